Source: an optimization exercise on an open RTL-to-GDS flow (aim: small area and a short achievable clock period). Production flows keep margins and buffers that such runs may drop.
RTL that was checked went through simulation tests only; none was proved equivalent to the original.
Order is by start time. A run may have started before the one above it ended, and the first run may already hold edits.
Not every run is shown, and edits may drop behaviour that the tests do not exercise.
Function not checked in runs 1, 2, 5, 6 and 15 to 18: the RTL went through the layout flow alone.
The clock port is modelled as an ideal driver, which makes a skipped or thinned clock tree look cheaper than it is; a real chip needs a root buffer or a tree.
Power and IR drop assume default switching activity.

==> flow/flow/run.sh <==
#!/bin/bash
# Standard layout with: port buffers of buf_2 (the default picks a delay cell),
# and the clock tree built without dummy loads, from larger sink clusters.
set -uo pipefail
bash standard.sh "BUFFER_PORTS_ARGS=-buffer_cell sky130_fd_sc_hd__buf_2" \
  "CTS_ARGS=-sink_clustering_enable -repair_clock_nets -dont_use_dummy_load -sink_clustering_size 30 -sink_clustering_max_diameter 100 -buf_list sky130_fd_sc_hd__clkbuf_16" \
  finish > make_finish.log 2>&1
==> flow/standard.sh <==
#!/bin/bash
# synth_recipe.tcl (not shown) runs the flow's synth.tcl, then flattens the netlist and writes it again
# the make line also repeats each setting of config.mk as NAME=value (left out here)
make -C /OpenROAD-flow-scripts/flow DESIGN_CONFIG=/design/flow/config.mk WORK_HOME=/design/flow/orfs CLKGATE_MAP_FILE= SYNTH_SCRIPT=/design/flow/synth_recipe.tcl "${@:-finish}"
==> flow/config.mk <==
export PLATFORM = sky130hd
export DESIGN_NAME = fifo_32
export DESIGN_NICKNAME = fifo_32
export VERILOG_FILES = /design/flow/design.v
export SDC_FILE = /design/flow/constraint.sdc
export NUM_CORES = 4
export LEC_CHECK = 0
export CAP_MARGIN = 20
export CORE_MARGIN = 2
export CORE_UTILIZATION = 40
export SETUP_SLACK_MARGIN = 1.9
export SLEW_MARGIN = 20
export SYNTH_HIERARCHICAL = 1
==> flow/constraint.sdc <==
create_clock -name core_clock -period 3.5 [get_ports {clock}]
set_input_delay 0.7000 -clock core_clock [delete_from_list [all_inputs] [get_ports {clock}]]
set_output_delay 0.7000 -clock core_clock [all_outputs]
set_load 0.01 [all_outputs]
==> flow/design.v <==
module fifo_32_incdec(
	input [4:0] a,
	output [4:0] inc,
	output [4:0] dec
	);
	assign inc = a + 5'd1;
	assign dec = a - 5'd1;
endmodule
module fifo_32_rmux(
	input [255:0] data,
	input [31:0] sel,
	output [7:0] q
	);
	reg [7:0] r;
	integer i;
	always @(*) begin
		r = 8'd0;
		for (i = 0; i < 32; i = i + 1)
			r = r | (data[8*i +: 8] & {8{sel[i]}});
	end
	assign q = r;
endmodule
module fifo_32_wdec(
	input [4:0] a,
	input en,
	output [31:0] sel
	);
	assign sel = {31'd0, en} << a;
endmodule
module fifo_32(
	clock,
	reset,
	write,
	datain,
	read,
	dataout,
	full,
	empty
	);
	input clock;
	input reset;
	input write, read;
	input [7:0] datain;
	output [7:0] dataout;
	output full, empty;
	reg [255:0] buffer;
	reg [4:0] wPtr;
	reg [31:0] rSel;
	reg [4:0] cnt;
	reg fullR, emptyR, nFull, nEmpty, aeR, afR;
	reg [7:0] dataoutReg;
	assign dataout = dataoutReg;
	assign full = fullR;
	assign empty = emptyR;
	wire writeEn = write & nFull;
	wire readEn = read & nEmpty;
	wire [31:0] wSel;
	fifo_32_wdec u_wdec(.a(wPtr), .en(nFull), .sel(wSel));
	integer k;
	always @(posedge clock) begin
		for (k = 0; k < 32; k = k + 1)
			if (write & wSel[k])
				buffer[8*k +: 8] <= datain;
	end
	wire [7:0] rData;
	fifo_32_rmux u_rmux(.data(buffer), .sel(rSel), .q(rData));
	wire rAdv = readEn & ~reset;
	wire rHold = ~readEn & ~reset;
	wire [31:0] rSelNext = ({32{rAdv}} & {rSel[30:0], rSel[31]})
	                     | ({32{rHold}} & rSel)
	                     | {31'd0, reset};
	always @(posedge clock) begin
		rSel <= rSelNext;
	end
	wire [4:0] cntInc, cntDec, wInc, wDecUnused;
	fifo_32_incdec u_cnt(.a(cnt), .inc(cntInc), .dec(cntDec));
	fifo_32_incdec u_wp(.a(wPtr), .inc(wInc), .dec(wDecUnused));
	wire onlyW = writeEn & ~readEn;
	wire onlyR = readEn & ~writeEn;
	wire eq2 = (cnt == 5'd2);
	wire eq30 = (cnt == 5'd30);
	wire emptyNext = ~writeEn & (~nEmpty | (read & aeR));
	wire fullNext = ~readEn & (~nFull | (write & afR));
	always @(posedge clock) begin
		if (reset) begin
			wPtr <= 5'd0;
			cnt <= 5'd0;
			fullR <= 1'b0;
			nFull <= 1'b1;
			emptyR <= 1'b1;
			nEmpty <= 1'b0;
			aeR <= 1'b0;
			afR <= 1'b0;
			dataoutReg <= 8'd0;
		end
		else begin
			if (writeEn) wPtr <= wInc;
			if (onlyW) cnt <= cntInc;
			else if (onlyR) cnt <= cntDec;
			emptyR <= emptyNext;
			nEmpty <= ~emptyNext;
			fullR <= fullNext;
			nFull <= ~fullNext;
			if (onlyW) begin
				aeR <= ~nEmpty;
				afR <= eq30;
			end
			else if (onlyR) begin
				aeR <= eq2;
				afR <= ~nFull;
			end
			dataoutReg <= readEn ? rData : 8'd0;
		end
	end
endmodule
==> summary.txt, run 1 <==
Detailed routing
  – Met3 wire len: 1530 um
  – Routed Antenna Nets: 0
  – Average via count per standard cell: 5.64
  – DR DRC count: 0
  – Highest routing layer actually used: met4
  – Final WL: 27100 um
  – Starting DRT DRC Count: 756
  – Metal2 WL: 12400 um
  – DRT met1 WL: 12600 um
  – Number of search-and-repair iterations in the first detailed-routing pass: 5
  – Via count of the routed design: 6675
  – Routed len/inst: around 23 um

Setup path
  – Capturing element type of the critical path: flop
  – Register-to-register path setup slack: 1.71 ns
  – Required time of the critical path: 3.90 ns
  – Worst Path Class, Setup: flop to flop
  – Max incr delay on CP: 0.58 ns
  – Delay-heaviest family, CP: simple AND/OR/NAND/NOR gates
  – Number of cells on the worst reg-to-reg path: 4
  – Cell with the largest stage delay on the worst path: sky130_fd_sc_hd__or4_4
  – Startpoint type of the worst setup path: flop
  – Cell chain of the critical path: a22oi_2 -> nand4_1 -> or4_4 -> and2_1
  – Reg-to-Reg Start: buffer[20]
  – Arrival time of the worst setup path: 2.20 ns
  – Destination of the worst register-to-register timing path: dataoutReg[4]
  – Critical path buffer and inverter count: 0
  – Crit-path max FO: 1

Timing
  – Highest clock rate: 0.558 GHz
  – Worst rel slew slack: 55.2%
  – Setup violators final: 0
  – Worst Max-Slew Pin Slew: 0.672 ns
  – Worst clock skew: 0.0320 ns
  – Final cycle utilization of the critical path: 51.2%
  – Setup TNS Final: 0 ns
  – Unrepaired setup endpoints after global routing: true
  – Post-layout min period: around 1.8 ns
  – Final count of pins violating max slew: 0
  – Final hold viol count: 0

GRT
  – Antenna violations before repair: 2
  – Maximum number of pins on one net before global-route repair: 39
  – Final global-route overflow total: 0
  – Overall fraction of global-route tracks in use: 17.8%
  – Vias in the first global route: 6388
  – Global-route wire length before repair: 41200 um

Floorplanning
  – Initial cell density of the core: 40.8%
  – Core Region: 0.0288 mm^2
  – Cell Rows: 62
  – Horizontal die dimension: 175 um
  – Total die area: 0.0308 mm^2
  – I/O pin total: 22
  – Chip height: approximately 180 um

Worst hold path
  – Hold worst-path end: nEmpty
  – Hold path startpoint: write
  – Worst hold path depth: 3
  – Worst min-delay path category: primary input to flop

Clocking
  – Clock-pin slew on the worst setup and hold paths: 0.12 ns
  – Maximum level of the CTS H-tree: 1
  – Number of buffers created by CTS: 14
  – CTS Root Buffer Type: sky130_fd_sc_hd__clkbuf_16
  – TritonCTS clock tree: yes
  – Total number of clock tree sinks: 312
  – Maximum buffer depth of the clock tree: 3
  – Clk Latency, worst-skew pair: 0.50 ns

Placement
  – Post-Place Cell Area: 0.0121 mm^2
  – Last weighted congestion value of the routability-driven placer: around 0.76
  – IO Port Bufs: 21
  – Half-perimeter wire length of the detailed placement result: approximately 17000 um

Final layout
  – Commonest cells after routing, fill and taps aside: 256 x sky130_fd_sc_hd__edfxtp_1, 102 x sky130_fd_sc_hd__a22oi_1, 77 x sky130_fd_sc_hd__nand2_1
  – Design Area, Final: about 0.013 mm^2
  – Fillcell total: about 2600
  – Commonest non-fill, non-tap cell in the layout: sky130_fd_sc_hd__edfxtp_1
  – Post-synthesis to final-layout area growth: 10.0%
  – Share of cells above drive strength 1: ~22%
  – Total Nets Final: 816

Yosys
  – Yosys warnings: 8
  – Number of cells produced by synthesis: 799
  – Post-Synthesis Mean Instance Area: 14.7 um^2
  – Post-Syn Nets: 816
  – Summed instance area of the synthesized netlist: 0.0117 mm^2

Job
  – Max-cap violations: 0

Power and ir drop
  – Final total power: 6140 uW
  – Power density relative to cell area: 475 mW/mm^2
  – IR drop worst, VDD: between 0.3 and 0.4 mV
  – Cell leakage power: 0.00397 uW

Status
  – Status: complete, no violations
[metrics by stage]
stage	instances	worst slack (ns)	utilization, %	hold slack, ns
finish	1183	1.71	44.9	0.526
global route	1183	1.71	44.9	0.527
CTS	1176	1.78	44.5	0.517
detailed placement	1148	0.949	42.0	0.496
global placement	1148	0.965	42.0	0.490
floorplan	799	1.46	-	0.442
[state kept, by name (all words and copies together) (netlist names)]
name        flops
aeR             1
afR             1
buffer        256
cnt             5
dataoutReg      8
emptyR          1
fullR           1
nEmpty          1
nFull           1
rSel           32
wPtr            5
[power breakdown]
| part | internal (uW) | switching (uW) | leakage [uW] | total, uW |
|---|---|---|---|---|
| logic | 98.0 | 179 | 0.00101 | 277 |
| clock network | 727 | 1070 | 0.000173 | 1790 |
| registers | 4030 | 35.3 | 0.00278 | 4070 |
[routing by layer]
layer  track usage [%]  vias up
li1                  -     3039
met3              2.27       31
met2              27.3      187
met1              27.0     3418
met5                 0        -
met4              4.20        0
[worst reg2reg max path, stage by stage, from the launching register on]
cell and delay (ns):
sky130_fd_sc_hd__edfxtp_1 0.40, sky130_fd_sc_hd__a22oi_2 0.25, sky130_fd_sc_hd__nand4_1 0.31, sky130_fd_sc_hd__or4_4 0.58, sky130_fd_sc_hd__and2_1 0.15
[worst max path at each step]
stage / cells past startpoint / from / slack, ns / to
3_3_place_gp: 6 / read / 0.97 / afR
4_1_cts: 4 / buffer[17] / 1.78 / dataoutReg[1]
5_1_grt: 4 / rSel[2] / 1.71 / dataoutReg[1]
6_report: 4 / buffer[20] / 1.71 / dataoutReg[4]
2_1_floorplan: 7 / read / 1.46 / aeR
3_5_place_dp: 6 / read / 0.95 / afR
[what timing repair did]
action | 4_1_cts | 5_1_grt
resized for setup | 82 | 33
pin swaps | 17 | 13
hold buffers | 0 | 0
gates cloned | 2 | 0
setup buffers | 12 | 5
endpoints found under the setup margin | 281 | 228
[area by class of cell]
class,count,area (um^2),area share [%]
sequential,312,8890,68.8
antenna,2,5.00,0.0387
timing repair inverter,1,8.76,0.0678
clock buffer,14,350,2.71
timing repair buffer,40,275,2.13
inverter,8,42.5,0.329
tap,384,480,3.72
multi-input combinational,422,2870,22.2
==> run 2, diff against run 1 <==
--- a/flow/config.mk
+++ b/flow/config.mk
@@ -11,3 +11,2 @@
 export SETUP_SLACK_MARGIN = 1.9
 export SLEW_MARGIN = 20
-export SYNTH_HIERARCHICAL = 1
==> summary.txt, run 2 <==
Final layout
  – Total Nets Final: 804 (was 816)
  – Antenna cell count: 0 (was 2)
  – Commonest cells after routing, fill and taps aside: 256 x sky130_fd_sc_hd__edfxtp_1, 105 x sky130_fd_sc_hd__a22oi_1, 70 x sky130_fd_sc_hd__nand2_1 (was 256 x sky130_fd_sc_hd__edfxtp_1, 102 x sky130_fd_sc_hd__a22oi_1, 77 x sky130_fd_sc_hd__nand2_1)
  – Commonest non-fill, non-tap cell in the layout: sky130_fd_sc_hd__edfxtp_1 (unchanged)
  – Core occupancy in the finished layout: 47.8% (was 44.9%)
  – Register with the most flip-flops: buffer (unchanged)
  – Post-synthesis to final-layout area growth: 17.6% (was 10.0%)
  – Share of cells above drive strength 1: 27.7% (was 22.3%)
  – Non-filler instance count after layout: 1162 (was 1183)
  – Largest registers: buffer: 256 flops, rSel: 32 flops, dataoutReg: 8 flops (unchanged)
  – Fillcell total: 2343 (was 2554)
  – Max FFs per register: 256 (unchanged)

Power and ir drop
  – Power density relative to cell area: 467 mW/mm^2 (was 475 mW/mm^2)
  – IR drop worst, VDD: 0.242 mV (was 0.331 mV)
  – Cell leakage power: 0.00402 uW (was 0.00397 uW)

GRT
  – Vias in the first global route: 6413 (was 6388)
  – Global-route wire length before repair: 46000 um (was 41200 um)
  – Antenna violations before repair: 1 (was 2)
  – Overall fraction of global-route tracks in use: 22.2% (was 17.8%)
  – Final global-route overflow total: 0 (unchanged)
  – Maximum number of pins on one net before global-route repair: 35 (was 39)

Timing
  – Highest clock rate: 0.524 GHz (was 0.558 GHz)
  – Worst rel slew slack: 50.8% (was 55.2%)
  – Setup TNS Final: 0 ns (unchanged)
  – Final cycle utilization of the critical path: 54.5% (was 51.2%)
  – Final hold viol count: 0 (unchanged)
  – Worst clock skew: 0.0615 ns (was 0.0320 ns)
  – Final count of pins violating max slew: 0 (unchanged)
  – Setup violators final: 0 (unchanged)
  – Worst Max-Slew Pin Slew: 0.739 ns (was 0.672 ns)
  – Unrepaired setup endpoints after global routing: true (unchanged)
  – Final Worst Setup Slack: 1.59 ns (was 1.71 ns)
  – Post-layout min period: 1.91 ns (was 1.79 ns)

Setup path
  – Cell with the largest stage delay on the worst path: sky130_fd_sc_hd__fa_2 (was sky130_fd_sc_hd__or4_4)
  – Worst Path Class, Setup: flop to flop (unchanged)
  – Arrival time of the worst setup path: 2.32 ns (was 2.20 ns)
  – Cell chain of the critical path: and2_4 -> inv_12 -> ha_4 -> inv_6 -> fa_2 -> nand3_2 -> a211oi_1 -> a31oi_1 -> mux2_1 (was a22oi_2 -> nand4_1 -> or4_4 -> and2_1)
  – Capturing element type of the critical path: flop (unchanged)
  – Required time of the critical path: 3.91 ns (was 3.90 ns)
  – Critical path buffer and inverter count: 2 (was 0)
  – Delay-heaviest family, CP: adder cells (was simple AND/OR/NAND/NOR gates)
  – Max incr delay on CP: 0.38 ns (was 0.58 ns)
  – Startpoint type of the worst setup path: flop (unchanged)
  – Crit-path max FO: 6 (was 1)

Placement
  – Last weighted congestion value of the routability-driven placer: 0.849 (was 0.760)
  – Worst setup slack after placement: 0.804 ns (was 0.949 ns)
  – IO Port Bufs: 21 (unchanged)
  – Half-perimeter wire length of the detailed placement result: 20700 um (was 16700 um)
  – Count of placed standard cells including taps: 1098 (was 1148)

Yosys
  – Ys flop type: sky130_fd_sc_hd__edfxtp_1
  – Number of cells produced by synthesis: 747 (was 799)
  – Number of synthesized flops with an enable pin: 256
  – Portion of the post-synthesis area used by sequential elements: 77.8%
  – Count of different cell masters after synthesis: 39
  – Cell type with the largest total area after synthesis: sky130_fd_sc_hd__edfxtp_1
  – Yosys warnings: 2 (was 8)
  – Register bit count reported by yosys: 312
  – Post-Synthesis Mean Instance Area: 15.2 um^2 (was 14.7 um^2)
  – Area share of the largest cell type after synthesis: 67.9%
  – Most frequent cell after synthesis: sky130_fd_sc_hd__edfxtp_1
  – Post-Syn Nets: 765 (was 816)
  – Share of synthesized flip-flops with an asynchronous set or reset: 0%
  – Synth cell count leaders: 256 x sky130_fd_sc_hd__edfxtp_1, 128 x sky130_fd_sc_hd__a22oi_1, 75 x sky130_fd_sc_hd__nand2_1
  – Summed instance area of the synthesized netlist: 0.0113 mm^2 (was 0.0117 mm^2)
  – Synth area leaders: sky130_fd_sc_hd__edfxtp_1 68%, sky130_fd_sc_hd__dfxtp_1 9.9%, sky130_fd_sc_hd__a22oi_1 8.5%

Clocking
  – Maximum level of the CTS H-tree: 1 (unchanged)
  – Clk Latency, worst-skew pair: 0.51 ns (was 0.50 ns)
  – Clock-pin slew on the worst setup and hold paths: 0.11 ns (was 0.12 ns)
  – TritonCTS clock tree: yes (unchanged)
  – Maximum buffer depth of the clock tree: 3 (unchanged)
  – Total number of clock tree sinks: 312 (unchanged)
  – Number of buffers created by CTS: 14 (unchanged)
  – CTS Root Buffer Type: sky130_fd_sc_hd__clkbuf_16 (unchanged)

Status
  – Status: complete, no violations (unchanged)

Floorplanning
  – Cell Rows: 61 (was 62)
  – Horizontal die dimension: 172 um (was 175 um)
  – Total die area: 0.0297 mm^2 (was 0.0308 mm^2)
  – I/O pin total: 22 (unchanged)
  – Initial cell density of the core: 40.6% (was 40.8%)
  – Chip height: 172 um (was 175 um)
  – Core Region: 0.0279 mm^2 (was 0.0288 mm^2)

Worst hold path
  – Worst min-delay path category: primary input to flop (unchanged)

Detailed routing
  – Routed Antenna Nets: 0 (unchanged)
  – Routed len/inst: 28.2 um (was 22.9 um)
  – Number of search-and-repair iterations in the first detailed-routing pass: 5 (unchanged)
  – Starting DRT DRC Count: 1047 (was 756)
  – Via count of the routed design: 6904 (was 6675)
  – Final WL: 32700 um (was 27100 um)
  – Average via count per standard cell: 5.94 (was 5.64)
  – DR DRC count: 0 (unchanged)

Job
  – Max-cap violations: 0 (unchanged)
-- run 2: stage by stage --
stage | power [uW] | instance area (um^2) | hold slack [ns]
after global placement | 4460 | 12100 | 0.484
after detailed placement | 4460 | 12100 | 0.491
after floorplan | 4340 | 11700 | 0.464
final | 6220 | 13300 | 0.511
after global routing | 6370 | 13300 | 0.544
after CTS | 6210 | 13000 | 0.504
-- run 2: final cells by class --
class / instances / area, um^2 / share of cell area (%)
multi-input combinational: 380 / 2820 / 21.2
inverter: 5 / 36.3 / 0.272
sequential: 312 / 8870 / 66.6
timing repair inverter: 1 / 8.76 / 0.0658
timing repair buffer: 72 / 762 / 5.72
clock buffer: 14 / 350 / 2.63
tap: 378 / 473 / 3.55
-- run 2: kinds of logic after synthesis --
| group | after synthesis | synth area share (%) |
|---|---|---|
| compound gates | 172 | 10.6 |
| simple gates | 193 | 7.91 |
| buf+inv | 55 | 2.21 |
| fa+ha+maj | 6 | 0.729 |
| mux | 4 | 0.365 |
| xor+xnor | 5 | 0.387 |
| flops | 312 | 77.8 |
-- run 2: layer usage --
metal | part of all wire, % | global-route usage (%)
met1 | 40 | 31.7
met2 | 48 | 36.2
met3 | 9.6 | 3.34
met4 | 2.1 | 4.97
met5 | 0.18 | 0
-- run 2: report_power, final --
group	internal [uW]	switching [uW]
logic	131	208
clock network	727	1070
registers	4040	43.0
-- run 2: path summary, 6_finish.rpt --
check / startpoint / endpoint / slack [ns] / cells past startpoint
worst min register to register: afR / afR / 0.51 / 2
worst max register to register: nEmpty / cnt[4] / 1.59 / 9
worst min-delay path: read / nEmpty / 0.51 / 4
worst max-delay path: nEmpty / cnt[4] / 1.59 / 9
-- run 2: tightest hold or removal path, cell delays in order --
cell,delay (ns)
sky130_fd_sc_hd__buf_2,0.10
sky130_fd_sc_hd__nand2_1,0.05
sky130_fd_sc_hd__nand2_1,0.06
sky130_fd_sc_hd__a21oi_1,0.07
-- run 2: timing repair --
item	CTS	global route
setup buffers	33	16
hold buffers	0	0
pin swaps	32	30
gates cloned	1	0
endpoints found under the setup margin	279	132
gates resized for setup	65	27
==> run 3, diff against run 2 <==
==> flow/design.v (replaced) <==
module fifo_32_pre(
	input [4:0] cnt,
	input [4:0] wPtr,
	input nFull,
	output [4:0] cntInc,
	output [4:0] cntDec,
	output [4:0] wInc,
	output eq2,
	output eq30,
	output [3:0] wLo,
	output [7:0] wHi
	);
	assign cntInc = cnt + 5'd1;
	assign cntDec = cnt - 5'd1;
	assign wInc = wPtr + 5'd1;
	assign eq2 = (cnt == 5'd2);
	assign eq30 = (cnt == 5'd30);
	assign wLo = 4'd1 << wPtr[1:0];
	assign wHi = {7'd0, nFull} << wPtr[4:2];
endmodule
module fifo_32_nand4(
	input a,
	input b,
	input c,
	input d,
	output y
	);
	assign y = ~(a & b & c & d);
endmodule
module fifo_32_nor2(
	input a,
	input b,
	output y
	);
	assign y = ~(a | b);
endmodule
module fifo_32_ao22(
	input a,
	input b,
	input c,
	input d,
	output y
	);
	assign y = (a & b) | (c & d);
endmodule
module fifo_32_oa21(
	input a,
	input b,
	input c,
	output y
	);
	assign y = (a | b) & c;
endmodule
module fifo_32_and3(
	input a,
	input b,
	input c,
	output y
	);
	assign y = a & b & c;
endmodule
module fifo_32(
	clock,
	reset,
	write,
	datain,
	read,
	dataout,
	full,
	empty
	);
	input clock;
	input reset;
	input write, read;
	input [7:0] datain;
	output [7:0] dataout;
	output full, empty;
	reg [255:0] buffer;
	reg [4:0] wPtr;
	reg [31:0] rSel;
	reg [4:0] cnt;
	reg fullR, emptyR, nFull, nEmpty, aeR, afR;
	reg [7:0] dataoutReg;
	assign dataout = dataoutReg;
	assign full = fullR;
	assign empty = emptyR;
	wire writeEn = write & nFull;
	wire readEn = read & nEmpty;
	wire [4:0] cntInc, cntDec, wInc;
	wire eq2, eq30;
	wire [3:0] wLo;
	wire [7:0] wHi;
	fifo_32_pre u_pre(
		.cnt(cnt), .wPtr(wPtr), .nFull(nFull),
		.cntInc(cntInc), .cntDec(cntDec), .wInc(wInc),
		.eq2(eq2), .eq30(eq30), .wLo(wLo), .wHi(wHi));
	wire [31:0] rowWe;
	genvar g;
	generate
		for (g = 0; g < 32; g = g + 1) begin : gwe
			fifo_32_and3 u_we(.a(write), .b(wLo[g % 4]), .c(wHi[g / 4]), .y(rowWe[g]));
		end
	endgenerate
	integer k;
	always @(posedge clock) begin
		for (k = 0; k < 32; k = k + 1)
			if (rowWe[k])
				buffer[8*k +: 8] <= datain;
	end
	wire [8*16-1:0] pair;
	wire [8*8-1:0] quadN;
	wire [8*2-1:0] half;
	wire readOk = read & nEmpty & ~reset;
	wire [7:0] dataoutNext;
	genvar b;
	generate
		for (b = 0; b < 8; b = b + 1) begin : gbit
			for (g = 0; g < 16; g = g + 1) begin : gpair
				fifo_32_ao22 u_p(
					.a(buffer[16*g + b]), .b(rSel[2*g]),
					.c(buffer[16*g + 8 + b]), .d(rSel[2*g+1]),
					.y(pair[8*g + b]));
			end
			for (g = 0; g < 8; g = g + 1) begin : gquad
				fifo_32_nor2 u_q(
					.a(pair[16*g + b]), .b(pair[16*g + 8 + b]),
					.y(quadN[8*g + b]));
			end
			for (g = 0; g < 2; g = g + 1) begin : ghalf
				fifo_32_nand4 u_h(
					.a(quadN[32*g + b]), .b(quadN[32*g + 8 + b]),
					.c(quadN[32*g + 16 + b]), .d(quadN[32*g + 24 + b]),
					.y(half[8*g + b]));
			end
			fifo_32_oa21 u_d(.a(half[b]), .b(half[8 + b]), .c(readOk), .y(dataoutNext[b]));
		end
	endgenerate
	wire rAdv = readEn & ~reset;
	wire rHold = ~readEn & ~reset;
	wire [31:0] rSelNext;
	generate
		for (g = 0; g < 32; g = g + 1) begin : gsel
			wire ring;
			fifo_32_ao22 u_s(
				.a(rAdv), .b(rSel[(g + 31) % 32]),
				.c(rHold), .d(rSel[g]), .y(ring));
			if (g == 0) begin : g0
				assign rSelNext[g] = ring | reset;
			end else begin : gn
				assign rSelNext[g] = ring;
			end
		end
	endgenerate
	always @(posedge clock) begin
		rSel <= rSelNext;
		dataoutReg <= dataoutNext;
	end
	wire onlyW = writeEn & ~readEn;
	wire onlyR = readEn & ~writeEn;
	wire emptyNext = ~writeEn & (~nEmpty | (read & aeR));
	wire fullNext = ~readEn & (~nFull | (write & afR));
	always @(posedge clock) begin
		if (reset) begin
			wPtr <= 5'd0;
			cnt <= 5'd0;
			fullR <= 1'b0;
			nFull <= 1'b1;
			emptyR <= 1'b1;
			nEmpty <= 1'b0;
			aeR <= 1'b0;
			afR <= 1'b0;
		end
		else begin
			if (writeEn) wPtr <= wInc;
			if (onlyW) cnt <= cntInc;
			else if (onlyR) cnt <= cntDec;
			emptyR <= emptyNext;
			nEmpty <= ~emptyNext;
			fullR <= fullNext;
			nFull <= ~fullNext;
			if (onlyW) begin
				aeR <= ~nEmpty;
				afR <= eq30;
			end
			else if (onlyR) begin
				aeR <= eq2;
				afR <= ~nFull;
			end
		end
	end
endmodule
==> flow/flow/run.sh (replaced) <==
#!/bin/bash
# Standard layout (standard.sh) with three changes:
#  - port buffers are buf_2 (the default choice is a slow delay cell);
#  - the clock tree is built without dummy loads, from larger sink clusters;
#  - flow/cts_pre.tcl then removes the middle level of the clock tree, so the
#    root buffer drives the leaf buffers directly (every register still sees
#    two buffers from the clock port, balanced).
set -uo pipefail
HERE=$(pwd)
bash standard.sh "BUFFER_PORTS_ARGS=-buffer_cell sky130_fd_sc_hd__buf_2" \
  "PRE_CTS_TCL=$HERE/flow/cts_pre.tcl" \
  "CTS_ARGS=-sink_clustering_enable -repair_clock_nets -dont_use_dummy_load -sink_clustering_size 30 -sink_clustering_max_diameter 100 -buf_list sky130_fd_sc_hd__clkbuf_16" \
  finish > make_finish.log 2>&1
==> flow/flow/cts_pre.tcl (new file) <==
# Wrap clock_tree_synthesis: after the tree is built, remove the buffers between
# the root buffer and the leaf buffers, so the root drives every leaf buffer
# directly (two buffers from the clock port to each register, all balanced).
proc my_flatten_clock_tree {} {
  set block [ord::get_db_block]
  set port_net [[$block findBTerm clock] getNet]
  set roots {}
  foreach it [$port_net getITerms] { lappend roots [$it getInst] }
  foreach root $roots {
    set rnet [[$root findITerm X] getNet]
    set changed 1
    while {$changed} {
      set changed 0
      foreach it [$rnet getITerms] {
        if {[$it isOutputSignal]} { continue }
        set b [$it getInst]
        set m [[$b getMaster] getName]
        if {![string match "*clkbuf*" $m]} { continue }
        set bout [$b findITerm X]
        set bnet [$bout getNet]
        # only a buffer whose loads are all clock buffers is removed
        set allbuf 1
        foreach l [$bnet getITerms] {
          if {[$l isOutputSignal]} { continue }
          if {![string match "*clkbuf*" [[[$l getInst] getMaster] getName]]} { set allbuf 0 }
        }
        if {!$allbuf} { continue }
        set loads {}
        foreach l [$bnet getITerms] { if {![$l isOutputSignal]} { lappend loads $l } }
        foreach l $loads { $l disconnect; $l connect $rnet }
        $bout disconnect
        $it disconnect
        puts "flatten_clock_tree: removed [$b getName] ([llength $loads] loads moved to [$rnet getName])"
        odb::dbInst_destroy $b
        odb::dbNet_destroy $bnet
        set changed 1
        break
      }
    }
  }
}
rename clock_tree_synthesis my_orig_clock_tree_synthesis
proc clock_tree_synthesis {args} {
  my_orig_clock_tree_synthesis {*}$args
  my_flatten_clock_tree
}
--- a/flow/config.mk
+++ b/flow/config.mk
@@ -9,4 +9,5 @@
 export CORE_MARGIN = 2
 export CORE_UTILIZATION = 40
-export SETUP_SLACK_MARGIN = 1.9
+export SETUP_SLACK_MARGIN = 2.0
 export SLEW_MARGIN = 20
+export SYNTH_HIERARCHICAL = 1
==> summary.txt, run 3 <==
Status
  – Status: complete, no violations (unchanged)

GRT
  – Global-route wire length before repair: 37900 um (was 46000 um)
  – Overall fraction of global-route tracks in use: 17.1% (was 22.2%)
  – Final global-route overflow total: 0 (unchanged)
  – Antenna violations before repair: 0 (was 1)
  – Maximum number of pins on one net before global-route repair: 45 (was 35)
  – Vias in the first global route: 6241 (was 6413)

Floorplanning
  – Initial cell density of the core: 40.4% (was 40.6%)
  – Horizontal die dimension: 174 um (was 172 um)
  – Cell Rows: 62 (was 61)
  – I/O pin total: 22 (unchanged)
  – Total die area: 0.0302 mm^2 (was 0.0297 mm^2)
  – Chip height: 174 um (was 172 um)
  – Core Region: 0.0285 mm^2 (was 0.0279 mm^2)

Clocking
  – Quantity of hold-fixing buffers added after cts: 0 (unchanged)
  – Total number of clock tree sinks: 312 (unchanged)
  – Clk Latency, worst-skew pair: 0.45 ns (was 0.51 ns)
  – Clock-pin slew on the worst setup and hold paths: 0.11 ns (about the same)

Timing
  – Worst clock skew: 0.0471 ns (was 0.0615 ns)
  – Final cycle utilization of the critical path: 46.1% (was 54.5%)
  – Final count of pins violating max slew: 0 (unchanged)
  – Final hold viol count: 0 (unchanged)
  – Unrepaired setup endpoints after global routing: true (unchanged)
  – Post-layout min period: 1.61 ns (was 1.91 ns)
  – Worst rel slew slack: 51.1% (was 50.8%)
  – Highest clock rate: 0.620 GHz (was 0.524 GHz)
  – Setup TNS Final: 0 ns (unchanged)
  – Setup violators final: 0 (unchanged)
  – Worst Max-Slew Pin Slew: 0.734 ns (was 0.739 ns)

Placement
  – Last weighted congestion value of the routability-driven placer: 0.824 (was 0.849)
  – IO Port Bufs: 21 (unchanged)
  – Count of placed standard cells including taps: 1090 (was 1098)
  – Half-perimeter wire length of the detailed placement result: 15800 um (was 20700 um)

Yosys
  – Synth area leaders: sky130_fd_sc_hd__edfxtp_1 67%, sky130_fd_sc_hd__a22o_1 12%, sky130_fd_sc_hd__dfxtp_1 9.7% (was sky130_fd_sc_hd__edfxtp_1 68%, sky130_fd_sc_hd__dfxtp_1 9.9%, sky130_fd_sc_hd__a22oi_1 8.5%)
  – Share of synthesized flip-flops with an asynchronous set or reset: 0% (unchanged)
  – Count of different cell masters after synthesis: 36 (was 39)
  – Post-Synthesis Mean Instance Area: 16.6 um^2 (was 15.2 um^2)
  – Summed instance area of the synthesized netlist: 0.0115 mm^2 (was 0.0113 mm^2)
  – Number of cells produced by synthesis: 693 (was 747)
  – Cell type with the largest total area after synthesis: sky130_fd_sc_hd__edfxtp_1 (unchanged)
  – Most frequent cell after synthesis: sky130_fd_sc_hd__edfxtp_1 (unchanged)
  – Number of synthesized flops with an enable pin: 256 (unchanged)
  – Post-Syn Nets: 713 (was 765)
  – Yosys warnings: 7 (was 2)
  – Ys flop type: sky130_fd_sc_hd__edfxtp_1 (unchanged)
  – Synth cell count leaders: 256 x sky130_fd_sc_hd__edfxtp_1, 160 x sky130_fd_sc_hd__a22o_1, 71 x sky130_fd_sc_hd__nor2_1 (was 256 x sky130_fd_sc_hd__edfxtp_1, 128 x sky130_fd_sc_hd__a22oi_1, 75 x sky130_fd_sc_hd__nand2_1)
  – Register bit count reported by yosys: 312 (unchanged)
  – Portion of the post-synthesis area used by sequential elements: 76.4% (was 77.8%)
  – Area share of the largest cell type after synthesis: 66.6% (was 67.9%)

Worst hold path
  – Worst min-delay path category: flop to flop (was primary input to flop)

Power and ir drop
  – IR drop worst, VDD: 0.316 mV (was 0.242 mV)
  – Cell leakage power: 0.00416 uW (was 0.00402 uW)
  – Power density relative to cell area: 467 mW/mm^2 (about the same)

Detailed routing
  – Starting DRT DRC Count: 762 (was 1047)
  – Via count of the routed design: 6256 (was 6904)
  – Routed len/inst: 22.8 um (was 28.2 um)
  – Final WL: 25400 um (was 32700 um)
  – Number of search-and-repair iterations in the first detailed-routing pass: 5 (unchanged)
  – DR DRC count: 0 (unchanged)
  – Routed Antenna Nets: 0 (unchanged)
  – Average via count per standard cell: 5.62 (was 5.94)

Setup path
  – Capturing element type of the critical path: primary output (was flop)
  – Required time of the critical path: 2.80 ns (was 3.91 ns)
  – Critical path buffer and inverter count: 1 (was 2)
  – Startpoint type of the worst setup path: flop (unchanged)
  – Worst Path Class, Setup: flop to primary output (was flop to flop)
  – Delay-heaviest family, CP: flip-flops (was adder cells)
  – Max incr delay on CP: 0.37 ns (was 0.38 ns)
  – Crit-path max FO: 1 (was 6)
  – Cell chain of the critical path: buf_6 (was and2_4 -> inv_12 -> ha_4 -> inv_6 -> fa_2 -> nand3_2 -> a211oi_1 -> a31oi_1 -> mux2_1)
  – Arrival time of the worst setup path: 0.91 ns (was 2.32 ns)
  – Cell with the largest stage delay on the worst path: sky130_fd_sc_hd__dfxtp_2 (was sky130_fd_sc_hd__fa_2)

Final layout
  – Register with the most flip-flops: buffer (unchanged)
  – Max FFs per register: 256 (unchanged)
  – Commonest cells after routing, fill and taps aside: 256 x sky130_fd_sc_hd__edfxtp_1, 160 x sky130_fd_sc_hd__a22o_1, 62 x sky130_fd_sc_hd__nor2_1 (was 256 x sky130_fd_sc_hd__edfxtp_1, 105 x sky130_fd_sc_hd__a22oi_1, 70 x sky130_fd_sc_hd__nand2_1)
  – Antenna cell count: 0 (unchanged)
  – Largest registers: buffer: 256 flops, rSel: 32 flops, dataoutReg: 8 flops (unchanged)
  – Total Nets Final: 751 (was 804)
  – Fillcell total: 2513 (was 2343)
  – Commonest non-fill, non-tap cell in the layout: sky130_fd_sc_hd__edfxtp_1 (unchanged)
  – Share of cells above drive strength 1: 18.9% (was 27.7%)
  – Post-synthesis to final-layout area growth: 12.0% (was 17.6%)
  – Non-filler instance count after layout: 1113 (was 1162)

Job
  – Max-cap violations: 0 (unchanged)
run 3: changes by cell type in the layout (fill, tap and decap cells not counted), moves of 18 or more:
cell,previous run,this run
sky130_fd_sc_hd__and3_4,1,28
sky130_fd_sc_hd__a21oi_1,35,5
sky130_fd_sc_hd__nor2_4,33,5
sky130_fd_sc_hd__nor2_1,19,62
sky130_fd_sc_hd__a22oi_2,23,0
sky130_fd_sc_hd__buf_12,19,1
sky130_fd_sc_hd__a22o_1,0,160
sky130_fd_sc_hd__dfxtp_1,17,36
sky130_fd_sc_hd__nand2_1,70,3
sky130_fd_sc_hd__a22oi_1,105,0
sky130_fd_sc_hd__buf_4,29,7
run 3: what timing repair did:
action	CTS	global route
endpoints found under the hold margin	0	0
pin swaps	1	6
resized for setup	78	59
gates cloned	2	0
endpoints found under the setup margin	317	292
setup buffers	0	9
run 3: per-stage QoR:
stage / util [%] / total power (uW) / setup WS (ns) / area [um^2] / hold slack [ns]
finish: 45.3 / 6040 / 1.89 / 12900 / 0.495
global route: 45.3 / 6230 / 1.84 / 12900 / 0.524
CTS: 44.2 / 6040 / 1.85 / 12600 / 0.506
detailed placement: 42.4 / 4430 / 1.24 / 12100 / 0.482
global placement: 42.4 / 4420 / 1.27 / 12100 / 0.488
floorplan: - / 4310 / 1.71 / 11600 / 0.458
run 3: final cells by class:
cell class	count	area (um^2)	area share, %
Clock buffer	12	300	2.32
Inverter	6	26.3	0.203
Multi-Input combinational cell	369	3030	23.4
Sequential cell	312	8840	68.4
Tap cell	384	480	3.72
Timing Repair Buffer	30	249	1.93
run 3: path summary, 6_finish.rpt:
kind                  from         end  slack (ns)  cells past startpoint
max reg2reg          nFull  buffer[87]        1.99                      4
min reg2reg            afR       fullR        0.50                      2
max          dataoutReg[5]  dataout[5]        1.89                      1
min                    afR       fullR        0.50                      2
run 3: kinds of logic after synthesis:
family                   after synthesis  share of synthesized area, %
AND/OR/NAND/NOR                      154                          6.72
flip-flops                           312                          76.4
AO/OA/AOI/OAI                        191                          14.3
buffers and inverters                 14                         0.672
adder cells (fa/ha/maj)                8                         0.868
multiplexers                           5                         0.434
XOR/XNOR                               9                         0.683
run 3: per-module statistics from Yosys, one instance, submodules excluded:
module         times used  flops+latches  cells
fifo_32                 1            312    368
fifo_32_ao22          160              0      1
fifo_32_nor2           64              0      1
fifo_32_nand4          16              0      1
fifo_32_and3           32              0      1
fifo_32_pre             1              0     45
fifo_32_oa21            8              0      1
run 3: routing by layer:
metal  track usage, %  part of all wire, %  up-vias
li1                 -                    -     2870
met1             23.6                   46     3190
met2             26.5                   47      163
met3             3.90                  5.5       33
met4             6.34                  2.3        0
met5                0                    0        -
run 3: power by group:
group          switching (uW)  total (uW)  internal, uW
Sequential               43.3        4090          4050
Combinational             207         325           118
Clock                    1010        1630           619
Total                    1260        6040          4780
==> run 4, diff against run 3 <==
--- a/flow/config.mk
+++ b/flow/config.mk
@@ -8,5 +8,5 @@
 export CAP_MARGIN = 20
 export CORE_MARGIN = 2
-export CORE_UTILIZATION = 40
+export CORE_UTILIZATION = 60
 export SETUP_SLACK_MARGIN = 2.0
 export SLEW_MARGIN = 20
==> summary.txt, run 4 <==
Yosys
  – Share of synthesized flip-flops with an asynchronous set or reset: 0% (unchanged)
  – Summed instance area of the synthesized netlist: 0.0115 mm^2 (unchanged)
  – Area share of the largest cell type after synthesis: 66.6% (unchanged)
  – Synth cell count leaders: 256 x sky130_fd_sc_hd__edfxtp_1, 160 x sky130_fd_sc_hd__a22o_1, 71 x sky130_fd_sc_hd__nor2_1 (unchanged)
  – Post-Synthesis Mean Instance Area: 16.6 um^2 (unchanged)
  – Number of cells produced by synthesis: 693 (unchanged)
  – Cell type with the largest total area after synthesis: sky130_fd_sc_hd__edfxtp_1 (unchanged)
  – Portion of the post-synthesis area used by sequential elements: 76.4% (unchanged)
  – Synth area leaders: sky130_fd_sc_hd__edfxtp_1 67%, sky130_fd_sc_hd__a22o_1 12%, sky130_fd_sc_hd__dfxtp_1 9.7% (unchanged)
  – Post-Syn Nets: 713 (unchanged)
  – Count of different cell masters after synthesis: 36 (unchanged)
  – Yosys warnings: 7 (unchanged)
  – Most frequent cell after synthesis: sky130_fd_sc_hd__edfxtp_1 (unchanged)
  – Register bit count reported by yosys: 312 (unchanged)
  – Number of synthesized flops with an enable pin: 256 (unchanged)
  – Ys flop type: sky130_fd_sc_hd__edfxtp_1 (unchanged)

Final layout
  – Post-synthesis to final-layout area growth: 9.71% (was 12.0%)
  – Register Area: 0.00883 mm^2 (was 0.00884 mm^2)
  – Max FFs per register: 256 (unchanged)
  – Total Nets Final: 747 (was 751)
  – Antenna cell count: 0 (unchanged)
  – Commonest cells after routing, fill and taps aside: 256 x sky130_fd_sc_hd__edfxtp_1, 160 x sky130_fd_sc_hd__a22o_1, 57 x sky130_fd_sc_hd__nor2_1 (was 256 x sky130_fd_sc_hd__edfxtp_1, 160 x sky130_fd_sc_hd__a22o_1, 62 x sky130_fd_sc_hd__nor2_1)
  – Share of cells above drive strength 1: 17.8% (was 18.9%)
  – Register with the most flip-flops: buffer (unchanged)
  – Commonest non-fill, non-tap cell in the layout: sky130_fd_sc_hd__edfxtp_1 (unchanged)
  – Footprint of the multi-input gates: 0.00302 mm^2 (was 0.00303 mm^2)
  – Largest registers: buffer: 256 flops, rSel: 32 flops, dataoutReg: 8 flops (unchanged)
  – Fillcell total: 1303 (was 2513)

Placement
  – IO Port Bufs: 21 (unchanged)
  – Last weighted congestion value of the routability-driven placer: 0.771 (was 0.824)
  – Worst setup slack after placement: 1.19 ns (was 1.24 ns)
  – Half-perimeter wire length of the detailed placement result: 15500 um (was 15800 um)

Setup path
  – Destination of the worst register-to-register timing path: dataoutReg[2] (was buffer[87])
  – Register-to-register path setup slack: 1.99 ns (about the same)
  – Delay-heaviest family, CP: flip-flops (unchanged)
  – Required time of the critical path: 2.80 ns (about the same)
  – Worst Path Class, Setup: flop to primary output (unchanged)
  – Startpoint type of the worst setup path: flop (unchanged)
  – Reg-to-Reg Start: rSel[21] (was nFull)
  – Max incr delay on CP: 0.33 ns (was 0.37 ns)
  – Number of cells on the worst reg-to-reg path: 4 (unchanged)
  – Cell chain of the critical path: buf_2 (was buf_6)
  – Arrival time of the worst setup path: 0.89 ns (was 0.91 ns)
  – Cell with the largest stage delay on the worst path: sky130_fd_sc_hd__dfxtp_1 (was sky130_fd_sc_hd__dfxtp_2)
  – Critical path buffer and inverter count: 1 (unchanged)
  – Capturing element type of the critical path: primary output (unchanged)
  – Crit-path max FO: 1 (unchanged)

Clocking
  – Total number of clock tree sinks: 312 (unchanged)
  – Clock-pin slew on the worst setup and hold paths: 0.11 ns (about the same)
  – Clk Latency, worst-skew pair: 0.43 ns (was 0.45 ns)
  – Quantity of hold-fixing buffers added after cts: 0 (unchanged)

Status
  – Status: complete, no violations (unchanged)

Timing
  – Unrepaired setup endpoints after global routing: true (unchanged)
  – Post-layout min period: 1.59 ns (was 1.61 ns)
  – Final cycle utilization of the critical path: 45.5% (was 46.1%)
  – Worst clock skew: 0.0463 ns (was 0.0471 ns)
  – Final Worst Setup Slack: 1.91 ns (was 1.89 ns)
  – Final hold viol count: 0 (unchanged)
  – Worst rel slew slack: 47.4% (was 51.1%)
  – Setup violators final: 0 (unchanged)
  – Setup TNS Final: 0 ns (unchanged)
  – Final count of pins violating max slew: 0 (unchanged)
  – Worst Max-Slew Pin Slew: 0.789 ns (was 0.734 ns)
  – Highest clock rate: 0.628 GHz (was 0.620 GHz)
  – Worst hold margin: 0.495 ns (about the same)

Detailed routing
  – DR DRC count: 0 (unchanged)
  – Via count of the routed design: 6347 (was 6256)
  – Routed Antenna Nets: 0 (unchanged)
  – Final WL: 25100 um (was 25400 um)
  – Starting DRT DRC Count: 643 (was 762)
  – Highest routing layer actually used: met4 (unchanged)
  – Number of search-and-repair iterations in the first detailed-routing pass: 7 (was 5)
  – Average via count per standard cell: 6.62 (was 5.62)
  – Metal2 WL: 12200 um (was 11900 um)
  – Met3 wire len: 1550 um (was 1390 um)
  – Routed len/inst: 26.2 um (was 22.8 um)
  – DRT met1 WL: 10800 um (was 11600 um)

Floorplanning
  – Cell Rows: 50 (was 62)
  – I/O pin total: 22 (unchanged)
  – Total die area: 0.0204 mm^2 (was 0.0302 mm^2)
  – Core Region: 0.0188 mm^2 (was 0.0285 mm^2)
  – Initial cell density of the core: 61.5% (was 40.4%)
  – Horizontal die dimension: 143 um (was 174 um)
  – Chip height: 143 um (was 174 um)

GRT
  – Vias in the first global route: 6100 (was 6241)
  – Antenna violations before repair: 0 (unchanged)
  – Maximum number of pins on one net before global-route repair: 45 (unchanged)
  – Overall fraction of global-route tracks in use: 25.7% (was 17.1%)
  – Global-route wire length before repair: 37000 um (was 37900 um)
  – Final global-route overflow total: 0 (unchanged)

Power and ir drop
  – Power density relative to cell area: 473 mW/mm^2 (was 467 mW/mm^2)
  – IR drop worst, VDD: 0.617 mV (was 0.316 mV)
  – Cell leakage power: 0.00414 uW (was 0.00416 uW)

Worst hold path
  – Hold path startpoint: afR (unchanged)
  – Hold worst-path end: fullR (unchanged)
  – Worst min-delay path category: flop to flop (unchanged)
  – Worst hold path depth: 2 (unchanged)

Job
  – Max-cap violations: 0 (unchanged)
[run 4: modules after synthesis (local to each module, per instance)]
module / cells inside / copies in the design / flip-flops and latches / area (um^2)
fifo_32: 368 / 1 / 312 / 9210
fifo_32_oa21: 1 / 8 / 0 / 7.51
fifo_32_nand4: 1 / 16 / 0 / 6.26
fifo_32_ao22: 1 / 160 / 0 / 8.76
fifo_32_pre: 45 / 1 / 0 / 329
fifo_32_and3: 1 / 32 / 0 / 6.26
fifo_32_nor2: 1 / 64 / 0 / 3.75
[run 4: per-stage QoR]
step,util (%),instance area [um^2],std cells,total power [uW]
finish,67.4,12700,959,5980
global route,67.4,12700,959,6170
CTS,66.5,12500,956,6000
detailed placement,63.5,11900,941,4430
global placement,63.5,11900,941,4420
floorplan,-,11600,693,4310
[run 4: layer usage]
| layer | global-route usage [%] | vias up |
|---|---|---|
| met5 | 0 | - |
| met3 | 4.06 | 33 |
| li1 | - | 2861 |
| met4 | 8.29 | 0 |
| met2 | 40.2 | 206 |
| met1 | 37.6 | 3247 |
[run 4: cell families (layout without fill, tap and decap cells)]
| family | count (synthesis) | count (layout) | synth area share, % |
|---|---|---|---|
| DFF | 312 | 312 | 76.4 |
| and+or+nand+nor | 154 | 154 | 6.72 |
| adders and majority gates | 8 | 8 | 0.868 |
| buffers and inverters | 14 | 45 | 0.672 |
| AOI/OAI and AO/OA | 191 | 192 | 14.3 |
| muxes | 5 | 5 | 0.434 |
| xor gates and xnor gates | 9 | 9 | 0.683 |
[run 4: worst max path at each step]
stage | startpoint | end | slack, ns | cells past startpoint
3_3_place_gp | write | aeR | 1.27 | 5
6_report | dataoutReg[0] | dataout[0] | 1.91 | 1
5_1_grt | dataoutReg[7] | dataout[7] | 1.89 | 1
4_1_cts | dataoutReg[0] | dataout[0] | 1.90 | 1
2_1_floorplan | reset | rSel[0] | 1.71 | 5
3_5_place_dp | write | aeR | 1.19 | 5
[run 4: layout make-up]
class                           count  area share [%]
Timing Repair Buffer               27            1.52
Tap cell                          234            2.31
Multi-Input combinational cell    368            23.8
Inverter                            6           0.178
Clock buffer                       12            2.37
Sequential cell                   312            69.8
[run 4: repair_timing]
item                       in CTS  in global routing
buffers inserted                2                  3
gates resized for setup        83                 45
setup endpoints to repair     313                240
cloned                          1                  0
pin swaps                       2                  5
[run 4: where the power goes]
group          switching, uW  internal (uW)  leakage, uW
logic                    195            105      0.00122
clock network            977            619     0.000148
registers               42.5           4050      0.00277
[run 4: tightest hold or removal path, cell delays in order, from the launching register on]
cell	delay, ns
sky130_fd_sc_hd__dfxtp_1	0.31
sky130_fd_sc_hd__nand2_1	0.08
sky130_fd_sc_hd__a21boi_1	0.07
==> run 5, diff against run 4 <==
--- a/flow/design.v
+++ b/flow/design.v
@@ -1,21 +1,13 @@
 module fifo_32_pre(
 	input [4:0] cnt,
-	input [4:0] wPtr,
-	input nFull,
 	output [4:0] cntInc,
 	output [4:0] cntDec,
-	output [4:0] wInc,
 	output eq2,
-	output eq30,
-	output [3:0] wLo,
-	output [7:0] wHi
+	output eq30
 	);
 	assign cntInc = cnt + 5'd1;
 	assign cntDec = cnt - 5'd1;
-	assign wInc = wPtr + 5'd1;
 	assign eq2 = (cnt == 5'd2);
 	assign eq30 = (cnt == 5'd30);
-	assign wLo = 4'd1 << wPtr[1:0];
-	assign wHi = {7'd0, nFull} << wPtr[4:2];
 endmodule
 module fifo_32_nand4(
@@ -77,5 +69,6 @@
 	output full, empty;
 	reg [255:0] buffer;
-	reg [4:0] wPtr;
+	reg [3:0] wLo;
+	reg [7:0] wHi;
 	reg [31:0] rSel;
 	reg [4:0] cnt;
@@ -87,17 +80,50 @@
 	wire writeEn = write & nFull;
 	wire readEn = read & nEmpty;
-	wire [4:0] cntInc, cntDec, wInc;
+	wire [4:0] cntInc, cntDec;
 	wire eq2, eq30;
-	wire [3:0] wLo;
-	wire [7:0] wHi;
 	fifo_32_pre u_pre(
-		.cnt(cnt), .wPtr(wPtr), .nFull(nFull),
-		.cntInc(cntInc), .cntDec(cntDec), .wInc(wInc),
-		.eq2(eq2), .eq30(eq30), .wLo(wLo), .wHi(wHi));
+		.cnt(cnt), .cntInc(cntInc), .cntDec(cntDec),
+		.eq2(eq2), .eq30(eq30));
+	wire wAdv = writeEn & ~reset;
+	wire wHold = ~writeEn & ~reset;
+	wire wWrap = writeEn & wLo[3];
+	wire wHiAdv = wWrap & ~reset;
+	wire wHiHold = ~wWrap & ~reset;
+	wire [3:0] wLoNext;
+	wire [7:0] wHiNext;
+	wire [7:0] wHiF = wHi & {8{nFull}};
+	genvar g;
+	generate
+		for (g = 0; g < 4; g = g + 1) begin : gwlo
+			wire ring;
+			fifo_32_ao22 u_s(
+				.a(wAdv), .b(wLo[(g + 3) % 4]),
+				.c(wHold), .d(wLo[g]), .y(ring));
+			if (g == 0) begin : g0
+				assign wLoNext[g] = ring | reset;
+			end else begin : gn
+				assign wLoNext[g] = ring;
+			end
+		end
+		for (g = 0; g < 8; g = g + 1) begin : gwhi
+			wire ring;
+			fifo_32_ao22 u_s(
+				.a(wHiAdv), .b(wHi[(g + 7) % 8]),
+				.c(wHiHold), .d(wHi[g]), .y(ring));
+			if (g == 0) begin : g0
+				assign wHiNext[g] = ring | reset;
+			end else begin : gn
+				assign wHiNext[g] = ring;
+			end
+		end
+	endgenerate
+	always @(posedge clock) begin
+		wLo <= wLoNext;
+		wHi <= wHiNext;
+	end
 	wire [31:0] rowWe;
-	genvar g;
 	generate
 		for (g = 0; g < 32; g = g + 1) begin : gwe
-			fifo_32_and3 u_we(.a(write), .b(wLo[g % 4]), .c(wHi[g / 4]), .y(rowWe[g]));
+			fifo_32_and3 u_we(.a(write), .b(wLo[g % 4]), .c(wHiF[g / 4]), .y(rowWe[g]));
 		end
 	endgenerate
@@ -162,5 +188,4 @@
 	always @(posedge clock) begin
 		if (reset) begin
-			wPtr <= 5'd0;
 			cnt <= 5'd0;
 			fullR <= 1'b0;
@@ -172,5 +197,4 @@
 		end
 		else begin
-			if (writeEn) wPtr <= wInc;
 			if (onlyW) cnt <= cntInc;
 			else if (onlyR) cnt <= cntDec;
--- a/flow/flow/run.sh
+++ b/flow/flow/run.sh
@@ -5,5 +5,6 @@
 #  - flow/cts_pre.tcl then removes the middle level of the clock tree, so the
 #    root buffer drives the leaf buffers directly (every register still sees
-#    two buffers from the clock port, balanced).
+#    two buffers from the clock port, balanced), and splits the root into one
+#    root buffer per quadrant, each driven by the clock port.
 set -uo pipefail
 HERE=$(pwd)
--- a/flow/flow/cts_pre.tcl
+++ b/flow/flow/cts_pre.tcl
@@ -40,7 +40,57 @@
   }
 }
+proc my_split_clock_root {} {
+  set block [ord::get_db_block]
+  set port_net [[$block findBTerm clock] getNet]
+  set its [$port_net getITerms]
+  if {[llength $its] != 1} { return }
+  set root [[lindex $its 0] getInst]
+  set rnet [[$root findITerm X] getNet]
+  set loads {}
+  foreach l [$rnet getITerms] { if {![$l isOutputSignal]} { lappend loads $l } }
+  if {[llength $loads] < 6} { return }
+  set sx 0; set sy 0
+  foreach l $loads {
+    set loc [[$l getInst] getLocation]
+    set sx [expr {$sx + [lindex $loc 0]}]; set sy [expr {$sy + [lindex $loc 1]}]
+  }
+  set cx [expr {$sx / [llength $loads]}]; set cy [expr {$sy / [llength $loads]}]
+  array set grp {}
+  foreach l $loads {
+    set loc [[$l getInst] getLocation]
+    set q [expr {([lindex $loc 0] >= $cx ? 1 : 0) + ([lindex $loc 1] >= $cy ? 2 : 0)}]
+    lappend grp($q) $l
+  }
+  set master [$root getMaster]
+  set n 0
+  foreach q [lsort [array names grp]] {
+    set members $grp($q)
+    set gx 0; set gy 0
+    foreach l $members {
+      set loc [[$l getInst] getLocation]
+      set gx [expr {$gx + [lindex $loc 0]}]; set gy [expr {$gy + [lindex $loc 1]}]
+    }
+    set gx [expr {$gx / [llength $members]}]; set gy [expr {$gy / [llength $members]}]
+    if {$n == 0} {
+      $root setLocation $gx $gy
+      set keep $members
+    } else {
+      set b [odb::dbInst_create $block $master "clkbuf_root_${n}_clock"]
+      set net [odb::dbNet_create $block "clknet_root_${n}_clock"]
+      $net setSigType CLOCK
+      $b setLocation $gx $gy
+      $b setPlacementStatus PLACED
+      [$b findITerm A] connect $port_net
+      [$b findITerm X] connect $net
+      foreach l $members { $l disconnect; $l connect $net }
+      puts "split_clock_root: [$b getName] drives [llength $members] leaf buffers"
+    }
+    incr n
+  }
+}
 rename clock_tree_synthesis my_orig_clock_tree_synthesis
 proc clock_tree_synthesis {args} {
   my_orig_clock_tree_synthesis {*}$args
   my_flatten_clock_tree
+  my_split_clock_root
 }
--- a/flow/config.mk
+++ b/flow/config.mk
@@ -9,5 +9,5 @@
 export CORE_MARGIN = 2
 export CORE_UTILIZATION = 60
-export SETUP_SLACK_MARGIN = 2.0
+export SETUP_SLACK_MARGIN = 2.15
 export SLEW_MARGIN = 20
 export SYNTH_HIERARCHICAL = 1
==> summary.txt, run 5 <==
Floorplanning
  – Cell Rows: 50 (unchanged)
  – Core Region: 0.0188 mm^2 (about the same)
  – Total die area: 0.0204 mm^2 (about the same)
  – I/O pin total: 22 (unchanged)
  – Horizontal die dimension: 143 um (about the same)
  – Initial cell density of the core: 61.5% (about the same)
  – Chip height: 143 um (about the same)

Power and ir drop
  – IR drop worst, VDD: 0.434 mV (was 0.617 mV)
  – Final total power: 6190 uW (was 5980 uW)
  – Power density relative to cell area: 469 mW/mm^2 (was 473 mW/mm^2)
  – Cell leakage power: 0.00438 uW (was 0.00414 uW)

Detailed routing
  – Starting DRT DRC Count: 595 (was 643)
  – Average via count per standard cell: 6.46 (was 6.62)
  – Number of search-and-repair iterations in the first detailed-routing pass: 5 (was 7)
  – Via count of the routed design: 6494 (was 6347)
  – DR DRC count: 0 (unchanged)
  – Routed len/inst: 25.4 um (was 26.2 um)
  – Routed Antenna Nets: 0 (unchanged)
  – Final WL: 25500 um (was 25100 um)

Yosys
  – Most frequent cell after synthesis: sky130_fd_sc_hd__edfxtp_1 (unchanged)
  – Number of cells produced by synthesis: 689 (was 693)
  – Post-Syn Nets: 704 (was 713)
  – Post-Synthesis Mean Instance Area: 16.8 um^2 (was 16.6 um^2)
  – Ys flop type: sky130_fd_sc_hd__edfxtp_1 (unchanged)
  – Area share of the largest cell type after synthesis: 66.4% (was 66.6%)
  – Register bit count reported by yosys: 319 (was 312)
  – Synth cell count leaders: 256 x sky130_fd_sc_hd__edfxtp_1, 172 x sky130_fd_sc_hd__a22o_1, 69 x sky130_fd_sc_hd__nor2_1 (was 256 x sky130_fd_sc_hd__edfxtp_1, 160 x sky130_fd_sc_hd__a22o_1, 71 x sky130_fd_sc_hd__nor2_1)
  – Cell type with the largest total area after synthesis: sky130_fd_sc_hd__edfxtp_1 (unchanged)
  – Summed instance area of the synthesized netlist: 0.0116 mm^2 (was 0.0115 mm^2)
  – Yosys warnings: 7 (unchanged)
  – Number of synthesized flops with an enable pin: 256 (unchanged)
  – Portion of the post-synthesis area used by sequential elements: 77.3% (was 76.4%)
  – Share of synthesized flip-flops with an asynchronous set or reset: 0% (unchanged)
  – Synth area leaders: sky130_fd_sc_hd__edfxtp_1 66%, sky130_fd_sc_hd__a22o_1 13%, sky130_fd_sc_hd__dfxtp_1 11% (was sky130_fd_sc_hd__edfxtp_1 67%, sky130_fd_sc_hd__a22o_1 12%, sky130_fd_sc_hd__dfxtp_1 9.7%)
  – Count of different cell masters after synthesis: 34 (was 36)

GRT
  – Maximum number of pins on one net before global-route repair: 33 (was 45)
  – Vias in the first global route: 6039 (was 6100)
  – Overall fraction of global-route tracks in use: 25.3% (was 25.7%)
  – Antenna violations before repair: 0 (unchanged)
  – Global-route wire length before repair: 37200 um (was 37000 um)
  – Final global-route overflow total: 0 (unchanged)

Final layout
  – Share of cells above drive strength 1: 25.8% (was 17.8%)
  – Post-synthesis to final-layout area growth: 13.9% (was 9.71%)
  – Antenna cell count: 0 (unchanged)
  – Largest registers: buffer: 256 flops, rSel: 32 flops (was buffer: 256 flops, rSel: 32 flops, dataoutReg: 8 flops)
  – Commonest non-fill, non-tap cell in the layout: sky130_fd_sc_hd__edfxtp_1 (unchanged)
  – Register with the most flip-flops: buffer (unchanged)
  – Total Nets Final: 762 (was 747)
  – Non-filler instance count after layout: 1005 (was 959)
  – Max FFs per register: 256 (unchanged)
  – Commonest cells after routing, fill and taps aside: 256 x sky130_fd_sc_hd__edfxtp_1, 172 x sky130_fd_sc_hd__a22o_1, 45 x sky130_fd_sc_hd__nor2_1 (was 256 x sky130_fd_sc_hd__edfxtp_1, 160 x sky130_fd_sc_hd__a22o_1, 57 x sky130_fd_sc_hd__nor2_1)
  – Design Area, Final: 0.0132 mm^2 (was 0.0127 mm^2)
  – Fillcell total: 1220 (was 1303)

Placement
  – Post-Place Cell Area: 0.0121 mm^2 (was 0.0119 mm^2)
  – Count of placed standard cells including taps: 966 (was 941)
  – Half-perimeter wire length of the detailed placement result: 15200 um (was 15500 um)
  – IO Port Bufs: 21 (unchanged)
  – Last weighted congestion value of the routability-driven placer: 0.794 (was 0.771)

Clocking
  – Quantity of hold-fixing buffers added after cts: 0 (unchanged)
  – Clk Latency, worst-skew pair: 0.32 ns (was 0.43 ns)
  – Total number of clock tree sinks: 319 (was 312)
  – Clock-pin slew on the worst setup and hold paths: 0.11 ns (about the same)

Worst hold path
  – Worst min-delay path category: flop to flop (unchanged)

Timing
  – Unrepaired setup endpoints after global routing: true (unchanged)
  – Setup violators final: 0 (unchanged)
  – Worst clock skew: 0.0283 ns (was 0.0463 ns)
  – Post-layout min period: 1.51 ns (was 1.59 ns)
  – Worst Max-Slew Pin Slew: 0.749 ns (was 0.789 ns)
  – Worst hold margin: 0.485 ns (was 0.495 ns)
  – Highest clock rate: 0.662 GHz (was 0.628 GHz)
  – Worst rel slew slack: 50.0% (was 47.4%)
  – Final count of pins violating max slew: 0 (unchanged)
  – Final hold viol count: 0 (unchanged)
  – Final cycle utilization of the critical path: 43.2% (was 45.5%)
  – Setup TNS Final: 0 ns (unchanged)

Setup path
  – Max incr delay on CP: 0.38 ns (was 0.33 ns)
  – Startpoint type of the worst setup path: flop (unchanged)
  – Capturing element type of the critical path: primary output (unchanged)
  – Cell chain of the critical path: buf_6 (was buf_2)
  – Arrival time of the worst setup path: 0.81 ns (was 0.89 ns)
  – Required time of the critical path: 2.80 ns (about the same)
  – Critical path buffer and inverter count: 1 (unchanged)
  – Worst Path Class, Setup: flop to primary output (unchanged)
  – Cell with the largest stage delay on the worst path: sky130_fd_sc_hd__dfxtp_2 (was sky130_fd_sc_hd__dfxtp_1)
  – Delay-heaviest family, CP: flip-flops (unchanged)
  – Crit-path max FO: 1 (unchanged)

Status
  – Status: complete, no violations (unchanged)

Job
  – Max-cap violations: 0 (unchanged)
[run 5: cell types whose count changed in the layout (fill, tap and decap cells not counted), sizes merged, moves of 6 or more]
cell / before / now
a22o: 160 / 172
and2: 1 / 10
buf: 26 / 40
dfxtp: 56 / 63
nand2: 5 / 11
nand3: 9 / 2
nor2b: 7 / 0
[run 5: layout make-up, clock buffers not listed]
class	count	area (um^2)	share of cell area, %
repair buffers	41	427	3.24
inverters	5	23.8	0.180
well taps	260	325	2.47
plain buffers	3	75.1	0.569
flip-flops and latches	319	9020	68.4
multi-input cells	365	3010	22.9
[run 5: cells by family after synthesis]
kind of cell    count (synthesis)  share of synthesized area, %
fa+ha+maj                       3                         0.324
compound gates                200                          14.7
flops                         319                          77.3
simple gates                  150                          6.65
xor+xnor                        8                         0.670
buf+inv                         9                         0.389
[run 5: final timing paths]
| kind | to | slack, ns | cells after the start | start |
|---|---|---|---|---|
| worst min register to register | wHi[6] | 0.49 | 1 | wHi[5] |
| worst min-delay path | wHi[6] | 0.49 | 1 | wHi[5] |
| worst max register to register | wHi[0] | 2.12 | 6 | nFull |
| worst max-delay path | dataout[0] | 1.99 | 1 | dataoutReg[0] |
[run 5: Yosys stat by module (local to each module, per instance)]
module         flops+latches  times used  cell area (um^2)  cells
fifo_32                  319           1              9290    377
fifo_32_and3               0          32              6.26      1
fifo_32_nand4              0          16              6.26      1
fifo_32_pre                0           1               178     20
fifo_32_ao22               0         172              8.76      1
fifo_32_oa21               0           8              7.51      1
fifo_32_nor2               0          64              3.75      1
[run 5: through the flow]
| step | setup slack (ns) | utilization, % |
|---|---|---|
| floorplan | 1.83 | - |
| global placement | 1.32 | 64.0 |
| detailed placement | 1.28 | 64.0 |
| CTS | 2.01 | 68.2 |
| global route | 1.97 | 70.0 |
| finish | 1.99 | 70.0 |
[run 5: power breakdown]
| part | switching, uW | leakage, uW | internal, uW |
|---|---|---|---|
| clock network | 1000 | 0.000185 | 779 |
| registers | 35.0 | 0.00284 | 4110 |
| logic | 165 | 0.00136 | 99.0 |
[run 5: timing repair]
item | in CTS | in global routing
setup endpoints to repair | 327 | 256
pin swaps | 4 | 29
buffers inserted | 7 | 12
gates cloned | 5 | 0
resized for setup | 85 | 77
[run 5: metal layers]
layer / up-vias / track usage [%] / routed length, um
li1: 2911 / - / -
met1: 3334 / 38.5 / 11500
met2: 219 / 38.7 / 11900
met3: 30 / 4.19 / 1630
met4: 0 / 6.25 / 461
met5: - / 0 / 0
==> run 6, diff against run 5 <==
--- a/flow/flow/run.sh
+++ b/flow/flow/run.sh
@@ -5,6 +5,5 @@
 #  - flow/cts_pre.tcl then removes the middle level of the clock tree, so the
 #    root buffer drives the leaf buffers directly (every register still sees
-#    two buffers from the clock port, balanced), and splits the root into one
-#    root buffer per quadrant, each driven by the clock port.
+#    two buffers from the clock port, balanced).
 set -uo pipefail
 HERE=$(pwd)
==> flow/flow/cts_pre.tcl (replaced) <==
# Wrap clock_tree_synthesis: after the tree is built, remove the buffers between
# the root buffer and the leaf buffers, so the root drives every leaf buffer
# directly (two buffers from the clock port to each register, all balanced).
proc my_flatten_clock_tree {} {
  set block [ord::get_db_block]
  set port_net [[$block findBTerm clock] getNet]
  set roots {}
  foreach it [$port_net getITerms] { lappend roots [$it getInst] }
  foreach root $roots {
    set rnet [[$root findITerm X] getNet]
    set changed 1
    while {$changed} {
      set changed 0
      foreach it [$rnet getITerms] {
        if {[$it isOutputSignal]} { continue }
        set b [$it getInst]
        set m [[$b getMaster] getName]
        if {![string match "*clkbuf*" $m]} { continue }
        set bout [$b findITerm X]
        set bnet [$bout getNet]
        # only a buffer whose loads are all clock buffers is removed
        set allbuf 1
        foreach l [$bnet getITerms] {
          if {[$l isOutputSignal]} { continue }
          if {![string match "*clkbuf*" [[[$l getInst] getMaster] getName]]} { set allbuf 0 }
        }
        if {!$allbuf} { continue }
        set loads {}
        foreach l [$bnet getITerms] { if {![$l isOutputSignal]} { lappend loads $l } }
        foreach l $loads { $l disconnect; $l connect $rnet }
        $bout disconnect
        $it disconnect
        puts "flatten_clock_tree: removed [$b getName] ([llength $loads] loads moved to [$rnet getName])"
        odb::dbInst_destroy $b
        odb::dbNet_destroy $bnet
        set changed 1
        break
      }
    }
  }
}
rename clock_tree_synthesis my_orig_clock_tree_synthesis
proc clock_tree_synthesis {args} {
  my_orig_clock_tree_synthesis {*}$args
  my_flatten_clock_tree
}
--- a/flow/config.mk
+++ b/flow/config.mk
@@ -9,5 +9,5 @@
 export CORE_MARGIN = 2
 export CORE_UTILIZATION = 60
-export SETUP_SLACK_MARGIN = 2.15
+export SETUP_SLACK_MARGIN = 2.0
 export SLEW_MARGIN = 20
 export SYNTH_HIERARCHICAL = 1
==> summary.txt, run 6 <==
Timing
  – Worst hold margin: 0.514 ns (was 0.485 ns)
  – Unrepaired setup endpoints after global routing: true (unchanged)
  – Final cycle utilization of the critical path: 45.7% (was 43.2%)
  – Worst clock skew: 0.0336 ns (was 0.0283 ns)
  – Highest clock rate: 0.626 GHz (was 0.662 GHz)
  – Worst Max-Slew Pin Slew: 0.699 ns (was 0.749 ns)
  – Worst rel slew slack: 53.4% (was 50.0%)
  – Final count of pins violating max slew: 0 (unchanged)
  – Post-layout min period: 1.60 ns (was 1.51 ns)
  – Setup violators final: 0 (unchanged)
  – Setup TNS Final: 0 ns (unchanged)
  – Final hold viol count: 0 (unchanged)

Final layout
  – Register with the most flip-flops: buffer (unchanged)
  – Commonest non-fill, non-tap cell in the layout: sky130_fd_sc_hd__edfxtp_1 (unchanged)
  – Antenna cell count: 0 (unchanged)
  – Largest registers: buffer: 256 flops, rSel: 32 flops (unchanged)
  – Post-synthesis to final-layout area growth: 8.08% (was 13.9%)
  – Max FFs per register: 256 (unchanged)
  – Commonest cells after routing, fill and taps aside: 256 x sky130_fd_sc_hd__edfxtp_1, 172 x sky130_fd_sc_hd__a22o_1, 59 x sky130_fd_sc_hd__nor2_1 (was 256 x sky130_fd_sc_hd__edfxtp_1, 172 x sky130_fd_sc_hd__a22o_1, 45 x sky130_fd_sc_hd__nor2_1)
  – Core occupancy in the finished layout: 66.5% (was 70.0%)
  – Total Nets Final: 739 (was 762)
  – Share of cells above drive strength 1: 15.0% (was 25.8%)

Status
  – Status: complete, no violations (unchanged)

Yosys
  – Count of different cell masters after synthesis: 34 (unchanged)
  – Register bit count reported by yosys: 319 (unchanged)
  – Portion of the post-synthesis area used by sequential elements: 77.3% (unchanged)
  – Area share of the largest cell type after synthesis: 66.4% (unchanged)
  – Number of cells produced by synthesis: 689 (unchanged)
  – Synth cell count leaders: 256 x sky130_fd_sc_hd__edfxtp_1, 172 x sky130_fd_sc_hd__a22o_1, 69 x sky130_fd_sc_hd__nor2_1 (unchanged)
  – Synth area leaders: sky130_fd_sc_hd__edfxtp_1 66%, sky130_fd_sc_hd__a22o_1 13%, sky130_fd_sc_hd__dfxtp_1 11% (unchanged)
  – Post-Syn Nets: 704 (unchanged)
  – Cell type with the largest total area after synthesis: sky130_fd_sc_hd__edfxtp_1 (unchanged)
  – Ys flop type: sky130_fd_sc_hd__edfxtp_1 (unchanged)
  – Post-Synthesis Mean Instance Area: 16.8 um^2 (unchanged)
  – Yosys warnings: 7 (unchanged)
  – Summed instance area of the synthesized netlist: 0.0116 mm^2 (unchanged)
  – Share of synthesized flip-flops with an asynchronous set or reset: 0% (unchanged)
  – Most frequent cell after synthesis: sky130_fd_sc_hd__edfxtp_1 (unchanged)
  – Number of synthesized flops with an enable pin: 256 (unchanged)

Clocking
  – Quantity of hold-fixing buffers added after cts: 0 (unchanged)
  – Clk Latency, worst-skew pair: 0.44 ns (was 0.32 ns)
  – Clock-pin slew on the worst setup and hold paths: 0.11 ns (about the same)
  – Total number of clock tree sinks: 319 (unchanged)
  – Setup bufs post-CTS: 0 (was 7)

Setup path
  – Reg-to-Reg Start: rSel[6] (was nFull)
  – Arrival time of the worst setup path: 0.90 ns (was 0.81 ns)
  – Max incr delay on CP: 0.36 ns (was 0.38 ns)
  – Worst Path Class, Setup: flop to primary output (unchanged)
  – Capturing element type of the critical path: primary output (unchanged)
  – Required time of the critical path: 2.80 ns (about the same)
  – Delay-heaviest family, CP: flip-flops (unchanged)
  – Cell with the largest stage delay on the worst path: sky130_fd_sc_hd__dfxtp_2 (unchanged)
  – Crit-path max FO: 1 (unchanged)
  – Launching element of the worst setup path: dataoutReg[1] (was dataoutReg[0])
  – Startpoint type of the worst setup path: flop (unchanged)
  – Critical path buffer and inverter count: 1 (unchanged)
  – Cell chain of the critical path: buf_6 (unchanged)

Worst hold path
  – Hold path startpoint: wHi[2] (was wHi[5])
  – Worst min-delay path category: flop to flop (unchanged)

GRT
  – Overall fraction of global-route tracks in use: 25.3% (about the same)
  – Global-route wire length before repair: 36800 um (was 37200 um)
  – Met3 Resource Use GR: 5.90% (was 4.19%)
  – Most Crowded Layer GR: met1 (was met2)
  – Final global-route overflow total: 0 (unchanged)
  – Met1 track utilization from global routing: 38.0% (was 38.5%)
  – Antenna violations before repair: 0 (unchanged)
  – Maximum number of pins on one net before global-route repair: 38 (was 33)
  – Vias in the first global route: 6051 (was 6039)
  – GR Layer Usage met2: 38.0% (was 38.7%)

Placement
  – Last weighted congestion value of the routability-driven placer: 0.796 (was 0.794)
  – Half-perimeter wire length of the detailed placement result: 15000 um (was 15200 um)
  – IO Port Bufs: 21 (unchanged)

Detailed routing
  – Routed Antenna Nets: 0 (unchanged)
  – Starting DRT DRC Count: 749 (was 595)
  – DR DRC count: 0 (unchanged)
  – Average via count per standard cell: 6.43 (was 6.46)
  – Final WL: 24800 um (was 25500 um)
  – Routed len/inst: 25.2 um (was 25.4 um)
  – Number of search-and-repair iterations in the first detailed-routing pass: 5 (unchanged)
  – Via count of the routed design: 6315 (was 6494)

Power and ir drop
  – Power density relative to cell area: 476 mW/mm^2 (was 469 mW/mm^2)
  – Cell leakage power: 0.00420 uW (was 0.00438 uW)
  – IR drop worst, VDD: 0.459 mV (was 0.434 mV)

Floorplanning
  – Chip height: 143 um (unchanged)
  – Core Region: 0.0188 mm^2 (unchanged)
  – Horizontal die dimension: 143 um (unchanged)
  – Total die area: 0.0204 mm^2 (unchanged)
  – Initial cell density of the core: 61.5% (unchanged)
  – I/O pin total: 22 (unchanged)
  – Cell Rows: 50 (unchanged)

Job
  – Max-cap violations: 0 (unchanged)
[run 6: cell counts after synthesis]
Identical to the previous run, type by type.
[run 6: timing repair]
action | CTS | global route
pin swaps | 3 | 0
setup endpoints to repair | 318 | 126
cloned | 4 | 0
resized for setup | 48 | 23
[run 6: layout make-up]
| class | count | area [um^2] |
|---|---|---|
| inverter | 5 | 18.8 |
| multi-input combinational | 365 | 2720 |
| sequential | 319 | 8980 |
| tap | 260 | 325 |
| fill | 1311 | 6320 |
| timing repair buffer | 21 | 178 |
| clock buffer | 12 | 300 |
[run 6: kinds of logic after synthesis]
kind of cell / after synthesis / synth area share [%]
and+or+nand+nor: 150 / 6.65
xor gates and xnor gates: 8 / 0.670
buffers and inverters: 9 / 0.389
AOI/OAI and AO/OA: 200 / 14.7
DFF: 319 / 77.3
adders and majority gates: 3 / 0.324
[run 6: final timing paths]
| path | end | slack [ns] | cells after the start |
|---|---|---|---|
| worst max-delay path | dataout[1] | 1.90 | 1 |
| worst min-delay path | wHi[2] | 0.51 | 1 |
| worst max register to register | dataoutReg[7] | 2.00 | 4 |
| worst min register to register | wHi[2] | 0.51 | 1 |
[run 6: report_power, final]
part,internal [uW],leakage [uW],switching [uW]
sequential,4110,0.00282,32.6
combinational,56.4,0.00123,144
clock,619,0.000148,1000
total,4780,0.00420,1180
[run 6: Yosys stat by module (local to each module, per instance), excerpt]
module | cells inside | flops+latches
fifo_32_and3 | 1 | 0
fifo_32 | 377 | 319
fifo_32_pre | 20 | 0
fifo_32_nor2 | 1 | 0
fifo_32_nand4 | 1 | 0
fifo_32_ao22 | 1 | 0
[run 6: metrics by stage]
| step | std cells | setup slack, ns | power (uW) | instance area (um^2) |
|---|---|---|---|---|
| floorplan | 689 | 1.83 | 4300 | 11600 |
| CTS | 982 | 1.89 | 5990 | 12500 |
| detailed placement | 966 | 1.31 | 4410 | 12000 |
| global route | 982 | 1.87 | 6140 | 12500 |
| finish | 982 | 1.90 | 5960 | 12500 |
| global placement | 966 | 1.33 | 4400 | 12000 |
[run 6: routing by layer]
layer,wire length [um],share of wire [%],vias to the layer above
met5,0,0,-
met4,353,1.4,0
met3,1810,7.3,20
met2,11400,46,217
met1,11200,45,3210
li1,-,-,2868
==> run 7, diff against run 6 <==
--- a/flow/design.v
+++ b/flow/design.v
@@ -36,11 +36,20 @@
 	assign y = (a & b) | (c & d);
 endmodule
-module fifo_32_oa21(
-	input a,
-	input b,
-	input c,
-	output y
-	);
-	assign y = (a | b) & c;
+module fifo_32_aoi21(
+	input a,
+	input b,
+	input c,
+	output y
+	);
+	assign y = ~((a & b) | c);
+endmodule
+module fifo_32_aoi22(
+	input a,
+	input b,
+	input c,
+	input d,
+	output y
+	);
+	assign y = ~((a & b) | (c & d));
 endmodule
 module fifo_32_and3(
@@ -134,8 +143,8 @@
 				buffer[8*k +: 8] <= datain;
 	end
-	wire [8*16-1:0] pair;
-	wire [8*8-1:0] quadN;
-	wire [8*2-1:0] half;
-	wire readOk = read & nEmpty & ~reset;
+	wire [8*16-1:0] pairN;
+	wire [8*4-1:0] oct;
+	wire [8*2-1:0] halfN;
+	wire readOkN = ~(read & nEmpty & ~reset);
 	wire [7:0] dataoutNext;
 	genvar b;
@@ -143,21 +152,21 @@
 		for (b = 0; b < 8; b = b + 1) begin : gbit
 			for (g = 0; g < 16; g = g + 1) begin : gpair
-				fifo_32_ao22 u_p(
+				fifo_32_aoi22 u_p(
 					.a(buffer[16*g + b]), .b(rSel[2*g]),
 					.c(buffer[16*g + 8 + b]), .d(rSel[2*g+1]),
-					.y(pair[8*g + b]));
-			end
-			for (g = 0; g < 8; g = g + 1) begin : gquad
-				fifo_32_nor2 u_q(
-					.a(pair[16*g + b]), .b(pair[16*g + 8 + b]),
-					.y(quadN[8*g + b]));
+					.y(pairN[8*g + b]));
+			end
+			for (g = 0; g < 4; g = g + 1) begin : goct
+				fifo_32_nand4 u_o(
+					.a(pairN[32*g + b]), .b(pairN[32*g + 8 + b]),
+					.c(pairN[32*g + 16 + b]), .d(pairN[32*g + 24 + b]),
+					.y(oct[8*g + b]));
 			end
 			for (g = 0; g < 2; g = g + 1) begin : ghalf
-				fifo_32_nand4 u_h(
-					.a(quadN[32*g + b]), .b(quadN[32*g + 8 + b]),
-					.c(quadN[32*g + 16 + b]), .d(quadN[32*g + 24 + b]),
-					.y(half[8*g + b]));
-			end
-			fifo_32_oa21 u_d(.a(half[b]), .b(half[8 + b]), .c(readOk), .y(dataoutNext[b]));
+				fifo_32_nor2 u_h(
+					.a(oct[16*g + b]), .b(oct[16*g + 8 + b]),
+					.y(halfN[8*g + b]));
+			end
+			fifo_32_aoi21 u_d(.a(halfN[b]), .b(halfN[8 + b]), .c(readOkN), .y(dataoutNext[b]));
 		end
 	endgenerate
--- a/flow/flow/run.sh
+++ b/flow/flow/run.sh
@@ -1,4 +1,6 @@
 #!/bin/bash
-# Standard layout (standard.sh) with three changes:
+# Standard layout (standard.sh) with these changes:
+#  - flow/fp_pre.tcl sets the synthesised combinational cells to drive
+#    strength 1 before floorplanning (the resizer upsizes what timing needs);
 #  - port buffers are buf_2 (the default choice is a slow delay cell);
 #  - the clock tree is built without dummy loads, from larger sink clusters;
@@ -9,4 +11,5 @@
 HERE=$(pwd)
 bash standard.sh "BUFFER_PORTS_ARGS=-buffer_cell sky130_fd_sc_hd__buf_2" \
+  "PRE_FLOORPLAN_TCL=$HERE/flow/fp_pre.tcl" \
   "PRE_CTS_TCL=$HERE/flow/cts_pre.tcl" \
   "CTS_ARGS=-sink_clustering_enable -repair_clock_nets -dont_use_dummy_load -sink_clustering_size 30 -sink_clustering_max_diameter 100 -buf_list sky130_fd_sc_hd__clkbuf_16" \
==> flow/flow/fp_pre.tcl (new file) <==
# Before floorplanning, set every combinational cell of the synthesised
# netlist to its smallest drive strength (_1). Synthesis sizes cells for an
# assumed load; the resizer later upsizes the cells that timing needs.
# Registers and clock cells are left as synthesis made them.
set my_db [ord::get_db]
set my_n 0
foreach inst [[ord::get_db_block] getInsts] {
  set name [[$inst getMaster] getName]
  if {![regexp {^(sky130_fd_sc_hd__[a-z0-9]+)_([0-9]+)$} $name -> base size]} { continue }
  if {$size <= 1} { continue }
  if {[regexp {df|dl|clk|conb|tap|fill|decap} $base]} { continue }
  set small [$my_db findMaster ${base}_1]
  if {$small == "NULL" || $small == ""} { continue }
  $inst swapMaster $small
  incr my_n
}
puts "fp_pre: set $my_n cells to drive strength 1"
==> summary.txt, run 7 <==
Clocking
  – Clk Latency, worst-skew pair: 0.44 ns (about the same)
  – Quantity of hold-fixing buffers added after cts: 0 (unchanged)
  – Total number of clock tree sinks: 319 (unchanged)
  – Clock-pin slew on the worst setup and hold paths: 0.11 ns (about the same)

Timing
  – Setup TNS Final: 0 ns (unchanged)
  – Post-layout min period: 1.59 ns (was 1.60 ns)
  – Highest clock rate: 0.628 GHz (was 0.626 GHz)
  – Worst Max-Slew Pin Slew: 0.757 ns (was 0.699 ns)
  – Final cycle utilization of the critical path: 45.5% (was 45.7%)
  – Final count of pins violating max slew: 0 (unchanged)
  – Setup violators final: 0 (unchanged)
  – Final Worst Setup Slack: 1.91 ns (was 1.90 ns)
  – Worst rel slew slack: 49.6% (was 53.4%)
  – Final hold viol count: 0 (unchanged)
  – Worst clock skew: 0.0379 ns (was 0.0336 ns)
  – Unrepaired setup endpoints after global routing: true (unchanged)

GRT
  – Antenna violations before repair: 0 (unchanged)
  – Vias in the first global route: 5952 (was 6051)
  – Final global-route overflow total: 0 (unchanged)
  – Maximum number of pins on one net before global-route repair: 37 (was 38)
  – Overall fraction of global-route tracks in use: 25.6% (was 25.3%)
  – Global-route wire length before repair: 36600 um (was 36800 um)

Final layout
  – Non-filler instance count after layout: 925 (was 982)
  – Core occupancy in the finished layout: 65.5% (was 66.5%)
  – Antenna cell count: 0 (unchanged)
  – Register Area: 0.00897 mm^2 (was 0.00898 mm^2)
  – Register with the most flip-flops: buffer (unchanged)
  – Share of cells above drive strength 1: 13.0% (was 15.0%)
  – Fillcell total: 1339 (was 1311)
  – Largest registers: buffer: 256 flops, rSel: 32 flops (unchanged)
  – Commonest cells after routing, fill and taps aside: 256 x sky130_fd_sc_hd__edfxtp_1, 131 x sky130_fd_sc_hd__a22oi_1, 51 x sky130_fd_sc_hd__dfxtp_1 (was 256 x sky130_fd_sc_hd__edfxtp_1, 172 x sky130_fd_sc_hd__a22o_1, 59 x sky130_fd_sc_hd__nor2_1)
  – Max FFs per register: 256 (unchanged)
  – Total Nets Final: 708 (was 739)
  – Commonest non-fill, non-tap cell in the layout: sky130_fd_sc_hd__edfxtp_1 (unchanged)
  – Footprint of the multi-input gates: 0.00239 mm^2 (was 0.00272 mm^2)

Detailed routing
  – Average via count per standard cell: 6.73 (was 6.43)
  – Routed len/inst: 26.7 um (was 25.2 um)
  – Starting DRT DRC Count: 621 (was 749)
  – Routed Antenna Nets: 0 (unchanged)
  – Number of search-and-repair iterations in the first detailed-routing pass: 5 (unchanged)
  – DR DRC count: 0 (unchanged)
  – Final WL: 24700 um (was 24800 um)
  – Via count of the routed design: 6225 (was 6315)

Power and ir drop
  – Power density relative to cell area: 488 mW/mm^2 (was 476 mW/mm^2)
  – Switching Share: 19.5% (was 19.8%)
  – IR drop worst, VDD: 0.457 mV (was 0.459 mV)
  – Combinational share of power: 3.0% (was 3.4%)
  – Switch Pwr: 1160 uW (was 1180 uW)
  – Internal cell power: 4780 uW (about the same)
  – Sequential power share: 69.7% (was 69.4%)
  – Clock share of power: 27.3% (was 27.2%)
  – Final total power: 5930 uW (was 5960 uW)
  – Cell leakage power: 0.00389 uW (was 0.00420 uW)

Setup path
  – Capturing element type of the critical path: primary output (unchanged)
  – Cell with the largest stage delay on the worst path: sky130_fd_sc_hd__dfxtp_1 (was sky130_fd_sc_hd__dfxtp_2)
  – Worst Path Class, Setup: flop to primary output (unchanged)
  – Required time of the critical path: 2.80 ns (about the same)
  – Max incr delay on CP: 0.33 ns (was 0.36 ns)
  – Arrival time of the worst setup path: 0.89 ns (was 0.90 ns)
  – Crit-path max FO: 1 (unchanged)
  – Cell chain of the critical path: buf_2 (was buf_6)
  – Startpoint type of the worst setup path: flop (unchanged)
  – Critical path buffer and inverter count: 1 (unchanged)
  – Delay-heaviest family, CP: flip-flops (unchanged)

Job
  – Max-cap violations: 0 (unchanged)

Status
  – Status: complete, no violations (unchanged)

Floorplanning
  – Horizontal die dimension: 141 um (was 143 um)
  – Chip height: 141 um (was 143 um)
  – Initial cell density of the core: 60.5% (was 61.5%)
  – Core Region: 0.0186 mm^2 (was 0.0188 mm^2)
  – Cell Rows: 50 (unchanged)
  – I/O pin total: 22 (unchanged)
  – Total die area: 0.0199 mm^2 (was 0.0204 mm^2)

Placement
  – Half-perimeter wire length of the detailed placement result: 15200 um (was 15000 um)
  – Count of placed standard cells including taps: 906 (was 966)
  – Last weighted congestion value of the routability-driven placer: 0.774 (was 0.796)
  – Worst setup slack after placement: 1.02 ns (was 1.31 ns)
  – IO Port Bufs: 21 (unchanged)

Yosys
  – Yosys warnings: 7 (unchanged)
  – Post-Syn Nets: 670 (was 704)
  – Number of cells produced by synthesis: 655 (was 689)

Worst hold path
  – Worst min-delay path category: flop to flop (unchanged)
[run 7: metrics by stage]
step	area, um^2	hold slack (ns)
global route	12200	0.537
CTS	12100	0.512
detailed placement	11700	0.486
floorplan	11300	0.435
finish	12200	0.511
global placement	11700	0.483
[run 7: final timing paths]
kind | slack [ns] | to | startpoint | cells past startpoint
worst max-delay path | 1.91 | dataout[3] | dataoutReg[3] | 1
worst min register to register | 0.51 | wHi[2] | wHi[2] | 1
worst min-delay path | 0.51 | wHi[2] | wHi[2] | 1
worst max register to register | 1.97 | dataoutReg[6] | rSel[16] | 4
[run 7: final cells by class]
cell class,instances,area share [%]
flip-flops and latches,319,73.7
multi-input cells,327,19.7
clock buffers,12,2.47
well taps,234,2.41
repair buffers,26,1.45
inverters,6,0.216
repair inverters,1,0.0617
[run 7: routing by layer]
| metal | share of wire (%) | global-route usage (%) |
|---|---|---|
| met5 | 0 | 0 |
| met4 | 1.7 | 6.89 |
| met3 | 7.7 | 6.05 |
| met2 | 46 | 38.5 |
| met1 | 44 | 38.5 |
[run 7: repair_timing]
item                       4_1_cts  5_1_grt
pin swaps                        1        1
setup buffers                    5        0
setup endpoints to repair      309      122
gates cloned                     2        0
resized for setup               29       23
[run 7: power groups by stage]
stage               Sequential [uW]  Clock [uW]  Combinational, uW
floorplan                      4210           0               76.4
global placement               4220           0                161
detailed placement             4220           0                168
CTS                            4140        1660                176
global route                   4140        1770                196
finish                         4140        1620                180
==> run 8, diff against run 7 <==
--- a/flow/flow/run.sh
+++ b/flow/flow/run.sh
@@ -7,5 +7,6 @@
 #  - flow/cts_pre.tcl then removes the middle level of the clock tree, so the
 #    root buffer drives the leaf buffers directly (every register still sees
-#    two buffers from the clock port, balanced).
+#    two buffers from the clock port, balanced), and splits the root into one
+#    root buffer per quadrant, each driven by the clock port.
 set -uo pipefail
 HERE=$(pwd)
--- a/flow/flow/cts_pre.tcl
+++ b/flow/flow/cts_pre.tcl
@@ -40,7 +40,57 @@
   }
 }
+proc my_split_clock_root {} {
+  set block [ord::get_db_block]
+  set port_net [[$block findBTerm clock] getNet]
+  set its [$port_net getITerms]
+  if {[llength $its] != 1} { return }
+  set root [[lindex $its 0] getInst]
+  set rnet [[$root findITerm X] getNet]
+  set loads {}
+  foreach l [$rnet getITerms] { if {![$l isOutputSignal]} { lappend loads $l } }
+  if {[llength $loads] < 6} { return }
+  set sx 0; set sy 0
+  foreach l $loads {
+    set loc [[$l getInst] getLocation]
+    set sx [expr {$sx + [lindex $loc 0]}]; set sy [expr {$sy + [lindex $loc 1]}]
+  }
+  set cx [expr {$sx / [llength $loads]}]; set cy [expr {$sy / [llength $loads]}]
+  array set grp {}
+  foreach l $loads {
+    set loc [[$l getInst] getLocation]
+    set q [expr {([lindex $loc 0] >= $cx ? 1 : 0) + ([lindex $loc 1] >= $cy ? 2 : 0)}]
+    lappend grp($q) $l
+  }
+  set master [$root getMaster]
+  set n 0
+  foreach q [lsort [array names grp]] {
+    set members $grp($q)
+    set gx 0; set gy 0
+    foreach l $members {
+      set loc [[$l getInst] getLocation]
+      set gx [expr {$gx + [lindex $loc 0]}]; set gy [expr {$gy + [lindex $loc 1]}]
+    }
+    set gx [expr {$gx / [llength $members]}]; set gy [expr {$gy / [llength $members]}]
+    if {$n == 0} {
+      $root setLocation $gx $gy
+      set keep $members
+    } else {
+      set b [odb::dbInst_create $block $master "clkbuf_root_${n}_clock"]
+      set net [odb::dbNet_create $block "clknet_root_${n}_clock"]
+      $net setSigType CLOCK
+      $b setLocation $gx $gy
+      $b setPlacementStatus PLACED
+      [$b findITerm A] connect $port_net
+      [$b findITerm X] connect $net
+      foreach l $members { $l disconnect; $l connect $net }
+      puts "split_clock_root: [$b getName] drives [llength $members] leaf buffers"
+    }
+    incr n
+  }
+}
 rename clock_tree_synthesis my_orig_clock_tree_synthesis
 proc clock_tree_synthesis {args} {
   my_orig_clock_tree_synthesis {*}$args
   my_flatten_clock_tree
+  my_split_clock_root
 }
--- a/flow/config.mk
+++ b/flow/config.mk
@@ -9,5 +9,5 @@
 export CORE_MARGIN = 2
 export CORE_UTILIZATION = 60
-export SETUP_SLACK_MARGIN = 2.0
+export SETUP_SLACK_MARGIN = 2.1
 export SLEW_MARGIN = 20
 export SYNTH_HIERARCHICAL = 1
==> summary.txt, run 8 <==
Setup path
  – Critical path buffer and inverter count: 1 (unchanged)
  – Required time of the critical path: 2.80 ns (about the same)
  – Capturing element type of the critical path: primary output (unchanged)
  – Crit-path max FO: 1 (unchanged)
  – Worst Path Class, Setup: flop to primary output (unchanged)
  – Cell chain of the critical path: buf_2 (unchanged)
  – Arrival time of the worst setup path: 0.77 ns (was 0.89 ns)
  – Cell with the largest stage delay on the worst path: sky130_fd_sc_hd__dfxtp_1 (unchanged)
  – Max incr delay on CP: 0.33 ns (about the same)
  – Startpoint type of the worst setup path: flop (unchanged)
  – Delay-heaviest family, CP: flip-flops (unchanged)

Final layout
  – Fillcell total: 1262 (was 1339)
  – Antenna cell count: 0 (unchanged)
  – Register with the most flip-flops: buffer (unchanged)
  – Share of cells above drive strength 1: 21.5% (was 13.0%)
  – Commonest non-fill, non-tap cell in the layout: sky130_fd_sc_hd__edfxtp_1 (unchanged)
  – Design Area, Final: 0.0126 mm^2 (was 0.0122 mm^2)
  – Non-filler instance count after layout: 940 (was 925)
  – Total Nets Final: 723 (was 708)
  – Commonest cells after routing, fill and taps aside: 256 x sky130_fd_sc_hd__edfxtp_1, 131 x sky130_fd_sc_hd__a22oi_1, 44 x sky130_fd_sc_hd__a22o_1 (was 256 x sky130_fd_sc_hd__edfxtp_1, 131 x sky130_fd_sc_hd__a22oi_1, 51 x sky130_fd_sc_hd__dfxtp_1)
  – Max FFs per register: 256 (unchanged)
  – Largest registers: buffer: 256 flops, rSel: 32 flops (unchanged)
  – Core occupancy in the finished layout: 67.9% (was 65.5%)

Timing
  – Setup TNS Final: 0 ns (unchanged)
  – Final count of pins violating max slew: 0 (unchanged)
  – Final hold viol count: 0 (unchanged)
  – Worst clock skew: 0.0317 ns (was 0.0379 ns)
  – Post-layout min period: 1.47 ns (was 1.59 ns)
  – Final cycle utilization of the critical path: 42.0% (was 45.5%)
  – Worst Max-Slew Pin Slew: 0.705 ns (was 0.757 ns)
  – Highest clock rate: 0.681 GHz (was 0.628 GHz)
  – Worst rel slew slack: 53.0% (was 49.6%)
  – Setup violators final: 0 (unchanged)
  – Unrepaired setup endpoints after global routing: true (unchanged)

Job
  – Max-cap violations: 0 (unchanged)

Detailed routing
  – Routed Antenna Nets: 0 (unchanged)
  – Final WL: 24500 um (was 24700 um)
  – Starting DRT DRC Count: 631 (was 621)
  – Routed len/inst: 26.1 um (was 26.7 um)
  – DR DRC count: 0 (unchanged)
  – Via count of the routed design: 6226 (was 6225)
  – Number of search-and-repair iterations in the first detailed-routing pass: 5 (unchanged)
  – Average via count per standard cell: 6.62 (was 6.73)

Placement
  – Post-Place Cell Area: 0.0117 mm^2 (unchanged)
  – Last weighted congestion value of the routability-driven placer: 0.831 (was 0.774)
  – Count of placed standard cells including taps: 906 (unchanged)
  – IO Port Bufs: 21 (unchanged)
  – Half-perimeter wire length of the detailed placement result: 15400 um (was 15200 um)

GRT
  – Maximum number of pins on one net before global-route repair: 37 (unchanged)
  – Overall fraction of global-route tracks in use: 24.8% (was 25.6%)
  – Global-route wire length before repair: 36200 um (was 36600 um)
  – Vias in the first global route: 5878 (was 5952)
  – Final global-route overflow total: 0 (unchanged)
  – Antenna violations before repair: 0 (unchanged)

Yosys
  – Yosys warnings: 7 (unchanged)
  – Post-Syn Nets: 670 (unchanged)
  – Number of cells produced by synthesis: 655 (unchanged)

Status
  – Status: complete, no violations (unchanged)

Power and ir drop
  – Internal cell power: 4960 uW (was 4780 uW)
  – Sequential power share: 67.7% (was 69.7%)
  – Power density relative to cell area: 485 mW/mm^2 (was 488 mW/mm^2)
  – Combinational share of power: 3.5% (was 3.0%)
  – Clock share of power: 28.8% (was 27.3%)
  – Cell leakage power: 0.00403 uW (was 0.00389 uW)
  – Switching Share: 18.9% (was 19.5%)
  – Switch Pwr: 1150 uW (was 1160 uW)
  – IR drop worst, VDD: 0.357 mV (was 0.457 mV)

Floorplanning
  – Core Region: 0.0186 mm^2 (unchanged)
  – I/O pin total: 22 (unchanged)
  – Horizontal die dimension: 141 um (unchanged)
  – Chip height: 141 um (unchanged)
  – Cell Rows: 50 (unchanged)
  – Total die area: 0.0199 mm^2 (unchanged)
  – Initial cell density of the core: 60.5% (unchanged)

Clocking
  – Quantity of hold-fixing buffers added after cts: 0 (unchanged)
  – Clock-pin slew on the worst setup and hold paths: 0.11 ns (about the same)
  – Total number of clock tree sinks: 319 (unchanged)
  – Clk Latency, worst-skew pair: 0.32 ns (was 0.44 ns)

Worst hold path
  – Worst min-delay path category: flop to flop (unchanged)
==> run 8: final cells by class, clock buffers not listed <==
| type | count | area [um^2] | area share, % |
|---|---|---|---|
| Tap cell | 234 | 293 | 2.32 |
| Sequential cell | 319 | 9000 | 71.4 |
| Buffer | 3 | 75.1 | 0.595 |
| Timing Repair Buffer | 38 | 392 | 3.11 |
| Inverter | 6 | 26.3 | 0.208 |
| Multi-Input combinational cell | 327 | 2520 | 20.0 |
| Timing Repair inverter | 1 | 7.51 | 0.0595 |
==> run 8: per-layer routing <==
layer  global-route usage [%]  part of all wire, %  up-vias
met5                        0                    0        -
met4                     7.16                  1.6        0
met3                     3.36                  6.1       25
met2                     36.5                   45      228
met1                     39.5                   47     3150
li1                         -                    -     2823
==> run 8: power by group through the flow <==
stage                     clock network (uW)  registers (uW)  logic [uW]
after global routing                    1920            4140         233
final                                   1760            4140         214
after global placement                     0            4220         159
after detailed placement                   0            4220         166
after floorplan                            0            4210        77.3
after CTS                               1800            4140         190
==> run 8: what timing repair did <==
| item | CTS | global route |
|---|---|---|
| gates cloned | 3 | 2 |
| setup endpoints to repair | 327 | 167 |
| resized for setup | 77 | 49 |
| pin swaps | 1 | 32 |
| setup buffers | 9 | 5 |
==> run 8: per-stage QoR <==
stage / worst slack (ns) / hold WS (ns) / total power (uW)
2_1_floorplan: 1.66 / 0.433 / 4290
3_3_place_gp: 1.15 / 0.473 / 4380
3_5_place_dp: 1.12 / 0.481 / 4390
4_1_cts: 2.02 / 0.475 / 6120
5_1_grt: 2.00 / 0.498 / 6300
6_report: 2.03 / 0.469 / 6110
==> run 8: final timing paths <==
path	from	to	slack, ns	cells after the start
hold / removal	wHi[4]	wHi[5]	0.47	1
hold reg to reg	wHi[4]	wHi[5]	0.47	1
setup / recovery	fullR	full	2.03	1
setup reg to reg	nEmpty	dataoutReg[2]	2.07	5
==> run 9, diff against run 8 <==
--- a/flow/design.v
+++ b/flow/design.v
@@ -52,4 +52,12 @@
 	);
 	assign y = ~((a & b) | (c & d));
+endmodule
+module fifo_32_nand3(
+	input a,
+	input b,
+	input c,
+	output y
+	);
+	assign y = ~(a & b & c);
 endmodule
 module fifo_32_and3(
@@ -102,5 +110,5 @@
 	wire [7:0] wHiNext;
 	wire [7:0] wHiF = wHi & {8{nFull}};
-	genvar g;
+	genvar g, b;
 	generate
 		for (g = 0; g < 4; g = g + 1) begin : gwlo
@@ -131,15 +139,20 @@
 		wHi <= wHiNext;
 	end
-	wire [31:0] rowWe;
+	wire [31:0] rowWe, rowWeN;
+	wire [255:0] bufferNext;
 	generate
 		for (g = 0; g < 32; g = g + 1) begin : gwe
 			fifo_32_and3 u_we(.a(write), .b(wLo[g % 4]), .c(wHiF[g / 4]), .y(rowWe[g]));
-		end
-	endgenerate
-	integer k;
-	always @(posedge clock) begin
-		for (k = 0; k < 32; k = k + 1)
-			if (rowWe[k])
-				buffer[8*k +: 8] <= datain;
+			fifo_32_nand3 u_wen(.a(write), .b(wLo[g % 4]), .c(wHiF[g / 4]), .y(rowWeN[g]));
+			for (b = 0; b < 8; b = b + 1) begin : gbit
+				fifo_32_ao22 u_d(
+					.a(rowWe[g]), .b(datain[b]),
+					.c(rowWeN[g]), .d(buffer[8*g + b]),
+					.y(bufferNext[8*g + b]));
+			end
+		end
+	endgenerate
+	always @(posedge clock) begin
+		buffer <= bufferNext;
 	end
 	wire [8*16-1:0] pairN;
@@ -148,7 +161,6 @@
 	wire readOkN = ~(read & nEmpty & ~reset);
 	wire [7:0] dataoutNext;
-	genvar b;
-	generate
-		for (b = 0; b < 8; b = b + 1) begin : gbit
+	generate
+		for (b = 0; b < 8; b = b + 1) begin : gbitr
 			for (g = 0; g < 16; g = g + 1) begin : gpair
 				fifo_32_aoi22 u_p(
--- a/flow/config.mk
+++ b/flow/config.mk
@@ -8,5 +8,5 @@
 export CAP_MARGIN = 20
 export CORE_MARGIN = 2
-export CORE_UTILIZATION = 60
+export CORE_UTILIZATION = 70
 export SETUP_SLACK_MARGIN = 2.1
 export SLEW_MARGIN = 20
==> summary.txt, run 9 <==
Timing
  – Worst rel slew slack: 61.5% (was 53.0%)
  – Setup violators final: 0 (unchanged)
  – Final cycle utilization of the critical path: 41.7% (was 42.0%)
  – Highest clock rate: 0.685 GHz (was 0.681 GHz)
  – Worst Max-Slew Pin Slew: 0.578 ns (was 0.705 ns)
  – Final count of pins violating max slew: 0 (unchanged)
  – Final hold viol count: 0 (unchanged)
  – Worst clock skew: 0.0351 ns (was 0.0317 ns)
  – Post-layout min period: 1.46 ns (was 1.47 ns)
  – Unrepaired setup endpoints after global routing: true (unchanged)
  – Setup TNS Final: 0 ns (unchanged)

Clocking
  – Total number of clock tree sinks: 319 (unchanged)
  – Clock-pin slew on the worst setup and hold paths: 0.11 ns (about the same)
  – Clk Latency, worst-skew pair: 0.32 ns (about the same)

Yosys
  – Number of cells produced by synthesis: 943 (was 655)
  – Post-Syn Nets: 958 (was 670)
  – Yosys warnings: 7 (unchanged)

GRT
  – Final global-route overflow total: 0 (unchanged)
  – Overall fraction of global-route tracks in use: 37.2% (was 24.8%)
  – Maximum number of pins on one net before global-route repair: 33 (was 37)
  – Global-route wire length before repair: 48600 um (was 36200 um)
  – Antenna violations before repair: 0 (unchanged)
  – Vias in the first global route: 8564 (was 5878)

Placement
  – Last weighted congestion value of the routability-driven placer: 0.880 (was 0.831)
  – Count of placed standard cells including taps: 1177 (was 906)
  – Half-perimeter wire length of the detailed placement result: 19500 um (was 15400 um)
  – IO Port Bufs: 21 (unchanged)
  – Post-Place Cell Area: 0.0115 mm^2 (was 0.0117 mm^2)

Final layout
  – Total Nets Final: 1015 (was 723)
  – Design Area, Final: 0.0126 mm^2 (about the same)
  – Largest registers: buffer: 256 flops, rSel: 32 flops (unchanged)
  – Register with the most flip-flops: buffer (unchanged)
  – Share of cells above drive strength 1: 15.9% (was 21.5%)
  – Antenna cell count: 0 (unchanged)
  – Non-filler instance count after layout: 1214 (was 940)
  – Fillcell total: 940 (was 1262)
  – Commonest non-fill, non-tap cell in the layout: sky130_fd_sc_hd__a22o_1 (was sky130_fd_sc_hd__edfxtp_1)
  – Register Area: 0.00643 mm^2 (was 0.00900 mm^2)
  – Footprint of the multi-input gates: 0.00503 mm^2 (was 0.00252 mm^2)
  – Max FFs per register: 256 (unchanged)
  – Commonest cells after routing, fill and taps aside: 300 x sky130_fd_sc_hd__a22o_1, 297 x sky130_fd_sc_hd__dfxtp_1, 124 x sky130_fd_sc_hd__a22oi_1 (was 256 x sky130_fd_sc_hd__edfxtp_1, 131 x sky130_fd_sc_hd__a22oi_1, 44 x sky130_fd_sc_hd__a22o_1)

Setup path
  – Crit-path max FO: 1 (unchanged)
  – Register-to-register path setup slack: 2.09 ns (was 2.07 ns)
  – Number of cells on the worst reg-to-reg path: 3 (was 5)
  – Destination of the worst register-to-register timing path: buffer[6] (was dataoutReg[2])
  – Max incr delay on CP: 0.31 ns (was 0.33 ns)
  – Capturing element type of the critical path: primary output (unchanged)
  – Cell with the largest stage delay on the worst path: sky130_fd_sc_hd__dfxtp_1 (unchanged)
  – Cell chain of the critical path: buf_2 (unchanged)
  – Startpoint type of the worst setup path: flop (unchanged)
  – Required time of the critical path: 2.80 ns (about the same)
  – Critical path buffer and inverter count: 1 (unchanged)
  – Delay-heaviest family, CP: flip-flops (unchanged)
  – Reg-to-Reg Start: nFull (was nEmpty)
  – Worst Path Class, Setup: flop to primary output (unchanged)
  – Arrival time of the worst setup path: 0.76 ns (was 0.77 ns)

Floorplanning
  – Horizontal die dimension: 130 um (was 141 um)
  – Chip height: 130 um (was 141 um)
  – Initial cell density of the core: 70.8% (was 60.5%)
  – Total die area: 0.0169 mm^2 (was 0.0199 mm^2)
  – I/O pin total: 22 (unchanged)
  – Cell Rows: 46 (was 50)
  – Core Region: 0.0157 mm^2 (was 0.0186 mm^2)

Power and ir drop
  – IR drop worst, VDD: 0.447 mV (was 0.357 mV)
  – Cell leakage power: 0.00473 uW (was 0.00403 uW)
  – Power density relative to cell area: 479 mW/mm^2 (was 485 mW/mm^2)

Detailed routing
  – Final WL: 32200 um (was 24500 um)
  – Routed Antenna Nets: 0 (unchanged)
  – Number of search-and-repair iterations in the first detailed-routing pass: 5 (unchanged)
  – DR DRC count: 0 (unchanged)
  – Routed len/inst: 26.5 um (was 26.1 um)
  – Via count of the routed design: 9198 (was 6226)
  – Starting DRT DRC Count: 1245 (was 631)
  – Average via count per standard cell: 7.58 (was 6.62)

Worst hold path
  – Worst min-delay path category: flop to flop (unchanged)
  – Worst hold path depth: 1 (unchanged)
  – Hold path startpoint: buffer[155] (was wHi[4])
  – Hold worst-path end: buffer[155] (was wHi[5])

Status
  – Status: complete, no violations (unchanged)

Job
  – Max-cap violations: 0 (unchanged)
-- run 9: changes by cell type in the layout (fill, tap and decap cells not counted), sizes merged, moves of 4 or more --
cell and delta:
dfxtp +256, a22o +256, nand3 +32, clkbuf +4, edfxtp -256
-- run 9: timing repair --
| action | 4_1_cts | 5_1_grt |
|---|---|---|
| buffers inserted | 7 | 11 |
| hold buffers | 0 | 0 |
| resized for setup | 66 | 68 |
| setup endpoints to repair | 325 | 200 |
| endpoints found under the hold margin | 0 | 0 |
| cloned | 4 | 0 |
| pin swaps | 1 | 12 |
-- run 9: how the worst max path moves through the flow --
stage	start	to	slack, ns	cells after the start
after floorplan	read	rSel[0]	1.66	5
after global placement	reset	rSel[0]	1.18	5
after detailed placement	reset	rSel[0]	1.12	5
after CTS	dataoutReg[1]	dataout[1]	2.04	1
after global routing	dataoutReg[1]	dataout[1]	2.01	1
final	dataoutReg[5]	dataout[5]	2.04	1
-- run 9: stage by stage --
step	setup WS [ns]	utilization [%]	hold slack [ns]	total power [uW]
floorplan	1.66	-	0.433	4040
global placement	1.18	73.7	0.453	4190
detailed placement	1.12	73.7	0.455	4210
CTS	2.04	78.3	0.482	5960
global route	2.01	80.4	0.490	6170
finish	2.04	80.4	0.483	6030
-- run 9: final cells by class, clock buffers not listed --
| type | instances | area share (%) |
|---|---|---|
| buffer | 3 | 0.596 |
| tap | 216 | 2.15 |
| multi-input combinational | 615 | 40.0 |
| timing repair inverter | 1 | 0.0596 |
| timing repair buffer | 42 | 3.57 |
| inverter | 6 | 0.209 |
| sequential | 319 | 51.1 |
-- run 9: layer usage --
| layer | up-vias | GRT usage (%) | share of wire, % | wire length, um |
|---|---|---|---|---|
| met4 | 0 | 14.3 | 3.0 | 970 |
| met5 | - | 0 | 0 | 0 |
| met2 | 607 | 55.8 | 44 | 14200 |
| met1 | 4496 | 52.7 | 42 | 13400 |
| met3 | 88 | 8.28 | 11 | 3580 |
| li1 | 4007 | - | - | - |
-- run 9: report_power, final --
group	total [uW]	internal (uW)	switching (uW)
logic	395	164	230
clock network	1800	779	1020
registers	3840	3740	102
total	6030	4680	1360
==> run 10, diff against run 9 <==
--- a/flow/config.mk
+++ b/flow/config.mk
@@ -8,6 +8,6 @@
 export CAP_MARGIN = 20
 export CORE_MARGIN = 2
-export CORE_UTILIZATION = 70
-export SETUP_SLACK_MARGIN = 2.1
+export CORE_UTILIZATION = 60
+export SETUP_SLACK_MARGIN = 2.2
 export SLEW_MARGIN = 20
 export SYNTH_HIERARCHICAL = 1
==> summary.txt, run 10 <==
Clocking
  – Clock-pin slew on the worst setup and hold paths: 0.11 ns (about the same)
  – Total number of clock tree sinks: 319 (unchanged)
  – Clk Latency, worst-skew pair: 0.32 ns (about the same)

Final layout
  – Antenna cell count: 0 (unchanged)
  – Register with the most flip-flops: buffer (unchanged)
  – Commonest cells after routing, fill and taps aside: 300 x sky130_fd_sc_hd__a22o_1, 283 x sky130_fd_sc_hd__dfxtp_1, 99 x sky130_fd_sc_hd__a22oi_1 (was 300 x sky130_fd_sc_hd__a22o_1, 297 x sky130_fd_sc_hd__dfxtp_1, 124 x sky130_fd_sc_hd__a22oi_1)
  – Design Area, Final: 0.0136 mm^2 (was 0.0126 mm^2)
  – Largest registers: buffer: 256 flops, rSel: 32 flops (unchanged)
  – Commonest non-fill, non-tap cell in the layout: sky130_fd_sc_hd__a22o_1 (unchanged)
  – Total Nets Final: 1045 (was 1015)
  – Max FFs per register: 256 (unchanged)
  – Share of cells above drive strength 1: 26.1% (was 15.9%)

Floorplanning
  – Chip height: 140 um (was 130 um)
  – Cell Rows: 49 (was 46)
  – I/O pin total: 22 (unchanged)
  – Initial cell density of the core: 61.5% (was 70.8%)
  – Core Region: 0.0180 mm^2 (was 0.0157 mm^2)
  – Horizontal die dimension: 140 um (was 130 um)
  – Total die area: 0.0196 mm^2 (was 0.0169 mm^2)

Setup path
  – Startpoint type of the worst setup path: primary input (was flop)
  – Number of cells on the worst reg-to-reg path: 5 (was 3)
  – Arrival time of the worst setup path: 1.69 ns (was 0.76 ns)
  – Max incr delay on CP: 0.26 ns (was 0.31 ns)
  – Worst Setup EP: rSel[0] (was dataout[5])
  – Cell with the largest stage delay on the worst path: sky130_fd_sc_hd__a22o_1 (was sky130_fd_sc_hd__dfxtp_1)
  – Cell chain of the critical path: buf_12 -> nand2_8 -> or2_4 -> clkinvlp_4 -> a22o_1 -> or2_1 (was buf_2)
  – Reg-to-Reg Start: rSel[22] (was nFull)
  – Register-to-register path setup slack: 2.08 ns (was 2.09 ns)
  – Capturing element type of the critical path: flop (was primary output)
  – Worst Path Class, Setup: primary input to flop (was flop to primary output)
  – Required time of the critical path: 3.72 ns (was 2.80 ns)
  – Crit-path max FO: 4 (was 1)
  – Launching element of the worst setup path: read (was dataoutReg[5])
  – Destination of the worst register-to-register timing path: dataoutReg[2] (was buffer[6])

Timing
  – Final count of pins violating max slew: 0 (unchanged)
  – Highest clock rate: 0.679 GHz (was 0.685 GHz)
  – Setup TNS Final: 0 ns (unchanged)
  – Final cycle utilization of the critical path: 42.1% (was 41.7%)
  – Unrepaired setup endpoints after global routing: true (unchanged)
  – Worst clock skew: 0.0316 ns (was 0.0351 ns)
  – Post-layout min period: 1.47 ns (was 1.46 ns)
  – Worst hold margin: 0.481 ns (was 0.483 ns)
  – Worst rel slew slack: 61.7% (was 61.5%)
  – Setup violators final: 0 (unchanged)
  – Final hold viol count: 0 (unchanged)
  – Worst Max-Slew Pin Slew: 0.575 ns (was 0.578 ns)

GRT
  – Overall fraction of global-route tracks in use: 33.4% (was 37.2%)
  – Final global-route overflow total: 0 (unchanged)
  – Maximum number of pins on one net before global-route repair: 33 (unchanged)
  – Global-route wire length before repair: 51400 um (was 48600 um)
  – Vias in the first global route: 8698 (was 8564)
  – Antenna violations before repair: 0 (unchanged)

Placement
  – IO Port Bufs: 21 (unchanged)
  – Post-Place Cell Area: 0.0116 mm^2 (was 0.0115 mm^2)
  – Last weighted congestion value of the routability-driven placer: 0.921 (was 0.880)
  – Half-perimeter wire length of the detailed placement result: 20300 um (was 19500 um)

Detailed routing
  – Average via count per standard cell: 7.52 (was 7.58)
  – Starting DRT DRC Count: 1270 (was 1245)
  – Routed len/inst: 27.9 um (was 26.5 um)
  – Via count of the routed design: 9455 (was 9198)
  – Number of search-and-repair iterations in the first detailed-routing pass: 6 (was 5)
  – DR DRC count: 0 (unchanged)
  – Final WL: 35100 um (was 32200 um)
  – Routed Antenna Nets: 0 (unchanged)

Power and ir drop
  – Power density relative to cell area: 451 mW/mm^2 (was 479 mW/mm^2)
  – Cell leakage power: 0.00493 uW (was 0.00473 uW)
  – Final total power: 6130 uW (was 6030 uW)
  – IR drop worst, VDD: 0.622 mV (was 0.447 mV)

Worst hold path
  – Worst min-delay path category: flop to flop (unchanged)

Yosys
  – Post-Syn Nets: 958 (unchanged)
  – Yosys warnings: 7 (unchanged)
  – Number of cells produced by synthesis: 943 (unchanged)

Job
  – Max-cap violations: 0 (unchanged)

Status
  – Status: complete, no violations (unchanged)
-- run 10: routing by layer --
layer	global-route usage (%)	share of wire, %
met1	50.1	42
met2	50.3	44
met3	5.68	11
met4	8.58	3.6
met5	0	0
-- run 10: area by class of cell, clock buffers not listed --
| cell class | instances | area [um^2] |
|---|---|---|
| plain buffers | 3 | 75.1 |
| fillers | 1141 | 4420 |
| inverters | 6 | 28.8 |
| multi-input cells | 615 | 5590 |
| flip-flops and latches | 319 | 6460 |
| well taps | 229 | 287 |
| repair buffers | 72 | 863 |
| repair inverters | 1 | 7.51 |
-- run 10: how the worst min path moves through the flow --
stage / startpoint / end / slack, ns / depth (start not counted)
floorplan: cnt[2] / cnt[2] / 0.43 / 2
global placement: buffer[46] / buffer[46] / 0.45 / 1
detailed placement: buffer[223] / buffer[223] / 0.45 / 1
CTS: buffer[180] / buffer[180] / 0.48 / 1
global route: buffer[54] / buffer[54] / 0.49 / 1
finish: buffer[217] / buffer[217] / 0.48 / 1
-- run 10: critical path: cells and delay by family --
family	cells	cell delay [ns]
AOI/OAI and AO/OA	1	0.26
buffers and inverters	2	0.28
and+or+nand+nor	3	0.45
-- run 10: timing repair --
item | in CTS | in global routing
endpoints found under the setup margin | 329 | 221
resized for setup | 160 | 112
gates cloned | 7 | 1
buffers inserted | 20 | 23
hold buffers | 0 | 0
pin swaps | 15 | 65
-- run 10: report_power, final --
part / internal (uW) / switching (uW) / leakage [uW]
logic: 205 / 257 / 0.00214
registers: 3730 / 109 / 0.00260
clock network: 780 / 1050 / 0.000185
-- run 10: metrics by stage --
| stage | std cells | utilization (%) | worst slack, ns |
|---|---|---|---|
| global placement | 1191 | 64.5 | 1.09 |
| floorplan | 943 | - | 1.66 |
| detailed placement | 1191 | 64.5 | 1.01 |
| finish | 1257 | 75.5 | 2.03 |
| global route | 1257 | 75.5 | 2.01 |
| CTS | 1233 | 71.4 | 2.04 |
==> run 11, diff against run 10 <==
--- a/flow/config.mk
+++ b/flow/config.mk
@@ -9,5 +9,5 @@
 export CORE_MARGIN = 2
 export CORE_UTILIZATION = 60
-export SETUP_SLACK_MARGIN = 2.2
+export SETUP_SLACK_MARGIN = 2.04
 export SLEW_MARGIN = 20
 export SYNTH_HIERARCHICAL = 1
==> summary.txt, run 11 <==
Detailed routing
  – Average via count per standard cell: 7.38 (was 7.52)
  – Starting DRT DRC Count: 1266 (was 1270)
  – Routed len/inst: 26.2 um (was 27.9 um)
  – Number of search-and-repair iterations in the first detailed-routing pass: 6 (unchanged)
  – Final WL: 32000 um (was 35100 um)
  – Via count of the routed design: 9014 (was 9455)
  – Routed Antenna Nets: 0 (unchanged)
  – DR DRC count: 0 (unchanged)

Power and ir drop
  – Clock share of power: 30.1% (was 29.8%)
  – IR drop worst, VDD: 0.613 mV (was 0.622 mV)
  – Cell leakage power: 0.00468 uW (was 0.00493 uW)
  – Combinational share of power: 6.0% (was 7.5%)
  – Internal cell power: 4660 uW (was 4720 uW)
  – Switching Share: 22.4% (was 23.1%)
  – Switch Pwr: 1340 uW (was 1410 uW)
  – Sequential power share: 63.9% (was 62.6%)
  – Power density relative to cell area: 483 mW/mm^2 (was 451 mW/mm^2)

Timing
  – Unrepaired setup endpoints after global routing: true (unchanged)
  – Final cycle utilization of the critical path: 42.7% (was 42.1%)
  – Final count of pins violating max slew: 0 (unchanged)
  – Worst hold margin: 0.481 ns (about the same)
  – Setup TNS Final: 0 ns (unchanged)
  – Final hold viol count: 0 (unchanged)
  – Worst clock skew: 0.0434 ns (was 0.0316 ns)
  – Highest clock rate: 0.669 GHz (was 0.679 GHz)
  – Setup violators final: 0 (unchanged)
  – Post-layout min period: 1.50 ns (was 1.47 ns)
  – Worst Max-Slew Pin Slew: 0.958 ns (was 0.575 ns)
  – Worst rel slew slack: 36.1% (was 61.7%)

Placement
  – Half-perimeter wire length of the detailed placement result: 20000 um (was 20300 um)
  – Last weighted congestion value of the routability-driven placer: 0.895 (was 0.921)
  – IO Port Bufs: 21 (unchanged)
  – Count of placed standard cells including taps: 1191 (unchanged)

Setup path
  – Required time of the critical path: 3.69 ns (was 3.72 ns)
  – Arrival time of the worst setup path: 1.69 ns (about the same)
  – Worst Path Class, Setup: flop to flop (was primary input to flop)
  – Launching element of the worst setup path: rSel[0] (was read)
  – Capturing element type of the critical path: flop (unchanged)
  – Startpoint type of the worst setup path: flop (was primary input)
  – Crit-path max FO: 10 (was 4)
  – Reg-to-Reg Start: rSel[0] (was rSel[22])

GRT
  – Global-route wire length before repair: 49700 um (was 51400 um)
  – Maximum number of pins on one net before global-route repair: 33 (unchanged)
  – Overall fraction of global-route tracks in use: 32.2% (was 33.4%)
  – Antenna violations before repair: 0 (unchanged)
  – Final global-route overflow total: 0 (unchanged)
  – Vias in the first global route: 8649 (was 8698)

Floorplanning
  – Chip height: 140 um (unchanged)
  – Horizontal die dimension: 140 um (unchanged)
  – I/O pin total: 22 (unchanged)
  – Total die area: 0.0196 mm^2 (unchanged)
  – Core Region: 0.0180 mm^2 (unchanged)
  – Initial cell density of the core: 61.5% (unchanged)
  – Cell Rows: 49 (unchanged)

Clocking
  – Total number of clock tree sinks: 319 (unchanged)
  – Quantity of hold-fixing buffers added after cts: 0 (unchanged)
  – Clock-pin slew on the worst setup and hold paths: 0.12 ns (was 0.11 ns)
  – Clk Latency, worst-skew pair: 0.33 ns (was 0.32 ns)

Final layout
  – Commonest cells after routing, fill and taps aside: 305 x sky130_fd_sc_hd__dfxtp_1, 300 x sky130_fd_sc_hd__a22o_1, 126 x sky130_fd_sc_hd__a22oi_1 (was 300 x sky130_fd_sc_hd__a22o_1, 283 x sky130_fd_sc_hd__dfxtp_1, 99 x sky130_fd_sc_hd__a22oi_1)
  – Non-filler instance count after layout: 1222 (was 1257)
  – Largest registers: buffer: 256 flops, rSel: 32 flops (unchanged)
  – Total Nets Final: 1010 (was 1045)
  – Max FFs per register: 256 (unchanged)
  – Share of cells above drive strength 1: 13.0% (was 26.1%)
  – Commonest non-fill, non-tap cell in the layout: sky130_fd_sc_hd__dfxtp_1 (was sky130_fd_sc_hd__a22o_1)
  – Register with the most flip-flops: buffer (unchanged)
  – Antenna cell count: 0 (unchanged)

Worst hold path
  – Worst min-delay path category: flop to flop (unchanged)
  – Hold path startpoint: buffer[178] (was buffer[217])

Yosys
  – Yosys warnings: 7 (unchanged)
  – Number of cells produced by synthesis: 943 (unchanged)
  – Post-Syn Nets: 958 (unchanged)

Job
  – Max-cap violations: 0 (unchanged)

Status
  – Status: complete, no violations (unchanged)
==> run 11: metrics by stage <==
stage	worst slack, ns	util (%)	total power, uW	instance area [um^2]
floorplan	1.66	-	4040	11200
global placement	1.12	64.1	4200	11500
detailed placement	1.03	64.1	4210	11500
CTS	2.00	67.8	5980	12200
global route	1.91	68.9	6160	12400
finish	2.00	68.9	6000	12400
==> run 11: layout make-up, clock buffers not listed <==
type                    instances  area, um^2
flip-flops and latches        319        6420
fillers                      1315        5610
well taps                     229         287
repair buffers                 37         357
inverters                       6        26.3
repair inverters                1        7.51
multi-input cells             615        4950
plain buffers                   3        75.1
==> run 11: routing by layer <==
layer  GRT usage [%]  vias up  share of wire [%]
met5               0        -                  0
met4            10.6        0                3.3
met3            7.04       93                 10
met2            47.8      512                 43
met1            47.1     4404                 43
li1                -     4005                  -
==> run 11: timing repair <==
item / 4_1_cts / 5_1_grt
pin swaps: 1 / 5
buffers inserted: 7 / 6
resized for setup: 52 / 40
setup endpoints to repair: 315 / 192
cloned: 3 / 0
==> run 11: worst max-delay path: stages (launching register included) <==
cell	delay, ns
sky130_fd_sc_hd__dfxtp_1	0.45
sky130_fd_sc_hd__a22oi_1	0.29
sky130_fd_sc_hd__nand4_1	0.21
sky130_fd_sc_hd__nor2_1	0.25
sky130_fd_sc_hd__a21oi_1	0.15
==> run 11: power groups by stage <==
stage / Clock (uW) / Sequential (uW) / Combinational (uW)
floorplan: 0 / 3870 / 164
global placement: 0 / 3900 / 294
detailed placement: 0 / 3900 / 307
CTS: 1820 / 3830 / 336
global route: 1940 / 3850 / 376
finish: 1810 / 3830 / 357
==> run 11: path summary, 6_finish.rpt <==
| path | to | slack [ns] | depth (start not counted) |
|---|---|---|---|
| max | dataoutReg[3] | 2.00 | 4 |
| min | buffer[178] | 0.48 | 1 |
| min reg2reg | buffer[178] | 0.48 | 1 |
| max reg2reg | dataoutReg[3] | 2.00 | 4 |
==> run 12, diff against run 11 <==
--- a/flow/flow/run.sh
+++ b/flow/flow/run.sh
@@ -14,4 +14,4 @@
   "PRE_FLOORPLAN_TCL=$HERE/flow/fp_pre.tcl" \
   "PRE_CTS_TCL=$HERE/flow/cts_pre.tcl" \
-  "CTS_ARGS=-sink_clustering_enable -repair_clock_nets -dont_use_dummy_load -sink_clustering_size 30 -sink_clustering_max_diameter 100 -buf_list sky130_fd_sc_hd__clkbuf_16" \
+  "CTS_ARGS=-sink_clustering_enable -repair_clock_nets -dont_use_dummy_load -sink_clustering_size 20 -sink_clustering_max_diameter 80 -buf_list sky130_fd_sc_hd__clkbuf_16" \
   finish > make_finish.log 2>&1
--- a/flow/config.mk
+++ b/flow/config.mk
@@ -9,5 +9,5 @@
 export CORE_MARGIN = 2
 export CORE_UTILIZATION = 60
-export SETUP_SLACK_MARGIN = 2.04
+export SETUP_SLACK_MARGIN = 2.1
 export SLEW_MARGIN = 20
 export SYNTH_HIERARCHICAL = 1
==> summary.txt, run 12 <==
Setup path
  – Critical path buffer and inverter count: 2 (was 0)
  – Cell with the largest stage delay on the worst path: sky130_fd_sc_hd__a22o_1 (was sky130_fd_sc_hd__dfxtp_1)
  – Crit-path max FO: 5 (was 10)
  – Required time of the critical path: 3.69 ns (about the same)
  – Cell chain of the critical path: buf_12 -> nand2_8 -> or2_4 -> clkinvlp_4 -> a22o_1 -> or2_1 (was a22oi_1 -> nand4_1 -> nor2_1 -> a21oi_1)
  – Worst Path Class, Setup: primary input to flop (was flop to flop)
  – Reg-to-Reg Start: rSel[25] (was rSel[0])
  – Launching element of the worst setup path: read (was rSel[0])
  – Delay-heaviest family, CP: simple AND/OR/NAND/NOR gates (unchanged)
  – Arrival time of the worst setup path: 1.68 ns (was 1.69 ns)
  – Startpoint type of the worst setup path: primary input (was flop)
  – Capturing element type of the critical path: flop (unchanged)
  – Max incr delay on CP: 0.26 ns (was 0.45 ns)

Final layout
  – Register with the most flip-flops: buffer (unchanged)
  – Fillcell total: 1370 (was 1315)
  – Non-filler instance count after layout: 1226 (was 1222)
  – Footprint of the multi-input gates: 0.00504 mm^2 (was 0.00495 mm^2)
  – Antenna cell count: 0 (unchanged)
  – Commonest cells after routing, fill and taps aside: 300 x sky130_fd_sc_hd__a22o_1, 297 x sky130_fd_sc_hd__dfxtp_1, 121 x sky130_fd_sc_hd__a22oi_1 (was 305 x sky130_fd_sc_hd__dfxtp_1, 300 x sky130_fd_sc_hd__a22o_1, 126 x sky130_fd_sc_hd__a22oi_1)
  – Register Area: 0.00643 mm^2 (was 0.00642 mm^2)
  – Largest registers: buffer: 256 flops, rSel: 32 flops (unchanged)
  – Total Nets Final: 1014 (was 1010)
  – Commonest non-fill, non-tap cell in the layout: sky130_fd_sc_hd__a22o_1 (was sky130_fd_sc_hd__dfxtp_1)
  – Share of cells above drive strength 1: 17.9% (was 13.0%)
  – Design Area, Final: 0.0127 mm^2 (was 0.0124 mm^2)
  – Max FFs per register: 256 (unchanged)

Worst hold path
  – Worst min-delay path category: flop to flop (unchanged)
  – Hold path startpoint: buffer[49] (was buffer[178])

Power and ir drop
  – Cell leakage power: 0.00474 uW (was 0.00468 uW)
  – Sequential power share: 60.4% (was 63.9%)
  – Final total power: 6340 uW (was 6000 uW)
  – Combinational share of power: 5.7% (was 6.0%)
  – Power density relative to cell area: 501 mW/mm^2 (was 483 mW/mm^2)
  – Internal cell power: 4910 uW (was 4660 uW)
  – Switch Pwr: 1430 uW (was 1340 uW)
  – Switching Share: 22.6% (was 22.4%)
  – Clock share of power: 33.9% (was 30.1%)
  – IR drop worst, VDD: 0.557 mV (was 0.613 mV)

Detailed routing
  – Number of search-and-repair iterations in the first detailed-routing pass: 6 (unchanged)
  – Routed len/inst: 27.0 um (was 26.2 um)
  – Final WL: 33200 um (was 32000 um)
  – Routed Antenna Nets: 0 (unchanged)
  – Average via count per standard cell: 7.45 (was 7.38)
  – Starting DRT DRC Count: 1144 (was 1266)
  – Via count of the routed design: 9137 (was 9014)
  – DR DRC count: 0 (unchanged)

Floorplanning
  – Horizontal die dimension: 140 um (unchanged)
  – Chip height: 140 um (unchanged)
  – I/O pin total: 22 (unchanged)
  – Cell Rows: 49 (unchanged)
  – Total die area: 0.0196 mm^2 (unchanged)
  – Core Region: 0.0180 mm^2 (unchanged)
  – Initial cell density of the core: 61.5% (unchanged)

Timing
  – Final hold viol count: 0 (unchanged)
  – Highest clock rate: 0.671 GHz (was 0.669 GHz)
  – Worst rel slew slack: 59.4% (was 36.1%)
  – Final count of pins violating max slew: 0 (unchanged)
  – Final Worst Setup Slack: 2.01 ns (was 2.00 ns)
  – Post-layout min period: 1.49 ns (was 1.50 ns)
  – Unrepaired setup endpoints after global routing: true (unchanged)
  – Setup violators final: 0 (unchanged)
  – Setup TNS Final: 0 ns (unchanged)
  – Worst Max-Slew Pin Slew: 0.608 ns (was 0.958 ns)
  – Final cycle utilization of the critical path: 42.6% (was 42.7%)
  – Worst clock skew: 0.0333 ns (was 0.0434 ns)

Clocking
  – Clock-pin slew on the worst setup and hold paths: 0.08 ns (was 0.12 ns)
  – Quantity of hold-fixing buffers added after cts: 0 (unchanged)
  – Total number of clock tree sinks: 319 (unchanged)
  – Clk Latency, worst-skew pair: 0.32 ns (was 0.33 ns)

Placement
  – IO Port Bufs: 21 (unchanged)
  – Worst setup slack after placement: 1.12 ns (was 1.03 ns)
  – Count of placed standard cells including taps: 1194 (was 1191)
  – Half-perimeter wire length of the detailed placement result: 20500 um (was 20000 um)
  – Last weighted congestion value of the routability-driven placer: 0.949 (was 0.895)
  – Post-Place Cell Area: 0.0116 mm^2 (was 0.0115 mm^2)

Job
  – Max-cap violations: 0 (unchanged)

Yosys
  – Number of cells produced by synthesis: 943 (unchanged)
  – Yosys warnings: 7 (unchanged)
  – Post-Syn Nets: 958 (unchanged)

GRT
  – Final global-route overflow total: 0 (unchanged)
  – Vias in the first global route: 8814 (was 8649)
  – Antenna violations before repair: 0 (unchanged)
  – Overall fraction of global-route tracks in use: 33.6% (was 32.2%)
  – Maximum number of pins on one net before global-route repair: 33 (unchanged)
  – Global-route wire length before repair: 51600 um (was 49700 um)

Status
  – Status: complete, no violations (unchanged)
## run 12: layout make-up, clock buffers not listed
cell class	instances	area share (%)
buffer	3	0.593
sequential	319	50.8
timing repair inverter	2	0.119
inverter	6	0.208
multi-input combinational	614	39.8
tap	229	2.26
timing repair buffer	36	2.86
## run 12: metal layers
layer / share of wire (%) / vias to the layer above / GRT usage [%] / routed length, um
met4: 3.5 / 0 / 13.7 / 1160
met2: 45 / 552 / 51.6 / 14800
met5: 0 / - / 0 / 0
li1: - / 4014 / - / -
met3: 9.5 / 109 / 6.94 / 3160
met1: 42 / 4462 / 46.7 / 14000
## run 12: worst paths after layout
check             cells after the start  slack (ns)       endpoint
setup / recovery                      6        2.01        rSel[0]
hold reg to reg                       1        0.48     buffer[49]
setup reg to reg                      4        2.10  dataoutReg[5]
hold / removal                        1        0.48     buffer[49]
## run 12: power groups by stage
stage	Sequential, uW	Combinational, uW	Clock, uW
after floorplan	3870	165	0
after global placement	3900	297	0
after detailed placement	3910	307	0
after CTS	3820	338	2150
after global routing	3840	377	2280
final	3830	359	2150
## run 12: metrics by stage
stage	hold slack, ns	util, %
after floorplan	0.433	-
after global routing	0.491	70.2
after CTS	0.478	69.1
after detailed placement	0.454	64.2
after global placement	0.453	64.2
final	0.479	70.2
## run 12: worst register-to-register path, stage by stage (launching register included)
cell	delay, ns
sky130_fd_sc_hd__dfxtp_1	0.47
sky130_fd_sc_hd__a22oi_1	0.29
sky130_fd_sc_hd__nand4_1	0.15
sky130_fd_sc_hd__nor2_1	0.21
sky130_fd_sc_hd__a21oi_1	0.14
## run 12: repair_timing
action,CTS,global route
setup endpoints to repair,318,228
pin swaps,2,11
gates resized for setup,82,69
buffers inserted,8,1
endpoints found under the hold margin,0,0
gates cloned,3,0
==> run 13, diff against run 12 <==
--- a/flow/flow/run.sh
+++ b/flow/flow/run.sh
@@ -14,4 +14,4 @@
   "PRE_FLOORPLAN_TCL=$HERE/flow/fp_pre.tcl" \
   "PRE_CTS_TCL=$HERE/flow/cts_pre.tcl" \
-  "CTS_ARGS=-sink_clustering_enable -repair_clock_nets -dont_use_dummy_load -sink_clustering_size 20 -sink_clustering_max_diameter 80 -buf_list sky130_fd_sc_hd__clkbuf_16" \
+  "CTS_ARGS=-sink_clustering_enable -repair_clock_nets -dont_use_dummy_load -sink_clustering_size 30 -sink_clustering_max_diameter 100 -buf_list sky130_fd_sc_hd__clkbuf_16" \
   finish > make_finish.log 2>&1
--- a/flow/config.mk
+++ b/flow/config.mk
@@ -9,4 +9,5 @@
 export CORE_MARGIN = 2
 export CORE_UTILIZATION = 60
+export GPL_TIMING_DRIVEN = 1
 export SETUP_SLACK_MARGIN = 2.1
 export SLEW_MARGIN = 20
==> summary.txt, run 13 <==
Yosys
  – Yosys warnings: 7 (unchanged)
  – Post-Syn Nets: 958 (unchanged)
  – Number of cells produced by synthesis: 943 (unchanged)

Clocking
  – Clock-pin slew on the worst setup and hold paths: 0.11 ns (was 0.08 ns)
  – Clk Latency, worst-skew pair: 0.32 ns (about the same)
  – Total number of clock tree sinks: 319 (unchanged)
  – Quantity of hold-fixing buffers added after cts: 0 (unchanged)

Setup path
  – Worst Path Class, Setup: flop to primary output (was primary input to flop)
  – Cell with the largest stage delay on the worst path: sky130_fd_sc_hd__dfxtp_1 (was sky130_fd_sc_hd__a22o_1)
  – Arrival time of the worst setup path: 0.76 ns (was 1.68 ns)
  – Launching element of the worst setup path: dataoutReg[0] (was read)
  – Required time of the critical path: 2.80 ns (was 3.69 ns)
  – Cell chain of the critical path: buf_2 (was buf_12 -> nand2_8 -> or2_4 -> clkinvlp_4 -> a22o_1 -> or2_1)
  – Critical path buffer and inverter count: 1 (was 2)
  – Startpoint type of the worst setup path: flop (was primary input)
  – Capturing element type of the critical path: primary output (was flop)
  – Crit-path max FO: 1 (was 5)
  – Reg-to-Reg Start: rSel[20] (was rSel[25])
  – Max incr delay on CP: 0.33 ns (was 0.26 ns)
  – Delay-heaviest family, CP: flip-flops (was simple AND/OR/NAND/NOR gates)

Job
  – Max-cap violations: 0 (unchanged)

Power and ir drop
  – Cell leakage power: 0.00469 uW (was 0.00474 uW)
  – Power density relative to cell area: 479 mW/mm^2 (was 501 mW/mm^2)
  – IR drop worst, VDD: 0.532 mV (was 0.557 mV)

Final layout
  – Total Nets Final: 1010 (was 1014)
  – Design Area, Final: 0.0125 mm^2 (was 0.0127 mm^2)
  – Non-filler instance count after layout: 1223 (was 1226)
  – Commonest cells after routing, fill and taps aside: 300 x sky130_fd_sc_hd__a22o_1, 296 x sky130_fd_sc_hd__dfxtp_1, 124 x sky130_fd_sc_hd__a22oi_1 (was 300 x sky130_fd_sc_hd__a22o_1, 297 x sky130_fd_sc_hd__dfxtp_1, 121 x sky130_fd_sc_hd__a22oi_1)
  – Fillcell total: 1393 (was 1370)
  – Commonest non-fill, non-tap cell in the layout: sky130_fd_sc_hd__a22o_1 (unchanged)
  – Register with the most flip-flops: buffer (unchanged)
  – Share of cells above drive strength 1: 17.3% (was 17.9%)
  – Largest registers: buffer: 256 flops, rSel: 32 flops (unchanged)
  – Max FFs per register: 256 (unchanged)

Detailed routing
  – Number of search-and-repair iterations in the first detailed-routing pass: 6 (unchanged)
  – Routed len/inst: 26.9 um (was 27.0 um)
  – Via count of the routed design: 9114 (was 9137)
  – Starting DRT DRC Count: 1171 (was 1144)
  – Routed Antenna Nets: 0 (unchanged)
  – DR DRC count: 0 (unchanged)
  – Average via count per standard cell: 7.45 (about the same)
  – Final WL: 32900 um (was 33200 um)

Floorplanning
  – Core Region: 0.0180 mm^2 (unchanged)
  – Initial cell density of the core: 61.5% (unchanged)
  – Cell Rows: 49 (unchanged)
  – Chip height: 140 um (unchanged)
  – I/O pin total: 22 (unchanged)
  – Horizontal die dimension: 140 um (unchanged)
  – Total die area: 0.0196 mm^2 (unchanged)

GRT
  – Global-route wire length before repair: 50900 um (was 51600 um)
  – Maximum number of pins on one net before global-route repair: 33 (unchanged)
  – Final global-route overflow total: 0 (unchanged)
  – Antenna violations before repair: 0 (unchanged)
  – Vias in the first global route: 8755 (was 8814)
  – Overall fraction of global-route tracks in use: 33.1% (was 33.6%)

Worst hold path
  – Hold path startpoint: buffer[182] (was buffer[49])
  – Worst min-delay path category: flop to flop (unchanged)

Timing
  – Highest clock rate: 0.683 GHz (was 0.671 GHz)
  – Worst clock skew: 0.0339 ns (was 0.0333 ns)
  – Setup violators final: 0 (unchanged)
  – Unrepaired setup endpoints after global routing: true (unchanged)
  – Final hold viol count: 0 (unchanged)
  – Final count of pins violating max slew: 0 (unchanged)
  – Worst Max-Slew Pin Slew: 0.609 ns (was 0.608 ns)
  – Worst rel slew slack: 59.4% (about the same)
  – Final Worst Setup Slack: 2.04 ns (was 2.01 ns)
  – Setup TNS Final: 0 ns (unchanged)
  – Worst hold margin: 0.480 ns (was 0.479 ns)
  – Final cycle utilization of the critical path: 41.8% (was 42.6%)
  – Post-layout min period: 1.46 ns (was 1.49 ns)

Placement
  – Half-perimeter wire length of the detailed placement result: 20500 um (unchanged)
  – Worst setup slack after placement: 1.12 ns (unchanged)
  – IO Port Bufs: 21 (unchanged)
  – Post-Place Cell Area: 0.0116 mm^2 (unchanged)
  – Last weighted congestion value of the routability-driven placer: 0.949 (unchanged)
  – Count of placed standard cells including taps: 1194 (unchanged)

Status
  – Status: complete, no violations (unchanged)
[run 13: cell type report, clock buffers not listed]
type	instances	area, um^2	area share, %
inverter	6	26.3	0.209
multi-input combinational	614	5030	40.1
buffer	3	75.1	0.598
timing repair inverter	1	7.51	0.0598
timing repair buffer	38	384	3.06
sequential	319	6430	51.3
tap	229	287	2.28
antenna	1	2.50	0.0199
[run 13: path summary, 6_finish.rpt]
kind	endpoint	slack (ns)	depth (start not counted)
max	dataout[0]	2.04	1
max reg2reg	dataoutReg[2]	2.10	4
min reg2reg	buffer[182]	0.48	1
min	buffer[182]	0.48	1
[run 13: report_power, final]
group	total, uW	leakage (uW)	switching, uW	internal (uW)
Combinational	361	0.00191	212	150
Sequential	3830	0.00259	96.2	3730
Clock	1820	0.000185	1040	780
[run 13: what timing repair did]
item / 4_1_cts / 5_1_grt
buffers inserted: 5 / 6
gates cloned: 2 / 0
pin swaps: 3 / 6
resized for setup: 85 / 70
endpoints found under the setup margin: 318 / 213
[run 13: routing by layer]
| metal | up-vias | wire (um) | track usage (%) |
|---|---|---|---|
| met4 | 0 | 922 | 13.0 |
| met1 | 4495 | 14100 | 46.9 |
| met5 | - | 0 | 0 |
| met3 | 79 | 3040 | 5.47 |
| met2 | 538 | 14800 | 51.0 |
| li1 | 4002 | - | - |
[run 13: stage by stage]
stage / power, uW / util, %
4_1_cts: 5980 / 68.2
6_report: 6010 / 69.6
3_3_place_gp: 4200 / 64.2
3_5_place_dp: 4210 / 64.2
2_1_floorplan: 4040 / -
5_1_grt: 6170 / 69.6
==> run 14, diff against run 13 <==
--- a/flow/config.mk
+++ b/flow/config.mk
@@ -9,5 +9,4 @@
 export CORE_MARGIN = 2
 export CORE_UTILIZATION = 60
-export GPL_TIMING_DRIVEN = 1
 export SETUP_SLACK_MARGIN = 2.1
 export SLEW_MARGIN = 20
==> summary.txt, run 14 <==
Detailed routing
  – Final WL: 32900 um (unchanged)
  – Average via count per standard cell: 7.45 (unchanged)
  – Via count of the routed design: 9114 (unchanged)
  – Number of search-and-repair iterations in the first detailed-routing pass: 6 (unchanged)
  – DRT met1 WL: 14100 um (unchanged)
  – Met3 wire len: 3040 um (unchanged)
  – Metal2 WL: 14800 um (unchanged)
  – Routed Antenna Nets: 0 (unchanged)
  – DR DRC count: 0 (unchanged)
  – Starting DRT DRC Count: 1171 (unchanged)
  – Routed len/inst: 26.9 um (unchanged)
  – Highest routing layer actually used: met4 (unchanged)

Job
  – Max-cap violations: 0 (unchanged)

Power and ir drop
  – Power density relative to cell area: 479 mW/mm^2 (unchanged)
  – IR drop worst, VDD: 0.532 mV (unchanged)
  – Cell leakage power: 0.00469 uW (unchanged)
  – Final total power: 6010 uW (unchanged)

Yosys
  – Yosys warnings: 7 (unchanged)
  – Post-Syn Nets: 958 (unchanged)
  – Number of cells produced by synthesis: 943 (unchanged)

Placement
  – Half-perimeter wire length of the detailed placement result: 20500 um (unchanged)
  – Post-Place Cell Area: 0.0116 mm^2 (unchanged)
  – Last weighted congestion value of the routability-driven placer: 0.949 (unchanged)
  – IO Port Bufs: 21 (unchanged)

Clocking
  – Clock-pin slew on the worst setup and hold paths: 0.11 ns (about the same)
  – Quantity of hold-fixing buffers added after cts: 0 (unchanged)
  – Clk Latency, worst-skew pair: 0.32 ns (about the same)
  – Total number of clock tree sinks: 319 (unchanged)

Final layout
  – Max FFs per register: 256 (unchanged)
  – Fillcell total: 1393 (unchanged)
  – Register Area: 0.00643 mm^2 (unchanged)
  – Total Nets Final: 1010 (unchanged)
  – Largest registers: buffer: 256 flops, rSel: 32 flops (unchanged)
  – Commonest cells after routing, fill and taps aside: 300 x sky130_fd_sc_hd__a22o_1, 296 x sky130_fd_sc_hd__dfxtp_1, 124 x sky130_fd_sc_hd__a22oi_1 (unchanged)
  – Commonest non-fill, non-tap cell in the layout: sky130_fd_sc_hd__a22o_1 (unchanged)
  – Register with the most flip-flops: buffer (unchanged)
  – Share of cells above drive strength 1: 17.3% (unchanged)
  – Footprint of the multi-input gates: 0.00503 mm^2 (unchanged)
  – Design Area, Final: 0.0125 mm^2 (unchanged)

Status
  – Status: complete, no violations (unchanged)

Setup path
  – Cell chain of the critical path: buf_2 (unchanged)
  – Worst Path Class, Setup: flop to primary output (unchanged)
  – Reg-to-Reg Start: rSel[20] (unchanged)
  – Max incr delay on CP: 0.33 ns (about the same)
  – Startpoint type of the worst setup path: flop (unchanged)
  – Delay-heaviest family, CP: flip-flops (unchanged)
  – Launching element of the worst setup path: dataoutReg[0] (unchanged)
  – Critical path buffer and inverter count: 1 (unchanged)
  – Crit-path max FO: 1 (unchanged)
  – Capturing element type of the critical path: primary output (unchanged)
  – Number of cells on the worst reg-to-reg path: 4 (unchanged)
  – Cell with the largest stage delay on the worst path: sky130_fd_sc_hd__dfxtp_1 (unchanged)
  – Arrival time of the worst setup path: 0.76 ns (about the same)
  – Register-to-register path setup slack: 2.10 ns (about the same)
  – Worst Setup EP: dataout[0] (unchanged)
  – Required time of the critical path: 2.80 ns (about the same)
  – Destination of the worst register-to-register timing path: dataoutReg[2] (unchanged)
  – Number of stages on the worst setup path: 1 (unchanged)

Floorplanning
  – Core Region: 0.0180 mm^2 (unchanged)
  – Total die area: 0.0196 mm^2 (unchanged)
  – Initial cell density of the core: 61.5% (unchanged)
  – Cell Rows: 49 (unchanged)
  – Chip height: 140 um (unchanged)
  – I/O pin total: 22 (unchanged)
  – Horizontal die dimension: 140 um (unchanged)

Timing
  – Worst clock skew: 0.0339 ns (unchanged)
  – Highest clock rate: 0.683 GHz (unchanged)
  – Unrepaired setup endpoints after global routing: true (unchanged)
  – Final cycle utilization of the critical path: 41.8% (unchanged)
  – Final hold viol count: 0 (unchanged)
  – Setup TNS Final: 0 ns (unchanged)
  – Worst Max-Slew Pin Slew: 0.609 ns (unchanged)
  – Setup violators final: 0 (unchanged)
  – Final count of pins violating max slew: 0 (unchanged)
  – Post-layout min period: 1.46 ns (unchanged)
  – Worst rel slew slack: 59.4% (unchanged)

GRT
  – Maximum number of pins on one net before global-route repair: 33 (unchanged)
  – Global-route wire length before repair: 50900 um (unchanged)
  – Final global-route overflow total: 0 (unchanged)
  – Vias in the first global route: 8755 (unchanged)
  – Antenna violations before repair: 0 (unchanged)
  – Overall fraction of global-route tracks in use: 33.1% (unchanged)

Worst hold path
  – Worst min-delay path category: flop to flop (unchanged)
[run 14: cell counts in the layout (fill, tap and decap cells not counted)]
Identical to the previous run, type by type.
[run 14: metal layers]
layer | global-route usage [%] | vias up
li1 | - | 4002
met1 | 46.9 | 4495
met2 | 51.0 | 538
met3 | 5.47 | 79
met4 | 13.0 | 0
met5 | 0 | -
[run 14: worst min path at each step]
| stage | cells after the start | from | endpoint |
|---|---|---|---|
| 6_report | 1 | buffer[182] | buffer[182] |
| 3_5_place_dp | 1 | buffer[49] | buffer[49] |
| 4_1_cts | 1 | buffer[179] | buffer[179] |
| 3_3_place_gp | 1 | buffer[201] | buffer[201] |
| 2_1_floorplan | 2 | cnt[2] | cnt[2] |
| 5_1_grt | 1 | buffer[179] | buffer[179] |
[run 14: cell type report, clock buffers not listed]
cell class | count | share of cell area [%]
diodes | 1 | 0.0199
repair buffers | 38 | 3.06
inverters | 6 | 0.209
repair inverters | 1 | 0.0598
well taps | 229 | 2.28
flip-flops and latches | 319 | 51.3
plain buffers | 3 | 0.598
multi-input cells | 614 | 40.1
[run 14: what timing repair did]
action	CTS	global route
resized for setup	85	70
gates cloned	2	0
pin swaps	3	6
setup buffers	5	6
setup endpoints to repair	318	213
[run 14: per-stage QoR]
step / hold slack [ns] / util [%] / setup WS, ns / std cells
after global routing: 0.497 / 69.6 / 2.00 / 1222
after CTS: 0.479 / 68.2 / 2.03 / 1216
after floorplan: 0.433 / - / 1.66 / 943
after global placement: 0.453 / 64.2 / 1.18 / 1194
final: 0.480 / 69.6 / 2.04 / 1223
after detailed placement: 0.454 / 64.2 / 1.12 / 1194
[run 14: power breakdown]
group | switching, uW | internal, uW
combinational | 212 | 150
clock | 1040 | 780
sequential | 96.2 | 3730
==> run 15, diff against run 14 <==
==> flow/design.v (replaced) <==
module fifo_32_pre(
	input [4:0] cnt,
	output [4:0] cntInc,
	output [4:0] cntDec,
	output eq2,
	output eq30
	);
	assign cntInc = cnt + 5'd1;
	assign cntDec = cnt - 5'd1;
	assign eq2 = (cnt == 5'd2);
	assign eq30 = (cnt == 5'd30);
endmodule
module fifo_32_ao22(
	input a,
	input b,
	input c,
	input d,
	output y
	);
	assign y = (a & b) | (c & d);
endmodule
module fifo_32_ao221(
	input a,
	input b,
	input c,
	input d,
	input e,
	output y
	);
	assign y = (a & b) | (c & d) | e;
endmodule
module fifo_32_ao222(
	input a,
	input b,
	input c,
	input d,
	input e,
	input f,
	output y
	);
	assign y = (a & b) | (c & d) | (e & f);
endmodule
module fifo_32_aoi21(
	input a,
	input b,
	input c,
	output y
	);
	assign y = ~((a & b) | c);
endmodule
module fifo_32_aoi22(
	input a,
	input b,
	input c,
	input d,
	output y
	);
	assign y = ~((a & b) | (c & d));
endmodule
module fifo_32_and3b(
	input a,
	input b,
	input c,
	output y
	);
	assign y = a & b & ~c;
endmodule
module fifo_32_nand4(
	input a,
	input b,
	input c,
	input d,
	output y
	);
	assign y = ~(a & b & c & d);
endmodule
module fifo_32_nand3(
	input a,
	input b,
	input c,
	output y
	);
	assign y = ~(a & b & c);
endmodule
module fifo_32_and3(
	input a,
	input b,
	input c,
	output y
	);
	assign y = a & b & c;
endmodule
module fifo_32_nor2(
	input a,
	input b,
	output y
	);
	assign y = ~(a | b);
endmodule
module fifo_32(
	clock,
	reset,
	write,
	datain,
	read,
	dataout,
	full,
	empty
	);
	input clock;
	input reset;
	input write, read;
	input [7:0] datain;
	output [7:0] dataout;
	output full, empty;
	reg [255:0] buffer;
	reg [3:0] wLo;
	reg [7:0] wHi;
	reg [31:0] rSel;
	reg [4:0] cnt;
	reg fullR, emptyR, nFull, nEmpty, aeR, afR;
	reg [7:0] dataoutReg;
	assign dataout = dataoutReg;
	assign full = fullR;
	assign empty = emptyR;
	wire writeEn = write & nFull;
	wire readEn = read & nEmpty;
	wire [4:0] cntInc, cntDec;
	wire eq2, eq30;
	fifo_32_pre u_pre(
		.cnt(cnt), .cntInc(cntInc), .cntDec(cntDec),
		.eq2(eq2), .eq30(eq30));
	genvar g, b;
	wire wLo3F = wLo[3] & nFull;
	wire wAdv, wHold, wHiAdv, wHiHold;
	fifo_32_and3b u_wadv(.a(write), .b(nFull), .c(reset), .y(wAdv));
	fifo_32_aoi21 u_whold(.a(write), .b(nFull), .c(reset), .y(wHold));
	fifo_32_and3b u_whadv(.a(write), .b(wLo3F), .c(reset), .y(wHiAdv));
	fifo_32_aoi21 u_whhold(.a(write), .b(wLo3F), .c(reset), .y(wHiHold));
	wire [3:0] wLoNext;
	wire [7:0] wHiNext;
	generate
		for (g = 0; g < 4; g = g + 1) begin : gwlo
			if (g == 0) begin : g0
				fifo_32_ao221 u_s(
					.a(wAdv), .b(wLo[3]), .c(wHold), .d(wLo[0]), .e(reset),
					.y(wLoNext[0]));
			end else begin : gn
				fifo_32_ao22 u_s(
					.a(wAdv), .b(wLo[g - 1]), .c(wHold), .d(wLo[g]),
					.y(wLoNext[g]));
			end
		end
		for (g = 0; g < 8; g = g + 1) begin : gwhi
			if (g == 0) begin : g0
				fifo_32_ao221 u_s(
					.a(wHiAdv), .b(wHi[7]), .c(wHiHold), .d(wHi[0]), .e(reset),
					.y(wHiNext[0]));
			end else begin : gn
				fifo_32_ao22 u_s(
					.a(wHiAdv), .b(wHi[g - 1]), .c(wHiHold), .d(wHi[g]),
					.y(wHiNext[g]));
			end
		end
	endgenerate
	always @(posedge clock) begin
		wLo <= wLoNext;
		wHi <= wHiNext;
	end
	wire [7:0] wHiF = wHi & {8{nFull}};
	wire [31:0] rowWe, rowWeN;
	wire [255:0] bufferNext;
	generate
		for (g = 0; g < 32; g = g + 1) begin : gwe
			fifo_32_and3 u_we(.a(write), .b(wLo[g % 4]), .c(wHiF[g / 4]), .y(rowWe[g]));
			fifo_32_nand3 u_wen(.a(write), .b(wLo[g % 4]), .c(wHiF[g / 4]), .y(rowWeN[g]));
			for (b = 0; b < 8; b = b + 1) begin : gbit
				fifo_32_ao22 u_d(
					.a(rowWe[g]), .b(datain[b]),
					.c(rowWeN[g]), .d(buffer[8*g + b]),
					.y(bufferNext[8*g + b]));
			end
		end
	endgenerate
	always @(posedge clock) begin
		buffer <= bufferNext;
	end
	wire [8*16-1:0] pairN;
	wire [8*4-1:0] oct;
	wire [8*2-1:0] halfN;
	wire readOkN = ~(read & nEmpty & ~reset);
	wire [7:0] dataoutNext;
	generate
		for (b = 0; b < 8; b = b + 1) begin : gbitr
			for (g = 0; g < 16; g = g + 1) begin : gpair
				fifo_32_aoi22 u_p(
					.a(buffer[16*g + b]), .b(rSel[2*g]),
					.c(buffer[16*g + 8 + b]), .d(rSel[2*g+1]),
					.y(pairN[8*g + b]));
			end
			for (g = 0; g < 4; g = g + 1) begin : goct
				fifo_32_nand4 u_o(
					.a(pairN[32*g + b]), .b(pairN[32*g + 8 + b]),
					.c(pairN[32*g + 16 + b]), .d(pairN[32*g + 24 + b]),
					.y(oct[8*g + b]));
			end
			for (g = 0; g < 2; g = g + 1) begin : ghalf
				fifo_32_nor2 u_h(
					.a(oct[16*g + b]), .b(oct[16*g + 8 + b]),
					.y(halfN[8*g + b]));
			end
			fifo_32_aoi21 u_d(.a(halfN[b]), .b(halfN[8 + b]), .c(readOkN), .y(dataoutNext[b]));
		end
	endgenerate
	wire rAdv, rHold;
	fifo_32_and3b u_radv(.a(read), .b(nEmpty), .c(reset), .y(rAdv));
	fifo_32_aoi21 u_rhold(.a(read), .b(nEmpty), .c(reset), .y(rHold));
	wire [31:0] rSelNext;
	generate
		for (g = 0; g < 32; g = g + 1) begin : gsel
			if (g == 0) begin : g0
				fifo_32_ao221 u_s(
					.a(rAdv), .b(rSel[31]), .c(rHold), .d(rSel[0]), .e(reset),
					.y(rSelNext[0]));
			end else begin : gn
				fifo_32_ao22 u_s(
					.a(rAdv), .b(rSel[g - 1]), .c(rHold), .d(rSel[g]),
					.y(rSelNext[g]));
			end
		end
	endgenerate
	always @(posedge clock) begin
		rSel <= rSelNext;
		dataoutReg <= dataoutNext;
	end
	wire onlyW = writeEn & ~readEn;
	wire onlyR = readEn & ~writeEn;
	wire sW = onlyW & ~reset;
	wire sR = onlyR & ~reset;
	wire sK = ~onlyW & ~onlyR & ~reset;
	wire [4:0] cntNext;
	wire aeNext, afNext;
	generate
		for (g = 0; g < 5; g = g + 1) begin : gcnt
			fifo_32_ao222 u_c(
				.a(sW), .b(cntInc[g]), .c(sR), .d(cntDec[g]), .e(sK), .f(cnt[g]),
				.y(cntNext[g]));
		end
	endgenerate
	fifo_32_ao222 u_ae(.a(sW), .b(~nEmpty), .c(sR), .d(eq2), .e(sK), .f(aeR), .y(aeNext));
	fifo_32_ao222 u_af(.a(sW), .b(eq30), .c(sR), .d(~nFull), .e(sK), .f(afR), .y(afNext));
	wire emptyNext = reset | (~writeEn & (~nEmpty | (read & aeR)));
	wire fullNext = ~reset & ~readEn & (~nFull | (write & afR));
	always @(posedge clock) begin
		cnt <= cntNext;
		aeR <= aeNext;
		afR <= afNext;
		emptyR <= emptyNext;
		nEmpty <= ~emptyNext;
		fullR <= fullNext;
		nFull <= ~fullNext;
	end
endmodule
==> summary.txt, run 15 <==
GRT
  – Final global-route overflow total: 0 (unchanged)
  – Vias in the first global route: 8664 (was 8755)
  – Global-route wire length before repair: 50500 um (was 50900 um)
  – Overall fraction of global-route tracks in use: 33.1% (about the same)
  – Antenna violations before repair: 0 (unchanged)
  – Maximum number of pins on one net before global-route repair: 39 (was 33)

Setup path
  – Required time of the critical path: 3.70 ns (was 2.80 ns)
  – Capturing element type of the critical path: flop (was primary output)
  – Worst Path Class, Setup: primary input to flop (was flop to primary output)
  – Cell with the largest stage delay on the worst path: sky130_fd_sc_hd__and3_2 (was sky130_fd_sc_hd__dfxtp_1)
  – Crit-path max FO: 19 (was 1)
  – Startpoint type of the worst setup path: primary input (was flop)
  – Arrival time of the worst setup path: 1.69 ns (was 0.76 ns)
  – Max incr delay on CP: 0.27 ns (was 0.33 ns)
  – Cell chain of the critical path: buf_12 -> buf_4 -> buf_16 -> and3_2 -> a22o_1 (was buf_2)

Clocking
  – Clk Latency, worst-skew pair: 0.32 ns (about the same)
  – Clock-pin slew on the worst setup and hold paths: 0.10 ns (was 0.11 ns)
  – Quantity of hold-fixing buffers added after cts: 0 (unchanged)
  – Total number of clock tree sinks: 319 (unchanged)

Final layout
  – Share of cells above drive strength 1: 19.0% (was 17.3%)
  – Core occupancy in the finished layout: 70.9% (was 69.6%)
  – Largest registers: buffer: 256 flops, rSel: 32 flops (unchanged)
  – Antenna cell count: 0 (was 1)
  – Register with the most flip-flops: buffer (unchanged)
  – Fillcell total: 1274 (was 1393)
  – Commonest non-fill, non-tap cell in the layout: sky130_fd_sc_hd__a22o_1 (unchanged)
  – Commonest cells after routing, fill and taps aside: 297 x sky130_fd_sc_hd__a22o_1, 294 x sky130_fd_sc_hd__dfxtp_1, 105 x sky130_fd_sc_hd__a22oi_1 (was 300 x sky130_fd_sc_hd__a22o_1, 296 x sky130_fd_sc_hd__dfxtp_1, 124 x sky130_fd_sc_hd__a22oi_1)
  – Design Area, Final: 0.0128 mm^2 (was 0.0125 mm^2)
  – Max FFs per register: 256 (unchanged)
  – Total Nets Final: 1007 (was 1010)

Yosys
  – Yosys warnings: 7 (unchanged)
  – Post-Syn Nets: 952 (was 958)
  – Number of cells produced by synthesis: 935 (was 943)

Floorplanning
  – Total die area: 0.0196 mm^2 (about the same)
  – Horizontal die dimension: 140 um (about the same)
  – Chip height: 140 um (about the same)
  – Cell Rows: 49 (unchanged)
  – Initial cell density of the core: 61.4% (was 61.5%)
  – I/O pin total: 22 (unchanged)
  – Core Region: 0.0181 mm^2 (was 0.0180 mm^2)

Detailed routing
  – Final WL: 33700 um (was 32900 um)
  – Routed len/inst: 27.7 um (was 26.9 um)
  – Starting DRT DRC Count: 1126 (was 1171)
  – Via count of the routed design: 9187 (was 9114)
  – DR DRC count: 0 (unchanged)
  – Average via count per standard cell: 7.55 (was 7.45)
  – Routed Antenna Nets: 0 (unchanged)
  – Number of search-and-repair iterations in the first detailed-routing pass: 20 (was 6)

Timing
  – Setup TNS Final: 0 ns (unchanged)
  – Final cycle utilization of the critical path: 42.7% (was 41.8%)
  – Worst Max-Slew Pin Slew: 0.735 ns (was 0.609 ns)
  – Unrepaired setup endpoints after global routing: true (unchanged)
  – Worst clock skew: 0.0339 ns (about the same)
  – Post-layout min period: 1.50 ns (was 1.46 ns)
  – Highest clock rate: 0.668 GHz (was 0.683 GHz)
  – Final hold viol count: 0 (unchanged)
  – Setup violators final: 0 (unchanged)
  – Worst rel slew slack: 51.0% (was 59.4%)
  – Final count of pins violating max slew: 0 (unchanged)

Status
  – Status: complete, no violations (unchanged)

Power and ir drop
  – IR drop worst, VDD: 0.387 mV (was 0.532 mV)
  – Power density relative to cell area: 471 mW/mm^2 (was 479 mW/mm^2)
  – Cell leakage power: 0.00476 uW (was 0.00469 uW)

Placement
  – Half-perimeter wire length of the detailed placement result: 20000 um (was 20500 um)
  – IO Port Bufs: 21 (unchanged)
  – Post-Place Cell Area: 0.0116 mm^2 (about the same)
  – Last weighted congestion value of the routability-driven placer: 0.939 (was 0.949)

Job
  – Max-cap violations: 0 (unchanged)

Worst hold path
  – Worst min-delay path category: flop to flop (unchanged)
-- run 15: timing repair --
action | CTS | global route
endpoints found under the setup margin | 318 | 265
resized for setup | 73 | 127
cloned | 3 | 4
pin swaps | 6 | 12
buffers inserted | 4 | 6
-- run 15: cell type report, clock buffers not listed --
class,instances,area (um^2),share of cell area [%]
Buffer,3,75.1,0.585
Timing Repair Buffer,38,429,3.35
Sequential cell,319,6430,50.1
Tap cell,229,287,2.23
Inverter,14,52.6,0.410
Multi-Input combinational cell,602,5250,40.9
-- run 15: per-layer routing --
metal,global-route usage (%),part of all wire [%]
met2,48.6,43
met1,47.6,42
met5,0,0
met3,8.07,11
met4,12.7,3.9
-- run 15: critical path: cells and delay by family --
| family | cells | cell delay [ns] |
|---|---|---|
| AOI/OAI and AO/OA | 1 | 0.25 |
| buffers and inverters | 3 | 0.47 |
| and+or+nand+nor | 1 | 0.27 |
-- run 15: per-stage QoR --
stage / hold WS, ns / cells / total power [uW] / worst slack [ns]
2_1_floorplan: 0.440 / 935 / 4040 / 1.89
5_1_grt: 0.494 / 1217 / 6220 / 1.91
3_3_place_gp: 0.453 / 1185 / 4210 / 1.37
4_1_cts: 0.478 / 1207 / 5990 / 2.01
6_report: 0.484 / 1217 / 6040 / 2.00
3_5_place_dp: 0.453 / 1185 / 4220 / 1.27
-- run 15: worst paths after layout --
check,startpoint,endpoint,slack [ns],cells after the start
max,write,buffer[219],2.00,5
min,buffer[95],buffer[95],0.48,1
max reg2reg,cnt[0],cnt[4],2.04,6
min reg2reg,buffer[95],buffer[95],0.48,1
-- run 15: power by group --
group | switching, uW | internal [uW]
sequential | 102 | 3740
combinational | 230 | 153
clock | 1040 | 780
total | 1370 | 4670
==> run 16, diff against run 15 <==
--- a/flow/config.mk
+++ b/flow/config.mk
@@ -9,5 +9,5 @@
 export CORE_MARGIN = 2
 export CORE_UTILIZATION = 60
-export SETUP_SLACK_MARGIN = 2.1
+export SETUP_SLACK_MARGIN = 2.15
 export SLEW_MARGIN = 20
 export SYNTH_HIERARCHICAL = 1
==> summary.txt, run 16 <==
Floorplanning
  – Total die area: 0.0196 mm^2 (unchanged)
  – Horizontal die dimension: 140 um (unchanged)
  – Core Region: 0.0181 mm^2 (unchanged)
  – Cell Rows: 49 (unchanged)
  – Chip height: 140 um (unchanged)
  – Initial cell density of the core: 61.4% (unchanged)
  – I/O pin total: 22 (unchanged)

Final layout
  – Antenna cell count: 0 (unchanged)
  – Total Nets Final: 1009 (was 1007)
  – Footprint of the multi-input gates: 0.00524 mm^2 (was 0.00525 mm^2)
  – Design Area, Final: 0.0128 mm^2 (about the same)
  – Largest registers: buffer: 256 flops, rSel: 32 flops (unchanged)
  – Commonest cells after routing, fill and taps aside: 297 x sky130_fd_sc_hd__a22o_1, 290 x sky130_fd_sc_hd__dfxtp_1, 117 x sky130_fd_sc_hd__a22oi_1 (was 297 x sky130_fd_sc_hd__a22o_1, 294 x sky130_fd_sc_hd__dfxtp_1, 105 x sky130_fd_sc_hd__a22oi_1)
  – Register Area: 0.00644 mm^2 (was 0.00643 mm^2)
  – Commonest non-fill, non-tap cell in the layout: sky130_fd_sc_hd__a22o_1 (unchanged)
  – Fillcell total: 1247 (was 1274)
  – Register with the most flip-flops: buffer (unchanged)
  – Max FFs per register: 256 (unchanged)
  – Share of cells above drive strength 1: 18.4% (was 19.0%)

Setup path
  – Max incr delay on CP: 0.33 ns (was 0.27 ns)
  – Crit-path max FO: 13 (was 19)
  – Cell chain of the critical path: buf_16 -> buf_4 -> buf_12 -> and3b_2 -> a221o_1 (was buf_12 -> buf_4 -> buf_16 -> and3_2 -> a22o_1)
  – Worst Path Class, Setup: primary input to flop (unchanged)
  – Required time of the critical path: 3.71 ns (was 3.70 ns)
  – Arrival time of the worst setup path: 1.73 ns (was 1.69 ns)
  – Cell with the largest stage delay on the worst path: sky130_fd_sc_hd__a221o_1 (was sky130_fd_sc_hd__and3_2)
  – Capturing element type of the critical path: flop (unchanged)
  – Startpoint type of the worst setup path: primary input (unchanged)

Timing
  – Setup TNS Final: 0 ns (unchanged)
  – Worst rel slew slack: 54.0% (was 51.0%)
  – Worst Max-Slew Pin Slew: 0.689 ns (was 0.735 ns)
  – Highest clock rate: 0.658 GHz (was 0.668 GHz)
  – Setup violators final: 0 (unchanged)
  – Worst clock skew: 0.0381 ns (was 0.0339 ns)
  – Final count of pins violating max slew: 0 (unchanged)
  – Unrepaired setup endpoints after global routing: true (unchanged)
  – Final hold viol count: 0 (unchanged)
  – Post-layout min period: 1.52 ns (was 1.50 ns)
  – Final cycle utilization of the critical path: 43.4% (was 42.7%)
  – Worst hold margin: 0.484 ns (about the same)

Placement
  – Last weighted congestion value of the routability-driven placer: 0.949 (was 0.939)
  – Half-perimeter wire length of the detailed placement result: 19900 um (was 20000 um)
  – IO Port Bufs: 21 (unchanged)
  – Post-Place Cell Area: 0.0116 mm^2 (about the same)

Detailed routing
  – Starting DRT DRC Count: 1285 (was 1126)
  – Number of search-and-repair iterations in the first detailed-routing pass: 22 (was 20)
  – DR DRC count: 0 (unchanged)
  – Final WL: 33600 um (was 33700 um)
  – Average via count per standard cell: 7.50 (was 7.55)
  – Via count of the routed design: 9140 (was 9187)
  – Routed Antenna Nets: 0 (unchanged)
  – Routed len/inst: 27.6 um (was 27.7 um)

Power and ir drop
  – Clock share of power: 30.1% (about the same)
  – Cell leakage power: 0.00477 uW (was 0.00476 uW)
  – Combinational share of power: 6.5% (was 6.3%)
  – Switch Pwr: 1370 uW (about the same)
  – Switching Share: 22.7% (about the same)
  – Sequential power share: 63.5% (was 63.6%)
  – IR drop worst, VDD: 0.340 mV (was 0.387 mV)
  – Power density relative to cell area: 471 mW/mm^2 (about the same)
  – Internal cell power: 4680 uW (was 4670 uW)

Yosys
  – Yosys warnings: 7 (unchanged)
  – Number of cells produced by synthesis: 935 (unchanged)
  – Post-Syn Nets: 952 (unchanged)

GRT
  – Final global-route overflow total: 0 (unchanged)
  – Antenna violations before repair: 0 (unchanged)
  – Vias in the first global route: 8653 (was 8664)
  – Global-route wire length before repair: 50300 um (was 50500 um)
  – Overall fraction of global-route tracks in use: 32.9% (was 33.1%)
  – Maximum number of pins on one net before global-route repair: 33 (was 39)

Clocking
  – Clock-pin slew on the worst setup and hold paths: 0.11 ns (was 0.10 ns)
  – Total number of clock tree sinks: 319 (unchanged)
  – Quantity of hold-fixing buffers added after cts: 0 (unchanged)
  – Clk Latency, worst-skew pair: 0.33 ns (was 0.32 ns)

Worst hold path
  – Worst min-delay path category: flop to flop (unchanged)

Status
  – Status: complete, no violations (unchanged)

Job
  – Max-cap violations: 0 (unchanged)
==> run 16: changes by cell type in the layout (fill, tap and decap cells not counted), moves of 3 or more <==
cell | before | now
sky130_fd_sc_hd__dfxtp_2 | 20 | 23
sky130_fd_sc_hd__nand3_2 | 21 | 15
sky130_fd_sc_hd__a22oi_1 | 105 | 117
sky130_fd_sc_hd__nand3_4 | 11 | 15
sky130_fd_sc_hd__a22oi_2 | 23 | 11
sky130_fd_sc_hd__and3_4 | 22 | 26
sky130_fd_sc_hd__dfxtp_1 | 294 | 290
sky130_fd_sc_hd__and2_2 | 8 | 1
sky130_fd_sc_hd__and2_4 | 1 | 8
==> run 16: critical path: cells and delay by family <==
family | cells | cell delay [ns]
simple gates | 1 | 0.27
compound gates | 1 | 0.33
buf+inv | 3 | 0.42
==> run 16: repair_timing <==
item | 4_1_cts | 5_1_grt
pin swaps | 8 | 11
buffers inserted | 4 | 9
resized for setup | 106 | 94
endpoints found under the setup margin | 318 | 271
gates cloned | 4 | 3
==> run 16: power by group through the flow <==
stage / combinational (uW) / sequential [uW] / clock (uW)
final: 390 / 3840 / 1820
after global routing: 406 / 3850 / 1950
after CTS: 344 / 3830 / 1820
after global placement: 296 / 3900 / 0
after floorplan: 166 / 3880 / 0
after detailed placement: 310 / 3910 / 0
==> run 16: cell type report, clock buffers not listed <==
cell class / instances / share of cell area (%)
Sequential cell: 319 / 50.2
Multi-Input combinational cell: 602 / 40.8
Timing Repair Buffer: 40 / 3.48
Tap cell: 229 / 2.23
Buffer: 3 / 0.585
Inverter: 14 / 0.409
==> run 16: path summary, 6_finish.rpt <==
kind                   start    endpoint  slack [ns]  cells after the start
setup / recovery       write      wHi[0]        1.98                      5
hold / removal    buffer[25]  buffer[25]        0.48                      1
setup reg to reg      wLo[2]  buffer[50]        1.99                      2
hold reg to reg   buffer[25]  buffer[25]        0.48                      1
==> run 16: per-layer routing <==
layer / wire [um] / GRT usage [%]
met4: 807 / 11.2
met5: 0 / 0
met2: 15100 / 49.7
met1: 14600 / 48.7
met3: 3180 / 4.82
==> run 16: through the flow <==
stage | utilization (%) | power (uW) | instances | setup WS, ns
finish | 71.0 | 6050 | 1219 | 1.98
global route | 71.0 | 6210 | 1219 | 1.93
CTS | 68.4 | 6000 | 1207 | 1.99
detailed placement | 63.9 | 4220 | 1184 | 1.30
global placement | 63.9 | 4200 | 1184 | 1.40
floorplan | - | 4040 | 935 | 1.89
==> run 17, diff against run 16 <==
--- a/flow/design.v
+++ b/flow/design.v
@@ -75,11 +75,17 @@
 	assign y = ~(a & b & c & d);
 endmodule
-module fifo_32_nand3(
-	input a,
-	input b,
-	input c,
-	output y
-	);
-	assign y = ~(a & b & c);
+module fifo_32_nand2(
+	input a,
+	input b,
+	output y
+	);
+	assign y = ~(a & b);
+endmodule
+module fifo_32_and2(
+	input a,
+	input b,
+	output y
+	);
+	assign y = a & b;
 endmodule
 module fifo_32_and3(
@@ -168,11 +174,14 @@
 		wHi <= wHiNext;
 	end
-	wire [7:0] wHiF = wHi & {8{nFull}};
+	wire [3:0] wSelLo;
 	wire [31:0] rowWe, rowWeN;
 	wire [255:0] bufferNext;
 	generate
+		for (g = 0; g < 4; g = g + 1) begin : gwsel
+			fifo_32_and3 u_ws(.a(write), .b(nFull), .c(wLo[g]), .y(wSelLo[g]));
+		end
 		for (g = 0; g < 32; g = g + 1) begin : gwe
-			fifo_32_and3 u_we(.a(write), .b(wLo[g % 4]), .c(wHiF[g / 4]), .y(rowWe[g]));
-			fifo_32_nand3 u_wen(.a(write), .b(wLo[g % 4]), .c(wHiF[g / 4]), .y(rowWeN[g]));
+			fifo_32_and2 u_we(.a(wSelLo[g % 4]), .b(wHi[g / 4]), .y(rowWe[g]));
+			fifo_32_nand2 u_wen(.a(wSelLo[g % 4]), .b(wHi[g / 4]), .y(rowWeN[g]));
 			for (b = 0; b < 8; b = b + 1) begin : gbit
 				fifo_32_ao22 u_d(
--- a/flow/config.mk
+++ b/flow/config.mk
@@ -9,5 +9,5 @@
 export CORE_MARGIN = 2
 export CORE_UTILIZATION = 60
-export SETUP_SLACK_MARGIN = 2.15
+export SETUP_SLACK_MARGIN = 2.1
 export SLEW_MARGIN = 20
 export SYNTH_HIERARCHICAL = 1
==> summary.txt, run 17 <==
Status
  – Status: complete, no violations (unchanged)

Detailed routing
  – Highest routing layer actually used: met4 (unchanged)
  – Routed Antenna Nets: 0 (unchanged)
  – Number of search-and-repair iterations in the first detailed-routing pass: 6 (was 22)
  – Routed len/inst: 25.4 um (was 27.6 um)
  – Average via count per standard cell: 7.17 (was 7.50)
  – DR DRC count: 0 (unchanged)
  – Via count of the routed design: 8666 (was 9140)
  – Starting DRT DRC Count: 957 (was 1285)
  – Met3 wire len: 2260 um (was 3180 um)
  – Metal2 WL: 13700 um (was 15100 um)
  – Final WL: 30600 um (was 33600 um)
  – DRT met1 WL: 13700 um (was 14600 um)

Yosys
  – Yosys warnings: 7 (unchanged)
  – Number of cells produced by synthesis: 930 (was 935)
  – Post-Syn Nets: 947 (was 952)

Setup path
  – Worst Path Class, Setup: primary input to flop (unchanged)
  – Required time of the critical path: 3.70 ns (was 3.71 ns)
  – Crit-path max FO: 12 (was 13)
  – Startpoint type of the worst setup path: primary input (unchanged)
  – Register-to-register path setup slack: 2.03 ns (was 1.99 ns)
  – Arrival time of the worst setup path: 1.70 ns (was 1.73 ns)
  – Capturing element type of the critical path: flop (unchanged)

Final layout
  – Share of cells above drive strength 1: 18.7% (was 18.4%)
  – Max FFs per register: 256 (unchanged)
  – Largest registers: buffer: 256 flops, rSel: 32 flops (unchanged)
  – Antenna cell count: 0 (unchanged)
  – Fillcell total: 1301 (was 1247)
  – Commonest cells after routing, fill and taps aside: 297 x sky130_fd_sc_hd__a22o_1, 294 x sky130_fd_sc_hd__dfxtp_1, 107 x sky130_fd_sc_hd__a22oi_1 (was 297 x sky130_fd_sc_hd__a22o_1, 290 x sky130_fd_sc_hd__dfxtp_1, 117 x sky130_fd_sc_hd__a22oi_1)
  – Total Nets Final: 998 (was 1009)
  – Register with the most flip-flops: buffer (unchanged)
  – Commonest non-fill, non-tap cell in the layout: sky130_fd_sc_hd__a22o_1 (unchanged)
  – Design Area, Final: 0.0125 mm^2 (was 0.0128 mm^2)

Placement
  – Last weighted congestion value of the routability-driven placer: 0.856 (was 0.949)
  – Half-perimeter wire length of the detailed placement result: 19600 um (was 19900 um)
  – IO Port Bufs: 21 (unchanged)
  – Post-Place Cell Area: 0.0117 mm^2 (was 0.0116 mm^2)

Floorplanning
  – Core Region: 0.0180 mm^2 (was 0.0181 mm^2)
  – I/O pin total: 22 (unchanged)
  – Total die area: 0.0195 mm^2 (was 0.0196 mm^2)
  – Initial cell density of the core: 61.2% (was 61.4%)
  – Chip height: 140 um (about the same)
  – Horizontal die dimension: 140 um (about the same)
  – Cell Rows: 49 (unchanged)

Power and ir drop
  – IR drop worst, VDD: 0.625 mV (was 0.340 mV)
  – Final total power: 5980 uW (was 6050 uW)
  – Power density relative to cell area: 477 mW/mm^2 (was 471 mW/mm^2)
  – Cell leakage power: 0.00483 uW (was 0.00477 uW)

GRT
  – Vias in the first global route: 8166 (was 8653)
  – Antenna violations before repair: 0 (unchanged)
  – Maximum number of pins on one net before global-route repair: 33 (unchanged)
  – Final global-route overflow total: 0 (unchanged)
  – Overall fraction of global-route tracks in use: 30.7% (was 32.9%)
  – Global-route wire length before repair: 47500 um (was 50300 um)

Clocking
  – Clock-pin slew on the worst setup and hold paths: 0.10 ns (was 0.11 ns)
  – Clk Latency, worst-skew pair: 0.32 ns (was 0.33 ns)
  – Total number of clock tree sinks: 319 (unchanged)
  – Quantity of hold-fixing buffers added after cts: 0 (unchanged)

Timing
  – Worst rel slew slack: 38.6% (was 54.0%)
  – Post-layout min period: 1.50 ns (was 1.52 ns)
  – Unrepaired setup endpoints after global routing: true (unchanged)
  – Highest clock rate: 0.666 GHz (was 0.658 GHz)
  – Final cycle utilization of the critical path: 42.9% (was 43.4%)
  – Final count of pins violating max slew: 0 (unchanged)
  – Final hold viol count: 0 (unchanged)
  – Setup violators final: 0 (unchanged)
  – Setup TNS Final: 0 ns (unchanged)
  – Worst clock skew: 0.0333 ns (was 0.0381 ns)
  – Worst Max-Slew Pin Slew: 0.922 ns (was 0.689 ns)

Worst hold path
  – Worst min-delay path category: flop to flop (unchanged)

Job
  – Max-cap violations: 0 (unchanged)
## run 17: cell type report, clock buffers not listed
class                      count  area, um^2  share of cell area [%]
multi-input combinational    597        5030                    40.1
sequential                   319        6420                    51.2
buffer                         3        75.1                   0.599
timing repair buffer          34         373                    2.97
tap                          229         287                    2.29
inverter                      14        52.6                   0.419
## run 17: power by group
part           internal, uW  switching (uW)  total (uW)
Sequential             3740            85.4        3820
Clock                   780            1030        1810
Combinational           143             210         353
## run 17: layer usage
| layer | vias up | GRT usage, % |
|---|---|---|
| met1 | 4334 | 45.5 |
| met4 | 0 | 10.6 |
| met2 | 370 | 46.5 |
| met5 | - | 0 |
| met3 | 61 | 4.09 |
| li1 | 3901 | - |
## run 17: path summary, 6_finish.rpt
| kind | start | end | cells past startpoint |
|---|---|---|---|
| setup reg to reg | cnt[1] | cnt[4] | 6 |
| setup / recovery | write | buffer[198] | 6 |
| hold / removal | buffer[187] | buffer[187] | 1 |
| hold reg to reg | buffer[187] | buffer[187] | 1 |
## run 17: repair_timing
item                                    CTS  global route
cloned                                    2             0
pin swaps                                10             5
endpoints found under the setup margin  321            88
gates resized for setup                  37            47
setup buffers                            12             1
## run 17: worst max-delay path, cell delays in order
cell	delay, ns
sky130_fd_sc_hd__buf_12	0.11
sky130_fd_sc_hd__buf_12	0.12
sky130_fd_sc_hd__and3_4	0.19
sky130_fd_sc_hd__buf_12	0.16
sky130_fd_sc_hd__and2_4	0.20
sky130_fd_sc_hd__a22o_1	0.21
## run 17: through the flow
step                      cells  hold WS, ns  utilization [%]  setup WS [ns]
after floorplan             930        0.440                -           1.89
after global placement     1178        0.452             64.9           1.61
after detailed placement   1178        0.454             64.9           1.57
after CTS                  1207        0.478             68.6           2.02
after global routing       1208        0.497             69.6           1.95
final                      1208        0.481             69.6           2.00
==> run 18, diff against run 17 <==
--- a/flow/config.mk
+++ b/flow/config.mk
@@ -9,5 +9,5 @@
 export CORE_MARGIN = 2
 export CORE_UTILIZATION = 60
-export SETUP_SLACK_MARGIN = 2.1
+export SETUP_SLACK_MARGIN = 2.15
 export SLEW_MARGIN = 20
 export SYNTH_HIERARCHICAL = 1
==> summary.txt, run 18 <==
Worst hold path
  – Worst min-delay path category: flop to flop (unchanged)
  – Hold path startpoint: buffer[138] (was buffer[187])
  – Hold worst-path end: buffer[138] (was buffer[187])
  – Worst hold path depth: 1 (unchanged)

Power and ir drop
  – Cell leakage power: 0.00486 uW (was 0.00483 uW)
  – Power density relative to cell area: 478 mW/mm^2 (was 477 mW/mm^2)
  – Final total power: 5980 uW (about the same)
  – IR drop worst, VDD: 0.695 mV (was 0.625 mV)

GRT
  – Global-route wire length before repair: 46600 um (was 47500 um)
  – Antenna violations before repair: 0 (unchanged)
  – Maximum number of pins on one net before global-route repair: 33 (unchanged)
  – Overall fraction of global-route tracks in use: 30.4% (was 30.7%)
  – Final global-route overflow total: 0 (unchanged)
  – Vias in the first global route: 8243 (was 8166)

Setup path
  – Critical path buffer and inverter count: 2 (was 3)
  – Delay-heaviest family, CP: simple AND/OR/NAND/NOR gates (was buffers and inverters)
  – Required time of the critical path: 3.71 ns (was 3.70 ns)
  – Cell chain of the critical path: buf_12 -> and2_4 -> ha_4 -> nor2b_4 -> a222oi_1 -> inv_1 (was buf_12 -> buf_12 -> and3_4 -> buf_12 -> and2_4 -> a22o_1)
  – Number of cells on the worst reg-to-reg path: 6 (unchanged)
  – Register-to-register path setup slack: 2.04 ns (was 2.03 ns)
  – Crit-path max FO: 7 (was 12)
  – Cell with the largest stage delay on the worst path: sky130_fd_sc_hd__a222oi_1 (was sky130_fd_sc_hd__a22o_1)
  – Arrival time of the worst setup path: 1.73 ns (was 1.70 ns)
  – Worst Path Class, Setup: primary input to flop (unchanged)
  – Destination of the worst register-to-register timing path: cnt[1] (was cnt[4])
  – Reg-to-Reg Start: nFull (was cnt[1])
  – Startpoint type of the worst setup path: primary input (unchanged)
  – Max incr delay on CP: 0.32 ns (was 0.21 ns)
  – Capturing element type of the critical path: flop (unchanged)

Timing
  – Final cycle utilization of the critical path: 43.4% (was 42.9%)
  – Setup TNS Final: 0 ns (unchanged)
  – Worst hold margin: 0.474 ns (was 0.481 ns)
  – Worst rel slew slack: 49.9% (was 38.6%)
  – Post-layout min period: 1.52 ns (was 1.50 ns)
  – Final count of pins violating max slew: 0 (unchanged)
  – Setup violators final: 0 (unchanged)
  – Final Worst Setup Slack: 1.98 ns (was 2.00 ns)
  – Worst clock skew: 0.0397 ns (was 0.0333 ns)
  – Worst Max-Slew Pin Slew: 0.750 ns (was 0.922 ns)
  – Unrepaired setup endpoints after global routing: true (unchanged)
  – Final hold viol count: 0 (unchanged)
  – Highest clock rate: 0.658 GHz (was 0.666 GHz)

Floorplanning
  – Cell Rows: 49 (unchanged)
  – Initial cell density of the core: 61.2% (unchanged)
  – Horizontal die dimension: 140 um (unchanged)
  – Core Region: 0.0180 mm^2 (unchanged)
  – Chip height: 140 um (unchanged)
  – I/O pin total: 22 (unchanged)
  – Total die area: 0.0195 mm^2 (unchanged)

Detailed routing
  – Average via count per standard cell: 7.22 (was 7.17)
  – DR DRC count: 0 (unchanged)
  – Number of search-and-repair iterations in the first detailed-routing pass: 5 (was 6)
  – Final WL: 30600 um (about the same)
  – Via count of the routed design: 8737 (was 8666)
  – Starting DRT DRC Count: 981 (was 957)
  – Routed len/inst: 25.3 um (was 25.4 um)
  – Routed Antenna Nets: 0 (unchanged)

Final layout
  – Register with the most flip-flops: buffer (unchanged)
  – Core occupancy in the finished layout: 69.4% (was 69.6%)
  – Total Nets Final: 1000 (was 998)
  – Largest registers: buffer: 256 flops, rSel: 32 flops (unchanged)
  – Commonest cells after routing, fill and taps aside: 299 x sky130_fd_sc_hd__dfxtp_1, 297 x sky130_fd_sc_hd__a22o_1, 116 x sky130_fd_sc_hd__a22oi_1 (was 297 x sky130_fd_sc_hd__a22o_1, 294 x sky130_fd_sc_hd__dfxtp_1, 107 x sky130_fd_sc_hd__a22oi_1)
  – Max FFs per register: 256 (unchanged)
  – Fillcell total: 1331 (was 1301)
  – Antenna cell count: 0 (unchanged)
  – Commonest non-fill, non-tap cell in the layout: sky130_fd_sc_hd__dfxtp_1 (was sky130_fd_sc_hd__a22o_1)
  – Share of cells above drive strength 1: 17.4% (was 18.7%)

Yosys
  – Post-Syn Nets: 947 (unchanged)
  – Number of cells produced by synthesis: 930 (unchanged)
  – Yosys warnings: 7 (unchanged)

Placement
  – Worst setup slack after placement: 1.52 ns (was 1.57 ns)
  – IO Port Bufs: 21 (unchanged)
  – Last weighted congestion value of the routability-driven placer: 0.866 (was 0.856)
  – Half-perimeter wire length of the detailed placement result: 19500 um (was 19600 um)

Job
  – Max-cap violations: 0 (unchanged)

Clocking
  – Total number of clock tree sinks: 319 (unchanged)
  – Quantity of hold-fixing buffers added after cts: 0 (unchanged)
  – Clk Latency, worst-skew pair: 0.32 ns (about the same)
  – Clock-pin slew on the worst setup and hold paths: 0.11 ns (was 0.10 ns)

Status
  – Status: complete, no violations (unchanged)
[run 18: changes by cell type in the layout (fill, tap and decap cells not counted), sizes merged]
cell	delta
buf	+2
[run 18: repair_timing]
| action | CTS | global route |
|---|---|---|
| gates cloned | 2 | 0 |
| setup endpoints to repair | 322 | 306 |
| pin swaps | 12 | 26 |
| endpoints found under the hold margin | 0 | 0 |
| buffers inserted | 15 | 0 |
| resized for setup | 51 | 26 |
[run 18: metrics by stage]
stage	instance area (um^2)	cells
floorplan	11300	930
global placement	11700	1178
detailed placement	11700	1178
CTS	12400	1210
global route	12500	1210
finish	12500	1210
[run 18: layout make-up, clock buffers not listed]
class                   count  area, um^2  share of cell area [%]
plain buffers               3        75.1                   0.600
multi-input cells         597        4990                    39.9
inverters                  14        52.6                   0.420
well taps                 229         287                    2.29
flip-flops and latches    319        6420                    51.3
repair buffers             36         388                    3.10
[run 18: how the worst max path moves through the flow]
stage               start  endpoint  slack (ns)  cells after the start
floorplan           write       aeR        1.89                      5
global placement    reset   rSel[0]        1.59                      3
detailed placement  reset  rSel[17]        1.52                      3
CTS                 write    cnt[1]        2.00                      6
global route         read       afR        1.96                      7
finish              write    cnt[1]        1.98                      6
[run 18: worst register-to-register path: stages, from the launching register on]
cell and delay [ns]:
sky130_fd_sc_hd__dfxtp_4 0.42, sky130_fd_sc_hd__and2_4 0.18, sky130_fd_sc_hd__inv_1 0.05, sky130_fd_sc_hd__ha_1 0.20, sky130_fd_sc_hd__nor2b_4 0.15, sky130_fd_sc_hd__a222oi_1 0.26, sky130_fd_sc_hd__inv_1 0.09
[run 18: metal layers]
| layer | up-vias | global-route usage (%) | part of all wire, % |
|---|---|---|---|
| li1 | 3922 | - | - |
| met1 | 4305 | 41.9 | 43 |
| met2 | 443 | 47.7 | 45 |
| met3 | 67 | 6.95 | 9.3 |
| met4 | 0 | 10.4 | 3.1 |
| met5 | - | 0 | 0 |
[run 18: power by group]
part / internal, uW / leakage, uW / switching, uW / total (uW)
clock network: 779 / 0.000185 / 1020 / 1800
logic: 147 / 0.00208 / 210 / 357
registers: 3740 / 0.00259 / 85.9 / 3820
==> run 19, diff against run 18 <==
==> flow/design.v: back to that of run 9 <==
--- a/flow/config.mk
+++ b/flow/config.mk
@@ -9,5 +9,6 @@
 export CORE_MARGIN = 2
 export CORE_UTILIZATION = 60
-export SETUP_SLACK_MARGIN = 2.15
+export SETUP_SLACK_MARGIN = 2.1
 export SLEW_MARGIN = 20
 export SYNTH_HIERARCHICAL = 1
+export TNS_END_PERCENT = 30
==> summary.txt, run 19 <==
Status
  – Status: complete, no violations (unchanged)

Detailed routing
  – DR DRC count: 0 (unchanged)
  – Routed Antenna Nets: 0 (unchanged)
  – Starting DRT DRC Count: 1378 (was 981)
  – Average via count per standard cell: 7.36 (was 7.22)
  – Via count of the routed design: 9004 (was 8737)
  – Routed len/inst: 26.5 um (was 25.3 um)
  – Number of search-and-repair iterations in the first detailed-routing pass: 6 (was 5)
  – Final WL: 32400 um (was 30600 um)

Placement
  – Half-perimeter wire length of the detailed placement result: 19800 um (was 19500 um)
  – IO Port Bufs: 21 (unchanged)
  – Worst setup slack after placement: 1.10 ns (was 1.52 ns)
  – Last weighted congestion value of the routability-driven placer: 0.942 (was 0.866)

Setup path
  – Number of cells on the worst reg-to-reg path: 4 (was 6)
  – Capturing element type of the critical path: flop (unchanged)
  – Startpoint type of the worst setup path: flop (was primary input)
  – Crit-path max FO: 10 (was 7)
  – Arrival time of the worst setup path: 1.66 ns (was 1.73 ns)
  – Register-to-register path setup slack: 2.03 ns (was 2.04 ns)
  – Required time of the critical path: 3.69 ns (was 3.71 ns)
  – Worst Path Class, Setup: flop to flop (was primary input to flop)

Power and ir drop
  – IR drop worst, VDD: 0.455 mV (was 0.695 mV)
  – Power density relative to cell area: 477 mW/mm^2 (was 478 mW/mm^2)
  – Cell leakage power: 0.00467 uW (was 0.00486 uW)

Yosys
  – Post-Syn Nets: 958 (was 947)
  – Number of cells produced by synthesis: 943 (was 930)
  – Yosys warnings: 7 (unchanged)

Floorplanning
  – I/O pin total: 22 (unchanged)
  – Total die area: 0.0196 mm^2 (was 0.0195 mm^2)
  – Initial cell density of the core: 61.5% (was 61.2%)
  – Horizontal die dimension: 140 um (about the same)
  – Core Region: 0.0180 mm^2 (unchanged)
  – Chip height: 140 um (about the same)
  – Cell Rows: 49 (unchanged)

GRT
  – Vias in the first global route: 8332 (was 8243)
  – Maximum number of pins on one net before global-route repair: 53 (was 33)
  – Global-route wire length before repair: 48200 um (was 46600 um)
  – Final global-route overflow total: 0 (unchanged)
  – Antenna violations before repair: 0 (unchanged)
  – Overall fraction of global-route tracks in use: 31.2% (was 30.4%)

Timing
  – Final hold viol count: 0 (unchanged)
  – Post-layout min period: 1.47 ns (was 1.52 ns)
  – Setup violators final: 0 (unchanged)
  – Final count of pins violating max slew: 0 (unchanged)
  – Final cycle utilization of the critical path: 41.9% (was 43.4%)
  – Worst Max-Slew Pin Slew: 0.566 ns (was 0.750 ns)
  – Worst clock skew: 0.0353 ns (was 0.0397 ns)
  – Final Worst Setup Slack: 2.03 ns (was 1.98 ns)
  – Highest clock rate: 0.682 GHz (was 0.658 GHz)
  – Worst rel slew slack: 62.3% (was 49.9%)
  – Unrepaired setup endpoints after global routing: true (unchanged)
  – Setup TNS Final: 0 ns (unchanged)

Final layout
  – Antenna cell count: 0 (unchanged)
  – Largest registers: buffer: 256 flops, rSel: 32 flops (unchanged)
  – Max FFs per register: 256 (unchanged)
  – Register with the most flip-flops: buffer (unchanged)
  – Commonest cells after routing, fill and taps aside: 300 x sky130_fd_sc_hd__a22o_1, 299 x sky130_fd_sc_hd__dfxtp_1, 124 x sky130_fd_sc_hd__a22oi_1 (was 299 x sky130_fd_sc_hd__dfxtp_1, 297 x sky130_fd_sc_hd__a22o_1, 116 x sky130_fd_sc_hd__a22oi_1)
  – Total Nets Final: 1011 (was 1000)
  – Share of cells above drive strength 1: 17.0% (was 17.4%)
  – Commonest non-fill, non-tap cell in the layout: sky130_fd_sc_hd__a22o_1 (was sky130_fd_sc_hd__dfxtp_1)

Clocking
  – Total number of clock tree sinks: 319 (unchanged)
  – Clock-pin slew on the worst setup and hold paths: 0.11 ns (about the same)
  – Clk Latency, worst-skew pair: 0.32 ns (about the same)

Job
  – Max-cap violations: 0 (unchanged)

Worst hold path
  – Worst hold path depth: 1 (unchanged)
  – Worst min-delay path category: flop to flop (unchanged)
-- run 19: repair_timing --
item | 4_1_cts | 5_1_grt
setup endpoints to repair | 323 | 303
hold buffers | 0 | 0
resized for setup | 82 | 76
pin swaps | 1 | 4
cloned | 2 | 2
buffers inserted | 6 | 8
-- run 19: stage by stage --
step / hold WS (ns) / util [%] / cells / total power [uW] / instance area (um^2)
2_1_floorplan: 0.435 / - / 943 / 4040 / 11100
3_3_place_gp: 0.453 / 63.9 / 1190 / 4190 / 11500
3_5_place_dp: 0.453 / 63.9 / 1190 / 4200 / 11500
4_1_cts: 0.478 / 67.7 / 1213 / 5960 / 12200
5_1_grt: 0.493 / 69.6 / 1223 / 6160 / 12600
6_report: 0.476 / 69.6 / 1223 / 5990 / 12600
-- run 19: report_power, final --
| group | total (uW) | internal (uW) | switching, uW | leakage (uW) |
|---|---|---|---|---|
| sequential | 3830 | 3740 | 98.1 | 0.00259 |
| clock | 1800 | 779 | 1020 | 0.000185 |
| combinational | 356 | 142 | 213 | 0.00190 |
-- run 19: worst paths after layout --
| check | startpoint | endpoint |
|---|---|---|
| setup / recovery | rSel[21] | dataoutReg[0] |
| hold / removal | buffer[182] | buffer[182] |
| setup reg to reg | rSel[21] | dataoutReg[0] |
| hold reg to reg | buffer[182] | buffer[182] |
-- run 19: per-layer routing --
layer | track usage [%] | wire length, um | up-vias
met2 | 45.8 | 14000 | 504
met1 | 46.3 | 14100 | 4408
met5 | 0 | 0 | -
li1 | - | - | 4004
met4 | 10.9 | 937 | 0
met3 | 6.12 | 3380 | 88
-- run 19: area by class of cell, clock buffers not listed --
cell class | instances | area, um^2
Sequential cell | 319 | 6430
Fill cell | 1333 | 5470
Multi-Input combinational cell | 615 | 5070
Timing Repair Buffer | 38 | 362
Tap cell | 229 | 287
Buffer | 3 | 75.1
Inverter | 6 | 26.3
Timing Repair inverter | 1 | 7.51
-- run 19: worst max-delay path, stage by stage, from the launching register on --
cell                      delay, ns
sky130_fd_sc_hd__dfxtp_1       0.44
sky130_fd_sc_hd__a22oi_1       0.28
sky130_fd_sc_hd__nand4_1       0.25
sky130_fd_sc_hd__nor2_1        0.24
sky130_fd_sc_hd__a21oi_1       0.14
==> run 20, diff against run 19 <==
--- a/flow/config.mk
+++ b/flow/config.mk
@@ -9,5 +9,5 @@
 export CORE_MARGIN = 2
 export CORE_UTILIZATION = 60
-export SETUP_SLACK_MARGIN = 2.1
+export SETUP_SLACK_MARGIN = 2.15
 export SLEW_MARGIN = 20
 export SYNTH_HIERARCHICAL = 1
==> summary.txt, run 20 <==
Status
  – Status: complete, no violations (unchanged)

Floorplanning
  – Horizontal die dimension: 140 um (unchanged)
  – I/O pin total: 22 (unchanged)
  – Chip height: 140 um (unchanged)
  – Initial cell density of the core: 61.5% (unchanged)
  – Core Region: 0.0180 mm^2 (unchanged)
  – Total die area: 0.0196 mm^2 (unchanged)
  – Cell Rows: 49 (unchanged)

Detailed routing
  – Average via count per standard cell: 7.42 (was 7.36)
  – Routed Antenna Nets: 0 (unchanged)
  – Starting DRT DRC Count: 1195 (was 1378)
  – Final WL: 32600 um (was 32400 um)
  – DR DRC count: 0 (unchanged)
  – Via count of the routed design: 9160 (was 9004)
  – Routed len/inst: 26.4 um (was 26.5 um)
  – Number of search-and-repair iterations in the first detailed-routing pass: 5 (was 6)

Final layout
  – Fillcell total: 1239 (was 1333)
  – Core occupancy in the finished layout: 71.8% (was 69.6%)
  – Register with the most flip-flops: buffer (unchanged)
  – Share of cells above drive strength 1: 20.6% (was 17.0%)
  – Antenna cell count: 0 (unchanged)
  – Non-filler instance count after layout: 1235 (was 1223)
  – Max FFs per register: 256 (unchanged)
  – Largest registers: buffer: 256 flops, rSel: 32 flops (unchanged)
  – Commonest non-fill, non-tap cell in the layout: sky130_fd_sc_hd__a22o_1 (unchanged)
  – Design Area, Final: 0.0129 mm^2 (was 0.0126 mm^2)
  – Total Nets Final: 1023 (was 1011)
  – Commonest cells after routing, fill and taps aside: 300 x sky130_fd_sc_hd__a22o_1, 279 x sky130_fd_sc_hd__dfxtp_1, 115 x sky130_fd_sc_hd__a22oi_1 (was 300 x sky130_fd_sc_hd__a22o_1, 299 x sky130_fd_sc_hd__dfxtp_1, 124 x sky130_fd_sc_hd__a22oi_1)

Power and ir drop
  – Switching Share: 22.5% (was 22.3%)
  – Switch Pwr: 1360 uW (was 1330 uW)
  – Clock share of power: 30.0% (was 30.1%)
  – Power density relative to cell area: 468 mW/mm^2 (was 477 mW/mm^2)
  – Sequential power share: 63.3% (was 64.0%)
  – Internal cell power: 4690 uW (was 4660 uW)
  – Combinational share of power: 6.7% (was 5.9%)
  – Cell leakage power: 0.00482 uW (was 0.00467 uW)
  – Final total power: 6060 uW (was 5990 uW)
  – IR drop worst, VDD: 0.625 mV (was 0.455 mV)

GRT
  – Antenna violations before repair: 0 (unchanged)
  – Vias in the first global route: 8650 (was 8332)
  – Global-route wire length before repair: 50000 um (was 48200 um)
  – Final global-route overflow total: 0 (unchanged)
  – Maximum number of pins on one net before global-route repair: 33 (was 53)
  – Overall fraction of global-route tracks in use: 32.3% (was 31.2%)

Placement
  – IO Port Bufs: 21 (unchanged)
  – Post-Place Cell Area: 0.0115 mm^2 (about the same)
  – Half-perimeter wire length of the detailed placement result: 19800 um (about the same)
  – Last weighted congestion value of the routability-driven placer: 0.891 (was 0.942)
  – Count of placed standard cells including taps: 1192 (was 1190)

Setup path
  – Cell with the largest stage delay on the worst path: sky130_fd_sc_hd__dfxtp_2 (was sky130_fd_sc_hd__dfxtp_1)
  – Cell chain of the critical path: buf_6 (was a22oi_1 -> nand4_1 -> nor2_1 -> a21oi_1)
  – Delay-heaviest family, CP: flip-flops (was simple AND/OR/NAND/NOR gates)
  – Capturing element type of the critical path: primary output (was flop)
  – Worst Path Class, Setup: flop to primary output (was flop to flop)
  – Crit-path max FO: 1 (was 10)
  – Arrival time of the worst setup path: 0.77 ns (was 1.66 ns)
  – Required time of the critical path: 2.80 ns (was 3.69 ns)
  – Critical path buffer and inverter count: 1 (was 0)
  – Startpoint type of the worst setup path: flop (unchanged)
  – Max incr delay on CP: 0.34 ns (was 0.44 ns)

Timing
  – Setup violators final: 0 (unchanged)
  – Worst Max-Slew Pin Slew: 0.540 ns (was 0.566 ns)
  – Post-layout min period: 1.47 ns (about the same)
  – Final count of pins violating max slew: 0 (unchanged)
  – Unrepaired setup endpoints after global routing: true (unchanged)
  – Worst clock skew: 0.0345 ns (was 0.0353 ns)
  – Setup TNS Final: 0 ns (unchanged)
  – Final hold viol count: 0 (unchanged)
  – Worst rel slew slack: 64.0% (was 62.3%)
  – Highest clock rate: 0.680 GHz (was 0.682 GHz)
  – Final cycle utilization of the critical path: 42.0% (was 41.9%)

Clocking
  – Total number of clock tree sinks: 319 (unchanged)
  – Clock-pin slew on the worst setup and hold paths: 0.11 ns (about the same)
  – Quantity of hold-fixing buffers added after cts: 0 (unchanged)
  – Clk Latency, worst-skew pair: 0.32 ns (about the same)

Worst hold path
  – Worst min-delay path category: flop to flop (unchanged)

Yosys
  – Post-Syn Nets: 958 (unchanged)
  – Yosys warnings: 7 (unchanged)
  – Number of cells produced by synthesis: 943 (unchanged)

Job
  – Max-cap violations: 0 (unchanged)
run 20: per-stage QoR:
stage                     setup slack [ns]  hold WS, ns
after global placement                1.38        0.453
final                                 2.03        0.479
after global routing                  2.00        0.488
after CTS                             2.02        0.476
after detailed placement              1.30        0.454
after floorplan                       1.66        0.435
run 20: path summary, 6_finish.rpt:
kind	start	to	slack, ns	cells after the start
max reg2reg	nFull	buffer[176]	2.12	3
min reg2reg	buffer[188]	buffer[188]	0.48	1
max	dataoutReg[5]	dataout[5]	2.03	1
min	buffer[188]	buffer[188]	0.48	1
run 20: layout make-up, clock buffers not listed:
| cell class | instances | area, um^2 | area share [%] |
|---|---|---|---|
| Timing Repair Buffer | 51 | 606 | 4.68 |
| Tap cell | 229 | 287 | 2.21 |
| Multi-Input combinational cell | 615 | 5180 | 40.0 |
| Sequential cell | 319 | 6460 | 49.9 |
| Buffer | 3 | 75.1 | 0.580 |
| Inverter | 6 | 31.3 | 0.242 |
run 20: what timing repair did:
item                                   CTS  global route
gates resized for setup                117           100
pin swaps                               14            19
setup buffers                            9            13
setup endpoints to repair              322           252
cloned                                   4             2
endpoints found under the hold margin    0             0
run 20: routing by layer:
metal / routed length (um) / global-route usage, % / vias up / part of all wire (%)
met3: 3100 / 5.85 / 67 / 9.5
li1: - / - / 4025 / -
met4: 805 / 10.9 / 0 / 2.5
met1: 14200 / 48.2 / 4550 / 44
met5: 0 / 0 / - / 0
met2: 14500 / 47.6 / 518 / 44
run 20: power by group through the flow:
stage / combinational, uW / clock, uW / sequential, uW
2_1_floorplan: 161 / 0 / 3870
3_3_place_gp: 289 / 0 / 3900
3_5_place_dp: 299 / 0 / 3900
4_1_cts: 345 / 1820 / 3830
5_1_grt: 425 / 1960 / 3850
6_report: 405 / 1820 / 3840
==> run 21, diff against run 20 <==
--- a/flow/flow/run.sh
+++ b/flow/flow/run.sh
@@ -3,5 +3,6 @@
 #  - flow/fp_pre.tcl sets the synthesised combinational cells to drive
 #    strength 1 before floorplanning (the resizer upsizes what timing needs);
-#  - port buffers are buf_2 (the default choice is a slow delay cell);
+#  - input port buffers are buf_2 (the default choice is a slow delay cell),
+#    output port buffers are then sized to buf_4 (flow/rs_pre.tcl);
 #  - the clock tree is built without dummy loads, from larger sink clusters;
 #  - flow/cts_pre.tcl then removes the middle level of the clock tree, so the
@@ -12,4 +13,5 @@
 HERE=$(pwd)
 bash standard.sh "BUFFER_PORTS_ARGS=-buffer_cell sky130_fd_sc_hd__buf_2" \
+  "PRE_RESIZE_TCL=$HERE/flow/rs_pre.tcl" \
   "PRE_FLOORPLAN_TCL=$HERE/flow/fp_pre.tcl" \
   "PRE_CTS_TCL=$HERE/flow/cts_pre.tcl" \
==> flow/flow/rs_pre.tcl (new file) <==
# Size the output port buffers (made as buf_2 by buffer_ports) to buf_4.
set my_db [ord::get_db]
set my_buf4 [$my_db findMaster sky130_fd_sc_hd__buf_4]
foreach bt [[ord::get_db_block] getBTerms] {
  if {[$bt getIoType] ne "OUTPUT"} { continue }
  set net [$bt getNet]
  foreach it [$net getITerms] {
    if {![$it isOutputSignal]} { continue }
    set inst [$it getInst]
    if {[[$inst getMaster] getName] eq "sky130_fd_sc_hd__buf_2"} {
      $inst swapMaster $my_buf4
      puts "rs_pre: [$inst getName] -> buf_4"
    }
  }
}
--- a/flow/config.mk
+++ b/flow/config.mk
@@ -9,6 +9,5 @@
 export CORE_MARGIN = 2
 export CORE_UTILIZATION = 60
-export SETUP_SLACK_MARGIN = 2.15
+export SETUP_SLACK_MARGIN = 2.1
 export SLEW_MARGIN = 20
 export SYNTH_HIERARCHICAL = 1
-export TNS_END_PERCENT = 30
==> summary.txt, run 21 <==
Status
  – Status: complete, no violations (unchanged)

Setup path
  – Cell with the largest stage delay on the worst path: sky130_fd_sc_hd__a22o_1 (was sky130_fd_sc_hd__dfxtp_2)
  – Crit-path max FO: 6 (was 1)
  – Cell chain of the critical path: buf_12 -> nand2_8 -> or2_4 -> clkinvlp_4 -> a22o_1 -> or2_1 (was buf_6)
  – Capturing element type of the critical path: flop (was primary output)
  – Startpoint type of the worst setup path: primary input (was flop)
  – Required time of the critical path: 3.73 ns (was 2.80 ns)
  – Delay-heaviest family, CP: simple AND/OR/NAND/NOR gates (was flip-flops)
  – Worst Path Class, Setup: primary input to flop (was flop to primary output)
  – Arrival time of the worst setup path: 1.71 ns (was 0.77 ns)
  – Max incr delay on CP: 0.28 ns (was 0.34 ns)
  – Register-to-register path setup slack: 2.07 ns (was 2.12 ns)
  – Critical path buffer and inverter count: 2 (was 1)

Power and ir drop
  – Switching Share: 22.5% (about the same)
  – Sequential power share: 63.6% (was 63.3%)
  – Cell leakage power: 0.00467 uW (was 0.00482 uW)
  – Clock share of power: 30.4% (was 30.0%)
  – Internal cell power: 4660 uW (was 4690 uW)
  – Power density relative to cell area: 480 mW/mm^2 (was 468 mW/mm^2)
  – IR drop worst, VDD: 0.622 mV (was 0.625 mV)
  – Combinational share of power: 5.9% (was 6.7%)
  – Switch Pwr: 1350 uW (was 1360 uW)
  – Final total power: 6020 uW (was 6060 uW)

Timing
  – Final hold viol count: 0 (unchanged)
  – Worst hold margin: 0.478 ns (was 0.479 ns)
  – Setup violators final: 0 (unchanged)
  – Final count of pins violating max slew: 0 (unchanged)
  – Final cycle utilization of the critical path: 42.3% (was 42.0%)
  – Post-layout min period: 1.48 ns (was 1.47 ns)
  – Unrepaired setup endpoints after global routing: true (unchanged)
  – Worst Max-Slew Pin Slew: 0.588 ns (was 0.540 ns)
  – Highest clock rate: 0.675 GHz (was 0.680 GHz)
  – Worst clock skew: 0.0327 ns (was 0.0345 ns)
  – Setup TNS Final: 0 ns (unchanged)
  – Worst rel slew slack: 60.8% (was 64.0%)
  – Final Worst Setup Slack: 2.02 ns (was 2.03 ns)

Placement
  – Worst setup slack after placement: 1.13 ns (was 1.30 ns)
  – Last weighted congestion value of the routability-driven placer: 0.949 (was 0.891)
  – Count of placed standard cells including taps: 1194 (was 1192)
  – Half-perimeter wire length of the detailed placement result: 20500 um (was 19800 um)
  – IO Port Bufs: 21 (unchanged)

Clocking
  – Total number of clock tree sinks: 319 (unchanged)
  – Clock-pin slew on the worst setup and hold paths: 0.11 ns (about the same)
  – Clk Latency, worst-skew pair: 0.33 ns (was 0.32 ns)

GRT
  – Final global-route overflow total: 0 (unchanged)
  – Antenna violations before repair: 0 (unchanged)
  – Overall fraction of global-route tracks in use: 32.6% (was 32.3%)
  – Global-route wire length before repair: 50100 um (was 50000 um)
  – Maximum number of pins on one net before global-route repair: 33 (unchanged)
  – Vias in the first global route: 8707 (was 8650)

Detailed routing
  – Final WL: 32900 um (was 32600 um)
  – Routed len/inst: 27.0 um (was 26.4 um)
  – Routed Antenna Nets: 0 (unchanged)
  – Average via count per standard cell: 7.43 (was 7.42)
  – Number of search-and-repair iterations in the first detailed-routing pass: 7 (was 5)
  – DR DRC count: 0 (unchanged)
  – Via count of the routed design: 9060 (was 9160)
  – Starting DRT DRC Count: 1156 (was 1195)

Final layout
  – Antenna cell count: 0 (unchanged)
  – Non-filler instance count after layout: 1219 (was 1235)
  – Commonest non-fill, non-tap cell in the layout: sky130_fd_sc_hd__a22o_1 (unchanged)
  – Largest registers: buffer: 256 flops, rSel: 32 flops (unchanged)
  – Total Nets Final: 1007 (was 1023)
  – Max FFs per register: 256 (unchanged)
  – Share of cells above drive strength 1: 17.0% (was 20.6%)
  – Commonest cells after routing, fill and taps aside: 300 x sky130_fd_sc_hd__a22o_1, 293 x sky130_fd_sc_hd__dfxtp_1, 126 x sky130_fd_sc_hd__a22oi_1 (was 300 x sky130_fd_sc_hd__a22o_1, 279 x sky130_fd_sc_hd__dfxtp_1, 115 x sky130_fd_sc_hd__a22oi_1)
  – Fillcell total: 1370 (was 1239)
  – Register with the most flip-flops: buffer (unchanged)

Floorplanning
  – Core Region: 0.0180 mm^2 (unchanged)
  – Horizontal die dimension: 140 um (unchanged)
  – Cell Rows: 49 (unchanged)
  – I/O pin total: 22 (unchanged)
  – Chip height: 140 um (unchanged)
  – Total die area: 0.0196 mm^2 (unchanged)
  – Initial cell density of the core: 61.5% (unchanged)

Yosys
  – Yosys warnings: 7 (unchanged)
  – Number of cells produced by synthesis: 943 (unchanged)
  – Post-Syn Nets: 958 (unchanged)

Worst hold path
  – Worst min-delay path category: flop to flop (unchanged)

Job
  – Max-cap violations: 0 (unchanged)
[run 21: cell count changes in the layout (fill, tap and decap cells not counted), moves of 5 or more]
cell and delta:
sky130_fd_sc_hd__and3_4 -6, sky130_fd_sc_hd__and3_1 -9, sky130_fd_sc_hd__buf_6 +5, sky130_fd_sc_hd__and3_2 +15, sky130_fd_sc_hd__dfxtp_2 -11, sky130_fd_sc_hd__buf_4 -10, sky130_fd_sc_hd__a22oi_1 +11, sky130_fd_sc_hd__buf_2 -5
sky130_fd_sc_hd__a22oi_2 -11, sky130_fd_sc_hd__dfxtp_1 +14
[run 21: power by group through the flow]
stage,registers [uW],logic (uW),clock network [uW]
detailed placement,3900,309,0
finish,3830,358,1830
CTS,3830,337,1840
global route,3840,375,1960
global placement,3900,297,0
floorplan,3870,165,0
[run 21: layer usage]
metal,vias up,part of all wire (%),global-route usage (%),wire length [um]
li1,3994,-,-,-
met5,-,0,0,0
met4,0,2.9,12.4,964
met1,4471,42,45.5,13900
met3,68,9.7,6.05,3190
met2,527,45,50.8,14900
[run 21: area by class of cell, clock buffers not listed]
class	count	area (um^2)	area share, %
timing repair inverter	2	15.0	0.120
timing repair buffer	34	392	3.12
tap	229	287	2.29
buffer	3	75.1	0.599
inverter	6	26.3	0.210
multi-input combinational	614	5010	40.0
sequential	319	6430	51.3
[run 21: what timing repair did]
item,4_1_cts,5_1_grt
hold buffers,0,0
gates cloned,3,1
gates resized for setup,117,46
endpoints found under the setup margin,318,152
setup buffers,6,0
pin swaps,3,17
[run 21: stage by stage]
step | instance area (um^2) | util, %
floorplan | 11200 | -
global placement | 11600 | 64.2
detailed placement | 11600 | 64.3
CTS | 12400 | 68.7
global route | 12500 | 69.6
finish | 12500 | 69.6
[run 21: path summary, 6_finish.rpt]
check	cells after the start	start	end
worst max-delay path	6	read	rSel[0]
worst max register to register	4	rSel[20]	dataoutReg[2]
worst min-delay path	1	buffer[49]	buffer[49]
worst min register to register	1	buffer[49]	buffer[49]
[run 21: worst reg2reg max path: cells and delay by family (launching register included)]
kind / cells / cell delay [ns]
AOI/OAI and AO/OA: 2 / 0.41
DFF: 1 / 0.40
and+or+nand+nor: 2 / 0.49
==> run 22, diff against run 21 <==
--- a/flow/design.v
+++ b/flow/design.v
@@ -60,4 +60,22 @@
 	);
 	assign y = ~(a & b & c);
+endmodule
+module fifo_32_ao221(
+	input a,
+	input b,
+	input c,
+	input d,
+	input e,
+	output y
+	);
+	assign y = (a & b) | (c & d) | e;
+endmodule
+module fifo_32_and3b(
+	input a,
+	input b,
+	input c,
+	output y
+	);
+	assign y = a & b & ~c;
 endmodule
 module fifo_32_and3(
@@ -183,17 +201,18 @@
 		end
 	endgenerate
-	wire rAdv = readEn & ~reset;
-	wire rHold = ~readEn & ~reset;
+	wire rAdv, rHold;
+	fifo_32_and3b u_radv(.a(read), .b(nEmpty), .c(reset), .y(rAdv));
+	fifo_32_aoi21 u_rhold(.a(read), .b(nEmpty), .c(reset), .y(rHold));
 	wire [31:0] rSelNext;
 	generate
 		for (g = 0; g < 32; g = g + 1) begin : gsel
-			wire ring;
-			fifo_32_ao22 u_s(
-				.a(rAdv), .b(rSel[(g + 31) % 32]),
-				.c(rHold), .d(rSel[g]), .y(ring));
 			if (g == 0) begin : g0
-				assign rSelNext[g] = ring | reset;
+				fifo_32_ao221 u_s(
+					.a(rAdv), .b(rSel[31]), .c(rHold), .d(rSel[0]), .e(reset),
+					.y(rSelNext[0]));
 			end else begin : gn
-				assign rSelNext[g] = ring;
+				fifo_32_ao22 u_s(
+					.a(rAdv), .b(rSel[g - 1]), .c(rHold), .d(rSel[g]),
+					.y(rSelNext[g]));
 			end
 		end
--- a/flow/flow/run.sh
+++ b/flow/flow/run.sh
@@ -3,6 +3,5 @@
 #  - flow/fp_pre.tcl sets the synthesised combinational cells to drive
 #    strength 1 before floorplanning (the resizer upsizes what timing needs);
-#  - input port buffers are buf_2 (the default choice is a slow delay cell),
-#    output port buffers are then sized to buf_4 (flow/rs_pre.tcl);
+#  - port buffers are buf_2 (the default choice is a slow delay cell);
 #  - the clock tree is built without dummy loads, from larger sink clusters;
 #  - flow/cts_pre.tcl then removes the middle level of the clock tree, so the
@@ -13,5 +12,4 @@
 HERE=$(pwd)
 bash standard.sh "BUFFER_PORTS_ARGS=-buffer_cell sky130_fd_sc_hd__buf_2" \
-  "PRE_RESIZE_TCL=$HERE/flow/rs_pre.tcl" \
   "PRE_FLOORPLAN_TCL=$HERE/flow/fp_pre.tcl" \
   "PRE_CTS_TCL=$HERE/flow/cts_pre.tcl" \
removed: flow/flow/rs_pre.tcl
==> summary.txt, run 22 <==
Final layout
  – Max FFs per register: 256 (unchanged)
  – Register Area: 0.00642 mm^2 (was 0.00643 mm^2)
  – Commonest non-fill, non-tap cell in the layout: sky130_fd_sc_hd__dfxtp_1 (was sky130_fd_sc_hd__a22o_1)
  – Commonest cells after routing, fill and taps aside: 301 x sky130_fd_sc_hd__dfxtp_1, 299 x sky130_fd_sc_hd__a22o_1, 121 x sky130_fd_sc_hd__a22oi_1 (was 300 x sky130_fd_sc_hd__a22o_1, 293 x sky130_fd_sc_hd__dfxtp_1, 126 x sky130_fd_sc_hd__a22oi_1)
  – Footprint of the multi-input gates: 0.00505 mm^2 (was 0.00501 mm^2)
  – Largest registers: buffer: 256 flops, rSel: 32 flops (unchanged)
  – Total Nets Final: 1009 (was 1007)
  – Non-filler instance count after layout: 1221 (was 1219)
  – Fillcell total: 1351 (was 1370)
  – Antenna cell count: 0 (unchanged)
  – Share of cells above drive strength 1: 16.9% (was 17.0%)
  – Register with the most flip-flops: buffer (unchanged)

GRT
  – Overall fraction of global-route tracks in use: 32.0% (was 32.6%)
  – Maximum number of pins on one net before global-route repair: 33 (unchanged)
  – Global-route wire length before repair: 49100 um (was 50100 um)
  – Final global-route overflow total: 0 (unchanged)
  – Antenna violations before repair: 0 (unchanged)
  – Vias in the first global route: 8535 (was 8707)

Floorplanning
  – Chip height: 140 um (about the same)
  – Total die area: 0.0196 mm^2 (about the same)
  – Horizontal die dimension: 140 um (about the same)
  – Cell Rows: 49 (unchanged)
  – Initial cell density of the core: 61.5% (about the same)
  – I/O pin total: 22 (unchanged)
  – Core Region: 0.0180 mm^2 (unchanged)

Setup path
  – Cell with the largest stage delay on the worst path: sky130_fd_sc_hd__dfxtp_2 (was sky130_fd_sc_hd__a22o_1)
  – Critical path buffer and inverter count: 1 (was 2)
  – Max incr delay on CP: 0.34 ns (was 0.28 ns)
  – Startpoint type of the worst setup path: flop (was primary input)
  – Worst Path Class, Setup: flop to primary output (was primary input to flop)
  – Required time of the critical path: 2.80 ns (was 3.73 ns)
  – Crit-path max FO: 1 (was 6)
  – Arrival time of the worst setup path: 0.77 ns (was 1.71 ns)
  – Delay-heaviest family, CP: flip-flops (was simple AND/OR/NAND/NOR gates)
  – Cell chain of the critical path: buf_6 (was buf_12 -> nand2_8 -> or2_4 -> clkinvlp_4 -> a22o_1 -> or2_1)
  – Capturing element type of the critical path: primary output (was flop)

Clocking
  – Clk Latency, worst-skew pair: 0.33 ns (about the same)
  – Clock-pin slew on the worst setup and hold paths: 0.11 ns (about the same)
  – Total number of clock tree sinks: 319 (unchanged)

Timing
  – Unrepaired setup endpoints after global routing: true (unchanged)
  – Worst Max-Slew Pin Slew: 0.576 ns (was 0.588 ns)
  – Post-layout min period: 1.47 ns (was 1.48 ns)
  – Highest clock rate: 0.680 GHz (was 0.675 GHz)
  – Setup violators final: 0 (unchanged)
  – Setup TNS Final: 0 ns (unchanged)
  – Final count of pins violating max slew: 0 (unchanged)
  – Worst clock skew: 0.0417 ns (was 0.0327 ns)
  – Final hold viol count: 0 (unchanged)
  – Worst rel slew slack: 61.6% (was 60.8%)
  – Worst hold margin: 0.482 ns (was 0.478 ns)
  – Final cycle utilization of the critical path: 42.0% (was 42.3%)

Power and ir drop
  – Power density relative to cell area: 478 mW/mm^2 (was 480 mW/mm^2)
  – Cell leakage power: 0.00469 uW (was 0.00467 uW)
  – IR drop worst, VDD: 0.507 mV (was 0.622 mV)

Detailed routing
  – DR DRC count: 0 (unchanged)
  – Via count of the routed design: 9150 (was 9060)
  – Number of search-and-repair iterations in the first detailed-routing pass: 5 (was 7)
  – Starting DRT DRC Count: 1253 (was 1156)
  – Routed Antenna Nets: 0 (unchanged)
  – Final WL: 32400 um (was 32900 um)
  – Routed len/inst: 26.6 um (was 27.0 um)
  – Average via count per standard cell: 7.49 (was 7.43)

Job
  – Max-cap violations: 0 (unchanged)

Placement
  – Count of placed standard cells including taps: 1191 (was 1194)
  – Last weighted congestion value of the routability-driven placer: 0.878 (was 0.949)
  – IO Port Bufs: 21 (unchanged)
  – Half-perimeter wire length of the detailed placement result: 20000 um (was 20500 um)

Yosys
  – Post-Syn Nets: 957 (was 958)
  – Yosys warnings: 7 (unchanged)
  – Number of cells produced by synthesis: 942 (was 943)

Worst hold path
  – Worst min-delay path category: flop to flop (unchanged)

Status
  – Status: complete, no violations (unchanged)
[run 22: layout make-up, clock buffers not listed]
cell class,count,share of cell area (%)
buffer,3,0.597
inverter,5,0.149
multi-input combinational,615,40.2
sequential,319,51.1
tap,229,2.28
timing repair buffer,38,3.26
[run 22: power by group]
group          leakage (uW)  switching (uW)  internal [uW]
combinational       0.00192             216            150
sequential          0.00259            99.2           3740
clock              0.000185            1020            779
total               0.00469            1340           4670
[run 22: routing by layer]
layer	wire, um	global-route usage (%)	vias up
met5	0	0	-
met4	847	11.6	0
met3	3480	7.66	73
met2	14200	47.2	516
met1	13900	46.2	4574
li1	-	-	3987
[run 22: final timing paths]
kind / start / end / slack, ns / cells past startpoint
setup / recovery: dataoutReg[3] / dataout[3] / 2.03 / 1
hold / removal: buffer[106] / buffer[106] / 0.48 / 1
setup reg to reg: nFull / wHi[0] / 2.11 / 6
hold reg to reg: buffer[106] / buffer[106] / 0.48 / 1
[run 22: through the flow]
step / setup slack [ns] / utilization [%] / total power (uW) / instance area (um^2)
after floorplan: 2.04 / - / 4040 / 11100
after global placement: 1.19 / 64.0 / 4200 / 11500
after detailed placement: 1.12 / 64.0 / 4210 / 11500
after CTS: 2.03 / 68.1 / 5960 / 12300
after global routing: 2.01 / 69.7 / 6160 / 12600
final: 2.03 / 69.7 / 6000 / 12600
[run 22: what timing repair did]
action | CTS | global route
pin swaps | 0 | 4
cloned | 2 | 1
setup buffers | 3 | 9
endpoints found under the setup margin | 321 | 237
gates resized for setup | 79 | 67
hold buffers | 0 | 0
==> run 23, diff against run 22 <==
--- a/flow/config.mk
+++ b/flow/config.mk
@@ -9,5 +9,5 @@
 export CORE_MARGIN = 2
 export CORE_UTILIZATION = 60
-export SETUP_SLACK_MARGIN = 2.1
+export SETUP_SLACK_MARGIN = 2.06
 export SLEW_MARGIN = 20
 export SYNTH_HIERARCHICAL = 1
==> summary.txt, run 23 <==
Timing
  – Final count of pins violating max slew: 0 (unchanged)
  – Final hold viol count: 0 (unchanged)
  – Worst clock skew: 0.0280 ns (was 0.0417 ns)
  – Worst hold margin: 0.476 ns (was 0.482 ns)
  – Unrepaired setup endpoints after global routing: true (unchanged)
  – Worst rel slew slack: 38.7% (was 61.6%)
  – Setup TNS Final: 0 ns (unchanged)
  – Final Worst Setup Slack: 2.03 ns (about the same)
  – Worst Max-Slew Pin Slew: 0.919 ns (was 0.576 ns)
  – Post-layout min period: 1.47 ns (about the same)
  – Final cycle utilization of the critical path: 42.0% (about the same)
  – Highest clock rate: 0.680 GHz (about the same)
  – Setup violators final: 0 (unchanged)

Yosys
  – Yosys warnings: 7 (unchanged)
  – Number of cells produced by synthesis: 942 (unchanged)
  – Post-Syn Nets: 957 (unchanged)

Final layout
  – Antenna cell count: 0 (unchanged)
  – Non-filler instance count after layout: 1211 (was 1221)
  – Commonest non-fill, non-tap cell in the layout: sky130_fd_sc_hd__dfxtp_1 (unchanged)
  – Design Area, Final: 0.0124 mm^2 (was 0.0126 mm^2)
  – Fillcell total: 1336 (was 1351)
  – Max FFs per register: 256 (unchanged)
  – Commonest cells after routing, fill and taps aside: 300 x sky130_fd_sc_hd__dfxtp_1, 299 x sky130_fd_sc_hd__a22o_1, 125 x sky130_fd_sc_hd__a22oi_1 (was 301 x sky130_fd_sc_hd__dfxtp_1, 299 x sky130_fd_sc_hd__a22o_1, 121 x sky130_fd_sc_hd__a22oi_1)
  – Share of cells above drive strength 1: 14.7% (was 16.9%)
  – Largest registers: buffer: 256 flops, rSel: 32 flops (unchanged)
  – Total Nets Final: 999 (was 1009)
  – Register with the most flip-flops: buffer (unchanged)

Worst hold path
  – Worst hold path depth: 1 (unchanged)
  – Worst min-delay path category: flop to flop (unchanged)

Placement
  – Worst setup slack after placement: 1.17 ns (was 1.12 ns)
  – IO Port Bufs: 21 (unchanged)
  – Half-perimeter wire length of the detailed placement result: 20000 um (about the same)
  – Post-Place Cell Area: 0.0115 mm^2 (about the same)
  – Last weighted congestion value of the routability-driven placer: 0.905 (was 0.878)
  – Count of placed standard cells including taps: 1190 (was 1191)

Setup path
  – Number of cells on the worst reg-to-reg path: 4 (was 6)
  – Crit-path max FO: 1 (unchanged)
  – Startpoint type of the worst setup path: flop (unchanged)
  – Required time of the critical path: 2.80 ns (about the same)
  – Arrival time of the worst setup path: 0.77 ns (about the same)
  – Launching element of the worst setup path: emptyR (was dataoutReg[3])
  – Cell with the largest stage delay on the worst path: sky130_fd_sc_hd__dfxtp_2 (unchanged)
  – Register-to-register path setup slack: 2.04 ns (was 2.11 ns)
  – Cell chain of the critical path: buf_6 (unchanged)
  – Max incr delay on CP: 0.34 ns (about the same)
  – Worst Path Class, Setup: flop to primary output (unchanged)
  – Destination of the worst register-to-register timing path: dataoutReg[5] (was wHi[0])
  – Critical path buffer and inverter count: 1 (unchanged)
  – Capturing element type of the critical path: primary output (unchanged)
  – Worst Setup EP: empty (was dataout[3])
  – Reg-to-Reg Start: rSel[0] (was nFull)
  – Number of stages on the worst setup path: 1 (unchanged)
  – Delay-heaviest family, CP: flip-flops (unchanged)

Detailed routing
  – Via count of the routed design: 9001 (was 9150)
  – Number of search-and-repair iterations in the first detailed-routing pass: 6 (was 5)
  – DR DRC count: 0 (unchanged)
  – Starting DRT DRC Count: 1178 (was 1253)
  – Final WL: 32100 um (was 32400 um)
  – Average via count per standard cell: 7.43 (was 7.49)
  – Routed len/inst: 26.5 um (was 26.6 um)
  – Routed Antenna Nets: 0 (unchanged)

Power and ir drop
  – Power density relative to cell area: 485 mW/mm^2 (was 478 mW/mm^2)
  – Cell leakage power: 0.00461 uW (was 0.00469 uW)
  – IR drop worst, VDD: 0.617 mV (was 0.507 mV)

Floorplanning
  – Core Region: 0.0180 mm^2 (unchanged)
  – Cell Rows: 49 (unchanged)
  – Chip height: 140 um (unchanged)
  – Initial cell density of the core: 61.5% (unchanged)
  – Total die area: 0.0196 mm^2 (unchanged)
  – I/O pin total: 22 (unchanged)
  – Horizontal die dimension: 140 um (unchanged)

GRT
  – Maximum number of pins on one net before global-route repair: 35 (was 33)
  – Global-route wire length before repair: 48700 um (was 49100 um)
  – Vias in the first global route: 8346 (was 8535)
  – Final global-route overflow total: 0 (unchanged)
  – Antenna violations before repair: 0 (unchanged)
  – Overall fraction of global-route tracks in use: 31.8% (was 32.0%)

Job
  – Max-cap violations: 0 (unchanged)

Clocking
  – Clk Latency, worst-skew pair: 0.32 ns (was 0.33 ns)
  – Total number of clock tree sinks: 319 (unchanged)
  – Clock-pin slew on the worst setup and hold paths: 0.11 ns (about the same)

Status
  – Status: complete, no violations (unchanged)
## run 23: area by class of cell, clock buffers not listed
type	instances	area, um^2	area share, %
plain buffers	3	75.1	0.607
inverters	5	18.8	0.152
multi-input cells	616	5030	40.6
flip-flops and latches	319	6420	51.9
well taps	229	287	2.32
repair buffers	27	245	1.98
## run 23: timing repair
item / CTS / global route
pin swaps: 1 / 6
setup endpoints to repair: 319 / 255
gates cloned: 2 / 1
gates resized for setup: 56 / 68
hold buffers: 0 / 0
buffers inserted: 0 / 3
## run 23: worst min path at each step
stage,start,to,slack (ns)
after CTS,buffer[164],buffer[164],0.48
final,buffer[164],buffer[164],0.48
after detailed placement,buffer[164],buffer[164],0.45
after floorplan,cnt[2],cnt[2],0.44
after global routing,buffer[191],buffer[191],0.49
after global placement,buffer[121],buffer[121],0.45
## run 23: routing by layer
layer	up-vias	share of wire, %	track usage (%)
li1	3973	-	-
met1	4430	44	46.8
met2	523	43	46.6
met3	75	9.5	6.32
met4	0	3.3	12.0
met5	-	0	0
## run 23: power by group
group / switching, uW / internal (uW) / total, uW / leakage, uW
Combinational: 220 / 136 / 356 / 0.00183
Clock: 1030 / 780 / 1810 / 0.000185
Sequential: 99.5 / 3740 / 3840 / 0.00259
## run 23: metrics by stage
| step | utilization (%) | power, uW |
|---|---|---|
| 3_3_place_gp | 64.0 | 4200 |
| 3_5_place_dp | 64.0 | 4210 |
| 5_1_grt | 68.7 | 6170 |
| 6_report | 68.7 | 6000 |
| 2_1_floorplan | - | 4040 |
| 4_1_cts | 67.2 | 5970 |
==> run 24, diff against run 23 <==
--- a/flow/flow/run.sh
+++ b/flow/flow/run.sh
@@ -14,4 +14,4 @@
   "PRE_FLOORPLAN_TCL=$HERE/flow/fp_pre.tcl" \
   "PRE_CTS_TCL=$HERE/flow/cts_pre.tcl" \
-  "CTS_ARGS=-sink_clustering_enable -repair_clock_nets -dont_use_dummy_load -sink_clustering_size 30 -sink_clustering_max_diameter 100 -buf_list sky130_fd_sc_hd__clkbuf_16" \
+  "CTS_ARGS=-sink_clustering_enable -repair_clock_nets -dont_use_dummy_load -sink_clustering_size 25 -sink_clustering_max_diameter 100 -buf_list sky130_fd_sc_hd__clkbuf_16" \
   finish > make_finish.log 2>&1
--- a/flow/config.mk
+++ b/flow/config.mk
@@ -9,5 +9,5 @@
 export CORE_MARGIN = 2
 export CORE_UTILIZATION = 60
-export SETUP_SLACK_MARGIN = 2.06
+export SETUP_SLACK_MARGIN = 2.1
 export SLEW_MARGIN = 20
 export SYNTH_HIERARCHICAL = 1
==> summary.txt, run 24 <==
Final layout
  – Max FFs per register: 256 (unchanged)
  – Non-filler instance count after layout: 1221 (was 1211)
  – Commonest cells after routing, fill and taps aside: 303 x sky130_fd_sc_hd__dfxtp_1, 299 x sky130_fd_sc_hd__a22o_1, 123 x sky130_fd_sc_hd__a22oi_1 (was 300 x sky130_fd_sc_hd__dfxtp_1, 299 x sky130_fd_sc_hd__a22o_1, 125 x sky130_fd_sc_hd__a22oi_1)
  – Total Nets Final: 1008 (was 999)
  – Commonest non-fill, non-tap cell in the layout: sky130_fd_sc_hd__dfxtp_1 (unchanged)
  – Fillcell total: 1353 (was 1336)
  – Register with the most flip-flops: buffer (unchanged)
  – Largest registers: buffer: 256 flops, rSel: 32 flops (unchanged)
  – Share of cells above drive strength 1: 15.8% (was 14.7%)
  – Core occupancy in the finished layout: 69.6% (was 68.7%)

Timing
  – Worst Max-Slew Pin Slew: 0.580 ns (was 0.919 ns)
  – Final count of pins violating max slew: 0 (unchanged)
  – Final cycle utilization of the critical path: 41.6% (was 42.0%)
  – Worst rel slew slack: 61.3% (was 38.7%)
  – Final hold viol count: 0 (unchanged)
  – Setup violators final: 0 (unchanged)
  – Final Worst Setup Slack: 2.05 ns (was 2.03 ns)
  – Worst clock skew: 0.0238 ns (was 0.0280 ns)
  – Highest clock rate: 0.688 GHz (was 0.680 GHz)
  – Unrepaired setup endpoints after global routing: true (unchanged)
  – Setup TNS Final: 0 ns (unchanged)
  – Post-layout min period: 1.45 ns (was 1.47 ns)

GRT
  – Maximum number of pins on one net before global-route repair: 33 (was 35)
  – Final global-route overflow total: 0 (unchanged)
  – Antenna violations before repair: 0 (unchanged)
  – Global-route wire length before repair: 49900 um (was 48700 um)
  – Overall fraction of global-route tracks in use: 32.7% (was 31.8%)
  – Vias in the first global route: 8515 (was 8346)

Setup path
  – Arrival time of the worst setup path: 0.75 ns (was 0.77 ns)
  – Startpoint type of the worst setup path: flop (unchanged)
  – Capturing element type of the critical path: primary output (unchanged)
  – Worst Path Class, Setup: flop to primary output (unchanged)
  – Required time of the critical path: 2.80 ns (about the same)
  – Critical path buffer and inverter count: 1 (unchanged)
  – Crit-path max FO: 1 (unchanged)
  – Number of cells on the worst reg-to-reg path: 4 (unchanged)
  – Max incr delay on CP: 0.33 ns (was 0.34 ns)
  – Register-to-register path setup slack: 2.07 ns (was 2.04 ns)
  – Cell chain of the critical path: buf_6 (unchanged)
  – Cell with the largest stage delay on the worst path: sky130_fd_sc_hd__dfxtp_2 (unchanged)
  – Number of stages on the worst setup path: 1 (unchanged)
  – Delay-heaviest family, CP: flip-flops (unchanged)

Power and ir drop
  – Switch Pwr: 1360 uW (was 1350 uW)
  – Power density relative to cell area: 487 mW/mm^2 (was 485 mW/mm^2)
  – Final total power: 6120 uW (was 6000 uW)
  – Clock share of power: 31.4% (was 30.2%)
  – Combinational share of power: 5.9% (about the same)
  – IR drop worst, VDD: 0.627 mV (was 0.617 mV)
  – Cell leakage power: 0.00468 uW (was 0.00461 uW)
  – Internal cell power: 4750 uW (was 4650 uW)
  – Switching Share: 22.3% (was 22.5%)
  – Sequential power share: 62.7% (was 63.9%)

Worst hold path
  – Worst hold path depth: 1 (unchanged)
  – Worst min-delay path category: flop to flop (unchanged)

Clocking
  – Quantity of hold-fixing buffers added after cts: 0 (unchanged)
  – Clk Latency, worst-skew pair: 0.32 ns (about the same)
  – Clock-pin slew on the worst setup and hold paths: 0.10 ns (was 0.11 ns)
  – Total number of clock tree sinks: 319 (unchanged)

Floorplanning
  – Horizontal die dimension: 140 um (unchanged)
  – Core Region: 0.0180 mm^2 (unchanged)
  – Cell Rows: 49 (unchanged)
  – Chip height: 140 um (unchanged)
  – Total die area: 0.0196 mm^2 (unchanged)
  – I/O pin total: 22 (unchanged)
  – Initial cell density of the core: 61.5% (unchanged)

Detailed routing
  – Routed Antenna Nets: 0 (unchanged)
  – Final WL: 32700 um (was 32100 um)
  – DR DRC count: 0 (unchanged)
  – Number of search-and-repair iterations in the first detailed-routing pass: 6 (unchanged)
  – Via count of the routed design: 9143 (was 9001)
  – Starting DRT DRC Count: 1229 (was 1178)
  – Average via count per standard cell: 7.49 (was 7.43)
  – Routed len/inst: 26.8 um (was 26.5 um)

Placement
  – IO Port Bufs: 21 (unchanged)
  – Last weighted congestion value of the routability-driven placer: 0.878 (was 0.905)
  – Worst setup slack after placement: 1.12 ns (was 1.17 ns)
  – Count of placed standard cells including taps: 1191 (was 1190)
  – Half-perimeter wire length of the detailed placement result: 20000 um (about the same)

Yosys
  – Post-Syn Nets: 957 (unchanged)
  – Yosys warnings: 7 (unchanged)
  – Number of cells produced by synthesis: 942 (unchanged)

Job
  – Max-cap violations: 0 (unchanged)

Status
  – Status: complete, no violations (unchanged)
## run 24: cell count changes in the layout (fill, tap and decap cells not counted), moves of 3 or more
cell,delta
sky130_fd_sc_hd__clkbuf_4,-3
sky130_fd_sc_hd__buf_2,-3
sky130_fd_sc_hd__dfxtp_2,-4
sky130_fd_sc_hd__dfxtp_1,+3
sky130_fd_sc_hd__and3_1,-7
sky130_fd_sc_hd__nand3_2,-3
sky130_fd_sc_hd__and3_2,+7
sky130_fd_sc_hd__buf_4,+9
## run 24: per-layer routing
layer	track usage (%)	vias to the layer above	share of wire [%]
met5	0	-	0
met4	9.47	0	2.4
met3	8.62	77	11
met2	48.4	516	44
met1	47.4	4556	43
li1	-	3994	-
## run 24: stage by stage
step	hold WS, ns	instance area [um^2]
floorplan	0.433	11100
global placement	0.453	11500
detailed placement	0.453	11500
CTS	0.481	12300
global route	0.491	12500
finish	0.478	12500
## run 24: final timing paths
kind                 start             to
max reg2reg        rSel[6]  dataoutReg[2]
max          dataoutReg[1]     dataout[1]
min             buffer[30]     buffer[30]
min reg2reg     buffer[30]     buffer[30]
## run 24: timing repair
item                                    in CTS  in global routing
resized for setup                           77                 62
pin swaps                                    0                  1
setup buffers                                1                  8
endpoints found under the setup margin     322                234
gates cloned                                 3                  0
## run 24: area by class of cell, clock buffers not listed
class                           instances  area [um^2]  share of cell area, %
Buffer                                  3         75.1                  0.598
Timing Repair Buffer                   34          340                   2.71
Antenna cell                            1         2.50                 0.0199
Tap cell                              229          287                   2.28
Inverter                                5         18.8                  0.150
Multi-Input combinational cell        616         5050                   40.3
Sequential cell                       319         6420                   51.2
## run 24: power groups by stage
stage / sequential (uW) / clock [uW] / combinational [uW]
2_1_floorplan: 3870 / 0 / 164
3_3_place_gp: 3900 / 0 / 296
3_5_place_dp: 3900 / 0 / 309
4_1_cts: 3820 / 1930 / 332
5_1_grt: 3850 / 2060 / 380
6_report: 3830 / 1920 / 361
==> run 25, diff against run 24 <==
--- a/flow/config.mk
+++ b/flow/config.mk
@@ -9,5 +9,5 @@
 export CORE_MARGIN = 2
 export CORE_UTILIZATION = 60
-export SETUP_SLACK_MARGIN = 2.1
+export SETUP_SLACK_MARGIN = 2.06
 export SLEW_MARGIN = 20
 export SYNTH_HIERARCHICAL = 1
==> summary.txt, run 25 <==
Placement
  – Post-Place Cell Area: 0.0115 mm^2 (about the same)
  – Half-perimeter wire length of the detailed placement result: 20000 um (about the same)
  – IO Port Bufs: 21 (unchanged)
  – Last weighted congestion value of the routability-driven placer: 0.905 (was 0.878)

Timing
  – Unrepaired setup endpoints after global routing: true (unchanged)
  – Worst Max-Slew Pin Slew: 0.903 ns (was 0.580 ns)
  – Setup TNS Final: 0 ns (unchanged)
  – Worst clock skew: 0.0301 ns (was 0.0238 ns)
  – Setup violators final: 0 (unchanged)
  – Highest clock rate: 0.688 GHz (about the same)
  – Final count of pins violating max slew: 0 (unchanged)
  – Post-layout min period: 1.45 ns (about the same)
  – Final cycle utilization of the critical path: 41.5% (was 41.6%)
  – Worst rel slew slack: 39.8% (was 61.3%)
  – Final hold viol count: 0 (unchanged)

Final layout
  – Max FFs per register: 256 (unchanged)
  – Total Nets Final: 1003 (was 1008)
  – Commonest cells after routing, fill and taps aside: 304 x sky130_fd_sc_hd__dfxtp_1, 299 x sky130_fd_sc_hd__a22o_1, 120 x sky130_fd_sc_hd__a22oi_1 (was 303 x sky130_fd_sc_hd__dfxtp_1, 299 x sky130_fd_sc_hd__a22o_1, 123 x sky130_fd_sc_hd__a22oi_1)
  – Core occupancy in the finished layout: 69.2% (was 69.6%)
  – Largest registers: buffer: 256 flops, rSel: 32 flops (unchanged)
  – Fillcell total: 1325 (was 1353)
  – Antenna cell count: 0 (was 1)
  – Commonest non-fill, non-tap cell in the layout: sky130_fd_sc_hd__dfxtp_1 (unchanged)
  – Share of cells above drive strength 1: 14.3% (was 15.8%)
  – Register with the most flip-flops: buffer (unchanged)
  – Design Area, Final: 0.0125 mm^2 (about the same)

Setup path
  – Worst Path Class, Setup: flop to flop (was flop to primary output)
  – Cell with the largest stage delay on the worst path: sky130_fd_sc_hd__dfxtp_2 (unchanged)
  – Cell chain of the critical path: a22oi_1 -> nand4_1 -> nor2_1 -> a21oi_1 (was buf_6)
  – Arrival time of the worst setup path: 1.63 ns (was 0.75 ns)
  – Capturing element type of the critical path: flop (was primary output)
  – Required time of the critical path: 3.68 ns (was 2.80 ns)
  – Max incr delay on CP: 0.43 ns (was 0.33 ns)
  – Startpoint type of the worst setup path: flop (unchanged)
  – Crit-path max FO: 10 (was 1)

Detailed routing
  – Routed len/inst: 26.5 um (was 26.8 um)
  – Starting DRT DRC Count: 1112 (was 1229)
  – Final WL: 32300 um (was 32700 um)
  – Routed Antenna Nets: 0 (unchanged)
  – DR DRC count: 0 (unchanged)
  – Number of search-and-repair iterations in the first detailed-routing pass: 6 (unchanged)
  – Via count of the routed design: 9053 (was 9143)
  – Average via count per standard cell: 7.45 (was 7.49)

Floorplanning
  – Total die area: 0.0196 mm^2 (unchanged)
  – Cell Rows: 49 (unchanged)
  – I/O pin total: 22 (unchanged)
  – Chip height: 140 um (unchanged)
  – Horizontal die dimension: 140 um (unchanged)
  – Initial cell density of the core: 61.5% (unchanged)
  – Core Region: 0.0180 mm^2 (unchanged)

Worst hold path
  – Worst min-delay path category: flop to flop (unchanged)

Yosys
  – Number of cells produced by synthesis: 942 (unchanged)
  – Post-Syn Nets: 957 (unchanged)
  – Yosys warnings: 7 (unchanged)

GRT
  – Overall fraction of global-route tracks in use: 32.3% (was 32.7%)
  – Final global-route overflow total: 0 (unchanged)
  – Antenna violations before repair: 0 (unchanged)
  – Global-route wire length before repair: 49300 um (was 49900 um)
  – Maximum number of pins on one net before global-route repair: 33 (unchanged)
  – Vias in the first global route: 8440 (was 8515)

Clocking
  – Clk Latency, worst-skew pair: 0.32 ns (about the same)
  – Quantity of hold-fixing buffers added after cts: 0 (unchanged)
  – Clock-pin slew on the worst setup and hold paths: 0.09 ns (was 0.10 ns)
  – Total number of clock tree sinks: 319 (unchanged)

Power and ir drop
  – Final total power: 6110 uW (was 6120 uW)
  – IR drop worst, VDD: 0.667 mV (was 0.627 mV)
  – Cell leakage power: 0.00466 uW (was 0.00468 uW)
  – Power density relative to cell area: 490 mW/mm^2 (was 487 mW/mm^2)

Status
  – Status: complete, no violations (unchanged)

Job
  – Max-cap violations: 0 (unchanged)
## run 25: repair_timing
action,in CTS,in global routing
pin swaps,1,3
cloned,3,1
resized for setup,58,59
endpoints found under the setup margin,318,193
setup buffers,0,4
## run 25: per-layer routing
metal	GRT usage (%)	up-vias	routed length, um
li1	-	4001	-
met1	47.3	4459	14100
met2	48.0	520	14200
met3	6.63	73	3060
met4	10.6	0	952
met5	0	-	0
## run 25: final timing paths
path            start             to  slack, ns  cells after the start
max          rSel[16]  dataoutReg[2]       2.05                      4
min            cnt[0]         cnt[0]       0.48                      2
max reg2reg  rSel[16]  dataoutReg[2]       2.05                      4
min reg2reg    cnt[0]         cnt[0]       0.48                      2
## run 25: layout make-up, clock buffers not listed
class | count | area (um^2) | area share, %
Buffer | 3 | 75.1 | 0.602
Sequential cell | 319 | 6410 | 51.4
Inverter | 5 | 18.8 | 0.151
Timing Repair Buffer | 29 | 285 | 2.29
Multi-Input combinational cell | 616 | 5040 | 40.4
Tap cell | 229 | 287 | 2.30
## run 25: stage by stage
step | hold WS [ns] | instances | setup slack (ns)
global route | 0.492 | 1215 | 2.01
global placement | 0.453 | 1190 | 1.23
CTS | 0.479 | 1210 | 2.01
floorplan | 0.435 | 942 | 2.04
finish | 0.478 | 1215 | 2.05
detailed placement | 0.454 | 1190 | 1.17
## run 25: worst max-delay path: cells and delay by family (launching register included)
family / cells / cell delay (ns)
AND/OR/NAND/NOR: 2 / 0.47
flip-flops: 1 / 0.43
AO/OA/AOI/OAI: 2 / 0.42
## run 25: report_power, final
part	internal, uW	total (uW)	switching [uW]
logic	142	365	223
clock network	877	1910	1040
registers	3740	3830	99.1
total	4750	6110	1360

-- static timing again, ports no longer ideal --
No port has a modelled driver above. Below, the same layouts with a new extraction and two added sets of constraints. Step 1: set_driving_cell puts a clkbuf_16 on clock and a buf_2 on each other input, an assumption about the parent block. Step 2 adds t to the input delays and takes it off the output delays; t is the mean of the earliest and latest rising clock arrival at the registers after step 1. Input paths then give back, and output paths get back, about the clock's delay inside the block. Slacks: no drivers / after step 1 / after step 2; pairs: no drivers / after step 1.
run | t, ns | slack for setup (ns) | clock arrival spread, ns
run 1 | 0.538 | 1.707 / 1.707 / 1.430 | 0.037 / 0.037
run 2 | 0.530 | 1.593 / 1.593 / 1.112 | 0.065 / 0.064
run 3 | 0.468 | 1.886 / 1.841 / 1.534 | 0.048 / 0.048
run 4 | 0.455 | 1.908 / 1.864 / 1.592 | 0.047 / 0.047
run 5 | 0.396 | 1.989 / 1.897 / 1.740 | 0.029 / 0.028
run 6 | 0.468 | 1.902 / 1.857 / 1.566 | 0.039 / 0.039
run 7 | 0.468 | 1.907 / 1.863 / 1.583 | 0.039 / 0.039
run 8 | 0.398 | 2.031 / 1.936 / 1.672 | 0.032 / 0.032
run 9 | 0.411 | 2.041 / 1.937 / 1.639 | 0.036 / 0.036
run 10 | 0.412 | 2.026 / 1.927 / 1.640 | 0.035 / 0.035
run 11 | 0.415 | 2.005 / 1.905 / 1.608 | 0.045 / 0.044
run 12 | 0.406 | 2.011 / 1.952 / 1.614 | 0.034 / 0.034
run 13 | 0.400 | 2.036 / 1.937 / 1.675 | 0.037 / 0.036
run 14 | 0.400 | 2.036 / 1.937 / 1.675 | 0.037 / 0.036
run 15 | 0.406 | 2.004 / 1.923 / 1.634 | 0.035 / 0.034
run 16 | 0.403 | 1.981 / 1.927 / 1.580 | 0.038 / 0.038
run 17 | 0.402 | 1.999 / 1.929 / 1.639 | 0.035 / 0.035
run 18 | 0.404 | 1.980 / 1.926 / 1.628 | 0.040 / 0.040
run 19 | 0.398 | 2.035 / 1.941 / 1.650 | 0.035 / 0.035
run 20 | 0.411 | 2.029 / 1.925 / 1.693 | 0.039 / 0.039
run 21 | 0.411 | 2.019 / 1.923 / 1.656 | 0.033 / 0.033
run 22 | 0.401 | 2.030 / 1.936 / 1.602 | 0.043 / 0.043
run 23 | 0.406 | 2.030 / 1.929 / 1.643 | 0.029 / 0.030
run 24 | 0.414 | 2.046 / 1.940 / 1.634 | 0.031 / 0.030
run 25 | 0.406 | 2.047 / 1.947 / 1.607 | 0.032 / 0.032
After both steps every run listed still meets setup and hold. The setup slack of run 2, which loses most, moves by 0.000 ns with the drivers and by -0.481 ns with both steps.
